Background: an optimization exercise with open tools, aiming at small area, a short achievable clock period and few clock cycles. Do not read the settings as production practice.
At most, simulation tests tie the RTL to the original design; equivalence was not proved.
Runs are listed by start time; runs that overlapped did not see each other's results, and the first one shown may already differ from the original design.
The series may have gaps, and a smaller design here may also do less where the tests do not look.
Only the layout flow was run in runs 2, 6 and 8; the RTL was not checked for function there.
In runs 14 to 19 the design's own scripts or RTL, not TritonCTS, make the clock network.
The flow treats the clock pin as an ideal source. Dropping or thinning the clock tree relies on that and would not hold on a real chip.

===== design/flow/run.sh =====
#!/bin/bash
# synth_recipe.tcl (not shown) runs the flow's synth.tcl, then flattens the netlist and writes it again
# the make line also repeats each setting of config.mk as NAME=value (left out here)
make -C /OpenROAD-flow-scripts/flow DESIGN_CONFIG=/design/flow/config.mk WORK_HOME=/design/flow/orfs CLKGATE_MAP_FILE= SYNTH_SCRIPT=/design/flow/synth_recipe.tcl finish

===== design/flow/config.mk =====
export PLATFORM = sky130hd
export DESIGN_NAME = lcm_top
export DESIGN_NICKNAME = lcm_top
export VERILOG_FILES = /design/flow/design.v
export SDC_FILE = /design/flow/constraint.sdc
export NUM_CORES = 8
export LEC_CHECK = 0
export CAP_MARGIN = 20
export CORE_MARGIN = 2
export CORE_UTILIZATION = 40
export SLEW_MARGIN = 20

===== design/flow/constraint.sdc =====
create_clock -name core_clock -period 820.0 [get_ports {clk}]
set_input_delay 164.0000 -clock core_clock [delete_from_list [all_inputs] [get_ports {clk}]]
set_output_delay 164.0000 -clock core_clock [all_outputs]
set_load 0.01 [all_outputs]

===== design/flow/design.v =====
module lcm 
#(
    parameter DW = 8 
)(
    input  logic              clk      ,
    input  logic              rst_n    ,
    input  logic[DW-1:0]      data_a   ,       
    input  logic[DW-1:0]      data_b   ,       
    output logic[DW*2-1:0]    lcm_o    , 
    output logic[DW-1:0]      gcd_o      
);
    localparam DATA_MAX = 2**DW ;
    wire [DW-1:0] max_i = data_a > data_b ? data_a : data_b ;
    wire [DW-1:0] min_i = data_a > data_b ? data_b : data_a ;
    logic[DW-1:0] tmp ;
    logic[DW-1:0] res_a, res_b;    
    logic         done ;
    always_comb begin
        res_a = max_i;
        res_b = min_i;
        tmp   = res_a ;
        done  = 1'b0 ;
        for(int i=0; i<DATA_MAX; i++) begin
            if(done) begin
            end
            else if(res_a > res_b) begin
                tmp   = res_a ;
                res_a = tmp - res_b ;
            end
            else if(res_a < res_b) begin
                tmp   = res_a ;
                res_a = res_b ;
                res_b = tmp   ;        
            end
            else begin
                tmp   = res_a ;
                done  = 1'b1 ;
            end
        end
    end
    assign gcd_o = tmp ;
    assign lcm_o = (gcd_o == '0) ? '0 : (data_a/gcd_o) * data_b ;
endmodule
module lcm_top 
#(
    parameter DW = 8 
)(
    input  logic              clk      ,
    input  logic              rst_n    ,
    input  logic              start    ,
    input  logic[DW-1:0]      data_a   ,       
    input  logic[DW-1:0]      data_b   ,       
    output logic              done     ,
    output logic[DW*2-1:0]    lcm_o    ,
    output logic[DW-1:0]      gcd_o     
);
    logic[DW-1:0]   a_r, b_r ;
    logic           busy     ;
    logic[DW*2-1:0] lcm_c    ;
    logic[DW-1:0]   gcd_c    ;
    lcm #(.DW(DW)) U_LCM (
        .clk    (clk   ),
        .rst_n  (rst_n ),
        .data_a (a_r   ),
        .data_b (b_r   ),
        .lcm_o  (lcm_c ),
        .gcd_o  (gcd_c )
    );
    always_ff @(posedge clk, negedge rst_n) begin
        if (!rst_n) begin
            busy <= 1'b0 ;
            done <= 1'b0 ;
        end
        else begin
            busy <= start ;
            done <= busy  ;
        end
    end
    always_ff @(posedge clk) begin
        if (start) begin
            a_r <= data_a ;
            b_r <= data_b ;
        end
        if (busy) begin
            lcm_o <= lcm_c ;
            gcd_o <= gcd_c ;
        end
    end
endmodule

==> results of run 1 <==
[state kept, by name, summed over array words and instances (netlist names)]
signal  cells
a_r         8
b_r         8
done        1
busy        1
gcd_o       8
lcm_o      16
[through the flow]
stage / cell area, sq um / worst slack [ps] / std cells / utilization, % / hold slack [ps]
2_1_floorplan: 245000 / 162690 / 36100 / - / 810
3_3_place_gp: 246000 / 11230 / 43600 / 40.2 / 387
3_5_place_dp: 246000 / 9670 / 43600 / 40.3 / 379
4_1_cts: 246000 / 6910 / 43700 / 40.3 / 396
5_1_grt: 249000 / -921 / 43800 / 40.8 / 407
6_report: 250000 / 39130 / 43800 / 40.8 / 386
[kinds of logic after synthesis]
group           count (synthesis)  synth area share, %
other cells                     1              0.00153
flops                          42                0.510
mux                           164                0.751
fa+ha+maj                    2482                 13.6
xor+xnor                     1461                 5.22
simple gates                15300                 30.0
compound gates              13700                 40.6
buf+inv                      3017                 9.25
[repair_timing]
item | in CTS | in global routing
hold buffers | 0 | 0
endpoints found under the setup margin | 0 | 24
gates resized for setup | 0 | 561
buffers inserted | 0 | 105
[synthesized netlist by cell type, types with 216 or more instances]
cell / instances / share of area, %
nor2_1: 5127 / 7.8
nand2_1: 3937 / 6.0
a21oi_1: 3087 / 6.3
ha_1: 2166 / 11
o21ai_0: 1965 / 4.0
inv_1: 1609 / 2.5
a21o_1: 1295 / 4.0
nor3_1: 1225 / 2.5
clkbuf_8: 991 / 5.6
xnor2_1: 909 / 3.2
nand3_1: 840 / 1.7
nand4_1: 739 / 1.9
a31oi_1: 585 / 1.5
xor2_1: 551 / 2.0
o211ai_1: 484 / 1.5
o22ai_1: 473 / 1.2
a211oi_1: 461 / 1.4
o21bai_1: 427 / 1.3
o31ai_1: 391 / 1.2
and2_1: 386 / 0.98
o21a_1: 322 / 0.99
fa_1: 314 / 2.6
nor2b_1: 282 / 0.72
or2_2: 281 / 0.72
o21ai_1: 271 / 0.55
or3_1: 261 / 0.67
nand2b_1: 228 / 0.58
o221ai_1: 216 / 0.77
[routing by layer]
| layer | GRT usage (%) | up-vias | routed length [um] |
|---|---|---|---|
| met5 | 0 | - | 180 |
| li1 | - | 135000 | - |
| met4 | 16.4 | 20 | 71900 |
| met1 | 50.2 | 145000 | 505000 |
| met3 | 6.38 | 4492 | 140000 |
| met2 | 57.6 | 22200 | 527000 |
[area by class of cell]
type	count	share of cell area, %
clock inverter	2	0.0135
tap	8092	4.06
antenna	9	0.00903
clock buffer	5	0.0501
inverter	1662	2.53
multi-input combinational	33000	90.0
sequential	42	0.501
timing repair buffer	919	2.84
==> impl_metrics.py, run 1 <==
metrics = {
    "placement": {
        "gp_congestion": 1.10,
        "numPortBuffers": 43,
        "dp_hpwl_um": 1020000,
    },
    "finish": {
        "area_delta_synth_final_pct": 1.70,
        "regArea_sq_mm": 0.00125,
        "drive_gt1_share_pct": 13.8,
        "multi_input_area_sq_mm": 0.225,
        "nets": 38200,
        "layout_common_cells": "nor2_1, nand2_1, a21oi_1, ha_1, o21ai_0",
        "fillers": 65600,
        "final_common_cell": "nor2_1",
    },
    "global_route": {
        "grt_pass1_wl_um": 1830000,
        "grt_max_degree": 37,
        "grt_usage_pct": 37.1,
        "grt_pass1_vias": 284000,
        "antenna_found_initial": 19,
        "grt_overflow": 0,
    },
    "critical_path": {
        "cp-start-kind": "flip-flop",
        "cp_data_arrival_time_ps": 780970,
        "worst-setup-path-type": "flip-flop to flip-flop",
        "cp_num_buf_inv": 68,
        "crit_cells": 712,
        "crit_path_max_fanout": 32,
        "cp_data_required_time_ps": 820100,
        "cpMostUsedCell": "nor2_1",
        "crit_slowest_cell": "a221oi_1",
        "crit_end": "lcm_o[15]",
        "crit_path_end_kind": "flip-flop",
        "cp_top_family": "simple AND/OR/NAND/NOR gates",
        "max_stage_delay_ps": 850,
        "worstSetupStartpoint": "b_r[1]",
    },
    "routing": {
        "avgViaCountPerCell": 7.01,
        "drt_iter0_drc": 45800,
        "ant_nets": 0,
        "vias": 307000,
        "drt-pass1-iter-count": 10,
        "drc": 0,
        "wl_per_cell_um": 28.4,
        "drt_wl_total_um": 1240000,
    },
    "synth": {
        "synth_cell_types": 236,
        "syn-cell-area_sq_mm": 0.245,
        "synth_top_flop_cell": "edfxtp_1",
        "ys_ff_latch": 42,
        "netlist_instances": 36100,
        "avgSynthCellArea_sq_um": 6.80,
        "ys_seq_area_share_pct": 0.510,
        "ys_async_sr_fraction_pct": 4.76,
        "synth-edff-count": 40,
        "synth_warnings": 2,
    },
    "floorplan": {
        "dieArea_sq_mm": 0.620,
        "dieHeight_um": 787,
        "die_w_um": 787,
        "ios": 44,
        "coreArea_sq_mm": 0.611,
        "placementRows": 287,
        "initial_core_util_pct": 40.2,
    },
    "timing": {
        "fin_crit_ps": 780870,
        "finalClockSkew_ps": 20.4,
        "setup_viol": 0,
        "setup_tns_ps": 0,
        "finalHoldViolCount": 0,
        "fmax_mhz": 1.28,
        "slew_headroom_pct": 13.0,
        "slew_viol_final": 0,
        "fin_crit_sh_pct": 95.2,
    },
    "clock_tree": {
        "cts_tree": "done",
        "path_clk_slew_ps": 80,
        "cts_buffer_depth": 2,
        "clock_latency_ps": 350,
        "clock-sinks": 42,
        "cts.htree.levels": 2,
        "cts_root_buf": "clkbuf_16",
        "numCtsBuffers": 5,
    },
    "worst_hold_path": {
        "hold_start": "busy",
        "hold_depth": 0,
        "hp-class": "flip-flop to flip-flop",
        "worst_hold_path.endpoint": "done",
    },
    "run_status": {
        "status": "complete, no violations",
    },
    "run": {
        "timing.max_cap.violations": 0,
    },
}
Testbench counts, summed over its fixed seeds: cycles 6,408.
Power of run 1 is not shown: the default activity estimate is doubtful for this run.
==> run 2, diff against run 1 <==
==> design/flow/design.v (replaced) <==
module lcm
#(
    parameter DW = 8
)(
    input  logic[DW-1:0]      data_a   ,
    input  logic[DW-1:0]      data_b   ,
    output logic[DW*2-1:0]    lcm_o    ,
    output logic[DW-1:0]      gcd_o
);
    function automatic [7:0] odd_part(input [7:0] v);
        reg [7:0] t;
        begin
            t = v;
            if (t[3:0] == 4'd0) t = {4'd0, t[7:4]};
            if (t[1:0] == 2'd0) t = {2'd0, t[7:2]};
            if (t[0]   == 1'b0) t = {1'd0, t[7:1]};
            odd_part = t;
        end
    endfunction
    function automatic [15:0] stage(input [7:0] x, input [7:0] y, input big);
        reg [7:0] d, t, m;
        reg       s, bw;
        integer   i;
        begin
            bw = 1'b0;
            for (i = 0; i < 8; i = i + 1) begin
                d[i] = x[i] ^ y[i] ^ bw;
                bw   = (~x[i] & y[i]) | (~(x[i] ^ y[i]) & bw);
            end
            s = bw;                        
            m = s ? x : y;
            t = d;
            if (big && t[3:0] == 4'd0) t = {{4{s}}, t[7:4]};
            if (t[1:0] == 2'd0)        t = {{2{s}}, t[7:2]};
            if (t[0]   == 1'b0)        t = {s, t[7:1]};
            stage = {m, t[7:1] ^ {7{s}}, t[0]};
        end
    endfunction
    logic [7:0]  x, y, o, s, ss, bs, r, q;
    logic [2:0]  k;
    logic        bw, qi, oi, rj;
    logic [15:0] st;
    always_comb begin
        x = odd_part(data_a);
        y = odd_part(data_b);
        for (int i = 0; i < 7; i++) begin
            st = stage(x, y, i < 5);
            x  = st[15:8];
            y  = st[7:0];
        end
        o = x | y;
        s  = data_a | data_b;
        ss = s;
        k[2] = (ss[3:0] == 4'd0);
        if (k[2]) ss = {4'd0, ss[7:4]};
        k[1] = (ss[1:0] == 2'd0);
        if (k[1]) ss = {2'd0, ss[7:2]};
        k[0] = (ss[0] == 1'b0);
        gcd_o = o;
        if (k[0]) gcd_o = {gcd_o[6:0], 1'd0};
        if (k[1]) gcd_o = {gcd_o[5:0], 2'd0};
        if (k[2]) gcd_o = {gcd_o[3:0], 4'd0};
        bs = data_b;
        if (k[0]) bs = {1'd0, bs[7:1]};
        if (k[1]) bs = {2'd0, bs[7:2]};
        if (k[2]) bs = {4'd0, bs[7:4]};
        r = data_a;
        for (int i = 0; i < 8; i++) begin
            qi   = r[i];
            q[i] = qi;
            bw   = 1'b0;
            for (int j = i + 1; j < 8; j++) begin
                oi   = o[j-i] & qi;
                rj   = r[j];
                r[j] = rj ^ oi ^ bw;
                bw   = (~rj & oi) | (~(rj ^ oi) & bw);
            end
        end
        lcm_o = mul8(q, bs);
    end
    function automatic [15:0] mul8(input [7:0] a, input [7:0] b);
        reg [15:0] ps, pc, pp, ns, p;
        reg        c;
        integer    i;
        begin
            ps = 16'd0;
            pc = 16'd0;
            for (i = 0; i < 8; i = i + 1) begin
                pp = {8'd0, a & {8{b[i]}}} << i;
                ns = ps ^ pc ^ pp;
                pc = ((ps & pc) | (ps & pp) | (pc & pp)) << 1;
                ps = ns;
            end
            c = 1'b0;
            for (i = 0; i < 16; i = i + 1) begin
                p[i] = ps[i] ^ pc[i] ^ c;
                c    = (ps[i] & pc[i]) | (ps[i] & c) | (pc[i] & c);
            end
            mul8 = p;
        end
    endfunction
endmodule
module lcm_top
#(
    parameter DW = 8
)(
    input  logic              clk      ,
    input  logic              rst_n    ,
    input  logic              start    ,
    input  logic[DW-1:0]      data_a   ,
    input  logic[DW-1:0]      data_b   ,
    output logic              done     ,
    output logic[DW*2-1:0]    lcm_o    ,
    output logic[DW-1:0]      gcd_o
);
    logic           busy  ;
    logic[DW*2-1:0] lcm_c ;
    logic[DW-1:0]   gcd_c ;
    logic[DW*3-1:0] r     ;
    lcm #(.DW(DW)) U_LCM (
        .data_a (r[DW-1:0]     ),
        .data_b (r[DW*2-1:DW]  ),
        .lcm_o  (lcm_c         ),
        .gcd_o  (gcd_c         )
    );
    always_ff @(posedge clk, negedge rst_n) begin
        if (!rst_n) begin
            busy <= 1'b0 ;
            done <= 1'b0 ;
        end
        else begin
            busy <= start ;
            done <= busy  ;
        end
    end
    always_ff @(posedge clk) begin
        if (start) r[DW*2-1:0] <= {data_b, data_a} ;
        else       r[DW*2-1:0] <= {lcm_c[DW-1:0], gcd_c} ;
        r[DW*3-1:DW*2] <= lcm_c[DW*2-1:DW] ;
    end
    assign gcd_o = r[DW-1:0] ;
    assign lcm_o = r[DW*3-1:DW] ;
endmodule
--- a/design/flow/config.mk
+++ b/design/flow/config.mk
@@ -7,2 +7,3 @@
 export LEC_CHECK = 0
+export ABC_AREA = 1
 export CAP_MARGIN = 20
==> run 2 against run 1 <==
Net effect: flip-flop and latch count fell by 16; setup slack better by 620000 ps; sequential share of layout area grew 5.2 points; largest cell class unchanged; clock skew decreased by 16 ps; global-route usage down 16 points; maximum frequency increased to 4.7 times the previous value; still clean on timing, DRC and antenna; first-iteration DRC count decreased by 99%.
==> impl_metrics.py, run 2 <==
metrics = {
    "run_status": {
        "status": "complete, no violations",
    },
    "finish": {
        "antenna_cells": 0,
        "final_common_cell": "nand2_1",
        "layout_common_cells": "nand2_1, inv_1, nand3_1, fa_1, nor2_1",
        "fillers": 2256,
        "area_delta_synth_final_pct": 8.83,
        "largest_reg_flops": 24,
        "nets": 1469,
        "reg.largest.list": "r (24), busy (1), done (1)",
        "top_register": "r",
        "drive_gt1_share_pct": 9.63,
    },
    "timing": {
        "fmax_mhz": 6.04,
        "setup_tns_ps": 0,
        "fin_ws_ps": 654390,
        "tightest_slew_ps": 815,
        "fin_crit_ps": 165610,
        "finalClockSkew_ps": 4.16,
        "slew_headroom_pct": 45.5,
        "hold_slack_ps": 368,
        "rsz0062_at_grt": "false",
        "fin_crit_sh_pct": 20.2,
        "finalHoldViolCount": 0,
        "setup_viol": 0,
        "slew_viol_final": 0,
    },
    "critical_path": {
        "cp_num_buf_inv": 1,
        "crit_path_end_kind": "primary output",
        "reg2reg_depth": 148,
        "cp_top_family": "flip-flops",
        "path_cells": "clkdlybuf4s50_1",
        "max_stage_delay_ps": 680,
        "worst-setup-path-type": "flip-flop to primary output",
        "cp_data_arrival_time_ps": 1610,
        "r2r_setup_slack_ps": 780690,
        "r2r-end": "r[22]",
        "crit_slowest_cell": "dfxtp_1",
        "timing.rr.start": "r[0]",
        "crit_path_max_fanout": 12,
        "cp-start-kind": "flip-flop",
        "cp_data_required_time_ps": 656000,
    },
    "floorplan": {
        "placementRows": 53,
        "dieArea_sq_mm": 0.0226,
        "dieHeight_um": 150,
        "coreArea_sq_mm": 0.0210,
        "ios": 44,
        "die_w_um": 150,
        "initial_core_util_pct": 40.7,
    },
    "synth": {
        "synth_cell_types": 51,
        "ys_async_sr_fraction_pct": 7.69,
        "synth-edff-count": 0,
        "yosysTopAreaCell": "fa_1",
        "ys_ff_latch": 26,
        "yosys-top-cells-area": "fa_1, nand2_1, nand3_1",
        "avgSynthCellArea_sq_um": 6.64,
        "synth_commonest_cells": "nand2_1, inv_1, nand3_1",
        "synth_warnings": 2,
        "synth_top_cell_area_share_pct": 26.2,
        "syn-cell-area_sq_mm": 0.00856,
        "synth_most_common_cell": "nand2_1",
        "synth_top_flop_cell": "dfxtp_1",
        "ys_seq_area_share_pct": 6.20,
        "netlist_instances": 1288,
    },
    "routing": {
        "drc": 0,
        "drt_iter0_drc": 454,
        "drt-pass1-iter-count": 5,
        "ant_nets": 0,
        "drt_wl_total_um": 22400,
        "wl_per_cell_um": 14.1,
        "vias": 8022,
        "avgViaCountPerCell": 5.06,
    },
    "clock_tree": {
        "clock-sinks": 26,
        "post-cts-setup-buffers": 0,
        "cts_buffer_depth": 2,
        "cts.htree.levels": 1,
        "cts_root_buf": "clkbuf_16",
        "cts_tree": "done",
        "numCtsBuffers": 3,
        "cts_resized": 0,
        "hold_buffers": 0,
        "path_clk_slew_ps": 70,
        "clock_latency_ps": 270,
    },
    "placement": {
        "numPortBuffers": 43,
        "gp_congestion": 0.891,
        "dp_hpwl_um": 19400,
        "dp_slack_ps": 654310,
    },
    "worst_hold_path": {
        "hold_start": "busy",
        "hp-class": "flip-flop to flip-flop",
        "hold_depth": 0,
        "worst_hold_path.endpoint": "done",
    },
    "global_route": {
        "grt_usage_pct": 21.1,
        "grt_pass1_wl_um": 39000,
        "grt_overflow": 0,
        "antenna_found_initial": 0,
        "grt_pass1_vias": 7870,
        "grt_max_degree": 27,
    },
    "run": {
        "timing.max_cap.violations": 0,
    },
}
[run 2: changes by cell type after synthesis, moves of 1295 or more]
cell     change
nor2_1    -5037
a21o_1    -1295
ha_1      -2138
o21ai_0   -1899
a21oi_1   -3068
inv_1     -1448
nand2_1   -3550
[run 2: area by class of cell]
class	count	area (sq um)	share of cell area (%)
Inverter	190	721	7.74
Sequential cell	26	531	5.70
Tap cell	275	344	3.70
Clock inverter	1	30.0	0.322
Multi-Input combinational cell	1045	7170	77.0
Timing Repair Buffer	44	438	4.70
Clock buffer	3	75.1	0.806
[run 2: cell families after synthesis]
kind of cell             synth area share (%)
multiplexers                            0.249
AND/OR/NAND/NOR                          40.3
adder cells (fa/ha/maj)                  30.3
buffers and inverters                    9.96
XOR/XNOR                                 2.49
AO/OA/AOI/OAI                            10.5
flip-flops                               6.20
[run 2: metrics by stage]
stage	area [sq um]	cells	utilization [%]
2_1_floorplan	8560	1288	-
3_3_place_gp	9210	1580	43.8
3_5_place_dp	9210	1580	43.8
4_1_cts	9310	1584	44.3
5_1_grt	9310	1584	44.3
6_report	9310	1584	44.3
[run 2: how the worst max path moves through the flow]
stage	startpoint	endpoint	slack (ps)	depth (start not counted)
6_report	r[0]	gcd_o[0]	654390	1
4_1_cts	r[0]	gcd_o[0]	654380	1
3_3_place_gp	start	r[1]	654380	4
2_1_floorplan	start	r[15]	655290	3
3_5_place_dp	start	r[1]	654310	4
5_1_grt	r[0]	gcd_o[0]	654340	1
[run 2: metal layers]
metal	routed length, um	GRT usage (%)	vias up
met1	11400	31.9	3768
li1	-	-	4097
met5	0	0	-
met3	879	2.06	14
met2	9900	33.4	143
met4	194	3.02	0
Power of run 2 is left out: the tool's default activity adds up to more than one toggle a clock period on the data nets, which glitch-free logic cannot reach.
==> run 3, diff against run 2 <==
--- a/design/flow/design.v
+++ b/design/flow/design.v
@@ -19,4 +19,5 @@
     endfunction
-    function automatic [15:0] stage(input [7:0] x, input [7:0] y, input big);
-        reg [7:0] d, t, m;
+    function automatic [15:0] stage(input [7:0] x, input [7:0] y,
+                                    input integer w, input integer wxo);
+        reg [7:0] d, u, m, yo;
         reg       s, bw;
@@ -25,3 +26,4 @@
             bw = 1'b0;
-            for (i = 0; i < 8; i = i + 1) begin
+            d  = 8'd0;
+            for (i = 0; i < w; i = i + 1) begin
                 d[i] = x[i] ^ y[i] ^ bw;
@@ -30,8 +32,14 @@
             s = bw;                        
-            m = s ? x : y;
-            t = d;
-            if (big && t[3:0] == 4'd0) t = {{4{s}}, t[7:4]};
-            if (t[1:0] == 2'd0)        t = {{2{s}}, t[7:2]};
-            if (t[0]   == 1'b0)        t = {s, t[7:1]};
-            stage = {m, t[7:1] ^ {7{s}}, t[0]};
+            m = 8'd0;
+            for (i = 0; i < wxo; i = i + 1)
+                m[i] = s ? x[i] : y[i];
+            u = d ^ {8{s}};
+            for (i = w; i < 8; i = i + 1) u[i] = 1'b0;
+            if (w > 4 && d[3:0] == 4'd0) begin u = u >> 4; d = d >> 4; end
+            if (w > 2 && d[1:0] == 2'd0) begin u = u >> 2; d = d >> 2; end
+            if (d[0] == 1'b0)            begin u = u >> 1; end
+            yo = y;
+            for (i = 0; i < w; i = i + 1) yo[i] = u[i];
+            yo[0] = u[0] | s;
+            stage = {m, yo};
         end
@@ -45,8 +53,12 @@
         y = odd_part(data_b);
-        for (int i = 0; i < 7; i++) begin
-            st = stage(x, y, i < 5);
-            x  = st[15:8];
-            y  = st[7:0];
-        end
-        o = x | y;
+        st = stage(x, y, 8, 8); x = st[15:8]; y = st[7:0];
+        st = stage(x, y, 8, 7); x = st[15:8]; y = st[7:0];
+        st = stage(x, y, 7, 6); x = st[15:8]; y = st[7:0];
+        st = stage(x, y, 6, 5); x = st[15:8]; y = st[7:0];
+        st = stage(x, y, 5, 4); x = st[15:8]; y = st[7:0];
+        st = stage(x, y, 4, 3); x = st[15:8]; y = st[7:0];
+        bw = 1'b0;
+        for (int i = 0; i < 3; i++)
+            bw = (~x[i] & y[i]) | (~(x[i] ^ y[i]) & bw);
+        o = ((x[0] & bw) | ~y[0]) ? x : y;
         s  = data_a | data_b;
==> run 3 against run 2 <==
Net effect: sequential share of layout area increased by 1.4 points; die area decreased by 20%; still clean; clock skew increased by 5.2 ps; hold slack improved by 1.7 ps; flip-flop and latch count unchanged; final cell count decreased by 21%; via count decreased by 21%; cell area decreased by 20%.
==> impl_metrics.py, run 3 <==
metrics = {
    "run_status": {
        "status": "complete, no violations",
    },
    "finish": {
        "largest_reg_flops": 24,
        "top_register": "r",
        "area_delta_synth_final_pct": 9.52,
        "drive_gt1_share_pct": 8.00,
        "antenna_cells": 0,
        "reg.largest.list": "r (24), busy (1), done (1)",
        "nets": 1176,
        "final_common_cell": "nand2_1",
        "layout_common_cells": "nand2_1, inv_1, nor2_1, fa_1, o21ai_0",
    },
    "global_route": {
        "grt_overflow": 0,
        "antenna_found_initial": 0,
        "grt_usage_pct": 20.5,
        "grt_pass1_wl_um": 30500,
        "grt_max_degree": 27,
        "grt_pass1_vias": 6410,
    },
    "timing": {
        "setup_viol": 0,
        "fin_crit_sh_pct": 20.2,
        "rsz0062_at_grt": "false",
        "fin_crit_ps": 165630,
        "finalHoldViolCount": 0,
        "setup_tns_ps": 0,
        "finalClockSkew_ps": 9.35,
        "fmax_mhz": 6.04,
        "tightest_slew_ps": 821,
        "slew_headroom_pct": 45.1,
        "slew_viol_final": 0,
    },
    "floorplan": {
        "initial_core_util_pct": 41.1,
        "ios": 44,
        "coreArea_sq_mm": 0.0166,
        "placementRows": 47,
        "dieHeight_um": 135,
        "dieArea_sq_mm": 0.0181,
        "die_w_um": 135,
    },
    "worst_hold_path": {
        "hp-class": "flip-flop to flip-flop",
    },
    "placement": {
        "numPortBuffers": 43,
        "gp_congestion": 0.878,
        "dp_hpwl_um": 14700,
    },
    "critical_path": {
        "cp_data_arrival_time_ps": 1630,
        "crit_path_max_fanout": 12,
        "crit_slowest_cell": "dfxtp_1",
        "crit_path_end_kind": "primary output",
        "path_cells": "clkdlybuf4s50_1",
        "cp_data_required_time_ps": 656000,
        "cp_top_family": "flip-flops",
        "cp_num_buf_inv": 1,
        "max_stage_delay_ps": 690,
        "cp-start-kind": "flip-flop",
        "worst-setup-path-type": "flip-flop to primary output",
    },
    "synth": {
        "yosys-top-cells-area": "fa_1, nand2_1, inv_1",
        "netlist_instances": 1012,
        "ys_seq_area_share_pct": 7.76,
        "ys_ff_latch": 26,
        "syn-cell-area_sq_mm": 0.00683,
        "synth_most_common_cell": "nand2_1",
        "synth_cell_types": 50,
        "avgSynthCellArea_sq_um": 6.75,
        "synth_top_cell_area_share_pct": 27.8,
        "yosysTopAreaCell": "fa_1",
        "synth_top_flop_cell": "dfxtp_1",
        "synth-edff-count": 0,
        "synth_commonest_cells": "nand2_1, inv_1, nor2_1",
        "synth_warnings": 2,
        "ys_async_sr_fraction_pct": 7.69,
    },
    "routing": {
        "drt_iter0_drc": 336,
        "drt_wl_total_um": 17300,
        "avgViaCountPerCell": 5.05,
        "ant_nets": 0,
        "vias": 6349,
        "drt-pass1-iter-count": 5,
        "drc": 0,
        "wl_per_cell_um": 13.7,
    },
    "clock_tree": {
        "cts_resized": 0,
        "numCtsBuffers": 3,
        "post-cts-setup-buffers": 0,
        "cts_buffer_depth": 2,
        "hold_buffers": 0,
        "cts_tree": "done",
        "path_clk_slew_ps": 80,
        "clock-sinks": 26,
        "cts_root_buf": "clkbuf_16",
        "cts.htree.levels": 1,
        "clock_latency_ps": 280,
    },
    "run": {
        "timing.max_cap.violations": 0,
    },
}
[run 3: changes by cell type after synthesis, sizes merged, moves of 6 or more]
cell   change
fa        -17
xor2      -10
and2      -24
a21oi      -6
nand2    -101
xnor2     +10
nand3     -91
inv       -36
[run 3: worst paths after layout]
| kind | slack [ps] | end | startpoint | cells after the start |
|---|---|---|---|---|
| max in group asynchronous | 656000 | done | rst_n | 1 |
| max reg2reg | 785070 | r[22] | r[0] | 138 |
| min | 370 | done | busy | 0 |
| max | 654370 | gcd_o[0] | r[0] | 1 |
| min reg2reg | 370 | done | busy | 0 |
| min in group asynchronous | 163870 | busy | rst_n | 1 |
[run 3: layout make-up]
type / instances / area [sq um]
Fill cell: 1782 / 9160
Tap cell: 220 / 275
Clock inverter: 1 / 30.0
Timing Repair Buffer: 43 / 430
Multi-Input combinational cell: 813 / 5570
Clock buffer: 3 / 75.1
Sequential cell: 26 / 531
Inverter: 152 / 573
[run 3: metal layers]
layer  global-route usage, %  vias to the layer above  wire length [um]  share of wire, %
met5                       0                        -                 0                 0
met4                    4.15                        0               204               1.2
met3                    1.01                       15               569               3.3
met2                    34.8                      115              8020                46
met1                    29.0                     2978              8490                49
li1                        -                     3241                 -                 -
[run 3: stage by stage]
stage          std cells  hold slack (ps)  utilization, %  setup WS, ps  instance area [sq um]
2_1_floorplan       1012              331               -        655280                   6830
3_3_place_gp        1254              338            44.3        654300                   7380
3_5_place_dp        1254              342            44.3        654210                   7380
4_1_cts             1258              374            45.0        654390                   7480
5_1_grt             1258              384            45.0        654320                   7480
6_report            1258              370            45.0        654370                   7480
[run 3: logic make-up after synthesis]
kind of cell	Yosys count	share of synthesized area, %
DFF	26	7.76
AOI/OAI and AO/OA	149	12.7
muxes	4	0.604
xor gates and xnor gates	20	2.56
buffers and inverters	173	10.7
adders and majority gates	118	32.0
and+or+nand+nor	522	33.7
Testbench counts for the RTL of run 3, summed over its fixed seeds: cycles 6,408.
Power of run 3 is left out for the same reason.
==> run 4, diff against run 3 <==
==> design/flow/flow/run.sh (new file) <==
#!/bin/bash
# Own layout flow: the standard ORFS flow (standard.sh) with two changes
# to how the layout is made:
#  - the ABC script that maps the combinational logic to cells is an
#    area-oriented one (flow/abc_area.script) instead of ORFS's, which
#    sizes cells up for speed the design does not need;
#  - the port buffers are the smallest buffer, sky130_fd_sc_hd__buf_1.
# The registers, their names and cell types, the constraints, floorplan,
# power grid, tap cells, clock tree and routing are the standard flow's.
set -euo pipefail
W=$PWD
rm -rf "$W/scripts_own"
mkdir -p "$W/scripts_own"
cp -r "$FLOW_HOME/scripts/." "$W/scripts_own/"
cp "$W/flow/abc_area.script" "$W/scripts_own/abc_area.script"
export SCRIPTS_DIR="$W/scripts_own"
export BUFFER_PORTS_ARGS="-buffer_cell sky130_fd_sc_hd__buf_1"
bash "$W/standard.sh" finish > "$W/standard_flow.log" 2>&1
==> design/flow/flow/abc_area.script (new file) <==
strash
dc2
dch -f
amap
topo
==> design/flow/standard.sh (new file) <==
#!/bin/bash
# synth_recipe.tcl (not shown) runs the flow's synth.tcl, then flattens the netlist and writes it again
# the make line also repeats each setting of config.mk as NAME=value (left out here)
make -C /OpenROAD-flow-scripts/flow DESIGN_CONFIG=/design/flow/config.mk WORK_HOME=/design/flow/orfs CLKGATE_MAP_FILE= SYNTH_SCRIPT=/design/flow/synth_recipe.tcl "${@:-finish}"
removed: design/flow/run.sh
==> run 4 against run 3 <==
Net effect: still clean on timing, DRC and antenna; clock skew down 4.2 ps; synthesized area down 16%; global-route usage up 0.81 points; wire length down 9.8%; core utilization down 0.081 points; synthesized cell count down 26%; first-iteration DRC count up 28%; critical path depth up 3; critical path type is now primary input to flip-flop.
==> impl_metrics.py, run 4 <==
metrics = {
    "synth": {
        "ys_async_sr_fraction_pct": 7.69,
        "synth_most_common_cell": "clkinv_1",
        "synth_top_flop_cell": "dfxtp_1",
        "netlist_instances": 747,
        "synth-edff-count": 0,
        "syn-cell-area_sq_mm": 0.00577,
        "synth_commonest_cells": "clkinv_1, nor2_1, fa_1",
        "yosys-top-cells-area": "fa_1, clkinv_1, dfxtp_1",
        "synth_warnings": 2,
        "ys_ff_latch": 26,
        "ys_seq_area_share_pct": 9.20,
        "yosysTopAreaCell": "fa_1",
        "avgSynthCellArea_sq_um": 7.72,
        "synth_cell_types": 39,
        "synth_top_cell_area_share_pct": 33.0,
    },
    "critical_path": {
        "cp_data_required_time_ps": 820140,
        "path_cells": "buf_1 > clkinv_1 > nand2_1 > o221ai_1",
        "cp_top_family": "buffers and inverters",
        "worst-setup-path-type": "primary input to flip-flop",
        "cp_num_buf_inv": 2,
        "crit_slowest_cell": "buf_1",
        "crit_path_max_fanout": 24,
        "crit_path_end_kind": "flip-flop",
        "cp-start-kind": "primary input",
        "r2r-end": "r[22]",
        "reg2reg_depth": 127,
        "timing.rr.start": "r[0]",
        "r2r_setup_slack_ps": 782400,
        "max_stage_delay_ps": 740,
        "cp_data_arrival_time_ps": 165410,
    },
    "finish": {
        "nets": 935,
        "antenna_cells": 0,
        "top_register": "r",
        "reg.largest.list": "r (24), busy (1), done (1)",
        "fillers": 1419,
        "largest_reg_flops": 24,
        "layout_common_cells": "clkinv_1, nor2_1, fa_1, o22ai_1, a21oi_1",
        "drive_gt1_share_pct": 0.878,
        "final_common_cell": "clkinv_1",
        "finalNonFillerCells": 977,
        "area_delta_synth_final_pct": 8.92,
    },
    "worst_hold_path": {
        "hold_depth": 0,
        "worst_hold_path.endpoint": "done",
        "hold_start": "busy",
        "hp-class": "flip-flop to flip-flop",
    },
    "routing": {
        "vias": 5640,
        "drt_iter0_drc": 429,
        "drt-pass1-iter-count": 5,
        "drc": 0,
        "ant_nets": 0,
        "drt_wl_total_um": 15600,
        "avgViaCountPerCell": 5.77,
        "wl_per_cell_um": 15.9,
    },
    "floorplan": {
        "dieHeight_um": 124,
        "initial_core_util_pct": 41.2,
        "coreArea_sq_mm": 0.0140,
        "placementRows": 43,
        "die_w_um": 124,
        "dieArea_sq_mm": 0.0154,
        "ios": 44,
    },
    "timing": {
        "finalClockSkew_ps": 5.19,
        "fin_crit_sh_pct": 20.2,
        "finalHoldViolCount": 0,
        "setup_tns_ps": 0,
        "slew_headroom_pct": 32.0,
        "slew_viol_final": 0,
        "fin_crit_ps": 165270,
        "rsz0062_at_grt": "false",
        "tightest_slew_ps": 1020,
        "fmax_mhz": 6.05,
        "setup_viol": 0,
    },
    "placement": {
        "gp_congestion": 0.925,
        "placed_cells_incl_taps": 973,
        "dp_hpwl_um": 13200,
        "numPortBuffers": 43,
    },
    "clock_tree": {
        "clock_latency_ps": 270,
        "cts_tree": "done",
        "numCtsBuffers": 3,
        "path_clk_slew_ps": 80,
        "cts_root_buf": "clkbuf_16",
        "post-cts-setup-buffers": 0,
        "cts_resized": 0,
        "clock-sinks": 26,
        "cts.htree.levels": 1,
        "hold_buffers": 0,
        "cts_buffer_depth": 2,
    },
    "global_route": {
        "grt_usage_pct": 21.3,
        "grt_overflow": 0,
        "antenna_found_initial": 0,
        "grt_max_degree": 26,
        "grt_pass1_wl_um": 26100,
        "grt_pass1_vias": 5278,
    },
    "run_status": {
        "status": "complete, no violations",
    },
    "run": {
        "timing.max_cap.violations": 0,
    },
}
run 4: cell count changes after synthesis, sizes merged, moves of 55 or more:
cell	previous run	this run
nand2	308	45
inv	151	0
clkinv	1	134
nand3	75	14
o22ai	1	58
o21ai	102	47
run 4: metal layers:
metal	track usage (%)	wire length (um)	part of all wire, %
met5	0	0	0
met3	1.60	746	4.8
met2	35.2	7200	46
met4	3.09	179	1.1
met1	31.2	7460	48
run 4: final cells by class:
| class | count | area (sq um) | share of cell area [%] |
|---|---|---|---|
| well taps | 180 | 225 | 3.59 |
| clock buffers | 3 | 75.1 | 1.20 |
| repair buffers | 46 | 184 | 2.93 |
| multi-input cells | 587 | 4730 | 75.4 |
| inverters | 134 | 503 | 8.01 |
| flip-flops and latches | 26 | 531 | 8.45 |
| clock inverters | 1 | 30.0 | 0.478 |
run 4: how the worst max path moves through the flow:
stage               startpoint    to  slack, ps  cells past startpoint
CTS                      start  r[5]     654780                      4
detailed placement       start  r[6]     654490                      5
global route             start  r[5]     654620                      4
finish                   start  r[5]     654730                      4
floorplan                start  r[6]     655440                      4
global placement         start  r[7]     654560                      5
run 4: kinds of logic after synthesis:
| logic type | count (synthesis) | synth area share, % |
|---|---|---|
| compound gates | 228 | 25.5 |
| fa+ha+maj | 118 | 38.0 |
| buf+inv | 134 | 8.72 |
| flops | 26 | 9.20 |
| simple gates | 241 | 18.6 |
run 4: metrics by stage:
step	hold WS (ps)	util, %	area (sq um)	setup WS (ps)
detailed placement	366	44.1	6170	654490
floorplan	331	-	5770	655440
CTS	383	44.9	6280	654780
global route	394	44.9	6280	654620
finish	376	44.9	6280	654730
global placement	382	44.1	6170	654560
Power of run 4 is left out for the same reason.
==> run 5, diff against run 4 <==
--- a/design/flow/config.mk
+++ b/design/flow/config.mk
@@ -11,2 +11,5 @@
 export CORE_UTILIZATION = 40
+export CTS_BUF_LIST = sky130_fd_sc_hd__clkbuf_8
+export CTS_CLUSTER_DIAMETER = 500
+export CTS_CLUSTER_SIZE = 50
 export SLEW_MARGIN = 20
==> run 5 against run 4 <==
Net effect: synthesized area unchanged; flip-flop and latch count unchanged; synthesized cell count stayed put; die area did not move; largest cell class unchanged.
==> impl_metrics.py, run 5 <==
metrics = {
    "critical_path": {
        "crit_path_end_kind": "flip-flop",
        "cp-start-kind": "primary input",
        "cp_data_required_time_ps": 820180,
        "crit_path_max_fanout": 24,
        "r2r_setup_slack_ps": 782380,
        "worst-setup-path-type": "primary input to flip-flop",
        "cp_data_arrival_time_ps": 165390,
    },
    "synth": {
        "ys_async_sr_fraction_pct": 7.69,
        "synth_top_cell_area_share_pct": 33.0,
        "synth_top_flop_cell": "dfxtp_1",
        "ys_ff_latch": 26,
        "yosysTopAreaCell": "fa_1",
        "yosys-top-cells-area": "fa_1, clkinv_1, dfxtp_1",
        "avgSynthCellArea_sq_um": 7.72,
        "ys_seq_area_share_pct": 9.20,
        "synth_warnings": 2,
        "netlist_instances": 747,
        "synth_commonest_cells": "clkinv_1, nor2_1, fa_1",
        "synth_most_common_cell": "clkinv_1",
        "syn-cell-area_sq_mm": 0.00577,
        "synth-edff-count": 0,
        "synth_cell_types": 39,
    },
    "clock_tree": {
        "cts_root_buf": "clkbuf_8",
        "cts_tree": "done",
        "clock-sinks": 26,
        "numCtsBuffers": 3,
        "hold_buffers": 0,
        "post-cts-setup-buffers": 0,
        "clock_latency_ps": 280,
        "path_clk_slew_ps": 100,
        "cts_resized": 0,
        "cts_buffer_depth": 2,
        "cts.htree.levels": 1,
    },
    "routing": {
        "wl_per_cell_um": 15.9,
        "drt_iter0_drc": 403,
        "drt_wl_total_um": 15500,
        "avgViaCountPerCell": 5.71,
        "drc": 0,
        "drt-pass1-iter-count": 5,
        "vias": 5583,
        "ant_nets": 0,
    },
    "global_route": {
        "antenna_found_initial": 0,
        "grt_pass1_wl_um": 26000,
        "grt_usage_pct": 21.1,
        "grt_overflow": 0,
        "grt_pass1_vias": 5262,
        "grt_max_degree": 26,
    },
    "finish": {
        "top_register": "r",
        "finalNonFillerCells": 977,
        "antenna_cells": 0,
        "reg.largest.list": "r (24), busy (1), done (1)",
        "largest_reg_flops": 24,
        "layout_common_cells": "clkinv_1, nor2_1, fa_1, o22ai_1, a21oi_1",
        "regArea_sq_um": 531,
        "multi_input_area_sq_mm": 0.00473,
        "nets": 935,
        "area_delta_synth_final_pct": 8.33,
        "final_common_cell": "clkinv_1",
        "drive_gt1_share_pct": 0.878,
        "fillers": 1427,
    },
    "timing": {
        "fin_crit_sh_pct": 20.1,
        "slew_viol_final": 0,
        "setup_viol": 0,
        "fin_crit_ps": 165220,
        "tightest_slew_ps": 1030,
        "fmax_mhz": 6.05,
        "slew_headroom_pct": 30.8,
        "finalClockSkew_ps": 1.44,
        "finalHoldViolCount": 0,
        "rsz0062_at_grt": "false",
        "setup_tns_ps": 0,
    },
    "placement": {
        "dp_hpwl_um": 13200,
        "numPortBuffers": 43,
        "gp_congestion": 0.925,
        "placed_cells_incl_taps": 973,
    },
    "run_status": {
        "status": "complete, no violations",
    },
    "floorplan": {
        "dieHeight_um": 124,
        "die_w_um": 124,
        "placementRows": 43,
        "coreArea_sq_mm": 0.0140,
        "dieArea_sq_mm": 0.0154,
        "ios": 44,
        "initial_core_util_pct": 41.2,
    },
    "worst_hold_path": {
        "hp-class": "flip-flop to flip-flop",
    },
    "run": {
        "timing.max_cap.violations": 0,
    },
}
run 5: logic make-up after synthesis:
logic type | after synthesis | share of synthesized area, %
AO/OA/AOI/OAI | 228 | 25.5
AND/OR/NAND/NOR | 241 | 18.6
buffers and inverters | 134 | 8.72
adder cells (fa/ha/maj) | 118 | 38.0
flip-flops | 26 | 9.20
run 5: final timing paths:
check	depth (start not counted)	start	endpoint
max in group asynchronous	1	rst_n	busy
max reg2reg	127	r[0]	r[22]
min in group asynchronous	1	rst_n	busy
min	0	busy	done
min reg2reg	0	busy	done
max	5	start	r[6]
run 5: worst max-delay path, cell delays in order:
cell and delay (ps):
buf_1 700, nor2_1 280, o221a_1 190, a21oi_1 120, o21ai_0 90
run 5: layer usage:
metal	vias to the layer above	wire length [um]	global-route usage (%)
met4	0	157	2.67
li1	2730	-	-
met1	2698	7580	31.6
met3	12	619	1.10
met5	-	0	0
met2	143	7180	34.7
run 5: per-stage QoR:
stage               area, sq um  utilization [%]  hold WS, ps  worst slack (ps)
floorplan                  5770                -          331            655440
CTS                        6250             44.7          390            654800
global route               6250             44.7          401            654640
detailed placement         6170             44.1          366            654490
global placement           6170             44.1          382            654560
finish                     6250             44.7          386            654780
run 5: final cells by class:
type,count,area share [%]
Clock buffer,3,0.661
Clock inverter,1,0.481
Inverter,134,8.05
Multi-Input combinational cell,587,75.8
Sequential cell,26,8.49
Tap cell,180,3.61
Timing Repair Buffer,46,2.94
Power of run 5 is left out for the same reason.
==> run 6, diff against run 5 <==
--- a/design/flow/design.v
+++ b/design/flow/design.v
@@ -46,3 +46,54 @@
     endfunction
-    logic [7:0]  x, y, o, s, ss, bs, r, q;
+    function automatic [2:0] gtab(input [3:0] xh, input [3:0] yh);
+        begin
+            gtab[0] = (yh[0] & ~yh[1] & ~yh[2] & ~yh[3] & ~xh[0] & ~xh[1] & xh[2] & ~xh[3])
+                     | (yh[0] & ~xh[0] & xh[1] & xh[3])
+                     | (~yh[0] & yh[1] & yh[3] & xh[0])
+                     | (yh[0] & yh[1] & yh[2] & ~xh[0] & ~xh[1] & xh[2])
+                     | (yh[1] & yh[3] & xh[2])
+                     | (yh[0] & ~yh[1] & ~yh[2] & ~yh[3] & xh[0] & ~xh[1] & ~xh[2] & ~xh[3])
+                     | (yh[0] & ~yh[1] & ~yh[2] & xh[0] & xh[1] & xh[2])
+                     | (yh[0] & yh[1] & ~yh[2] & ~yh[3] & xh[0] & xh[1] & ~xh[2])
+                     | (~yh[0] & ~yh[1] & yh[2] & ~yh[3] & xh[0] & ~xh[1] & ~xh[2] & ~xh[3])
+                     | (~yh[0] & ~yh[1] & yh[2] & xh[0] & xh[1] & xh[2])
+                     | (yh[0] & yh[2] & yh[3] & xh[0])
+                     | (yh[0] & yh[1] & yh[2] & xh[0] & xh[1] & xh[2])
+                     | (yh[0] & ~yh[1] & yh[2] & xh[0] & ~xh[1] & xh[2])
+                     | (yh[0] & yh[1] & yh[2] & xh[0] & ~xh[1] & ~xh[2]);
+            gtab[1] = (~yh[0] & yh[1] & ~yh[2] & ~yh[3] & ~xh[0] & xh[1] & ~xh[2] & ~xh[3])
+                     | (yh[0] & yh[1] & xh[1] & xh[3])
+                     | (~yh[0] & yh[1] & yh[2] & ~xh[0] & xh[1] & xh[2])
+                     | (yh[0] & yh[1] & yh[2] & ~xh[0] & xh[1] & ~xh[2])
+                     | (yh[2] & yh[3] & xh[1])
+                     | (~yh[0] & yh[1] & ~yh[2] & xh[0] & xh[1] & xh[2])
+                     | (~yh[0] & yh[1] & yh[3] & xh[0] & xh[1])
+                     | (yh[0] & yh[1] & ~yh[2] & ~yh[3] & xh[0] & xh[1] & ~xh[2])
+                     | (yh[0] & yh[1] & yh[2] & xh[0] & xh[1] & xh[2]);
+            gtab[2] = (~yh[0] & ~yh[1] & yh[2] & ~xh[0] & ~xh[1] & xh[2])
+                     | (yh[0] & ~yh[1] & yh[2] & xh[0] & ~xh[1] & xh[2])
+                     | (~yh[0] & yh[1] & yh[2] & ~xh[0] & xh[1] & xh[2])
+                     | (yh[0] & yh[1] & yh[2] & xh[0] & xh[1] & xh[2]);
+        end
+    endfunction
+    function automatic [15:0] mul8(input [7:0] a, input [7:0] b);
+        reg [15:0] acc;
+        reg [7:0]  pp;
+        reg        c, t;
+        integer    i, j;
+        begin
+            acc = {8'd0, a & {8{b[0]}}};
+            for (i = 1; i < 8; i = i + 1) begin
+                pp = a & {8{b[i]}};
+                c  = 1'b0;
+                for (j = 0; j < 8; j = j + 1) begin
+                    t        = acc[i+j] ^ pp[j] ^ c;
+                    c        = (acc[i+j] & pp[j]) | (acc[i+j] & c) | (pp[j] & c);
+                    acc[i+j] = t;
+                end
+                acc[i+8] = c;
+            end
+            mul8 = acc;
+        end
+    endfunction
+    logic [7:0]  x, y, o, s, bs, r, q;
     logic [2:0]  k;
@@ -57,15 +108,11 @@
         st = stage(x, y, 6, 5); x = st[15:8]; y = st[7:0];
-        st = stage(x, y, 5, 4); x = st[15:8]; y = st[7:0];
-        st = stage(x, y, 4, 3); x = st[15:8]; y = st[7:0];
-        bw = 1'b0;
-        for (int i = 0; i < 3; i++)
-            bw = (~x[i] & y[i]) | (~(x[i] ^ y[i]) & bw);
-        o = ((x[0] & bw) | ~y[0]) ? x : y;
-        s  = data_a | data_b;
-        ss = s;
-        k[2] = (ss[3:0] == 4'd0);
-        if (k[2]) ss = {4'd0, ss[7:4]};
-        k[1] = (ss[1:0] == 2'd0);
-        if (k[1]) ss = {2'd0, ss[7:2]};
-        k[0] = (ss[0] == 1'b0);
+        if (~x[0])      o = y;
+        else if (~y[0]) o = x;
+        else            o = {4'd0, gtab(x[4:1], y[4:1]), 1'b1};
+        s    = data_a | data_b;
+        k[2] = (s[3:0] == 4'd0);
+        if (k[2]) s = {4'd0, s[7:4]};
+        k[1] = (s[1:0] == 2'd0);
+        if (k[1]) s = {2'd0, s[7:2]};
+        k[0] = (s[0] == 1'b0);
         gcd_o = o;
@@ -90,25 +137,4 @@
         end
-        lcm_o = mul8(q, bs);
+        lcm_o = mul8(bs, q);
     end
-    function automatic [15:0] mul8(input [7:0] a, input [7:0] b);
-        reg [15:0] ps, pc, pp, ns, p;
-        reg        c;
-        integer    i;
-        begin
-            ps = 16'd0;
-            pc = 16'd0;
-            for (i = 0; i < 8; i = i + 1) begin
-                pp = {8'd0, a & {8{b[i]}}} << i;
-                ns = ps ^ pc ^ pp;
-                pc = ((ps & pc) | (ps & pp) | (pc & pp)) << 1;
-                ps = ns;
-            end
-            c = 1'b0;
-            for (i = 0; i < 16; i = i + 1) begin
-                p[i] = ps[i] ^ pc[i] ^ c;
-                c    = (ps[i] & pc[i]) | (ps[i] & c) | (pc[i] & c);
-            end
-            mul8 = p;
-        end
-    endfunction
 endmodule
--- a/design/flow/config.mk
+++ b/design/flow/config.mk
@@ -11,5 +11,2 @@
 export CORE_UTILIZATION = 40
-export CTS_BUF_LIST = sky130_fd_sc_hd__clkbuf_8
-export CTS_CLUSTER_DIAMETER = 500
-export CTS_CLUSTER_SIZE = 50
 export SLEW_MARGIN = 20
==> run 6 against run 5 <==
Net effect: hold slack got worse by 36 ps; synthesized cell count fell by 2.9%; setup slack improved by 270 ps; wire length fell by 0.99%; register-to-register slack improved by 8600 ps; sequential share of layout area rose by 0.35 points; flip-flop and latch count did not move; non-clock buffer count rose by 1; first-iteration DRC count fell by 5.2%.
==> impl_metrics.py, run 6 <==
metrics = {
    "clock_tree": {
        "hold_buffers": 0,
        "cts_root_buf": "clkbuf_16",
        "clock-sinks": 26,
        "cts.htree.levels": 1,
        "cts_resized": 0,
        "cts_tree": "done",
        "clock_latency_ps": 260,
        "numCtsBuffers": 3,
        "cts_buffer_depth": 2,
        "post-cts-setup-buffers": 0,
        "path_clk_slew_ps": 70,
    },
    "floorplan": {
        "coreArea_sq_mm": 0.0133,
        "dieArea_sq_mm": 0.0147,
        "placementRows": 42,
        "dieHeight_um": 121,
        "initial_core_util_pct": 41.3,
        "ios": 44,
        "die_w_um": 121,
    },
    "critical_path": {
        "crit_path_end_kind": "primary output",
        "cp_data_required_time_ps": 656000,
        "r2r_setup_slack_ps": 791020,
        "crit_slowest_cell": "dfxtp_1",
        "timing.rr.start": "r[1]",
        "r2r-end": "r[22]",
        "cp_data_arrival_time_ps": 940,
        "reg2reg_depth": 101,
        "path_cells": "buf_1",
        "max_stage_delay_ps": 500,
        "worst-setup-path-type": "flip-flop to primary output",
        "worstSetupStartpoint": "r[7]",
        "cp_num_buf_inv": 1,
        "cp-start-kind": "flip-flop",
        "cp_top_family": "flip-flops",
        "crit_path_max_fanout": 6,
    },
    "timing": {
        "slew_headroom_pct": 36.6,
        "tightest_slew_ps": 941,
        "rsz0062_at_grt": "false",
        "fin_crit_sh_pct": 20.1,
        "setup_tns_ps": 0,
        "finalClockSkew_ps": 1.70,
        "fmax_mhz": 6.06,
        "setup_viol": 0,
        "slew_viol_final": 0,
        "fin_crit_ps": 164950,
        "finalHoldViolCount": 0,
    },
    "global_route": {
        "grt_pass1_wl_um": 25900,
        "grt_usage_pct": 21.8,
        "grt_max_degree": 24,
        "grt_pass1_vias": 5315,
        "antenna_found_initial": 0,
        "grt_overflow": 0,
    },
    "routing": {
        "drc": 0,
        "drt-pass1-iter-count": 5,
        "drt_iter0_drc": 382,
        "ant_nets": 0,
        "vias": 5410,
        "avgViaCountPerCell": 5.68,
        "drt_wl_total_um": 15400,
        "wl_per_cell_um": 16.2,
    },
    "synth": {
        "synth_top_family_by_area": "adder cells",
        "yosys-mux-area-fraction_pct": 0,
        "syn-cell-area_sq_mm": 0.00549,
        "synth_top_cell_area_share_pct": 32.1,
        "yosys-top-cells-area": "fa_1, nor2_1, dfxtp_1",
        "synth_most_common_cell": "nor2_1",
        "synth_cell_types": 41,
        "avgSynthCellArea_sq_um": 7.57,
        "synth_xor_area_share_pct": 0,
        "ys_ff_latch": 26,
        "synth-compound-area-share_pct": 25.8,
        "synthAdderAreaFrac_pct": 36.5,
        "synth-simple-area-share_pct": 20.3,
        "netlist_instances": 725,
        "synth-edff-count": 0,
        "synth_top_flop_cell": "dfxtp_1",
        "ys_seq_area_share_pct": 9.67,
        "synth_commonest_cells": "nor2_1, clkinv_1, fa_1",
        "synth_warnings": 2,
        "yosysTopAreaCell": "fa_1",
        "ys_async_sr_fraction_pct": 7.69,
    },
    "run_status": {
        "status": "complete, no violations",
    },
    "worst_hold_path": {
        "hold_depth": 0,
        "hp-class": "flip-flop to flip-flop",
        "hold_start": "busy",
        "worst_hold_path.endpoint": "done",
    },
    "finish": {
        "drive_gt1_share_pct": 1.03,
        "area_delta_synth_final_pct": 9.42,
        "largest_reg_flops": 24,
        "reg.largest.list": "r (24), busy (1), done (1)",
        "top_register": "r",
        "antenna_cells": 0,
        "nets": 903,
        "layout_common_cells": "nor2_1, clkinv_1, fa_1, a21oi_1, buf_1",
        "final_common_cell": "nor2_1",
    },
    "placement": {
        "numPortBuffers": 43,
        "gp_congestion": 0.861,
        "dp_hpwl_um": 13100,
    },
    "run": {
        "timing.max_cap.violations": 0,
    },
}
[run 6: cell families (layout without fill, tap and decap cells)]
logic type,count (synthesis),count (layout)
adder cells (fa/ha/maj),107,107
flip-flops,26,26
AND/OR/NAND/NOR,266,266
buffers and inverters,113,164
AO/OA/AOI/OAI,213,213
[run 6: area by class of cell]
| cell class | instances | area [sq um] |
|---|---|---|
| Clock buffer | 3 | 75.1 |
| Clock inverter | 1 | 30.0 |
| Fill cell | 1374 | 7290 |
| Inverter | 113 | 424 |
| Multi-Input combinational cell | 586 | 4530 |
| Sequential cell | 26 | 531 |
| Tap cell | 176 | 220 |
| Timing Repair Buffer | 47 | 191 |
[run 6: how the worst max path moves through the flow]
stage               cells after the start  slack, ps       end
floorplan                               3     655490      r[0]
global placement                        4     655000     r[14]
detailed placement                      4     654970     r[14]
CTS                                     1     655060  gcd_o[7]
global route                            1     655030  gcd_o[7]
finish                                  1     655060  gcd_o[7]
[run 6: layer usage]
| layer | routed length, um | track usage [%] |
|---|---|---|
| met5 | 0 | 0 |
| met4 | 220 | 3.13 |
| met3 | 576 | 0.940 |
| met2 | 7660 | 39.2 |
| met1 | 6930 | 29.9 |
[run 6: per-stage QoR]
step                hold slack, ps  util, %  area (sq um)  cells  setup WS [ps]
floorplan                      331        -          5490    725         655490
global placement               361     44.4          5900    948         655000
finish                         350     45.1          6000    952         655060
global route                   375     45.1          6000    952         655030
CTS                            351     45.1          6000    952         655060
detailed placement             336     44.4          5900    948         654970
Power of run 6 is left out for the same reason.
==> run 7, diff against run 6 <==
--- a/design/flow/design.v
+++ b/design/flow/design.v
@@ -164,10 +164,7 @@
     always_ff @(posedge clk, negedge rst_n) begin
-        if (!rst_n) begin
-            busy <= 1'b0 ;
-            done <= 1'b0 ;
-        end
-        else begin
-            busy <= start ;
-            done <= busy  ;
-        end
+        if (!rst_n) done <= 1'b0 ;
+        else        done <= busy ;
+    end
+    always_ff @(posedge clk) begin
+        busy <= start ;
     end
==> design/flow/flow/run.sh (replaced) <==
#!/bin/bash
# Own layout flow: the standard ORFS flow (standard.sh), with these
# changes to how the layout is made:
#  - the ABC script that maps the combinational logic to cells is an
#    area-oriented one (flow/abc_area.script) instead of ORFS's, which
#    sizes cells up for speed the design does not need;
#  - after synthesis, flow/faflip.py picks for each full adder whether to
#    use it complemented (a full adder is self-dual), so that fewer
#    inverters sit between adders, and the logic around the adders is
#    mapped again (flow/remap.ys); adders and flip-flops keep their
#    instances, names and cell types. The new netlist is checked against
#    gcd/lcm on all 65536 operand pairs (flow/check_tb.sv) and is used
#    only if it passes;
#  - the port buffers are the smallest buffer, sky130_fd_sc_hd__buf_1;
#  - the clock tree is built from clkbuf_8 without dummy loads.
# Each tool's output goes to a log file in this folder.
set -euo pipefail
W=$PWD
LIB=$FLOW_HOME/platforms/sky130hd/lib/sky130_fd_sc_hd__tt_025C_1v80.lib
RES=$W/orfs/results/sky130hd/lcm_top/base
rm -rf "$W/scripts_own"
mkdir -p "$W/scripts_own"
cp -r "$FLOW_HOME/scripts/." "$W/scripts_own/"
cp "$W/flow/abc_area.script" "$W/scripts_own/abc_area.script"
export SCRIPTS_DIR="$W/scripts_own"
export BUFFER_PORTS_ARGS="-buffer_cell sky130_fd_sc_hd__buf_1"
export CTS_ARGS="-sink_clustering_enable -repair_clock_nets -buf_list sky130_fd_sc_hd__clkbuf_8 -dont_use_dummy_load"

bash "$W/standard.sh" synth > "$W/log_synth.log" 2>&1

# full adder polarity and a second mapping of the logic around the adders
cp "$RES/1_2_yosys.v" "$W/netlist_standard_synth.v"
DU=$(sed -n '/DONT_USE_CELLS/,/^$/p' "$FLOW_HOME/platforms/sky130hd/config.mk" | grep -o 'sky130_fd_sc_hd__[a-z0-9_]*' | sed 's/^/-dont_use /' | tr '\n' ' ')
if python3 "$W/flow/faflip.py" "$W/netlist_standard_synth.v" "$W/netlist_flip.v" > "$W/log_faflip.log" 2>&1; then
  sed -e "s|@LIB@|$LIB|g; s|@IN@|$W/netlist_flip.v|; s|@OUT@|$W/netlist_remap.v|; s|@TOP@|$FLOW_TOP|; s|@SCRIPT@|$W/flow/abc_area.script|; s|@DONTUSE@|$DU|" \
    "$W/flow/remap.ys" > "$W/remap_run.ys"
  if yosys -s "$W/remap_run.ys" > "$W/log_remap.log" 2>&1; then
    # exhaustive check of the new netlist (cells read as their liberty functions)
    mkdir -p "$W/check"
    yosys -p "read_liberty -ignore_miss_func $LIB; read_verilog $W/netlist_remap.v; hierarchy -top $FLOW_TOP; flatten; opt_clean; write_verilog -noattr $W/check/net.v" > "$W/log_check_yosys.log" 2>&1 \
    && (cd "$W/check" && verilator --binary --timing -Wno-fatal -Wno-lint -Wno-style --top-module exh_top -o sim "$W/flow/check_tb.sv" net.v > "$W/log_check_build.log" 2>&1) \
    && "$W/check/obj_dir/sim" > "$W/log_check_sim.log" 2>&1 || true
    if grep -q "EXHTOP errors=0" "$W/log_check_sim.log" 2>/dev/null; then
      cp "$W/netlist_remap.v" "$RES/1_2_yosys.v"
      rm -f "$RES/1_synth.odb" "$RES/1_synth.sdc"
      echo "using the remapped netlist" > "$W/log_choice.log"
    else
      echo "remapped netlist failed its check; using the standard one" > "$W/log_choice.log"
    fi
  fi
fi

bash "$W/standard.sh" finish > "$W/log_layout.log" 2>&1
==> design/flow/flow/check_tb.sv (new file) <==
module exh_top;
  logic clk=0, rst_n=0, start=0; logic [7:0] a,b; logic done; logic [15:0] l; logic [7:0] g;
  integer errs=0;
  lcm_top U(.clk(clk),.rst_n(rst_n),.start(start),.data_a(a),.data_b(b),.done(done),.lcm_o(l),.gcd_o(g));
  always #5 clk=~clk;
  function automatic logic [7:0] rg(input logic [7:0] a, input logic [7:0] b);
    logic [7:0] x,y,t; x=a;y=b; while(y!=0) begin t=x%y;x=y;y=t; end return x; endfunction
  initial begin
    repeat(2) @(negedge clk); rst_n=1; @(negedge clk);
    for (int i=0;i<65536;i++) begin
      a=i[7:0]; b=i[15:8]; start=1; @(negedge clk); start=0; a=$random; b=$random; @(negedge clk);
      if (!done || g!==rg(i[7:0],i[15:8]) || l!==((rg(i[7:0],i[15:8])==0)?16'd0:(16'(i[7:0]/rg(i[7:0],i[15:8]))*16'(i[15:8])))) begin errs++; if (errs<10) $display("ERR a=%0d b=%0d g=%0d l=%0d d=%b",i[7:0],i[15:8],g,l,done); end
    end
    $display("EXHTOP errors=%0d",errs); $finish;
  end
endmodule
==> design/flow/flow/faflip.py (new file) <==
#!/usr/bin/env python3
"""Full-adder polarity choice on a mapped sky130 netlist, ahead of a new
logic mapping.

A full adder is self-dual: FA(~a, ~b, ~c) = (~sum, ~cout). Synthesis
leaves inverters on some nets between adder cells (and between adders and
flip-flops). For every fa cell this picks whether to use it in the
complemented sense so that as few of those nets as possible need an
inverter; logic gates are taken as able to absorb an inversion for free
(the logic is mapped again afterwards). A cell used complemented gets an
inverter on each of its pins here, which leaves the function unchanged;
the new mapping then cancels inverter pairs and folds inverters into the
gates around.

usage: faflip2.py IN.v OUT.v
"""
import re, sys, random

INV_RE = re.compile(r'^sky130_fd_sc_hd__(clk)?inv_\d+$')
BUF_RE = re.compile(r'^sky130_fd_sc_hd__(clk)?buf_\d+$')
FA_RE = re.compile(r'^sky130_fd_sc_hd__fa_\d+$')
FIXED_RE = re.compile(r'^sky130_fd_sc_hd__(ha_\d+|df\w+|sdf\w+|edf\w+|dl\w+)$')
OUT_PINS = {'X', 'Y', 'Q', 'Q_N', 'SUM', 'COUT', 'HI', 'LO'}


def main(src, dst):
    text = open(src).read()
    m = re.search(r'\bmodule\s+(\S+)\s*\((.*?)\);(.*?)\bendmodule', text, re.S)
    body = m.group(3)
    cells = []
    for cm in re.finditer(r'^\s*(sky130_fd_sc_hd__\w+)\s+(\S+)\s*\((.*?)\);', body, re.M | re.S):
        pins = [(p, n.strip()) for p, n in re.findall(r'\.(\w+)\(([^()]*)\)', cm.group(3))]
        cells.append((cm.group(1), cm.group(2), pins, cm.start(), cm.end()))
    driver, loads = {}, {}
    for ci, (typ, nm, pins, s, e) in enumerate(cells):
        for p, n in pins:
            if p in OUT_PINS:
                driver[n] = (ci, p)
            else:
                loads.setdefault(n, []).append((ci, p))
    ports = set()
    for dm in re.finditer(r'^\s*(input|output)\s+(\[(\d+):(\d+)\]\s*)?(\S+?)\s*;', body, re.M):
        nm = dm.group(5)
        ports.add(nm)
        if dm.group(2):
            for i in range(min(int(dm.group(3)), int(dm.group(4))), max(int(dm.group(3)), int(dm.group(4))) + 1):
                ports.add('%s[%d]' % (nm, i))
                ports.add('%s [%d]' % (nm, i))
    assigned = set()
    for am in re.finditer(r'^\s*assign\s+(.*?);', body, re.M | re.S):
        assigned.add(am.group(1))

    fa = [ci for ci, c in enumerate(cells) if FA_RE.match(c[0])]
    kind = {}
    for ci, c in enumerate(cells):
        if FA_RE.match(c[0]):
            kind[ci] = 'fa'
        elif FIXED_RE.match(c[0]):
            kind[ci] = 'fixed'
        elif INV_RE.match(c[0]):
            kind[ci] = 'inv'
        elif BUF_RE.match(c[0]):
            kind[ci] = 'buf'
        else:
            kind[ci] = 'logic'

    # walk from every fa/fixed output through inverters/buffers to fa/fixed
    # inputs (and ports): each such connection is a polarity constraint.
    # constraints: (src_cell or None, dst_cell or None, parity)
    cons = []
    def walk(net, par, src):
        for lc, lp in loads.get(net, []):
            k = kind[lc]
            if k in ('inv', 'buf'):
                on = dict(cells[lc][2])[ 'Y' if k == 'inv' else 'X']
                walk(on, par ^ (k == 'inv'), src)
            elif k in ('fa', 'fixed'):
                cons.append((src, lc, par))
        if net in ports or any(net in a for a in assigned):
            cons.append((src, None, par))
    for ci in range(len(cells)):
        if kind[ci] in ('fa', 'fixed'):
            for p, n in cells[ci][2]:
                if p in OUT_PINS:
                    walk(n, 0, ci)
    # input ports straight into adders
    for n in list(loads):
        if n in ports and n not in driver:
            walk(n, 0, None)

    flip = {ci: 0 for ci in fa}
    def f(c):
        return flip.get(c, 0) if c is not None else 0
    by_cell = {}
    for i, (s, d, par) in enumerate(cons):
        for c in (s, d):
            if c in flip:
                by_cell.setdefault(c, []).append(i)
    def ccost(i):
        s, d, par = cons[i]
        return f(s) ^ f(d) ^ par
    start = sum(ccost(i) for i in range(len(cons)))
    best, best_flip = start, dict(flip)
    rnd = random.Random(7)
    order = list(flip)
    for restart in range(40):
        if restart:
            for c in order:
                flip[c] = best_flip[c] if rnd.random() > 0.25 else 1 - best_flip[c]
        improved = True
        while improved:
            improved = False
            rnd.shuffle(order)
            for c in order:
                cs = by_cell.get(c, [])
                before = sum(ccost(i) for i in cs)
                flip[c] ^= 1
                if sum(ccost(i) for i in cs) < before:
                    improved = True
                else:
                    flip[c] ^= 1
        t = sum(ccost(i) for i in range(len(cons)))
        if t < best:
            best, best_flip = t, dict(flip)
    flip = best_flip

    pre = 'flp'
    while re.search(r'\b_?%s\d' % pre, text):
        pre += 'x'
    out, pos, k, extra, wires = [], 0, 0, [], []
    for ci, (typ, nm, pins, s, e) in enumerate(cells):
        out.append(body[pos:s])
        pos = e
        if not flip.get(ci):
            out.append(body[s:e])
            continue
        pl = []
        for p, n in pins:
            w = '_%s%d_' % (pre, k)
            k += 1
            wires.append(w)
            pl.append('.%s(%s )' % (p, w))
            if p in OUT_PINS:     # cell drives ~n on w; n = ~w
                extra.append('  sky130_fd_sc_hd__inv_1 %s_i (.A(%s ), .Y(%s ));' % (w, w, n))
            else:                 # cell wants ~n on its pin
                extra.append('  sky130_fd_sc_hd__inv_1 %s_i (.A(%s ), .Y(%s ));' % (w, n, w))
        out.append('%s %s (%s);' % (typ, nm, ', '.join(pl)))
    out.append(body[pos:])
    newbody = ''.join('\n  wire %s;' % w for w in wires) + ''.join(out).rstrip() + '\n' + '\n'.join(extra) + '\n'
    open(dst, 'w').write(text[:m.start(3)] + newbody + text[m.end(3):])
    print('faflip2: %d full adders, %d flipped; adder-side inverters %d -> %d'
          % (len(fa), sum(flip.values()), start, best))


if __name__ == '__main__':
    main(sys.argv[1], sys.argv[2])
==> design/flow/flow/remap.ys (new file) <==
# Map the combinational logic of a synthesised netlist again, keeping its
# full/half adders and flip-flops (instances, names and cell types) as
# they are.
read_liberty -ignore_miss_func @LIB@
blackbox sky130_fd_sc_hd__fa_1 sky130_fd_sc_hd__fa_2 sky130_fd_sc_hd__fa_4 sky130_fd_sc_hd__ha_1 sky130_fd_sc_hd__ha_2 sky130_fd_sc_hd__ha_4 sky130_fd_sc_hd__dfxtp_1 sky130_fd_sc_hd__dfxtp_2 sky130_fd_sc_hd__dfxtp_4 sky130_fd_sc_hd__dfrtp_1 sky130_fd_sc_hd__dfrtp_2 sky130_fd_sc_hd__dfrtp_4 sky130_fd_sc_hd__conb_1
read_verilog @IN@
hierarchy -top @TOP@
flatten
opt_clean
opt -fast
abc -script @SCRIPT@ -liberty @LIB@ @DONTUSE@
opt_clean -purge
stat -liberty @LIB@
write_verilog -noattr -noexpr @OUT@
==> run 7 against run 6 <==
Net effect: still clean; critical endpoint is now r[7]; first-iteration DRC count up 32%; clock skew up 14 ps; core utilization down 1.1 points; non-clock buffer count unchanged.
==> impl_metrics.py, run 7 <==
metrics = {
    "synth": {
        "synth_warnings": 2,
        "syn-cell-area_sq_mm": 0.00532,
        "netlist_instances": 690,
        "avgSynthCellArea_sq_um": 7.70,
    },
    "finish": {
        "area_delta_synth_final_pct": 8.52,
        "largest_reg_flops": 24,
        "top_register": "r",
        "nets": 868,
        "fin_util_pct": 44.1,
        "antenna_cells": 0,
        "final_common_cell": "nor2_1",
        "reg.largest.list": "r (24), busy (1), done (1)",
        "multi_input_area_sq_mm": 0.00443,
        "layout_common_cells": "nor2_1, clkinv_1, fa_1, o22ai_1, a21oi_1",
        "drive_gt1_share_pct": 0.946,
        "regArea_sq_um": 526,
        "fillers": 1380,
    },
    "timing": {
        "finalClockSkew_ps": 15.7,
        "fin_crit_ps": 165580,
        "slew_headroom_pct": 39.4,
        "slew_viol_final": 0,
        "setup_tns_ps": 0,
        "fmax_mhz": 6.04,
        "setup_viol": 0,
        "fin_ws_ps": 654420,
        "rsz0062_at_grt": "false",
        "finalHoldViolCount": 0,
        "fin_crit_sh_pct": 20.2,
        "tightest_slew_ps": 908,
    },
    "floorplan": {
        "ios": 44,
        "dieArea_sq_mm": 0.0142,
        "placementRows": 42,
        "dieHeight_um": 119,
        "coreArea_sq_mm": 0.0131,
        "die_w_um": 119,
        "initial_core_util_pct": 40.6,
    },
    "global_route": {
        "grt_max_degree": 21,
        "grt_pass1_vias": 5094,
        "grt_usage_pct": 21.1,
        "antenna_found_initial": 0,
        "grt_overflow": 0,
        "grt_pass1_wl_um": 24600,
    },
    "routing": {
        "drc": 0,
        "drt_wl_total_um": 14900,
        "drt-pass1-iter-count": 6,
        "drt_iter0_drc": 506,
        "ant_nets": 0,
        "wl_per_cell_um": 16.2,
        "avgViaCountPerCell": 5.72,
        "vias": 5243,
    },
    "critical_path": {
        "cp_data_required_time_ps": 820130,
        "crit_path_max_fanout": 20,
        "crit_path_end_kind": "flip-flop",
        "worst-setup-path-type": "primary input to flip-flop",
        "cp-start-kind": "primary input",
        "cp_data_arrival_time_ps": 165710,
    },
    "placement": {
        "numPortBuffers": 43,
        "dp_hpwl_um": 12500,
        "gp_congestion": 0.944,
        "dp_slack_ps": 654190,
    },
    "clock_tree": {
        "clock-sinks": 26,
        "hold_buffers": 0,
        "numCtsBuffers": 3,
        "cts.htree.levels": 1,
        "cts_buffer_depth": 2,
        "cts_tree": "done",
        "clock_latency_ps": 280,
        "post-cts-setup-buffers": 0,
        "path_clk_slew_ps": 90,
        "cts_root_buf": "clkbuf_8",
        "cts_resized": 0,
    },
    "run": {
        "timing.max_cap.violations": 0,
    },
    "worst_hold_path": {
        "hp-class": "flip-flop to flip-flop",
    },
    "run_status": {
        "status": "complete, no violations",
    },
}
==> run 7: path summary, 6_finish.rpt <==
| kind | from | to | slack [ps] | depth (start not counted) |
|---|---|---|---|---|
| worst max-delay path | start | r[7] | 654420 | 4 |
| worst min-delay path | busy | done | 340 | 0 |
| worst max register to register | r[1] | r[22] | 789860 | 93 |
| worst min register to register | busy | done | 340 | 0 |
| max in group asynchronous | rst_n | done | 656450 | 1 |
| min in group asynchronous | rst_n | done | 163460 | 1 |
==> run 7: final cells by class <==
cell class	count	share of cell area, %
multi-input cells	569	76.9
flip-flops and latches	26	9.11
inverters	95	6.18
well taps	176	3.82
repair buffers	47	3.32
clock buffers	3	0.716
==> run 7: per-layer routing <==
layer | wire length, um | GRT usage [%] | share of wire (%) | vias up
met2 | 7290 | 37.1 | 49 | 121
met3 | 621 | 1.25 | 4.2 | 30
met1 | 6560 | 28.3 | 44 | 2536
met5 | 0 | 0 | 0 | -
met4 | 374 | 5.88 | 2.5 | 0
li1 | - | - | - | 2556
==> run 7: metrics by stage <==
step | hold WS [ps] | area [sq um] | instances
2_1_floorplan | 316 | 5320 | 690
3_3_place_gp | 319 | 5730 | 913
3_5_place_dp | 328 | 5730 | 913
4_1_cts | 341 | 5770 | 916
5_1_grt | 350 | 5770 | 916
6_report | 338 | 5770 | 916
==> run 7: worst max-delay path, stage by stage <==
cell,delay [ps]
buf_1,660
clkinv_1,560
nand2_1,310
o311ai_0,170
Testbench counts for the RTL of run 7, summed over its fixed seeds: cycles 6,408.
Power of run 7 is left out for the same reason.
==> run 8, diff against run 7 <==
--- a/design/flow/design.v
+++ b/design/flow/design.v
@@ -171,4 +171,4 @@
     always_ff @(posedge clk) begin
-        if (start) r[DW*2-1:0] <= {data_b, data_a} ;
-        else       r[DW*2-1:0] <= {lcm_c[DW-1:0], gcd_c} ;
+        if (busy) r[DW*2-1:0] <= {lcm_c[DW-1:0], gcd_c} ;
+        else      r[DW*2-1:0] <= {data_b, data_a} ;
         r[DW*3-1:DW*2] <= lcm_c[DW*2-1:DW] ;
==> run 8 against run 7 <==
Net effect: hold slack gained 310 ps; cell area grew 0.37%; count of clock-buffer cells in the layout is the same; final cell count grew 0.22%; critical path depth shrank 3; die area grew 0.39%; non-clock buffer count is the same; first-iteration DRC count shrank 33%; flip-flop and latch count is the same; synthesized cell count grew 0.29%; wire length grew 1.1%.
==> impl_metrics.py, run 8 <==
metrics = {
    "run_status": {
        "status": "complete, no violations",
    },
    "synth": {
        "synth_warnings": 2,
        "avgSynthCellArea_sq_um": 7.71,
        "syn-cell-area_sq_mm": 0.00534,
        "netlist_instances": 692,
    },
    "critical_path": {
        "cp_data_arrival_time_ps": 980,
        "crit_path_max_fanout": 6,
        "cp_num_buf_inv": 1,
        "cp_top_family": "flip-flops",
        "crit_slowest_cell": "dfxtp_1",
        "crit_path_end_kind": "primary output",
        "path_cells": "buf_1",
        "cp_data_required_time_ps": 656000,
        "cp-start-kind": "flip-flop",
        "max_stage_delay_ps": 490,
        "worst-setup-path-type": "flip-flop to primary output",
    },
    "global_route": {
        "grt_usage_pct": 21.5,
        "antenna_found_initial": 0,
        "use_met2_pct": 36.7,
        "grt_overflow": 0,
        "grt_pass1_wl_um": 25000,
        "met3_usage_pct": 1.90,
        "grt_pass1_vias": 5198,
        "use_met1_pct": 29.4,
        "grt_max_degree": 19,
        "grt.busiest_layer": "met2",
    },
    "routing": {
        "drt_iter0_drc": 341,
        "wl_per_cell_um": 16.4,
        "drt_wl_total_um": 15000,
        "drt-pass1-iter-count": 5,
        "ant_nets": 0,
        "avgViaCountPerCell": 5.78,
        "drc": 0,
        "vias": 5304,
    },
    "placement": {
        "gp_congestion": 0.963,
        "numPortBuffers": 43,
        "dp_hpwl_um": 12500,
    },
    "finish": {
        "drive_gt1_share_pct": 0.943,
        "reg.largest.list": "r (24), busy (1), done (1)",
        "area_delta_synth_final_pct": 8.49,
        "antenna_cells": 0,
        "top_register": "r",
        "largest_reg_flops": 24,
        "final_common_cell": "nor2_1",
        "layout_common_cells": "nor2_1, clkinv_1, fa_1, o22ai_1",
        "nets": 870,
    },
    "worst_hold_path": {
        "hp-class": "flip-flop to flip-flop",
    },
    "clock_tree": {
        "cts_resized": 0,
        "cts_tree": "done",
        "path_clk_slew_ps": 100,
        "clock-sinks": 26,
        "hold_buffers": 0,
        "cts_buffer_depth": 2,
        "clock_latency_ps": 290,
        "cts_root_buf": "clkbuf_8",
        "numCtsBuffers": 3,
        "post-cts-setup-buffers": 0,
        "cts.htree.levels": 1,
    },
    "floorplan": {
        "initial_core_util_pct": 40.6,
        "dieHeight_um": 120,
        "dieArea_sq_mm": 0.0143,
        "coreArea_sq_mm": 0.0131,
        "ios": 44,
        "placementRows": 42,
        "die_w_um": 120,
    },
    "timing": {
        "rsz0062_at_grt": "false",
        "setup_tns_ps": 0,
        "finalClockSkew_ps": 6.10,
        "fmax_mhz": 6.06,
        "finalHoldViolCount": 0,
        "fin_crit_sh_pct": 20.1,
        "setup_viol": 0,
        "slew_headroom_pct": 37.2,
        "fin_crit_ps": 164980,
        "tightest_slew_ps": 932,
        "slew_viol_final": 0,
    },
    "run": {
        "timing.max_cap.violations": 0,
    },
}
-- run 8: area by class of cell --
type                    count  area (sq um)
clock buffers               3          41.3
fillers                  1423          7350
inverters                  98           368
multi-input cells         568          4440
flip-flops and latches     26           526
well taps                 176           220
repair buffers             47           191
-- run 8: path summary, 6_finish.rpt --
kind                            depth (start not counted)  slack [ps]       end  startpoint
worst min-delay path                                    0         650      done        busy
worst max register to register                         92      790460     r[22]        r[1]
max in group asynchronous                               1      656450      done       rst_n
min in group asynchronous                               1      163450      done       rst_n
worst max-delay path                                    1      655020  lcm_o[2]       r[10]
worst min register to register                          0         650      done        busy
-- run 8: per-stage QoR --
step	hold slack [ps]	std cells	utilization (%)	area, sq um	worst slack (ps)
after floorplan	467	692	-	5340	655590
after global placement	639	915	43.8	5750	655380
after detailed placement	639	915	43.8	5750	655350
after CTS	653	918	44.1	5790	655030
after global routing	658	918	44.1	5790	654980
final	645	918	44.1	5790	655020
-- run 8: metal layers --
| layer | vias to the layer above | wire length [um] |
|---|---|---|
| met5 | - | 0 |
| met4 | 0 | 288 |
| met3 | 26 | 630 |
| met2 | 152 | 7360 |
| met1 | 2564 | 6730 |
| li1 | 2562 | - |
Power of run 8 is left out for the same reason.
==> run 9, diff against run 8 <==
--- a/design/flow/design.v
+++ b/design/flow/design.v
@@ -125,3 +125,3 @@
         if (k[2]) bs = {4'd0, bs[7:4]};
-        r = data_a;
+        r = bs;
         for (int i = 0; i < 8; i++) begin
@@ -137,3 +137,3 @@
         end
-        lcm_o = mul8(bs, q);
+        lcm_o = mul8(data_a, q);
     end
--- a/design/flow/flow/run.sh
+++ b/design/flow/flow/run.sh
@@ -26,3 +26,3 @@
 export BUFFER_PORTS_ARGS="-buffer_cell sky130_fd_sc_hd__buf_1"
-export CTS_ARGS="-sink_clustering_enable -repair_clock_nets -buf_list sky130_fd_sc_hd__clkbuf_8 -dont_use_dummy_load"
+export CTS_ARGS="-sink_clustering_enable -sink_clustering_size 30 -sink_clustering_max_diameter 400 -repair_clock_nets -buf_list sky130_fd_sc_hd__clkbuf_8 -dont_use_dummy_load"
 
==> run 9 against run 8 <==
Net effect: first-iteration DRC count up 20%; final cell count down 0.54%; clock skew up 5.4 ps; non-clock buffer count up 1; flip-flop and latch count unchanged; via count up 0.53%; die area down 0.99%; setup slack worse by 8.0 ps; core utilization up 0.93 points; critical endpoint is now lcm_o[0]; cell area down 0.71%; synthesized area down 1.0%; synthesized cell count down 0.29%; still clean on timing, DRC and antenna.
==> impl_metrics.py, run 9 <==
metrics = {
    "critical_path": {
        "worst-setup-path-type": "flip-flop to primary output",
        "crit_path_max_fanout": 7,
        "max_stage_delay_ps": 500,
        "cp_data_arrival_time_ps": 990,
        "cp_num_buf_inv": 1,
        "cp_data_required_time_ps": 656000,
        "crit_path_end_kind": "primary output",
        "cp_top_family": "flip-flops",
        "crit_slowest_cell": "dfxtp_1",
        "cp-start-kind": "flip-flop",
        "path_cells": "buf_1",
    },
    "timing": {
        "rsz0062_at_grt": "false",
        "tightest_slew_ps": 1010,
        "fmax_mhz": 6.06,
        "slew_headroom_pct": 32.5,
        "finalClockSkew_ps": 11.5,
        "slew_viol_final": 0,
        "finalHoldViolCount": 0,
        "setup_viol": 0,
        "fin_crit_ps": 164990,
        "fin_crit_sh_pct": 20.1,
        "setup_tns_ps": 0,
    },
    "finish": {
        "multi_input_area_sq_mm": 0.00442,
        "regArea_sq_um": 526,
        "finalNonFillerCells": 913,
        "layout_common_cells": "nor2_1, clkinv_1, fa_1, o22ai_1, o21ai_0",
        "reg.largest.list": "r (24), busy (1), done (1)",
        "antenna_cells": 0,
        "largest_reg_flops": 24,
        "fillers": 1305,
        "top_register": "r",
        "area_delta_synth_final_pct": 8.83,
        "drive_gt1_share_pct": 1.35,
        "nets": 869,
        "finalInstanceArea_sq_mm": 0.00575,
        "final_common_cell": "nor2_1",
    },
    "synth": {
        "avgSynthCellArea_sq_um": 7.66,
        "syn-cell-area_sq_mm": 0.00528,
        "synth_warnings": 2,
        "netlist_instances": 690,
    },
    "placement": {
        "numPortBuffers": 43,
        "placed_cells_incl_taps": 910,
        "placed_cell_area_sq_mm": 0.00571,
        "gp_congestion": 0.963,
        "dp_hpwl_um": 12800,
    },
    "floorplan": {
        "ios": 44,
        "placementRows": 41,
        "die_w_um": 119,
        "dieArea_sq_mm": 0.0141,
        "coreArea_sq_mm": 0.0128,
        "initial_core_util_pct": 41.4,
        "dieHeight_um": 119,
    },
    "routing": {
        "drt_iter0_drc": 409,
        "drt-pass1-iter-count": 5,
        "vias": 5332,
        "drc": 0,
        "ant_nets": 0,
        "wl_per_cell_um": 16.5,
        "avgViaCountPerCell": 5.84,
        "drt_wl_total_um": 15000,
    },
    "clock_tree": {
        "path_clk_slew_ps": 100,
        "cts_root_buf": "clkbuf_8",
        "cts_buffer_depth": 2,
        "clock_latency_ps": 270,
        "post-cts-setup-buffers": 0,
        "hold_buffers": 0,
        "numCtsBuffers": 3,
        "cts.htree.levels": 1,
        "clock-sinks": 26,
        "cts_resized": 0,
        "cts_tree": "done",
    },
    "global_route": {
        "grt_overflow": 0,
        "grt_pass1_vias": 5070,
        "grt_max_degree": 19,
        "antenna_found_initial": 0,
        "grt_usage_pct": 21.4,
        "grt_pass1_wl_um": 24900,
    },
    "run_status": {
        "status": "complete, no violations",
    },
    "worst_hold_path": {
        "hp-class": "flip-flop to flip-flop",
    },
    "run": {
        "timing.max_cap.violations": 0,
    },
}
-- run 9: cell count changes in the layout (fill, tap and decap cells not counted), sizes merged, moves of 4 or more --
cell | previous run | this run
clkinv | 98 | 94
nand2 | 32 | 43
o22ai | 58 | 49
o21ai | 36 | 44
a21oi | 43 | 39
-- run 9: per-stage QoR --
stage	hold slack [ps]	utilization [%]	worst slack, ps
after floorplan	479	-	655570
after global placement	592	44.7	655370
after detailed placement	612	44.7	655340
after CTS	614	45.0	655030
after global routing	647	45.0	654960
final	600	45.0	655010
-- run 9: final timing paths --
| check | startpoint | end | slack, ps | depth (start not counted) |
|---|---|---|---|---|
| max in group asynchronous | rst_n | done | 656440 | 1 |
| max | r[8] | lcm_o[0] | 655010 | 1 |
| min | busy | done | 600 | 0 |
| min in group asynchronous | rst_n | done | 163460 | 1 |
| max reg2reg | r[0] | r[22] | 790210 | 102 |
| min reg2reg | busy | done | 600 | 0 |
-- run 9: metal layers --
| metal | track usage [%] | vias up | wire, um |
|---|---|---|---|
| li1 | - | 2545 | - |
| met1 | 29.3 | 2581 | 6550 |
| met2 | 37.1 | 179 | 7420 |
| met3 | 1.10 | 27 | 679 |
| met4 | 5.36 | 0 | 388 |
| met5 | 0 | - | 0 |
-- run 9: layout make-up --
class,count,area share [%]
Sequential cell,26,9.14
Inverter,94,6.14
Clock buffer,3,0.718
Tap cell,172,3.74
Timing Repair Buffer,48,3.46
Multi-Input combinational cell,570,76.8
Testbench counts for the RTL of run 9, summed over its fixed seeds: cycles 6,408.
Power of run 9 is left out for the same reason.
==> run 10, diff against run 9 <==
--- a/design/flow/flow/run.sh
+++ b/design/flow/flow/run.sh
@@ -26,3 +26,3 @@
 export BUFFER_PORTS_ARGS="-buffer_cell sky130_fd_sc_hd__buf_1"
-export CTS_ARGS="-sink_clustering_enable -sink_clustering_size 30 -sink_clustering_max_diameter 400 -repair_clock_nets -buf_list sky130_fd_sc_hd__clkbuf_8 -dont_use_dummy_load"
+export CTS_ARGS="-sink_clustering_enable -sink_clustering_size 30 -sink_clustering_max_diameter 400 -repair_clock_nets -buf_list sky130_fd_sc_hd__clkbuf_16 -dont_use_dummy_load"
 
--- a/design/flow/config.mk
+++ b/design/flow/config.mk
@@ -8,5 +8,6 @@
 export ABC_AREA = 1
-export CAP_MARGIN = 20
+export CAP_MARGIN = 0
 export CORE_MARGIN = 2
 export CORE_UTILIZATION = 40
-export SLEW_MARGIN = 20
+export GPL_TIMING_DRIVEN = 0
+export SLEW_MARGIN = 0
==> run 10 against run 9 <==
Net effect: via count decreased by 1.6%; flip-flop and latch count is the same; register-to-register slack worse by 140 ps; wire length shrank 2.8%; count of clock-buffer cells in the layout unchanged; core utilization is 0.22 points higher; synthesized area stayed put; synthesized cell count is the same; critical path type unchanged; critical endpoint unchanged.
==> impl_metrics.py, run 10 <==
metrics = {
    "timing": {
        "slew_viol_final": 0,
        "setup_viol": 0,
        "rsz0062_at_grt": "false",
        "finalHoldViolCount": 0,
        "finalClockSkew_ps": 6.17,
        "hold_slack_ps": 597,
        "setup_tns_ps": 0,
        "slew_headroom_pct": 28.2,
        "fmax_mhz": 6.06,
        "fin_crit_sh_pct": 20.1,
        "fin_crit_ps": 165000,
        "tightest_slew_ps": 1070,
    },
    "clock_tree": {
        "cts_buffer_depth": 2,
        "numCtsBuffers": 3,
        "post-cts-setup-buffers": 0,
        "clock-sinks": 26,
        "clock_latency_ps": 260,
        "cts.htree.levels": 1,
        "hold_buffers": 0,
        "cts_resized": 0,
        "path_clk_slew_ps": 70,
        "cts_root_buf": "clkbuf_16",
        "cts_tree": "done",
    },
    "critical_path": {
        "cp_num_buf_inv": 1,
        "cp-start-kind": "flip-flop",
        "max_stage_delay_ps": 510,
        "worst-setup-path-type": "flip-flop to primary output",
        "cp_data_arrival_time_ps": 1000,
        "crit_slowest_cell": "dfxtp_1",
        "crit_path_max_fanout": 7,
        "cp_top_family": "flip-flops",
        "crit_path_end_kind": "primary output",
        "path_cells": "buf_1",
        "cp_data_required_time_ps": 656000,
    },
    "floorplan": {
        "ios": 44,
        "die_w_um": 119,
        "coreArea_sq_mm": 0.0128,
        "dieHeight_um": 119,
        "dieArea_sq_mm": 0.0141,
        "placementRows": 41,
        "initial_core_util_pct": 41.4,
    },
    "routing": {
        "vias": 5248,
        "drt_iter0_drc": 419,
        "wl_per_cell_um": 16.1,
        "drt_wl_total_um": 14600,
        "ant_nets": 0,
        "avgViaCountPerCell": 5.77,
        "drt-pass1-iter-count": 6,
        "drc": 0,
    },
    "finish": {
        "antenna_cells": 0,
        "top_register": "r",
        "reg.largest.list": "r (24), busy (1), done (1)",
        "drive_gt1_share_pct": 1.22,
        "largest_reg_flops": 24,
        "final_common_cell": "nor2_1",
        "nets": 866,
        "fillers": 1297,
        "layout_common_cells": "nor2_1, clkinv_1, fa_1, o22ai_1, o21ai_0",
        "regArea_sq_um": 526,
        "multi_input_area_sq_mm": 0.00443,
        "area_delta_synth_final_pct": 9.36,
    },
    "placement": {
        "numPortBuffers": 43,
        "gp_congestion": 0.971,
        "dp_hpwl_um": 12300,
    },
    "worst_hold_path": {
        "hp-class": "flip-flop to flip-flop",
    },
    "run_status": {
        "status": "complete, no violations",
    },
    "run": {
        "timing.max_cap.violations": 0,
    },
    "synth": {
        "syn-cell-area_sq_mm": 0.00528,
        "synth_warnings": 2,
        "avgSynthCellArea_sq_um": 7.66,
        "netlist_instances": 690,
    },
    "global_route": {
        "grt_pass1_wl_um": 24300,
        "antenna_found_initial": 0,
        "grt_pass1_vias": 5135,
        "grt_overflow": 0,
        "grt_usage_pct": 20.7,
        "grt_max_degree": 19,
    },
}
## run 10: metrics by stage
stage | area, sq um | std cells | util, % | worst slack [ps]
floorplan | 5280 | 690 | - | 655570
CTS | 5770 | 910 | 45.2 | 655020
detailed placement | 5700 | 907 | 44.6 | 655290
finish | 5780 | 910 | 45.2 | 655010
global placement | 5660 | 905 | 44.3 | 655350
global route | 5780 | 910 | 45.2 | 654980
## run 10: cell type report
type / instances / share of cell area [%]
timing repair buffer: 45 / 3.12
sequential: 26 / 9.10
multi-input combinational: 570 / 76.7
inverter: 94 / 6.11
tap: 172 / 3.73
clock buffer: 3 / 1.30
## run 10: routing by layer
metal / global-route usage, % / wire (um) / vias to the layer above
li1: - / - / 2541
met1: 28.7 / 6520 / 2503
met4: 4.32 / 261 / 0
met5: 0 / 0 / -
met3: 0.192 / 643 / 24
met2: 36.4 / 7200 / 180
## run 10: path summary, 6_finish.rpt
path | startpoint | endpoint | slack [ps] | depth (start not counted)
hold / removal | busy | done | 600 | 0
setup reg to reg | r[0] | r[22] | 790070 | 100
max in group asynchronous | rst_n | done | 656390 | 1
setup / recovery | r[8] | lcm_o[0] | 655010 | 1
min in group asynchronous | rst_n | done | 163500 | 1
hold reg to reg | busy | done | 600 | 0
Power of run 10 is left out for the same reason.
==> run 11, diff against run 10 <==
--- a/design/flow/flow/run.sh
+++ b/design/flow/flow/run.sh
@@ -26,3 +26,3 @@
 export BUFFER_PORTS_ARGS="-buffer_cell sky130_fd_sc_hd__buf_1"
-export CTS_ARGS="-sink_clustering_enable -sink_clustering_size 30 -sink_clustering_max_diameter 400 -repair_clock_nets -buf_list sky130_fd_sc_hd__clkbuf_16 -dont_use_dummy_load"
+export CTS_ARGS="-sink_clustering_enable -sink_clustering_size 30 -sink_clustering_max_diameter 400 -repair_clock_nets -buf_list sky130_fd_sc_hd__clkbuf_8 -dont_use_dummy_load"
 
==> run 11 against run 10 <==
Net effect: highest routed layer unchanged; wire length shrank 0.69%; maximum frequency is essentially flat; still clean on timing, DRC and antenna; count of clock-buffer cells in the layout is the same; critical path depth is the same; final cell count is the same.
==> impl_metrics.py, run 11 <==
metrics = {
    "clock_tree": {
        "numCtsBuffers": 3,
        "hold_buffers": 0,
        "post-cts-setup-buffers": 0,
        "path_clk_slew_ps": 90,
        "clock-sinks": 26,
        "cts_buffer_depth": 2,
        "cts.htree.levels": 1,
        "cts_resized": 0,
        "clock_latency_ps": 270,
        "cts_tree": "done",
        "cts_root_buf": "clkbuf_8",
    },
    "worst_hold_path": {
        "hold_depth": 0,
        "hp-class": "flip-flop to flip-flop",
        "hold_start": "busy",
        "worst_hold_path.endpoint": "done",
    },
    "timing": {
        "rsz0062_at_grt": "false",
        "slew_headroom_pct": 27.2,
        "finalClockSkew_ps": 10.5,
        "slew_viol_final": 0,
        "fin_crit_ps": 165010,
        "fin_crit_sh_pct": 20.1,
        "setup_viol": 0,
        "tightest_slew_ps": 1090,
        "finalHoldViolCount": 0,
        "setup_tns_ps": 0,
        "fmax_mhz": 6.06,
    },
    "routing": {
        "top_layer_used": "met4",
        "wl_met3_um": 668,
        "wl_met1_um": 6490,
        "drt_wl_total_um": 14500,
        "vias": 5262,
        "drc": 0,
        "wl_met2_um": 7070,
        "wl_per_cell_um": 16.0,
        "ant_nets": 0,
        "avgViaCountPerCell": 5.78,
        "drt-pass1-iter-count": 5,
        "drt_iter0_drc": 424,
    },
    "finish": {
        "drive_gt1_share_pct": 1.22,
        "layout_common_cells": "nor2_1, clkinv_1, fa_1, o22ai_1, o21ai_0",
        "area_delta_synth_final_pct": 8.72,
        "largest_reg_flops": 24,
        "reg.largest.list": "r (24), busy (1), done (1)",
        "nets": 866,
        "fillers": 1299,
        "final_common_cell": "nor2_1",
        "top_register": "r",
        "antenna_cells": 0,
    },
    "critical_path": {
        "crit_path_max_fanout": 7,
        "cp_data_arrival_time_ps": 1010,
        "r2r_setup_slack_ps": 790050,
        "r2r-end": "r[22]",
        "path_cells": "buf_1",
        "cp_num_buf_inv": 1,
        "timing.rr.start": "r[0]",
        "crit_slowest_cell": "dfxtp_1",
        "cp_top_family": "flip-flops",
        "cp-start-kind": "flip-flop",
        "worst-setup-path-type": "flip-flop to primary output",
        "max_stage_delay_ps": 510,
        "crit_path_end_kind": "primary output",
        "cp_data_required_time_ps": 656000,
        "reg2reg_depth": 100,
    },
    "floorplan": {
        "ios": 44,
        "placementRows": 41,
        "initial_core_util_pct": 41.4,
        "dieArea_sq_mm": 0.0141,
        "die_w_um": 119,
        "dieHeight_um": 119,
        "coreArea_sq_mm": 0.0128,
    },
    "placement": {
        "dp_hpwl_um": 12300,
        "numPortBuffers": 43,
        "gp_congestion": 0.971,
    },
    "global_route": {
        "grt_pass1_wl_um": 24300,
        "grt_max_degree": 19,
        "grt_usage_pct": 20.6,
        "grt_pass1_vias": 5140,
        "grt_overflow": 0,
        "antenna_found_initial": 0,
    },
    "run_status": {
        "status": "complete, no violations",
    },
    "synth": {
        "avgSynthCellArea_sq_um": 7.66,
        "synth_warnings": 2,
        "netlist_instances": 690,
        "syn-cell-area_sq_mm": 0.00528,
    },
    "run": {
        "timing.max_cap.violations": 0,
    },
}
[run 11: layout make-up]
class	count	area, sq um	share of cell area [%]
tap	172	215	3.75
clock buffer	3	41.3	0.719
timing repair buffer	45	180	3.14
multi-input combinational	570	4430	77.1
inverter	94	353	6.14
sequential	26	526	9.15
[run 11: worst max-delay path by stage]
stage / from / to / slack (ps) / depth (start not counted)
floorplan: data_a[7] / r[7] / 655570 / 1
global placement: r[8] / lcm_o[0] / 655350 / 1
detailed placement: r[8] / lcm_o[0] / 655290 / 1
CTS: r[8] / lcm_o[0] / 655000 / 1
global route: r[8] / lcm_o[0] / 654950 / 1
finish: r[8] / lcm_o[0] / 654990 / 1
[run 11: through the flow]
step                instance area [sq um]  util [%]  instances  hold WS [ps]  setup WS, ps
finish                               5740      45.0        910           595        654990
floorplan                            5280         -        690           479        655570
detailed placement                   5700      44.6        907           590        655290
global route                         5740      45.0        910           627        654950
global placement                     5660      44.3        905           577        655350
CTS                                  5740      44.9        910           591        655000
[run 11: layer usage]
layer / track usage [%] / up-vias
met3: 0.335 / 28
met1: 28.7 / 2511
li1: - / 2542
met2: 35.9 / 181
met5: 0 / -
met4: 4.46 / 0
Power of run 11 is left out for the same reason.
==> run 12, diff against run 11 <==
--- a/design/flow/flow/run.sh
+++ b/design/flow/flow/run.sh
@@ -14,4 +14,2 @@
 #  - the port buffers are the smallest buffer, sky130_fd_sc_hd__buf_1;
-#  - the clock tree is built from clkbuf_8 without dummy loads.
-# Each tool's output goes to a log file in this folder.
 set -euo pipefail
==> run 12 against run 11 <==
Net effect: synthesized cell count unchanged; critical path depth unchanged; cell area unchanged; global-route usage unchanged; still clean on timing, DRC and antenna; final cell count unchanged; maximum frequency unchanged; die area unchanged; core utilization unchanged; wire length unchanged.
==> impl_metrics.py, run 12 <==
metrics = {
    "placement": {
        "numPortBuffers": 43,
        "placed_cell_area_sq_mm": 0.00570,
        "gp_congestion": 0.971,
        "dp_hpwl_um": 12300,
        "placed_cells_incl_taps": 907,
    },
    "critical_path": {
        "max_stage_delay_ps": 510,
        "cp-start-kind": "flip-flop",
        "cp_num_buf_inv": 1,
        "cp_data_required_time_ps": 656000,
        "cp_data_arrival_time_ps": 1010,
        "crit_path_max_fanout": 7,
        "path_cells": "buf_1",
        "worst-setup-path-type": "flip-flop to primary output",
        "crit_path_end_kind": "primary output",
        "cp_top_family": "flip-flops",
        "crit_slowest_cell": "dfxtp_1",
    },
    "global_route": {
        "antenna_found_initial": 0,
        "grt_overflow": 0,
        "grt_pass1_vias": 5140,
        "grt_max_degree": 19,
        "grt_usage_pct": 20.6,
        "grt_pass1_wl_um": 24300,
    },
    "clock_tree": {
        "cts.htree.levels": 1,
        "hold_buffers": 0,
        "cts_buffer_depth": 2,
        "clock_latency_ps": 270,
        "path_clk_slew_ps": 90,
        "post-cts-setup-buffers": 0,
        "cts_tree": "done",
        "cts_resized": 0,
        "clock-sinks": 26,
        "cts_root_buf": "clkbuf_8",
        "numCtsBuffers": 3,
    },
    "synth": {
        "avgSynthCellArea_sq_um": 7.66,
        "syn-cell-area_sq_mm": 0.00528,
        "synth_warnings": 2,
        "netlist_instances": 690,
    },
    "finish": {
        "drive_gt1_share_pct": 1.22,
        "layout_common_cells": "nor2_1, clkinv_1, fa_1, o22ai_1, o21ai_0",
        "antenna_cells": 0,
        "top_register": "r",
        "final_common_cell": "nor2_1",
        "finalNonFillerCells": 910,
        "nets": 866,
        "largest_reg_flops": 24,
        "area_delta_synth_final_pct": 8.72,
        "finalInstanceArea_sq_mm": 0.00574,
        "reg.largest.list": "r (24), busy (1), done (1)",
    },
    "timing": {
        "fin_crit_sh_pct": 20.1,
        "fmax_mhz": 6.06,
        "setup_viol": 0,
        "hold_slack_ps": 595,
        "tightest_slew_ps": 1090,
        "slew_viol_final": 0,
        "slew_headroom_pct": 27.2,
        "finalHoldViolCount": 0,
        "finalClockSkew_ps": 10.5,
        "rsz0062_at_grt": "false",
        "setup_tns_ps": 0,
        "fin_crit_ps": 165010,
    },
    "routing": {
        "drc": 0,
        "avgViaCountPerCell": 5.78,
        "wl_per_cell_um": 16.0,
        "ant_nets": 0,
        "drt-pass1-iter-count": 5,
        "drt_wl_total_um": 14500,
        "vias": 5262,
        "drt_iter0_drc": 424,
    },
    "floorplan": {
        "placementRows": 41,
        "dieHeight_um": 119,
        "die_w_um": 119,
        "dieArea_sq_mm": 0.0141,
        "coreArea_sq_mm": 0.0128,
        "initial_core_util_pct": 41.4,
        "ios": 44,
    },
    "worst_hold_path": {
        "hp-class": "flip-flop to flip-flop",
    },
    "run": {
        "timing.max_cap.violations": 0,
    },
    "run_status": {
        "status": "complete, no violations",
    },
}
[run 12: final cells by class]
class,instances,area [sq um]
fill,1299,7030
multi-input combinational,570,4430
clock buffer,3,41.3
inverter,94,353
sequential,26,526
tap,172,215
timing repair buffer,45,180
[run 12: worst paths after layout]
path | start | to | slack [ps] | cells past startpoint
worst max register to register | r[0] | r[22] | 790050 | 100
min in group asynchronous | rst_n | done | 163480 | 1
worst min-delay path | busy | done | 590 | 0
worst min register to register | busy | done | 590 | 0
max in group asynchronous | rst_n | done | 656420 | 1
worst max-delay path | r[8] | lcm_o[0] | 654990 | 1
[run 12: per-layer routing]
| layer | global-route usage (%) | vias to the layer above | routed length, um | part of all wire [%] |
|---|---|---|---|---|
| met4 | 4.46 | 0 | 289 | 2.0 |
| met2 | 35.9 | 181 | 7070 | 49 |
| met5 | 0 | - | 0 | 0 |
| met3 | 0.335 | 28 | 668 | 4.6 |
| met1 | 28.7 | 2511 | 6490 | 45 |
| li1 | - | 2542 | - | - |
[run 12: through the flow]
step | setup slack [ps] | utilization [%]
global route | 654950 | 45.0
detailed placement | 655290 | 44.6
floorplan | 655570 | -
global placement | 655350 | 44.3
CTS | 655000 | 44.9
finish | 654990 | 45.0
Power of run 12 is left out for the same reason.
==> run 13, diff against run 12 <==
--- a/design/flow/flow/run.sh
+++ b/design/flow/flow/run.sh
@@ -22,5 +22,6 @@
 cp "$W/flow/abc_area.script" "$W/scripts_own/abc_area.script"
+sed -i "s|^log_cmd clock_tree_synthesis .*|source $W/flow/cts_single.tcl|" "$W/scripts_own/cts.tcl"
+grep -q "cts_single.tcl" "$W/scripts_own/cts.tcl"
 export SCRIPTS_DIR="$W/scripts_own"
 export BUFFER_PORTS_ARGS="-buffer_cell sky130_fd_sc_hd__buf_1"
-export CTS_ARGS="-sink_clustering_enable -sink_clustering_size 30 -sink_clustering_max_diameter 400 -repair_clock_nets -buf_list sky130_fd_sc_hd__clkbuf_8 -dont_use_dummy_load"
 
==> design/flow/flow/cts_single.tcl (new file) <==
# Clock tree for this small design: one clkbuf_16 at the centre of the
# flip-flops drives all their clock pins; the clock port drives only it.
# Sourced by cts.tcl in place of clock_tree_synthesis.
set block [ord::get_db_block]
set sx 0
set sy 0
set n 0
foreach i [$block getInsts] {
  if { ![[$i getMaster] isSequential] } { continue }
  set b [$i getBBox]
  set sx [expr { $sx + ([$b xMin] + [$b xMax]) / 2 }]
  set sy [expr { $sy + ([$b yMin] + [$b yMax]) / 2 }]
  incr n
}
set dbu [$block getDbUnitsPerMicron]
set cx [expr { double($sx) / $n / $dbu }]
set cy [expr { double($sy) / $n / $dbu }]
puts "single clock buffer for $n flip-flops at ($cx, $cy)"
log_cmd insert_buffer -buffer_cell sky130_fd_sc_hd__clkbuf_16 -net clk \
  -location [list $cx $cy] -buffer_name clkbuf_0_clk -net_name clknet_0_clk
foreach name {clk clknet_0_clk} {
  [$block findNet $name] setSigType CLOCK
}
set_propagated_clock [all_clocks]
==> run 13 against run 12 <==
Net effect: the run now fails in clock tree synthesis; synthesized cell count unchanged; synthesized area unchanged.
==> impl_metrics.py, run 13 <==
metrics = {
    "floorplan": {
        "dieHeight_um": 119,
        "placementRows": 41,
        "initial_core_util_pct": 41.4,
        "ios": 44,
        "die_w_um": 119,
    },
    "run_status": {
        "haltStage": "clock tree synthesis",
        "error_line": "Error: cts.tcl, 36 invalid command name \"NULL\"",
        "status": "stopped before the end",
    },
    "placement": {
        "numPortBuffers": 43,
        "gp_congestion": 0.971,
        "dp_hpwl_um": 12300,
    },
    "synth": {
        "avgSynthCellArea_sq_um": 7.66,
        "synth_warnings": 2,
        "syn-cell-area_sq_mm": 0.00528,
        "netlist_instances": 690,
    },
}
-- run 13: worst min path at each step --
stage | slack [ps] | depth (start not counted) | endpoint
after floorplan | 480 | 0 | done
after global placement | 580 | 0 | done
after detailed placement | 590 | 0 | done
-- run 13: metrics by stage --
| stage | setup WS, ps | utilization, % | hold WS (ps) | instances | cell area, sq um |
|---|---|---|---|---|---|
| after detailed placement | 655290 | 44.6 | 590 | 907 | 5700 |
| after global placement | 655350 | 44.3 | 577 | 905 | 5660 |
| after floorplan | 655570 | - | 479 | 690 | 5280 |
==> run 14, diff against run 13 <==
--- a/design/flow/flow/cts_single.tcl
+++ b/design/flow/flow/cts_single.tcl
@@ -20,5 +20,2 @@
   -location [list $cx $cy] -buffer_name clkbuf_0_clk -net_name clknet_0_clk
-foreach name {clk clknet_0_clk} {
-  [$block findNet $name] setSigType CLOCK
-}
 set_propagated_clock [all_clocks]
==> run 14 against run 13 <==
Net effect: now clean on timing, DRC and antenna; synthesized area is the same; synthesized cell count is the same.
==> impl_metrics.py, run 14 <==
metrics = {
    "run_status": {
        "status": "complete, no violations",
    },
    "floorplan": {
        "die_w_um": 119,
        "coreArea_sq_mm": 0.0128,
        "dieHeight_um": 119,
        "placementRows": 41,
        "initial_core_util_pct": 41.4,
        "ios": 44,
        "dieArea_sq_mm": 0.0141,
    },
    "global_route": {
        "grt_pass1_vias": 5126,
        "grt_max_degree": 27,
        "antenna_found_initial": 0,
        "grt_pass1_wl_um": 24300,
        "grt_overflow": 0,
        "grt_usage_pct": 20.5,
    },
    "critical_path": {
        "cp_top_family": "flip-flops",
        "crit_path_max_fanout": 7,
        "path_cells": "buf_1",
        "cp_data_arrival_time_ps": 920,
        "max_stage_delay_ps": 520,
        "cp_data_required_time_ps": 656000,
        "crit_path_end_kind": "primary output",
        "cp_num_buf_inv": 1,
        "cp-start-kind": "flip-flop",
        "crit_slowest_cell": "dfxtp_1",
        "worst-setup-path-type": "flip-flop to primary output",
    },
    "clock_tree": {
        "clock_latency_ps": 160,
        "post-cts-setup-buffers": 0,
        "hold_buffers": 0,
        "path_clk_slew_ps": 100,
        "cts_resized": 0,
    },
    "synth": {
        "avgSynthCellArea_sq_um": 7.66,
        "synth_warnings": 2,
        "netlist_instances": 690,
        "syn-cell-area_sq_mm": 0.00528,
    },
    "placement": {
        "numPortBuffers": 43,
        "dp_slack_ps": 655290,
        "gp_congestion": 0.971,
        "dp_hpwl_um": 12300,
    },
    "timing": {
        "finalClockSkew_ps": 4.25,
        "fin_crit_ps": 164920,
        "setup_viol": 0,
        "fmax_mhz": 6.06,
        "fin_ws_ps": 655080,
        "tightest_slew_ps": 1110,
        "finalHoldViolCount": 0,
        "setup_tns_ps": 0,
        "slew_headroom_pct": 26.0,
        "fin_crit_sh_pct": 20.1,
        "slew_viol_final": 0,
        "rsz0062_at_grt": "false",
    },
    "routing": {
        "ant_nets": 0,
        "drt_wl_total_um": 14500,
        "drc": 0,
        "drt-pass1-iter-count": 5,
        "drt_iter0_drc": 364,
        "vias": 5268,
        "wl_per_cell_um": 16.0,
        "avgViaCountPerCell": 5.80,
    },
    "run": {
        "timing.max_cap.violations": 0,
    },
    "finish": {
        "drive_gt1_share_pct": 0.951,
        "largest_reg_flops": 24,
        "top_register": "r",
        "area_delta_synth_final_pct": 8.41,
        "layout_common_cells": "nor2_1, clkinv_1, fa_1, o22ai_1, o21ai_0",
        "fillers": 1303,
        "final_common_cell": "nor2_1",
        "antenna_cells": 0,
        "nets": 864,
        "reg.largest.list": "r (24), busy (1), done (1)",
    },
    "worst_hold_path": {
        "hp-class": "flip-flop to flip-flop",
    },
}
[run 14: layout make-up, clock buffers not listed]
| cell class | instances | area [sq um] | share of cell area (%) |
|---|---|---|---|
| repair buffers | 45 | 180 | 3.15 |
| flip-flops and latches | 26 | 526 | 9.18 |
| inverters | 94 | 353 | 6.16 |
| well taps | 172 | 215 | 3.76 |
| multi-input cells | 570 | 4430 | 77.3 |
[run 14: worst paths after layout]
check,depth (start not counted),to,start,slack (ps)
worst min register to register,0,done,busy,600
worst max register to register,100,r[22],r[0],790040
min in group asynchronous,1,done,rst_n,163580
worst max-delay path,1,lcm_o[0],r[8],655080
max in group asynchronous,1,done,rst_n,656310
worst min-delay path,0,done,busy,600
[run 14: stage by stage]
step                hold WS (ps)  utilization, %  instances  area, sq um
global route                 629            44.8        908         5730
detailed placement           590            44.6        907         5700
floorplan                    479               -        690         5280
finish                       599            44.8        908         5730
global placement             577            44.3        905         5660
CTS                          593            44.8        908         5720
[run 14: routing by layer]
metal / wire length [um] / vias up / GRT usage, % / part of all wire (%)
li1: - / 2535 / - / -
met3: 628 / 31 / 0.335 / 4.3
met1: 6550 / 2534 / 28.7 / 45
met5: 0 / - / 0 / 0
met2: 7030 / 168 / 35.8 / 48
met4: 335 / 0 / 3.87 / 2.3
Power of run 14 is left out for the same reason.
==> run 15, diff against run 14 <==
--- a/design/flow/flow/run.sh
+++ b/design/flow/flow/run.sh
@@ -9,3 +9,4 @@
 #    inverters sit between adders, and the logic around the adders is
-#    mapped again (flow/remap.ys); adders and flip-flops keep their
+#    mapped again (flow/remap.ys, with ABC's &deepsyn restructuring ahead
+#    of the area mapping, flow/abc_remap.script); adders and flip-flops keep their
 #    instances, names and cell types. The new netlist is checked against
@@ -33,3 +34,3 @@
 if python3 "$W/flow/faflip.py" "$W/netlist_standard_synth.v" "$W/netlist_flip.v" > "$W/log_faflip.log" 2>&1; then
-  sed -e "s|@LIB@|$LIB|g; s|@IN@|$W/netlist_flip.v|; s|@OUT@|$W/netlist_remap.v|; s|@TOP@|$FLOW_TOP|; s|@SCRIPT@|$W/flow/abc_area.script|; s|@DONTUSE@|$DU|" \
+  sed -e "s|@LIB@|$LIB|g; s|@IN@|$W/netlist_flip.v|; s|@OUT@|$W/netlist_remap.v|; s|@TOP@|$FLOW_TOP|; s|@SCRIPT@|$W/flow/abc_remap.script|; s|@DONTUSE@|$DU|" \
     "$W/flow/remap.ys" > "$W/remap_run.ys"
==> design/flow/flow/abc_remap.script (new file) <==
strash
&get -n
&deepsyn -J 100 -T 300
&put
dch -f
amap
topo
==> run 15 against run 14 <==
Net effect: synthesized cell count is 2.3% lower; register-to-register slack better by 2900 ps; still clean on timing, DRC and antenna; final cell count is 2.0% lower.
==> impl_metrics.py, run 15 <==
metrics = {
    "timing": {
        "setup_viol": 0,
        "tightest_slew_ps": 1220,
        "slew_viol_final": 0,
        "hold_slack_ps": 593,
        "slew_headroom_pct": 18.4,
        "fin_ws_ps": 655080,
        "setup_tns_ps": 0,
        "rsz0062_at_grt": "false",
        "finalHoldViolCount": 0,
        "finalClockSkew_ps": 5.94,
        "fmax_mhz": 6.06,
        "fin_crit_sh_pct": 20.1,
        "fin_crit_ps": 164920,
    },
    "global_route": {
        "grt_pass1_wl_um": 23900,
        "grt_usage_pct": 20.6,
        "grt_overflow": 0,
        "grt_max_degree": 27,
        "grt_pass1_vias": 4990,
        "antenna_found_initial": 0,
    },
    "finish": {
        "drive_gt1_share_pct": 0.139,
        "multi_input_area_sq_mm": 0.00430,
        "fillers": 1276,
        "final_common_cell": "nor2_1",
        "reg.largest.list": "r (24), busy (1), done (1)",
        "area_delta_synth_final_pct": 7.80,
        "nets": 846,
        "regArea_sq_um": 526,
        "finalNonFillerCells": 890,
        "largest_reg_flops": 24,
        "layout_common_cells": "nor2_1, fa_1, clkinv_1, nand2_1, o21ai_0",
        "antenna_cells": 0,
        "top_register": "r",
    },
    "critical_path": {
        "path_cells": "buf_1",
        "crit_path_max_fanout": 8,
        "crit_slowest_cell": "dfxtp_1",
        "cp_top_family": "flip-flops",
        "worst-setup-path-type": "flip-flop to primary output",
        "crit_path_end_kind": "primary output",
        "max_stage_delay_ps": 540,
        "cp_num_buf_inv": 1,
        "cp_data_required_time_ps": 656000,
        "cp_data_arrival_time_ps": 920,
        "cp-start-kind": "flip-flop",
    },
    "clock_tree": {
        "hold_buffers": 0,
        "clock_latency_ps": 160,
        "cts_resized": 0,
        "path_clk_slew_ps": 100,
        "post-cts-setup-buffers": 0,
    },
    "placement": {
        "gp_congestion": 0.903,
        "dp_hpwl_um": 12200,
        "placed_cells_incl_taps": 889,
        "dp_slack_ps": 655260,
        "numPortBuffers": 43,
    },
    "routing": {
        "avgViaCountPerCell": 5.74,
        "ant_nets": 0,
        "drt-pass1-iter-count": 5,
        "drt_iter0_drc": 405,
        "vias": 5105,
        "wl_per_cell_um": 16.2,
        "drc": 0,
        "drt_wl_total_um": 14400,
    },
    "synth": {
        "netlist_instances": 674,
        "synth_warnings": 2,
        "avgSynthCellArea_sq_um": 7.64,
        "syn-cell-area_sq_mm": 0.00515,
    },
    "run": {
        "timing.max_cap.violations": 0,
    },
    "floorplan": {
        "placementRows": 41,
        "dieHeight_um": 117,
        "die_w_um": 117,
        "coreArea_sq_mm": 0.0126,
        "initial_core_util_pct": 40.9,
        "ios": 44,
        "dieArea_sq_mm": 0.0138,
    },
    "worst_hold_path": {
        "hp-class": "flip-flop to flip-flop",
    },
    "run_status": {
        "status": "complete, no violations",
    },
}
[run 15: changes by cell type in the layout (fill, tap and decap cells not counted), sizes merged, moves of 3 or more]
cell / previous run / this run
nor2: 172 / 168
a221oi: 0 / 3
o21ai: 44 / 52
o21a: 4 / 0
clkinv: 94 / 85
o32a: 3 / 0
o22a: 15 / 12
o22ai: 49 / 41
nor4: 5 / 0
nand3: 8 / 5
nor2b: 1 / 4
a41oi: 3 / 0
nand2: 43 / 54
a22oi: 2 / 8
[run 15: worst paths after layout]
kind	start	cells past startpoint	slack (ps)	end
setup / recovery	r[13]	1	655080	lcm_o[5]
hold / removal	busy	0	590	done
setup reg to reg	r[4]	87	792910	r[22]
hold reg to reg	busy	0	590	done
max in group asynchronous	rst_n	1	656330	done
min in group asynchronous	rst_n	1	163570	done
[run 15: metrics by stage]
step           instance area (sq um)  util [%]
4_1_cts                         5550      44.1
3_3_place_gp                    5520      43.9
5_1_grt                         5550      44.1
3_5_place_dp                    5520      43.9
2_1_floorplan                   5150         -
6_report                        5550      44.1
[run 15: cell type report, clock buffers not listed]
cell class,count,area share [%]
repair buffers,43,2.91
well taps,172,3.88
inverters,85,5.75
multi-input cells,563,77.5
flip-flops and latches,26,9.47
[run 15: metal layers]
metal	vias up	routed length [um]	track usage (%)
met4	0	228	3.61
met1	2478	6250	28.1
met2	162	7340	37.1
met3	18	559	0.438
li1	2447	-	-
met5	-	0	0
Power of run 15 is left out for the same reason.
==> run 16, diff against run 15 <==
==> design/flow/flow/run.sh (replaced) <==
#!/bin/bash
# Own layout flow: the standard ORFS flow (standard.sh), with these
# changes to how the layout is made:
#  - the ABC script that maps the combinational logic to cells in the
#    standard synthesis is an area-oriented one (flow/abc_area.script)
#    instead of ORFS's, which sizes cells up for speed the design does not
#    need;
#  - after synthesis all the combinational logic (adder cells included) is
#    mapped again (flow/remap.ys): ABC's &deepsyn restructures it, then an
#    area mapping (flow/abc_remap.script). This runs with four random
#    seeds side by side and keeps the smallest netlist that passes an
#    exhaustive check against gcd/lcm on all 65536 operand pairs
#    (flow/check_tb.sv); if none passes, the standard netlist is used.
#    The flip-flops keep their instances, names and cell types;
#  - the port buffers are the smallest buffer, sky130_fd_sc_hd__buf_1;
set -euo pipefail
W=$PWD
LIB=$FLOW_HOME/platforms/sky130hd/lib/sky130_fd_sc_hd__tt_025C_1v80.lib
RES=$W/orfs/results/sky130hd/lcm_top/base
rm -rf "$W/scripts_own"
mkdir -p "$W/scripts_own"
cp -r "$FLOW_HOME/scripts/." "$W/scripts_own/"
cp "$W/flow/abc_area.script" "$W/scripts_own/abc_area.script"
sed -i "s|^log_cmd clock_tree_synthesis .*|source $W/flow/cts_single.tcl|" "$W/scripts_own/cts.tcl"
grep -q "cts_single.tcl" "$W/scripts_own/cts.tcl"
export SCRIPTS_DIR="$W/scripts_own"
export BUFFER_PORTS_ARGS="-buffer_cell sky130_fd_sc_hd__buf_1"

bash "$W/standard.sh" synth > "$W/log_synth.log" 2>&1
cp "$RES/1_2_yosys.v" "$W/netlist_standard_synth.v"

DU=$(sed -n '/DONT_USE_CELLS/,/^$/p' "$FLOW_HOME/platforms/sky130hd/config.mk" | grep -o 'sky130_fd_sc_hd__[a-z0-9_]*' | sed 's/^/-dont_use /' | tr '\n' ' ')
remap() {   # seed
  local s=$1 d="$W/remap_s$1"
  mkdir -p "$d"
  sed -e "s|@SEED@|$s|" "$W/flow/abc_remap.script" > "$d/abc.script"
  sed -e "s|@LIB@|$LIB|g; s|@IN@|$W/netlist_standard_synth.v|; s|@OUT@|$d/netlist.v|; s|@TOP@|$FLOW_TOP|; s|@SCRIPT@|$d/abc.script|; s|@DONTUSE@|$DU|" \
    "$W/flow/remap.ys" > "$d/remap.ys"
  yosys -s "$d/remap.ys" > "$W/log_remap_s$s.log" 2>&1 || return 0
  grep -i "chip area" "$W/log_remap_s$s.log" | tail -1 | awk '{print $NF}' > "$d/area"
  # exhaustive check (cells read as their liberty functions)
  yosys -p "read_liberty -ignore_miss_func $LIB; read_verilog $d/netlist.v; hierarchy -top $FLOW_TOP; flatten; opt_clean; write_verilog -noattr $d/net.v" > "$W/log_check_yosys_s$s.log" 2>&1 \
  && (cd "$d" && verilator --binary --timing -Wno-fatal -Wno-lint -Wno-style --top-module exh_top -o sim "$W/flow/check_tb.sv" net.v > "$W/log_check_build_s$s.log" 2>&1) \
  && "$d/obj_dir/sim" > "$W/log_check_sim_s$s.log" 2>&1 || true
  if grep -q "EXHTOP errors=0" "$W/log_check_sim_s$s.log" 2>/dev/null; then touch "$d/ok"; fi
}
for s in 0 1 2 3; do remap $s & done
wait
best=""
for s in 0 1 2 3; do
  d="$W/remap_s$s"
  [[ -f "$d/ok" && -f "$d/area" ]] || continue
  if [[ -z "$best" ]] || awk -v a="$(cat $d/area)" -v b="$(cat $W/remap_s$best/area)" 'BEGIN{exit !(a<b)}'; then best=$s; fi
done
{
  for s in 0 1 2 3; do echo "seed $s: area $(cat $W/remap_s$s/area 2>/dev/null) check $([[ -f $W/remap_s$s/ok ]] && echo pass || echo fail)"; done
  if [[ -n "$best" ]]; then echo "using seed $best"; else echo "using the standard netlist"; fi
} > "$W/log_choice.log"
if [[ -n "$best" ]]; then
  cp "$W/remap_s$best/netlist.v" "$RES/1_2_yosys.v"
  rm -f "$RES/1_synth.odb" "$RES/1_synth.sdc"
fi

bash "$W/standard.sh" finish > "$W/log_layout.log" 2>&1
==> design/flow/flow/abc_remap.script (replaced) <==
strash
&get -n
&deepsyn -J 100 -T 1800 -S @SEED@
&put
dch -f
amap
topo
==> design/flow/flow/remap.ys (replaced) <==
# Map all the combinational logic of a synthesised netlist again (the full
# and half adders included, so ABC sees the whole logic), keeping the
# flip-flops (instances, names and cell types) as they are.
read_liberty -ignore_miss_func @LIB@
blackbox sky130_fd_sc_hd__dfxtp_1 sky130_fd_sc_hd__dfxtp_2 sky130_fd_sc_hd__dfxtp_4 sky130_fd_sc_hd__dfrtp_1 sky130_fd_sc_hd__dfrtp_2 sky130_fd_sc_hd__dfrtp_4 sky130_fd_sc_hd__conb_1
read_verilog @IN@
hierarchy -top @TOP@
flatten
opt_clean
opt -fast
abc -script @SCRIPT@ -liberty @LIB@ @DONTUSE@
opt_clean -purge
stat -liberty @LIB@
write_verilog -noattr -noexpr @OUT@
removed: design/flow/flow/faflip.py
==> run 16 against run 15 <==
Net effect: global-route usage increased by 2.8 points; clock skew decreased by 2.1 ps; die area decreased by 3.9%; cell area decreased by 4.1%; sequential share of layout area increased by 0.40 points; hold slack got worse by 3.4 ps; critical path type unchanged.
==> impl_metrics.py, run 16 <==
metrics = {
    "finish": {
        "reg.largest.list": "r (24), busy (1), done (1)",
        "fillers": 1370,
        "multi_input_area_sq_mm": 0.00401,
        "antenna_cells": 0,
        "final_common_cell": "nor2_1",
        "layout_common_cells": "nor2_1, o21ai_0, nand2_1, clkinv_1, a21oi_1",
        "largest_reg_flops": 24,
        "top_register": "r",
        "area_delta_synth_final_pct": 7.73,
        "regArea_sq_um": 526,
        "drive_gt1_share_pct": 0.304,
        "finalNonFillerCells": 1134,
        "nets": 1008,
    },
    "clock_tree": {
        "post-cts-setup-buffers": 0,
        "hold_buffers": 0,
        "cts_resized": 0,
        "clock_latency_ps": 170,
        "path_clk_slew_ps": 110,
    },
    "critical_path": {
        "cp_top_family": "flip-flops",
        "cp_data_arrival_time_ps": 1270,
        "cp_num_buf_inv": 1,
        "crit_path_max_fanout": 20,
        "max_stage_delay_ps": 890,
        "crit_path_end_kind": "primary output",
        "cp_data_required_time_ps": 656000,
        "crit_slowest_cell": "dfxtp_1",
        "worst-setup-path-type": "flip-flop to primary output",
        "path_cells": "buf_1",
        "cp-start-kind": "flip-flop",
    },
    "placement": {
        "numPortBuffers": 43,
        "dp_hpwl_um": 12700,
        "placed_cells_incl_taps": 1133,
        "gp_congestion": 0.928,
    },
    "synth": {
        "avgSynthCellArea_sq_um": 5.24,
        "netlist_instances": 942,
        "synth_warnings": 2,
        "syn-cell-area_sq_mm": 0.00494,
    },
    "floorplan": {
        "die_w_um": 115,
        "initial_core_util_pct": 41.1,
        "dieArea_sq_mm": 0.0133,
        "ios": 44,
        "dieHeight_um": 115,
        "placementRows": 40,
        "coreArea_sq_mm": 0.0120,
    },
    "timing": {
        "setup_viol": 0,
        "slew_viol_final": 0,
        "setup_tns_ps": 0,
        "tightest_slew_ps": 1180,
        "slew_headroom_pct": 20.3,
        "rsz0062_at_grt": "false",
        "finalHoldViolCount": 0,
        "finalClockSkew_ps": 3.89,
        "fin_crit_ps": 165270,
        "fin_crit_sh_pct": 20.2,
        "fmax_mhz": 6.05,
    },
    "global_route": {
        "grt_overflow": 0,
        "grt_usage_pct": 23.3,
        "grt_pass1_wl_um": 26000,
        "grt_pass1_vias": 5474,
        "antenna_found_initial": 0,
        "grt_max_degree": 27,
    },
    "routing": {
        "drt_wl_total_um": 15600,
        "drt_iter0_drc": 511,
        "avgViaCountPerCell": 5.63,
        "wl_per_cell_um": 13.7,
        "vias": 6389,
        "drt-pass1-iter-count": 5,
        "drc": 0,
        "ant_nets": 0,
    },
    "worst_hold_path": {
        "hp-class": "flip-flop to flip-flop",
    },
    "run": {
        "timing.max_cap.violations": 0,
    },
    "run_status": {
        "status": "complete, no violations",
    },
}
-- run 16: cell types whose count changed in the layout (fill, tap and decap cells not counted), sizes merged, moves of 13 or more --
cell    previous run  this run
nor2             168       217
o22ai             41        68
a21oi             40       106
o21a               0        13
o21ai             52       156
fa                88         0
nand2             54       116
ha                19         0
clkinv            85       110
nor3               7        21
-- run 16: area by class of cell, clock buffers not listed --
class | instances | area share (%)
Multi-Input combinational cell | 806 | 75.3
Sequential cell | 26 | 9.88
Inverter | 110 | 7.76
Tap cell | 147 | 3.46
Timing Repair Buffer | 44 | 3.13
-- run 16: path summary, 6_finish.rpt --
path	from	endpoint	slack (ps)	depth (start not counted)
max in group asynchronous	rst_n	done	656340	1
min reg2reg	r[7]	r[23]	590	1
max	r[1]	gcd_o[1]	654740	1
min	r[7]	r[23]	590	1
max reg2reg	r[0]	r[23]	792880	140
min in group asynchronous	rst_n	done	163570	1
-- run 16: stage by stage --
stage | instance area, sq um | hold slack, ps | setup WS (ps) | util (%)
3_5_place_dp | 5300 | 561 | 654950 | 44.1
4_1_cts | 5320 | 577 | 654760 | 44.3
2_1_floorplan | 4940 | 514 | 655370 | -
5_1_grt | 5320 | 603 | 654680 | 44.3
3_3_place_gp | 5290 | 564 | 654960 | 44.0
6_report | 5320 | 589 | 654740 | 44.3
-- run 16: worst register-to-register path, delay by kind of cell (launching register included) --
kind | cells | cell delay, ps
compound gates | 65 | 14020
simple gates | 55 | 8120
buf+inv | 20 | 4240
flops | 1 | 690
-- run 16: layer usage --
layer  track usage [%]  up-vias  routed length [um]  part of all wire [%]
met5                 0        -                   0                     0
met4              2.97        0                 179                   1.1
met3             0.791       14                 889                   5.7
met2              38.3      176                6750                    43
met1              34.8     2692                7770                    50
li1                  -     3507                   -                     -
Power of run 16 is left out for the same reason.
==> run 17, diff against run 16 <==
==> design/flow/flow/run.sh (replaced) <==
#!/bin/bash
# Own layout flow: the standard ORFS flow (standard.sh), with these
# changes to how the layout is made:
#  - the ABC script that maps the combinational logic to cells in the
#    standard synthesis is an area-oriented one (flow/abc_area.script)
#    instead of ORFS's, which sizes cells up for speed the design does not
#    need;
#  - the port buffers are the smallest buffer, sky130_fd_sc_hd__buf_1;
set -euo pipefail
W=$PWD
LIB=$FLOW_HOME/platforms/sky130hd/lib/sky130_fd_sc_hd__tt_025C_1v80.lib
RES=$W/orfs/results/sky130hd/lcm_top/base
rm -rf "$W/scripts_own"
mkdir -p "$W/scripts_own"
cp -r "$FLOW_HOME/scripts/." "$W/scripts_own/"
cp "$W/flow/abc_area.script" "$W/scripts_own/abc_area.script"
sed -i "s|^log_cmd clock_tree_synthesis .*|source $W/flow/cts_single.tcl|" "$W/scripts_own/cts.tcl"
grep -q "cts_single.tcl" "$W/scripts_own/cts.tcl"
export SCRIPTS_DIR="$W/scripts_own"
export BUFFER_PORTS_ARGS="-buffer_cell sky130_fd_sc_hd__buf_1"

bash "$W/standard.sh" synth > "$W/log_synth.log" 2>&1
cp "$RES/1_2_yosys.v" "$W/netlist_standard_synth.v"

DU=$(sed -n '/DONT_USE_CELLS/,/^$/p' "$FLOW_HOME/platforms/sky130hd/config.mk" | grep -o 'sky130_fd_sc_hd__[a-z0-9_]*' | sed 's/^/-dont_use /' | tr '\n' ' ')
remap() {   # input netlist, tag, seed
  local in=$1 t=$2 s=$3 d="$W/remap_$2"
  mkdir -p "$d"
  sed -e "s|@SEED@|$s|" "$W/flow/abc_remap.script" > "$d/abc.script"
  sed -e "s|@LIB@|$LIB|g; s|@IN@|$in|; s|@OUT@|$d/netlist.v|; s|@TOP@|$FLOW_TOP|; s|@SCRIPT@|$d/abc.script|; s|@DONTUSE@|$DU|" \
    "$W/flow/remap.ys" > "$d/remap.ys"
  yosys -s "$d/remap.ys" > "$W/log_remap_$t.log" 2>&1 || return 0
  grep -i "chip area" "$W/log_remap_$t.log" | tail -1 | awk '{print $NF}' > "$d/area"
  # exhaustive check (cells read as their liberty functions)
  yosys -p "read_liberty -ignore_miss_func $LIB; read_verilog $d/netlist.v; hierarchy -top $FLOW_TOP; flatten; opt_clean; write_verilog -noattr $d/net.v" > "$W/log_check_yosys_$t.log" 2>&1 \
  && (cd "$d" && verilator --binary --timing -Wno-fatal -Wno-lint -Wno-style --top-module exh_top -o sim "$W/flow/check_tb.sv" net.v > "$W/log_check_build_$t.log" 2>&1) \
  && "$d/obj_dir/sim" > "$W/log_check_sim_$t.log" 2>&1 || true
  if grep -q "EXHTOP errors=0" "$W/log_check_sim_$t.log" 2>/dev/null; then touch "$d/ok"; fi
}
pick() {    # tags...: prints the tag of the smallest netlist that passed
  local best=""
  for t in "$@"; do
    d="$W/remap_$t"
    [[ -f "$d/ok" && -f "$d/area" ]] || continue
    if [[ -z "$best" ]] || awk -v a="$(cat $d/area)" -v b="$(cat $W/remap_$best/area)" 'BEGIN{exit !(a<b)}'; then best=$t; fi
  done
  echo "$best"
}
# round 1: eight seeds on the standard netlist; round 2: four seeds on the
# best of round 1
R1="a0 a1 a2 a3 a4 a5 a6 a7"
for s in 0 1 2 3 4 5 6 7; do remap "$W/netlist_standard_synth.v" a$s $s & done
wait
b1=$(pick $R1)
R2=""
if [[ -n "$b1" ]]; then
  R2="b0 b1 b2 b3"
  for s in 0 1 2 3; do remap "$W/remap_$b1/netlist.v" b$s $s & done
  wait
fi
best=$(pick $b1 $R2)
{
  for t in $R1 $R2; do echo "$t: area $(cat $W/remap_$t/area 2>/dev/null) check $([[ -f $W/remap_$t/ok ]] && echo pass || echo fail)"; done
  if [[ -n "$best" ]]; then echo "using $best"; else echo "using the standard netlist"; fi
} > "$W/log_choice.log"
if [[ -n "$best" ]]; then
  cp "$W/remap_$best/netlist.v" "$RES/1_2_yosys.v"
  rm -f "$RES/1_synth.odb" "$RES/1_synth.sdc"
fi

bash "$W/standard.sh" finish > "$W/log_layout.log" 2>&1
==> run 17 against run 16 <==
Net effect: hold slack improved by 93 ps; via count rose by 1.2%; global-route usage rose by 0.88 points; critical path depth did not move; critical path type unchanged; flip-flop and latch count did not move; register-to-register slack improved by 1500 ps; highest routed layer unchanged; still clean.
==> impl_metrics.py, run 17 <==
metrics = {
    "run_status": {
        "status": "complete, no violations",
    },
    "finish": {
        "layout_common_cells": "nor2_1, o21ai_0, a21oi_1, nand2_1, clkinv_1",
        "reg.largest.list": "r (24), busy (1), done (1)",
        "antenna_cells": 0,
        "fillers": 1348,
        "final_common_cell": "nor2_1",
        "top_register": "r",
        "area_delta_synth_final_pct": 7.86,
        "nets": 994,
        "drive_gt1_share_pct": 0.308,
        "largest_reg_flops": 24,
    },
    "timing": {
        "setup_tns_ps": 0,
        "fin_crit_ps": 165190,
        "slew_headroom_pct": 15.1,
        "tightest_slew_ps": 1260,
        "setup_viol": 0,
        "rsz0062_at_grt": "false",
        "finalHoldViolCount": 0,
        "finalClockSkew_ps": 5.05,
        "fin_crit_sh_pct": 20.1,
        "fmax_mhz": 6.05,
        "slew_viol_final": 0,
    },
    "clock_tree": {
        "cts_resized": 0,
        "hold_buffers": 0,
        "post-cts-setup-buffers": 0,
        "clock_latency_ps": 180,
        "path_clk_slew_ps": 120,
    },
    "critical_path": {
        "cp_data_required_time_ps": 656000,
        "cp_data_arrival_time_ps": 1190,
        "cp_num_buf_inv": 1,
        "path_cells": "buf_1",
        "max_stage_delay_ps": 780,
        "crit_path_end_kind": "primary output",
        "crit_slowest_cell": "dfxtp_1",
        "crit_path_max_fanout": 14,
        "cp_top_family": "flip-flops",
        "cp-start-kind": "flip-flop",
        "worst-setup-path-type": "flip-flop to primary output",
        "r2r_setup_slack_ps": 794340,
    },
    "floorplan": {
        "dieHeight_um": 114,
        "ios": 44,
        "placementRows": 40,
        "initial_core_util_pct": 40.8,
        "coreArea_sq_mm": 0.0119,
        "dieArea_sq_mm": 0.0130,
        "die_w_um": 114,
    },
    "global_route": {
        "grt_overflow": 0,
        "use_met1_pct": 35.7,
        "grt_max_degree": 27,
        "use_met2_pct": 38.9,
        "antenna_found_initial": 0,
        "grt_pass1_vias": 5598,
        "met3_usage_pct": 1.80,
        "grt_pass1_wl_um": 26600,
        "grt_usage_pct": 24.2,
        "grt.busiest_layer": "met2",
    },
    "routing": {
        "drt_iter0_drc": 512,
        "ant_nets": 0,
        "wl_per_cell_um": 14.1,
        "drt-pass1-iter-count": 5,
        "drt_wl_total_um": 15800,
        "drc": 0,
        "avgViaCountPerCell": 5.77,
        "vias": 6463,
    },
    "placement": {
        "numPortBuffers": 43,
        "dp_hpwl_um": 12300,
        "gp_congestion": 0.971,
    },
    "synth": {
        "netlist_instances": 927,
        "avgSynthCellArea_sq_um": 5.24,
        "synth_warnings": 2,
        "syn-cell-area_sq_mm": 0.00486,
    },
    "worst_hold_path": {
        "hp-class": "flip-flop to flip-flop",
    },
    "run": {
        "timing.max_cap.violations": 0,
    },
}
==> run 17: metal layers <==
layer,routed length [um],up-vias
li1,-,3460
met1,7600,2748
met5,0,-
met4,299,0
met2,6720,227
met3,1230,28
==> run 17: layout make-up, clock buffers not listed <==
cell class,instances,area (sq um),share of cell area (%)
multi-input cells,805,3970,75.8
flip-flops and latches,26,526,10.0
inverters,96,360,6.88
well taps,147,184,3.51
repair buffers,45,171,3.27
==> run 17: path summary, 6_finish.rpt <==
check	start	to	cells past startpoint
setup / recovery	r[1]	gcd_o[1]	1
hold / removal	r[7]	r[23]	1
setup reg to reg	r[2]	r[23]	131
hold reg to reg	r[7]	r[23]	1
max in group asynchronous	rst_n	done	1
min in group asynchronous	rst_n	done	1
==> run 17: metrics by stage <==
stage                     instances  setup slack (ps)  hold slack, ps  area (sq um)  util (%)
after floorplan                 927            655460             537          4860         -
after global placement         1117            655050             631          5200      43.7
after detailed placement       1119            655050             630          5210      43.8
after CTS                      1120            654840             648          5240      44.0
after global routing           1120            654800             692          5240      44.0
final                          1120            654810             682          5240      44.0
Power of run 17 is left out for the same reason.
==> run 18, diff against run 17 <==
--- a/design/flow/flow/run.sh
+++ b/design/flow/flow/run.sh
@@ -16,4 +16,4 @@
 cp "$W/flow/abc_area.script" "$W/scripts_own/abc_area.script"
-sed -i "s|^log_cmd clock_tree_synthesis .*|source $W/flow/cts_single.tcl|" "$W/scripts_own/cts.tcl"
-grep -q "cts_single.tcl" "$W/scripts_own/cts.tcl"
+sed -i "s|^log_cmd clock_tree_synthesis .*|source $W/flow/cts_two.tcl|" "$W/scripts_own/cts.tcl"
+grep -q "cts_two.tcl" "$W/scripts_own/cts.tcl"
 export SCRIPTS_DIR="$W/scripts_own"
@@ -48,4 +48,2 @@
 }
-# round 1: eight seeds on the standard netlist; round 2: four seeds on the
-# best of round 1
 R1="a0 a1 a2 a3 a4 a5 a6 a7"
@@ -60,5 +58,12 @@
 fi
-best=$(pick $b1 $R2)
+b2=$(pick $b1 $R2)
+R3=""
+if [[ -n "$b2" && "$b2" != "$b1" ]]; then
+  R3="c0 c1 c2 c3"
+  for s in 0 1 2 3; do remap "$W/remap_$b2/netlist.v" c$s $s & done
+  wait
+fi
+best=$(pick $b2 $R3)
 {
-  for t in $R1 $R2; do echo "$t: area $(cat $W/remap_$t/area 2>/dev/null) check $([[ -f $W/remap_$t/ok ]] && echo pass || echo fail)"; done
+  for t in $R1 $R2 $R3; do echo "$t: area $(cat $W/remap_$t/area 2>/dev/null) check $([[ -f $W/remap_$t/ok ]] && echo pass || echo fail)"; done
   if [[ -n "$best" ]]; then echo "using $best"; else echo "using the standard netlist"; fi
==> design/flow/flow/cts_two.tcl (new file) <==
# Clock tree for this small design: the flip-flops are split into two
# halves by position and each half gets one clkbuf_8 at its centre, fed
# straight from the clock port (which then drives two cell pins).
# Sourced by cts.tcl in place of clock_tree_synthesis.
set block [ord::get_db_block]
set dbu [$block getDbUnitsPerMicron]
set ffs {}
foreach i [$block getInsts] {
  if { ![[$i getMaster] isSequential] } { continue }
  set b [$i getBBox]
  lappend ffs [list [expr { ([$b xMin] + [$b xMax]) / 2 }] [expr { ([$b yMin] + [$b yMax]) / 2 }] $i]
}
# split along the longer side of the flip-flops' bounding box
set xs [lmap f $ffs {lindex $f 0}]
set ys [lmap f $ffs {lindex $f 1}]
set wx [expr { [tcl::mathfunc::max {*}$xs] - [tcl::mathfunc::min {*}$xs] }]
set wy [expr { [tcl::mathfunc::max {*}$ys] - [tcl::mathfunc::min {*}$ys] }]
set k [expr { $wx >= $wy ? 0 : 1 }]
set ffs [lsort -integer -index $k $ffs]
set h [expr { [llength $ffs] / 2 }]
set groups [list [lrange $ffs 0 [expr { $h - 1 }]] [lrange $ffs $h end]]
set g 0
foreach grp $groups {
  set sx 0
  set sy 0
  set pins {}
  foreach f $grp {
    set sx [expr { $sx + [lindex $f 0] }]
    set sy [expr { $sy + [lindex $f 1] }]
    set inst [lindex $f 2]
    foreach it [$inst getITerms] {
      if { [[$it getMTerm] getSigType] == "CLOCK" || [[$it getMTerm] getName] == "CLK" } {
        lappend pins [get_pins -of_objects [get_cells [$inst getName]] -filter "name == [[$it getMTerm] getName]"]
      }
    }
  }
  set n [llength $grp]
  set cx [expr { double($sx) / $n / $dbu }]
  set cy [expr { double($sy) / $n / $dbu }]
  puts "clock buffer $g for $n flip-flops at ($cx, $cy)"
  log_cmd insert_buffer -buffer_cell sky130_fd_sc_hd__clkbuf_8 -net clk -load_pins $pins \
    -location [list $cx $cy] -buffer_name clkbuf_${g}_clk -net_name clknet_${g}_clk
  incr g
}
set_propagated_clock [all_clocks]
removed: design/flow/flow/cts_single.tcl
==> run 18 against run 17 <==
Net effect: register-to-register slack better by 400 ps; critical path depth stayed put; sequential share of layout area hardly changed; first-iteration DRC count is 7.0% lower; via count is 1.2% lower; critical path type unchanged; largest cell class unchanged.
==> impl_metrics.py, run 18 <==
metrics = {
    "run_status": {
        "status": "complete, no violations",
    },
    "routing": {
        "top_layer_used": "met4",
        "avgViaCountPerCell": 5.78,
        "wl_per_cell_um": 13.7,
        "wl_met1_um": 7280,
        "wl_met3_um": 808,
        "drt_iter0_drc": 476,
        "drt_wl_total_um": 15100,
        "vias": 6386,
        "wl_met2_um": 6720,
        "ant_nets": 0,
        "drc": 0,
        "drt-pass1-iter-count": 6,
    },
    "clock_tree": {
        "cts_resized": 0,
        "post-cts-setup-buffers": 0,
        "path_clk_slew_ps": 100,
        "clock_latency_ps": 160,
        "hold_buffers": 0,
    },
    "global_route": {
        "grt_max_degree": 21,
        "antenna_found_initial": 0,
        "grt_pass1_vias": 5616,
        "grt_pass1_wl_um": 25700,
        "grt_overflow": 0,
        "grt_usage_pct": 23.2,
    },
    "critical_path": {
        "reg2reg_depth": 126,
        "cp_data_required_time_ps": 656000,
        "path_cells": "buf_1",
        "timing.rr.start": "r[1]",
        "cp_data_arrival_time_ps": 1090,
        "crit_path_end_kind": "primary output",
        "max_stage_delay_ps": 710,
        "r2r_setup_slack_ps": 794740,
        "crit_slowest_cell": "dfxtp_1",
        "crit_path_max_fanout": 13,
        "cp_num_buf_inv": 1,
        "worst-setup-path-type": "flip-flop to primary output",
        "cp_top_family": "flip-flops",
        "cp-start-kind": "flip-flop",
        "r2r-end": "r[22]",
    },
    "timing": {
        "slew_headroom_pct": 22.7,
        "fmax_mhz": 6.06,
        "tightest_slew_ps": 1150,
        "setup_tns_ps": 0,
        "fin_crit_ps": 165090,
        "finalHoldViolCount": 0,
        "slew_viol_final": 0,
        "setup_viol": 0,
        "finalClockSkew_ps": 17.7,
        "rsz0062_at_grt": "false",
        "fin_crit_sh_pct": 20.1,
    },
    "floorplan": {
        "ios": 44,
        "dieArea_sq_mm": 0.0130,
        "die_w_um": 114,
        "coreArea_sq_mm": 0.0119,
        "placementRows": 40,
        "dieHeight_um": 114,
        "initial_core_util_pct": 40.6,
    },
    "finish": {
        "area_delta_synth_final_pct": 7.84,
        "largest_reg_flops": 24,
        "reg.largest.list": "r (24), busy (1), done (1)",
        "drive_gt1_share_pct": 0.313,
        "layout_common_cells": "nor2_1, o21ai_0, a21oi_1, nand2_1, clkinv_1",
        "antenna_cells": 0,
        "final_common_cell": "nor2_1",
        "nets": 979,
        "fillers": 1312,
        "regArea_sq_um": 526,
        "top_register": "r",
        "fin_util_pct": 43.8,
        "multi_input_area_sq_mm": 0.00393,
    },
    "placement": {
        "gp_congestion": 0.930,
        "numPortBuffers": 43,
        "dp_hpwl_um": 12200,
    },
    "synth": {
        "synth_warnings": 2,
        "avgSynthCellArea_sq_um": 5.30,
        "netlist_instances": 912,
        "syn-cell-area_sq_mm": 0.00483,
    },
    "run": {
        "timing.max_cap.violations": 0,
    },
    "worst_hold_path": {
        "worst_hold_path.endpoint": "r[8]",
        "hold_start": "r[0]",
        "hold_depth": 1,
        "hp-class": "flip-flop to flip-flop",
    },
}
run 18: metal layers:
metal,vias to the layer above,track usage (%)
met5,-,0
li1,3441,-
met1,2742,31.9
met4,0,5.12
met3,31,1.97
met2,172,39.6
run 18: worst max-delay path by stage:
stage          startpoint       end  depth (start not counted)
3_3_place_gp         r[2]  gcd_o[2]                          1
3_5_place_dp         r[2]  gcd_o[2]                          1
4_1_cts              r[2]  gcd_o[2]                          1
6_report             r[2]  gcd_o[2]                          1
2_1_floorplan        r[2]  gcd_o[2]                          0
5_1_grt              r[2]  gcd_o[2]                          1
run 18: layout make-up, clock buffers not listed:
cell class	instances	area share (%)
inverters	102	7.35
flip-flops and latches	26	10.1
repair buffers	44	3.19
multi-input cells	784	75.3
well taps	147	3.53
run 18: through the flow:
stage          cells  cell area, sq um  hold slack [ps]  setup slack, ps
6_report        1105              5210              793           654910
2_1_floorplan    912              4830              549           655480
4_1_cts         1105              5210              781           654950
5_1_grt         1105              5210              827           654900
3_5_place_dp    1103              5180              760           655150
3_3_place_gp    1102              5180              782           655140
run 18: worst reg2reg max path, delay by kind of cell (launching register included):
kind	cells	cell delay [ps]
flops	1	680
compound gates	67	14810
buf+inv	14	3340
simple gates	45	6330
Power of run 18 is left out for the same reason.
==> run 19, diff against run 18 <==
--- a/design/flow/flow/run.sh
+++ b/design/flow/flow/run.sh
@@ -48,22 +48,18 @@
 }
-R1="a0 a1 a2 a3 a4 a5 a6 a7"
-for s in 0 1 2 3 4 5 6 7; do remap "$W/netlist_standard_synth.v" a$s $s & done
+ALL=""
+for s in 0 1 2 3 4 5 6 7; do remap "$W/netlist_standard_synth.v" r0s$s $s & ALL="$ALL r0s$s"; done
 wait
-b1=$(pick $R1)
-R2=""
-if [[ -n "$b1" ]]; then
-  R2="b0 b1 b2 b3"
-  for s in 0 1 2 3; do remap "$W/remap_$b1/netlist.v" b$s $s & done
+best=$(pick $ALL)
+for r in 1 2 3; do
+  [[ -n "$best" ]] || break
+  R=""
+  for s in 0 1 2 3 4 5 6 7; do remap "$W/remap_$best/netlist.v" r${r}s$s $s & R="$R r${r}s$s"; done
   wait
-fi
-b2=$(pick $b1 $R2)
-R3=""
-if [[ -n "$b2" && "$b2" != "$b1" ]]; then
-  R3="c0 c1 c2 c3"
-  for s in 0 1 2 3; do remap "$W/remap_$b2/netlist.v" c$s $s & done
-  wait
-fi
-best=$(pick $b2 $R3)
+  ALL="$ALL $R"
+  nb=$(pick $best $R)
+  [[ "$nb" != "$best" ]] || break
+  best=$nb
+done
 {
-  for t in $R1 $R2 $R3; do echo "$t: area $(cat $W/remap_$t/area 2>/dev/null) check $([[ -f $W/remap_$t/ok ]] && echo pass || echo fail)"; done
+  for t in $ALL; do echo "$t: area $(cat $W/remap_$t/area 2>/dev/null) check $([[ -f $W/remap_$t/ok ]] && echo pass || echo fail)"; done
   if [[ -n "$best" ]]; then echo "using $best"; else echo "using the standard netlist"; fi
==> run 19 against run 18 <==
Net effect: final cell count is the same; global-route usage is the same; cell area is the same; via count is the same; clock skew is the same; still clean on timing, DRC and antenna; synthesized cell count is the same; maximum frequency is the same; die area is the same; sequential share of layout area is the same.
==> impl_metrics.py, run 19 <==
metrics = {
    "finish": {
        "reg.largest.list": "r (24), busy (1), done (1)",
        "top_register": "r",
        "area_delta_synth_final_pct": 7.84,
        "layout_common_cells": "nor2_1, o21ai_0, a21oi_1, nand2_1, clkinv_1",
        "drive_gt1_share_pct": 0.313,
        "finalInstanceArea_sq_mm": 0.00521,
        "nets": 979,
        "antenna_cells": 0,
        "final_common_cell": "nor2_1",
        "largest_reg_flops": 24,
    },
    "timing": {
        "fin_crit_ps": 165090,
        "rsz0062_at_grt": "false",
        "slew_headroom_pct": 22.7,
        "setup_tns_ps": 0,
        "setup_viol": 0,
        "finalClockSkew_ps": 17.7,
        "finalHoldViolCount": 0,
        "fin_crit_sh_pct": 20.1,
        "tightest_slew_ps": 1150,
        "slew_viol_final": 0,
        "fmax_mhz": 6.06,
    },
    "critical_path": {
        "max_stage_delay_ps": 710,
        "timing.rr.start": "r[1]",
        "cp_num_buf_inv": 1,
        "crit_slowest_cell": "dfxtp_1",
        "crit_path_max_fanout": 13,
        "reg2reg_depth": 126,
        "r2r-end": "r[22]",
        "cp-start-kind": "flip-flop",
        "cp_top_family": "flip-flops",
        "worst-setup-path-type": "flip-flop to primary output",
        "crit_path_end_kind": "primary output",
        "path_cells": "buf_1",
        "r2r_setup_slack_ps": 794740,
        "cp_data_arrival_time_ps": 1090,
        "cp_data_required_time_ps": 656000,
    },
    "floorplan": {
        "die_w_um": 114,
        "dieArea_sq_mm": 0.0130,
        "initial_core_util_pct": 40.6,
        "placementRows": 40,
        "dieHeight_um": 114,
        "ios": 44,
        "coreArea_sq_mm": 0.0119,
    },
    "worst_hold_path": {
        "hp-class": "flip-flop to flip-flop",
        "hold_depth": 1,
        "hold_start": "r[0]",
        "worst_hold_path.endpoint": "r[8]",
    },
    "global_route": {
        "grt_usage_pct": 23.2,
        "antenna_found_initial": 0,
        "grt_max_degree": 21,
        "grt_overflow": 0,
        "grt_pass1_wl_um": 25700,
        "grt_pass1_vias": 5616,
    },
    "placement": {
        "gp_congestion": 0.930,
        "placed_cell_area_sq_mm": 0.00518,
        "dp_hpwl_um": 12200,
        "numPortBuffers": 43,
    },
    "routing": {
        "wl_per_cell_um": 13.7,
        "avgViaCountPerCell": 5.78,
        "drt-pass1-iter-count": 6,
        "ant_nets": 0,
        "drc": 0,
        "drt_iter0_drc": 476,
        "drt_wl_total_um": 15100,
        "vias": 6386,
    },
    "clock_tree": {
        "cts_resized": 0,
        "post-cts-setup-buffers": 0,
        "hold_buffers": 0,
        "path_clk_slew_ps": 100,
        "clock_latency_ps": 160,
    },
    "run_status": {
        "status": "complete, no violations",
    },
    "synth": {
        "avgSynthCellArea_sq_um": 5.30,
        "syn-cell-area_sq_mm": 0.00483,
        "synth_warnings": 2,
        "netlist_instances": 912,
    },
    "run": {
        "timing.max_cap.violations": 0,
    },
}
## run 19: per-stage QoR
| step | instances | setup slack (ps) | hold WS, ps | util [%] |
|---|---|---|---|---|
| floorplan | 912 | 655480 | 549 | - |
| finish | 1105 | 654910 | 793 | 43.8 |
| global route | 1105 | 654900 | 827 | 43.8 |
| detailed placement | 1103 | 655150 | 760 | 43.5 |
| CTS | 1105 | 654950 | 781 | 43.8 |
| global placement | 1102 | 655140 | 782 | 43.5 |
## run 19: worst max path at each step
stage / endpoint / cells past startpoint / from
floorplan: gcd_o[2] / 0 / r[2]
global placement: gcd_o[2] / 1 / r[2]
detailed placement: gcd_o[2] / 1 / r[2]
CTS: gcd_o[2] / 1 / r[2]
global route: gcd_o[2] / 1 / r[2]
finish: gcd_o[2] / 1 / r[2]
## run 19: cell type report, clock buffers not listed
class	count	area, sq um
Timing Repair Buffer	44	166
Inverter	102	383
Tap cell	147	184
Multi-Input combinational cell	784	3930
Fill cell	1312	6700
Sequential cell	26	526
## run 19: per-layer routing
metal  vias up  GRT usage [%]  share of wire (%)
met4         0           5.12                2.2
met3        31           1.97                5.3
met5         -              0                  0
met1      2742           31.9                 48
met2       172           39.6                 44
li1       3441              -                  -
Power of run 19 is left out for the same reason.

==> afterwards: timing with drivers on the ports <==
How much do the figures lean on ideal ports? The routed layouts below were timed once more, with nothing changed but the port constraints. Step 1 (the two cells are an assumption about what drives the block):
set clk [get_ports {clk}]
set_driving_cell -lib_cell sky130_fd_sc_hd__clkbuf_16 $clk
set_driving_cell -lib_cell sky130_fd_sc_hd__buf_2 [delete_from_list [all_inputs] $clk]
Step 2, shift: input delay + t, output delay - t, t = (earliest + latest rising clock arrival at the registers) / 2. This alone moves slack from input paths to output paths. Slacks: ideal / step 1 / step 2; pairs: ideal / step 1.
run	shift t [ns]	slack for setup (ns)	cell pins on the clock port's net
run 1	0.403	39.127 / 39.127 / 39.127	1
run 2	0.300	654.394 / 654.362 / 654.289	1
run 3	0.307	654.373 / 654.340 / 654.197	1
run 4	0.299	654.730 / 654.735 / 654.436	1
run 5	0.306	654.784 / 654.785 / 654.478	1
run 6	0.290	655.055 / 655.023 / 654.961	1
run 7	0.298	654.423 / 654.417 / 654.120	1
run 8	0.316	655.016 / 654.983 / 655.299	1
run 9	0.294	655.008 / 654.983 / 655.277	1
run 10	0.281	655.005 / 654.978 / 655.259	1
run 11	0.285	654.991 / 654.971 / 655.256	1
run 12	0.285	654.991 / 654.971 / 655.256	1
run 14	0.189	655.080 / 655.052 / 655.241	1
run 15	0.193	655.082 / 655.051 / 655.225	1
run 16	0.200	654.735 / 654.699 / 654.899	1
run 17	0.210	654.814 / 654.779 / 654.990	1
run 18	0.198	654.909 / 654.863 / 655.061	2
run 19	0.198	654.909 / 654.863 / 655.061	2
After both steps setup and hold are still met in every run listed. The setup slack of run 5, which loses most, moves by +0.001 ns with the drivers and by -0.306 ns with both steps.
